This is an optimization exercise on Yosys and OpenROAD, whose aim is small area and a short achievable clock period, not a production implementation.
At most, simulation tests tie the RTL to the original design; equivalence was not proved.
Order is by start time. A run may have started before the one above it ended, and the first run may already hold edits.
The series may have gaps, and a smaller design here may also do less where the tests do not look.
Only the layout flow was run in runs 5 to 9, 15, 16 and 19 to 22; the RTL was not checked for function there.
Power and IR drop assume default switching activity.

[design/flow/run.sh]
#!/bin/bash
# synth_recipe.tcl (not shown) runs the flow's synth.tcl, then flattens the netlist and writes it again
# the make line also repeats each setting of config.mk as NAME=value (left out here)
make -C /OpenROAD-flow-scripts/flow DESIGN_CONFIG=/design/flow/config.mk WORK_HOME=/design/flow/orfs CLKGATE_MAP_FILE= SYNTH_SCRIPT=/design/flow/synth_recipe.tcl finish
[design/flow/config.mk]
export PLATFORM = sky130hd
export DESIGN_NAME = top_fft
export DESIGN_NICKNAME = top_fft
export VERILOG_FILES = /design/flow/design.v
export SDC_FILE = /design/flow/constraint.sdc
export NUM_CORES = 4
export LEC_CHECK = 0
export CAP_MARGIN = 20
export CORE_MARGIN = 2
export CORE_UTILIZATION = 40
export SLEW_MARGIN = 20
[design/flow/constraint.sdc]
create_clock -name core_clock -period 7.0 [get_ports {clk}]
set_input_delay 1.4000 -clock core_clock [delete_from_list [all_inputs] [get_ports {clk}]]
set_output_delay 1.4000 -clock core_clock [all_outputs]
set_load 0.01 [all_outputs]
[design/flow/design.v]
module top_fft(
    input clk,
    input reset_p,
    input [23:0] fft_input,
    output [23:0] fft_output
);
    reg [3:0] cnt;
    wire in_m_s0, in_m_s1, in_m_s2;
    wire [2:0] index_0;
    reg [2:0] index_1, index_2; 
    assign index_0 = cnt[2:0];
    assign in_m_s0 = cnt[3];
    always @( posedge clk) begin
        if (reset_p) begin
            cnt <= 4'b1111;
        end
        else begin
            cnt <= cnt + 1;
        end
    end
    wire [23:0] w_first_reg_1, w_first_butterfly_0, w_first_butterfly_1, 
    w_first_reg_8, w_first_twiddle_value, w_first_2_second_output;
    reg1    first_stage_reg1(       .clk(clk),
                                    .reset_p(reset_p),
                                    .fft_input(fft_input),
                                    .fft_output_1clk(w_first_reg_1));       
    reg8    first_stage_reg8(       .clk(clk),
                                    .reset_p(reset_p),
                                    .fft_input(in_m_s0 ? w_first_butterfly_1 : w_first_reg_1 ),  
                                    .fft_output_8clk(w_first_reg_8));  
    Butterfly first_stage_butterfly(        .fft_input_A(w_first_reg_8 ),       
                                            .fft_input_B(w_first_reg_1),       
                                            .fft_output_0(w_first_butterfly_0),     
                                            .fft_output_1(w_first_butterfly_1));
    twiddle_factor first_stage_twiddle(     .fft_input(w_first_reg_8),
                                            .twiddle_factor_value(w_first_twiddle_value),                  
                                            .fft_output(w_first_2_second_output)  );         
    twiddle_w_value first_stage_w_value(    .index(index_0),     
                                            .W_value(w_first_twiddle_value));      
    wire [23:0] w_second_reg_1, w_second_butterfly_0, w_second_butterfly_1, w_second_reg_4, w_second_twiddle_value, w_second_2_third_output;
    assign in_m_s1 = (cnt == 4'd1) | (cnt == 4'd2) | (cnt == 4'd3) | (cnt == 4'd4) | (cnt == 4'd9) | (cnt == 4'd10) | (cnt == 4'd11) | (cnt == 4'd12); 
    reg1    second_stage_reg1(       .clk(clk),
                                    .reset_p(reset_p),
                                    .fft_input(in_m_s0 ? w_first_butterfly_0 : w_first_2_second_output ),
                                    .fft_output_1clk(w_second_reg_1));       
    reg4    second_stage_reg4(       .clk(clk),
                                    .reset_p(reset_p),
                                    .fft_input(in_m_s1 ? w_second_reg_1 : w_second_butterfly_1 ),  
                                    .fft_output_4clk(w_second_reg_4));  
    Butterfly second_stage_butterfly(        .fft_input_A(w_second_reg_4 ),       
                                            .fft_input_B(w_second_reg_1),       
                                            .fft_output_0(w_second_butterfly_0),     
                                            .fft_output_1(w_second_butterfly_1));
    twiddle_factor second_stage_twiddle(    .fft_input(w_second_reg_4),
                                            .twiddle_factor_value(w_second_twiddle_value),                  
                                            .fft_output(w_second_2_third_output)  );         
    twiddle_w_value second_stage_w_value(    .index(index_1),     
                                             .W_value(w_second_twiddle_value));      
    wire [23:0] w_third_reg_1, w_third_butterfly_0, w_third_butterfly_1, w_third_reg_2, w_third_twiddle_value, w_third_2_fourth_output;
    assign in_m_s2 = (cnt == 4'd2) | (cnt == 4'd3) | (cnt == 4'd6) | (cnt == 4'd7) | (cnt == 4'd10) | (cnt == 4'd11) | (cnt == 4'd14) | (cnt == 4'd15);
    reg1    third_stage_reg1(       .clk(clk),
                                    .reset_p(reset_p),
                                    .fft_input(in_m_s1 ? w_second_2_third_output : w_second_butterfly_0 ),
                                    .fft_output_1clk(w_third_reg_1));       
    reg2    third_stage_reg2(       .clk(clk),
                                    .reset_p(reset_p),
                                    .fft_input(in_m_s2 ? w_third_reg_1 : w_third_butterfly_1),  
                                    .fft_output_2clk(w_third_reg_2));  
    Butterfly third_stage_butterfly(        .fft_input_A(w_third_reg_2 ),       
                                            .fft_input_B(w_third_reg_1),       
                                            .fft_output_0(w_third_butterfly_0),     
                                            .fft_output_1(w_third_butterfly_1));
    twiddle_factor third_stage_twiddle(     .fft_input(w_third_reg_2),
                                            .twiddle_factor_value(w_third_twiddle_value),                  
                                            .fft_output(w_third_2_fourth_output)  );         
    twiddle_w_value third_stage_w_value(    .index(index_2),     
                                            .W_value(w_third_twiddle_value));      
    wire [23:0] w_fourth_reg_1_0, w_fourth_butterfly_0, w_fourth_butterfly_1, w_fourth_reg_1_1;
    assign in_m_s3 = (cnt == 4'd1) | (cnt == 4'd3) | (cnt == 4'd5) | (cnt == 4'd7) | (cnt == 4'd9) | (cnt == 4'd11) | (cnt == 4'd13) | (cnt == 4'd15);
    reg1    fourth_stage_reg1(      .clk(clk),
                                    .reset_p(reset_p),
                                    .fft_input(in_m_s2 ? w_third_2_fourth_output : w_third_butterfly_0  ),
                                    .fft_output_1clk(w_fourth_reg_1_0));       
    reg1    fourth_stage_reg1_1(    .clk(clk),
                                    .reset_p(reset_p),
                                    .fft_input(in_m_s3 ? w_fourth_reg_1_0: w_fourth_butterfly_1),  
                                    .fft_output_1clk(w_fourth_reg_1_1));  
    Butterfly fourth_stage_butterfly(        .fft_input_A(w_fourth_reg_1_1 ),       
                                            .fft_input_B(w_fourth_reg_1_0),       
                                            .fft_output_0(w_fourth_butterfly_0),     
                                            .fft_output_1(w_fourth_butterfly_1));
    wire [23:0] w_fft_output;
    assign w_fft_output = in_m_s3 ? w_fourth_reg_1_1 : w_fourth_butterfly_0;
    reg1   output_reg1(         .clk(clk),
                                .reset_p(reset_p),
                                .fft_input(w_fft_output),
                                .fft_output_1clk(fft_output));       
    always @ (posedge clk) begin
        if(reset_p) begin
            index_1 <= 3'b000;
        end
        else begin
            case (cnt)
                0: begin
                    index_1 <= 3'b000;
                end
                1: begin
                    index_1 <= 3'b010;
                end 
                2: begin
                    index_1 <= 3'b100;
                end
                3: begin
                    index_1 <= 3'b110;
                end
                8: begin
                    index_1 <= 3'b000;
                end
                9: begin
                    index_1 <= 3'b010;
                end
                10: begin
                    index_1 <= 3'b100;
                end
                11: begin
                    index_1 <= 3'b110;
                end
                default: ;
            endcase
        end
    end
    always @(posedge clk) begin
        if (reset_p) begin
            index_2 = 0;
        end
        else begin
            case (cnt)
                1: begin
                    index_2 <= 000;
                end
                2: begin
                    index_2 <= 100;
                end
                5: begin
                    index_2 <= 000;
                end 
                6: begin
                    index_2 <= 100;
                end
                9: begin
                    index_2 <= 000;
                end
                10: begin
                    index_2 <= 100;
                end
                13: begin
                    index_2 <= 000;
                end
                14: begin
                    index_2 <= 100;
                end
                default: ;
            endcase
        end
    end
endmodule
module reg8(
    input clk,
    input reset_p,
    input [23:0] fft_input,
    output reg [23:0] fft_output_8clk);
    reg [23:0] fft_reg [6:0];
    always @ (posedge clk) begin
        if (reset_p) begin
            fft_reg[0] <= 0;
            fft_reg[1] <= 0;
            fft_reg[2] <= 0;
            fft_reg[3] <= 0;
            fft_reg[4] <= 0;
            fft_reg[5] <= 0;
            fft_reg[6] <= 0;
            fft_output_8clk <= 0;
        end
        else begin
            fft_reg[0] <= fft_input;
            fft_reg[1] <= fft_reg[0];
            fft_reg[2] <= fft_reg[1];
            fft_reg[3] <= fft_reg[2];
            fft_reg[4] <= fft_reg[3];
            fft_reg[5] <= fft_reg[4];
            fft_reg[6] <= fft_reg[5];
            fft_output_8clk <= fft_reg[6];
        end
    end
endmodule
module reg4(
    input clk,
    input reset_p,
    input [23:0] fft_input,
    output reg [23:0] fft_output_4clk);
    reg [23:0] fft_reg [2:0];
    always @ (posedge clk) begin
        if (reset_p) begin
            fft_reg[0] <= 0;
            fft_reg[1] <= 0;
            fft_reg[2] <= 0;
            fft_output_4clk <= 0;
        end
        else begin
            fft_reg[0] <= fft_input;
            fft_reg[1] <= fft_reg[0];
            fft_reg[2] <= fft_reg[1];
            fft_output_4clk <= fft_reg[2];
        end
    end
endmodule
module reg2(
    input clk,
    input reset_p,
    input [23:0] fft_input,
    output reg [23:0] fft_output_2clk);
    reg [23:0] fft_reg;
    always @ (posedge clk) begin
        if (reset_p) begin
            fft_reg <= 0;
            fft_output_2clk <= 0;
        end
        else begin
            fft_reg <= fft_input;
            fft_output_2clk <= fft_reg;
        end
    end
endmodule
module reg1(
    input clk,
    input reset_p,
    input [23:0] fft_input,
    output reg [23:0] fft_output_1clk);
    always @ (posedge clk) begin
        if (reset_p) begin
            fft_output_1clk <= 0;
        end
        else begin
            fft_output_1clk <= fft_input;
        end
    end
endmodule
module Butterfly(
    input [23:0] fft_input_A,        
    input [23:0] fft_input_B,        
    output [23:0] fft_output_0,      
    output [23:0] fft_output_1
);
    wire signed [11:0] fft_input_A_r, fft_input_A_i, fft_input_B_r, fft_input_B_i;               
    wire signed [12:0] fft_input_x_0_r, fft_input_x_0_i, fft_input_x_1_r, fft_input_x_1_i;       
    assign fft_input_A_r = fft_input_A[23:12];       
    assign fft_input_A_i = fft_input_A[11:0];        
    assign fft_input_B_r = fft_input_B[23:12];       
    assign fft_input_B_i = fft_input_B[11:0];        
    assign fft_input_x_0_r = fft_input_A_r + fft_input_B_r;
    assign fft_input_x_0_i = fft_input_A_i + fft_input_B_i;
    assign fft_input_x_1_r = fft_input_A_r - fft_input_B_r;
    assign fft_input_x_1_i = fft_input_A_i - fft_input_B_i;
    assign fft_output_0 = {fft_input_x_0_r[12:1], fft_input_x_0_i[12:1]};    
    assign fft_output_1 = {fft_input_x_1_r[12:1], fft_input_x_1_i[12:1]};
endmodule
module twiddle_factor(
    input [23:0] fft_input,
    input [23:0] twiddle_factor_value,   
    output [23:0] fft_output   
);       
    wire signed [11:0] fft_input_r, fft_input_i, twiddle_factor_value_r, twiddle_factor_value_i;
    wire signed [21:0] fft_output_r, fft_output_i;           
    assign fft_input_r = fft_input[23:12];
    assign fft_input_i = fft_input[11:0];
    assign twiddle_factor_value_r = twiddle_factor_value[23:12];
    assign twiddle_factor_value_i = twiddle_factor_value[11:0];
    assign fft_output_r = fft_input_r * twiddle_factor_value_r - fft_input_i * twiddle_factor_value_i;
    assign fft_output_i = fft_input_r * twiddle_factor_value_i + fft_input_i * twiddle_factor_value_r;
    assign fft_output = {fft_output_r[21:10], fft_output_i[21:10]};
endmodule
module twiddle_w_value(
    input [2:0] index,
    output reg [23:0]  W_value
);  
always @ (*) begin
    case (index)
    3'b000 : begin
        W_value <= 24'h400000;           
    end
    3'b001 : begin
        W_value <= 24'h3B2E78;           
    end
    3'b010 : begin
        W_value <= 24'h2D4D2C;           
    end
    3'b011 : begin
        W_value <= 24'h188C4E;           
    end
    3'b100 : begin
        W_value <= 24'h000C00;           
    end
    3'b101 : begin
        W_value <= 24'hE78C4E;           
    end
    3'b110 : begin
        W_value <= 24'hD2CD2C;           
    end
    3'b111 : begin
        W_value <= 24'hC4EE78;           
    end
    endcase
end
endmodule
==> results of run 1 <==
-- repair_timing --
item / CTS / global route
resized for setup: 0 / 18
hold buffers: 0 / 0
endpoints found under the setup margin: 0 / 10
-- worst max-delay path, stage by stage, from the launching register on --
cell and delay, ps:
dfxtp_1 540, buf_4 220, nand2_1 90, fa_1 550, fa_1 550, inv_1 50, fa_1 510, fa_1 610
fa_1 450, fa_1 490, inv_1 50, fa_1 470, inv_1 40, ha_1 290, o21ai_0 120, a211oi_1 250
o21ai_0 160, o21ai_1 150, buf_4 170, a21oi_1 70, buf_4 190, o21ai_1 210, nor3_1 80, a221o_1 270
-- how the worst min path moves through the flow --
stage and endpoint:
3_3_place_gp second_stage_reg4.fft_reg[1][9]$_SDFF_PP0_, 3_5_place_dp first_stage_reg8.fft_reg[3][2]$_SDFF_PP0_, 6_report second_stage_reg4.fft_reg[2][18]$_SDFF_PP0_, 5_1_grt second_stage_reg4.fft_output_4clk[15]$_SDFF_PP0_, 2_1_floorplan first_stage_reg8.fft_output_8clk[0]$_SDFF_PP0_, 4_1_cts second_stage_reg4.fft_output_4clk[15]$_SDFF_PP0_
-- routing by layer --
| metal | track usage | routed length, um |
|---|---|---|
| met5 | 0 | 0 |
| met4 | 0.0930 | 7750 |
| met3 | 0.0324 | 8870 |
| met2 | 0.332 | 69100 |
| met1 | 0.296 | 71000 |
-- layout by cell type, fill, tap and decap left out, types with 23 or more instances in the layout --
cell type and count:
ha_1 758, a31oi_1 29, xor2_1 54, nand3_1 56, and3_1 25, xnor2_1 204
o21ai_0 130, nor2_1 241, nor2b_1 373, dfxtp_1 496, nor3_1 79, buf_4 206
a21oi_1 200, clkbuf_16 56, inv_1 1403, o21a_1 23, and2_1 361, nand2b_1 54
o21bai_1 36, clkdlybuf4s50_1 48, fa_1 850, nand2_1 351, a211oi_1 59
-- cells by family (layout without fill, tap and decap cells) --
kind of cell | count (synthesis) | after routing | share of synthesized area
buffers and inverters | 1638 | 1765 | 0.105
adder cells (fa/ha/maj) | 1609 | 1609 | 0.452
multiplexers | 17 | 17 | 0.00294
XOR/XNOR | 258 | 258 | 0.0385
other | 0 | 4 | 0
AND/OR/NAND/NOR | 1644 | 1644 | 0.149
flip-flops | 511 | 511 | 0.174
AO/OA/AOI/OAI | 686 | 686 | 0.0776
-- power by group --
group	switching (mW)	leakage (nW)	internal, mW	total (mW)
Combinational	5.51	27.0	3.94	9.46
Clock	1.34	0.952	1.81	3.15
Sequential	0.432	4.19	3.40	3.84
Total	7.29	32.1	9.16	16.4
-- layout make-up --
cell class                      instances  area (um^2)  share of cell area
Antenna cell                            4         10.0            0.000156
Clock inverter                         34          467             0.00725
Clock buffer                           67         1500              0.0234
Timing Repair Buffer                  259         2120              0.0330
Inverter                             1405         5270              0.0820
Sequential cell                       511        10200               0.159
Multi-Input combinational cell       4214        42300               0.658
Tap cell                             1917         2400              0.0373
==> key figures, run 1 <==
Routing
  • DRT Pass-1 Iters: 6
  • Initial drt markers: 2,682
  • Vias per cell: 4.93
  • Routed Antenna Nets: 0
  • WL final: 157 mm
  • Routed vias: 41,500
  • WL/cell: 18.6 um
  • DR DRC count: 0

Worst setup path
  • CP Max Fanout: 8
  • Data arrival, critical path: 7260 ps
  • Worst Path Required: 7570 ps
  • Critical path class: flop to flop
  • CP startpoint kind: flop
  • CP endpoint: second_stage_reg1.fft_output_1clk[8]$_SDFF_PP0_
  • Worst setup EP type: flop
  • Start point of the critical path: first_stage_twiddle.twiddle_factor_value[11]$_SDFF_PP1_
  • Reg-to-Reg Start: first_stage_twiddle.twiddle_factor_value[11]$_SDFF_PP1_
  • Flop-to-flop setup slack: 310 ps
  • Reg2reg end: second_stage_reg1.fft_output_1clk[8]$_SDFF_PP0_
  • Worst reg2reg path depth: 23

Die
  • Cell row count: 140
  • Initial core utilization: 0.403
  • I/O pin count: 50
  • Chip width: 387 um
  • Die height: 387 um
  • Core footprint: 0.146 mm^2
  • Die area: 0.150 mm^2

Timing
  • Max transition margin: 0.211
  • Max Slew Vio Count: 0
  • Fin crit share: 0.956
  • Final min period: 6690 ps
  • Final worst slack: 307 ps
  • Setup TNS: 0 ps
  • Final setup vio count: 0
  • RSZ-0062 raised after global routing: false
  • Max Freq: 149 MHz
  • Actual slew at the worst max-slew pin: 1180 ps
  • Min Hold Slack: 414 ps
  • Clock skew: 78.7 ps
  • Final hold violations: 0

Min path
  • HP Start: second_stage_reg4.fft_reg[1][18]$_SDFF_PP0_
  • Worst hold stages: 1
  • Worst min-delay path class: flop to flop

CTS
  • Clock latency on the worst-skew pair: 700 ps
  • Clk buf depth: 3
  • Clock transition at path regs: 70 ps
  • # Post-CTS Setup Buffers: 0
  • Clk root buf: clkbuf_16
  • CTS sink count: 511
  • H-tree depth: 2
  • Num CTS Buffers: 56
  • CTS tree: done

Global routing
  • Largest net degree at the start of global routing: 182
  • All-Layer GR Usage: 0.214
  • First-pass GRT wire length: 249 mm
  • GRT overflow: 0
  • Number of global-route vias before repair: 43,100
  • Initial antenna violation count: 1

Place
  • Placed cells: 8,306
  • Count of input and output buffers: 49
  • Worst slack, placed: 185 ps
  • Area of placed instances: 0.0623 mm^2
  • Placer congestion estimate: 0.945
  • Dpl hpwl: 131 mm

Finish
  • Design area: 0.0643 mm^2
  • Non-filler cells, final: 8,411
  • # fillers: 14,200
  • Post-layout nets: 8,082
  • Max reg flops: 168
  • Ratio of cells with drive above 1 in the final layout: 0.0567
  • Layout area overhead: 9.69%
  • Fin util: 0.442

Synth
  • Most instantiated cells after synthesis: 1,404 x inv_1, 851 x fa_1, 758 x ha_1
  • Top cells by area, synth: fa_1 29%, dfxtp_1 17%, ha_1 16%
  • Synth Flop Type: dfxtp_1
  • Number of synthesized register bits: 511
  • Post-synth EDFFs: 0
  • Mapped Cells: 6,363
  • Sequential share of the synthesized area: 0.174
  • Synthesized cell area: 0.0586 mm^2
  • Most numerous cell in the Yosys netlist: inv_1
  • Synth top area share: 0.290
  • Synthesized area per cell: 9.22 um^2
  • FFs w/ async S/R, synth: 0
  • Leading area contributor after synthesis: fa_1
  • Yosys warns: 9
  • Yosys cell types: 81

Flow run
  • # Max-Cap Violations: 0

Power and ir drop
  • Leakage: 32.1 nW
  • Worst VDD drop: 0.257 mV
  • Total power after layout: 16.4 mW
  • Pwr/cell area: 256 mW/mm^2

Outcome
  • Status: timing/DRC/antenna clean
==> run 2: changes to the inputs <==
==> design/flow/design.v (replaced) <==
module top_fft(
    input clk,
    input reset_p,
    input [23:0] fft_input,
    output reg [23:0] fft_output
);
    reg [3:0] cnt;
    reg       f1, f2;    
    always @(posedge clk) begin
        if (reset_p) begin
            cnt <= 4'b1111;
            f1  <= 1'b1;
            f2  <= 1'b1;
        end else begin
            cnt <= cnt + 4'd1;
            if (cnt == 4'd14) f1 <= 1'b0;
            if (cnt == 4'd1 && !f1) f2 <= 1'b0;
        end
    end
    wire [3:0] cm1 = cnt - 4'd1;
    wire sel1 = cnt[3];
    wire sel2 = ~cm1[2];
    wire sel3 = cnt[1];
    wire sel4 = cnt[0];
    reg  [23:0] s1_in;
    reg  [23:0] s1_dl [0:7];
    wire [23:0] s1_a = s1_dl[7];
    wire [23:0] s1_b0, s1_b1, s1_tw;
    Butterfly bf1(.fft_input_A(s1_a), .fft_input_B(s1_in), .fft_output_0(s1_b0), .fft_output_1(s1_b1));
    twiddle_factor #(.FULL(1)) tw1(.fft_input(s1_a), .k(cnt[2:0]), .fft_output(s1_tw));
    integer i;
    always @(posedge clk) begin
        s1_in <= fft_input;
        s1_dl[0] <= sel1 ? s1_b1 : s1_in;
        for (i = 1; i < 8; i = i + 1) s1_dl[i] <= s1_dl[i-1];
    end
    reg  [23:0] s2_in;
    reg  [23:0] s2_dl [0:3];
    wire [23:0] s2_a = s2_dl[3];
    wire [23:0] s2_b0, s2_b1, s2_tw;
    Butterfly bf2(.fft_input_A(s2_a), .fft_input_B(s2_in), .fft_output_0(s2_b0), .fft_output_1(s2_b1));
    twiddle_factor #(.FULL(0)) tw2(.fft_input(s2_a), .k({cm1[1:0], 1'b0}), .fft_output(s2_tw));
    always @(posedge clk) begin
        s2_in <= sel1 ? s1_b0 : s1_tw;
        s2_dl[0] <= sel2 ? s2_in : s2_b1;
        for (i = 1; i < 4; i = i + 1) s2_dl[i] <= s2_dl[i-1];
    end
    reg  [23:0] s3_in;
    reg  [23:0] s3_dl [0:1];
    wire [23:0] s3_a = s3_dl[1];
    wire [23:0] s3_b0, s3_b1, s3_tw;
    Butterfly bf3(.fft_input_A(s3_a), .fft_input_B(s3_in), .fft_output_0(s3_b0), .fft_output_1(s3_b1));
    wire [11:0] s3_neg_r = -s3_a[23:12];
    assign s3_tw = cnt[0] ? {s3_a[11:0], s3_neg_r} : s3_a;
    always @(posedge clk) begin
        s3_in <= sel2 ? s2_tw : s2_b0;
        s3_dl[0] <= sel3 ? s3_in : s3_b1;
        s3_dl[1] <= s3_dl[0];
    end
    reg  [23:0] s4_in;
    reg  [23:0] s4_dl;
    wire [23:0] s4_b0, s4_b1;
    Butterfly bf4(.fft_input_A(s4_dl), .fft_input_B(s4_in), .fft_output_0(s4_b0), .fft_output_1(s4_b1));
    always @(posedge clk) begin
        s4_in <= sel3 ? s3_tw : s3_b0;
        s4_dl <= sel4 ? s4_in : s4_b1;
        fft_output <= (reset_p | f2) ? 24'd0 : (sel4 ? s4_dl : s4_b0);
    end
endmodule
module Butterfly(
    input [23:0] fft_input_A,
    input [23:0] fft_input_B,
    output [23:0] fft_output_0,
    output [23:0] fft_output_1
);
    wire signed [11:0] ar = fft_input_A[23:12], ai = fft_input_A[11:0];
    wire signed [11:0] br = fft_input_B[23:12], bi = fft_input_B[11:0];
    wire signed [12:0] x0r = ar + br, x0i = ai + bi, x1r = ar - br, x1i = ai - bi;
    assign fft_output_0 = {x0r[12:1], x0i[12:1]};
    assign fft_output_1 = {x1r[12:1], x1i[12:1]};
endmodule
module twiddle_factor #(parameter FULL = 1) (
    input  [23:0] fft_input,
    input  [2:0]  k,
    output [23:0] fft_output
);
    wire signed [11:0] xr = fft_input[23:12];
    wire signed [11:0] xi = fft_input[11:0];
    wire signed [12:0] nxr = -{xr[11], xr};
    wire signed [12:0] nxi = -{xi[11], xi};
    wire signed [12:0] u  = k[2] ? {xi[11], xi} : {xr[11], xr};
    wire signed [12:0] v  = k[2] ? nxr : {xi[11], xi};
    wire signed [12:0] nu = k[2] ? nxi : nxr;
    wire [1:0] m = FULL ? k[1:0] : {k[1], 1'b0};
    twiddle_w_value re(.p(u), .q(v),  .m(m), .y(fft_output[23:12]));
    twiddle_w_value im(.p(v), .q(nu), .m(m), .y(fft_output[11:0]));
endmodule
module twiddle_w_value(
    input  signed [12:0] p,
    input  signed [12:0] q,
    input  [1:0] m,
    output [11:0] y
);
    wire m0 = (m == 2'd0);
    wire m2 = (m == 2'd2);
    wire sw = (m == 2'd3);
    wire signed [12:0] pp = sw ? q : p;
    wire signed [12:0] qq = sw ? p : q;
    wire signed [13:0] s  = pp + qq;
    wire signed [21:0] t  = m2 ? s : pp;
    wire signed [21:0] q2 = qq;
    wire signed [21:0] z  = 22'sd0;
    wire signed [21:0] rA = t <<< 10;
    wire signed [21:0] rB = m0 ? z : (t <<< 6);
    wire signed [21:0] rC = m0 ? z : (m2 ? (t <<< 8) : (t <<< 4));
    wire signed [21:0] rD = m0 ? z : (m2 ? (t <<< 4) : (t <<< 1));
    wire signed [21:0] rE = m0 ? z : (m2 ? (t <<< 2) : (q2 <<< 9));
    wire signed [21:0] rF = (m0 | m2) ? z : (q2 <<< 7);
    wire signed [21:0] rG = (m0 | m2) ? z : (q2 <<< 3);
    wire signed [21:0] sum = rA - rB - rC + rD + rE - rF + rG;
    assign y = sum[21:10];
endmodule
==> run 2 against run 1 <==
Effect of this change: sequential cell count fell by 25; hold slack got worse by 98 ps; the layout now fails its checks (negative setup slack); design area fell by 34%; register-to-register slack got worse by 400 ps; area after synthesis fell by 41%; die area fell by 41%; setup slack got worse by 400 ps; wire length fell by 43%; largest cell class unchanged; global-route usage fell by 1.5 points.
==> key figures, run 2 <==
Worst setup path
  • Worst setup EP type: flop
  • Worst Path Required: 7470 ps
  • CP Max Fanout: 4
  • Data arrival, critical path: 7570 ps
  • Largest stage delay, worst path: 520 ps
  • Crit path buffers/inverters: 6
  • Critical path class: flop to flop
  • CP most frequent cell: fa_1
  • Slowest cell on the critical path: fa_1
  • Flop-to-flop setup slack: -100 ps
  • Kind of cell adding the most delay to the critical path: adder cells
  • CP startpoint kind: flop

CTS
  • Clock transition at path regs: 70 ps
  • Clock latency on the worst-skew pair: 620 ps
  • Clk root buf: clkbuf_16
  • CTS tree: done
  • CTS sink count: 486
  • H-tree depth: 2
  • Num CTS Buffers: 51
  • Clk buf depth: 3

Routing
  • Routed vias: 27,600
  • DR DRC count: 0
  • Initial drt markers: 1,299
  • WL/cell: 16.2 um
  • DRT Pass-1 Iters: 5
  • Vias per cell: 4.99
  • Routed Antenna Nets: 0
  • WL final: 89.6 mm

Timing
  • Actual slew at the worst max-slew pin: 1030 ps
  • Min Hold Slack: 316 ps
  • Fin crit share: 1.01
  • Max Slew Vio Count: 0
  • RSZ-0062 raised after global routing: true
  • Final min period: 7100 ps
  • Max transition margin: 0.315
  • Clock skew: 31.2 ps
  • Max Freq: 141 MHz
  • Final setup vio count: 1
  • Final hold violations: 0
  • Final worst slack: -95.4 ps

Finish
  • Layout area overhead: 23.5%
  • Most frequent cells in the layout: 522 x inv_1, 476 x dfxtp_1, 441 x buf_4
  • Post-layout nets: 4,986
  • Commonest non-fill, non-tap cell in the layout: inv_1
  • Ratio of cells with drive above 1 in the final layout: 0.193
  • Max reg flops: 192

Die
  • Die area: 0.0888 mm^2
  • Cell row count: 107
  • Chip width: 298 um
  • Die height: 298 um
  • Core footprint: 0.0854 mm^2
  • Initial core utilization: 0.405
  • I/O pin count: 50

Synth
  • Post-synth EDFFs: 0
  • Post-synthesis mux area share: 0.0219
  • Synth Flop Type: dfxtp_1
  • Largest family of logic cells by synthesized area: adder cells
  • Mapped Cells: 3,922
  • Synthesized area per cell: 8.81 um^2
  • Top cells by area, synth: dfxtp_1 28%, ha_1 14%, fa_1 13%
  • Synthesized cell area: 0.0346 mm^2
  • FFs w/ async S/R, synth: 0
  • Yosys cell types: 80
  • Sequential share of the synthesized area: 0.282
  • Most instantiated cells after synthesis: 534 x inv_1, 486 x dfxtp_1, 379 x ha_1
  • Post-synthesis xor/xnor area fraction: 0.0661
  • Yosys warns: 4
  • Post-synthesis simple-gate area fraction: 0.121
  • Most numerous cell in the Yosys netlist: inv_1
  • Synth top area share: 0.282
  • Leading area contributor after synthesis: dfxtp_1
  • Adder-Cell Fraction of Synth Area: 0.270
  • Number of synthesized register bits: 486
  • Post-synthesis compound-gate area fraction: 0.167

Global routing
  • GRT overflow: 0
  • First-pass GRT wire length: 142 mm
  • All-Layer GR Usage: 0.198
  • Number of global-route vias before repair: 27,400
  • Largest net degree at the start of global routing: 91
  • Initial antenna violation count: 0

Flow run
  • # Max-Cap Violations: 0

Outcome
  • Status: complete, but fails checks
  • SO Viols: negative setup slack

Place
  • Placer congestion estimate: 0.915
  • Dpl hpwl: 70.6 mm
  • Count of input and output buffers: 49

Min path
  • Worst min-delay path class: flop to flop
[run 2: cell types whose count changed after synthesis, sizes merged, moves of 123 or more]
cell,previous run,this run
o21ai,144,267
nor2b,373,43
inv,1405,535
fa,851,230
ha,758,379
and2,362,29
[run 2: cell type report]
cell class | count | area (um^2)
Fill cell | 8065 | 42800
Clock inverter | 27 | 298
Clock buffer | 68 | 1450
Multi-Input combinational cell | 2778 | 23800
Inverter | 536 | 2010
Antenna cell | 1 | 2.50
Timing Repair Buffer | 498 | 3910
Sequential cell | 486 | 9740
Tap cell | 1144 | 1430
[run 2: kinds of logic (layout without fill, tap and decap cells)]
group                    Yosys count  count (layout)
multiplexers                      73              73
other                              0               1
adder cells (fa/ha/maj)          609             609
XOR/XNOR                         260             260
AO/OA/AOI/OAI                    929             929
flip-flops                       486             486
buffers and inverters            658            1129
AND/OR/NAND/NOR                  907             907
[run 2: stage by stage]
stage | cell area [um^2] | TNS, ps | util | instances | setup WS [ps]
after floorplan | 34900 | 0 | - | 3922 | 1.06
after global placement | 39300 | -1110 | 0.461 | 5398 | -219
after detailed placement | 39300 | -2740 | 0.461 | 5398 | -404
after CTS | 41700 | -33.3 | 0.488 | 5517 | -33.3
after global routing | 42700 | -2360 | 0.499 | 5537 | -356
final | 42700 | -95.4 | 0.499 | 5538 | -95.4
[run 2: worst register-to-register path, delay by kind of cell (launching register included)]
family                     cells  cell delay (ps)
AOI/OAI and AO/OA              7             1300
xor gates and xnor gates       4              710
adders and majority gates      7             2580
buffers and inverters          6              430
DFF                            1              320
muxes                          1              270
and+or+nand+nor                8             1370
[run 2: routing by layer]
layer	GRT usage	up-vias	wire [um]
met5	0	-	0
met4	0.0647	0	3030
met3	0.0228	136	3010
met2	0.343	474	42900
met1	0.258	13100	40700
li1	-	13900	-
[run 2: timing repair]
action	4_1_cts	5_1_grt
resized for setup	101	198
pin swaps	74	133
setup endpoints to repair	13	28
hold buffers	0	0
setup buffers	25	21
[run 2: worst paths after layout]
kind | startpoint | to | depth (start not counted)
min | s1_dl[3][6]$_DFF_P_ | s1_dl[4][6]$_DFF_P_ | 0
max reg2reg | s1_dl[7][1]$_DFF_P_ | s2_in[11]$_DFF_P_ | 33
max | s1_dl[7][1]$_DFF_P_ | s2_in[11]$_DFF_P_ | 33
min reg2reg | s1_dl[3][6]$_DFF_P_ | s1_dl[4][6]$_DFF_P_ | 0
Power of run 2 is left out: the tool's default activity adds up to more than one toggle a clock period on the data nets, which glitch-free logic cannot reach.
==> run 3: changes to the inputs <==
==> design/flow/design.v (replaced) <==
module top_fft(
    input clk,
    input reset_p,
    input [23:0] fft_input,
    output reg [23:0] fft_output
);
    reg [3:0] cnt;
    reg       f1, f2;    
    wire [3:0] nc = reset_p ? 4'b1111 : cnt + 4'd1;    
    always @(posedge clk) begin
        cnt <= nc;
        if (reset_p) begin
            f1  <= 1'b1;
            f2  <= 1'b1;
        end else begin
            if (cnt == 4'd14) f1 <= 1'b0;
            if (cnt == 4'd1 && !f1) f2 <= 1'b0;
        end
    end
    wire [3:0] nc1 = nc + 4'd1;
    wire [3:0] nc2 = nc + 4'd2;
    wire [3:0] ncm1 = nc - 4'd1;
    reg sel1, sel2, sel3, sel4, rot3;
    reg [2:0] k1p, k1m, k2p, k2m;
    always @(posedge clk) begin
        sel1 <= nc[3];
        sel2 <= ~ncm1[2];
        sel3 <= nc[1];
        sel4 <= nc[0];
        rot3 <= nc1[1] & nc1[0];
        k1p  <= nc2[3] ? 3'd0 : nc2[2:0];
        k1m  <= nc1[3] ? 3'd0 : nc1[2:0];
        k2p  <= nc1[2] ? 3'd0 : {nc1[1:0], 1'b0};
        k2m  <= nc[2]  ? 3'd0 : {nc[1:0], 1'b0};
    end
    reg  [23:0] s1_in;
    reg  [23:0] s1_dl [0:5];
    reg  [27:0] s1_d6;
    reg  [23:0] s1_d7;
    wire [23:0] s1_b0, s1_b1;
    wire [27:0] s1_p;
    wire [23:0] s1_m;
    Butterfly bf1(.fft_input_A(s1_d7), .fft_input_B(s1_in), .fft_output_0(s1_b0), .fft_output_1(s1_b1));
    twiddle_prep #(.FULL(1)) tp1(.x(s1_dl[5]), .k(k1p), .t(s1_p));
    twiddle_factor #(.FULL(1)) tw1(.t(s1_d6), .k(k1m), .y(s1_m));
    integer i;
    always @(posedge clk) begin
        s1_in <= fft_input;
        s1_dl[0] <= sel1 ? s1_b1 : s1_in;
        for (i = 1; i < 6; i = i + 1) s1_dl[i] <= s1_dl[i-1];
        s1_d6 <= s1_p;
        s1_d7 <= s1_m;
    end
    reg  [23:0] s2_in;
    reg  [23:0] s2_d0, s2_d1;
    reg  [27:0] s2_d2;
    reg  [23:0] s2_d3;
    wire [23:0] s2_b0, s2_b1;
    wire [27:0] s2_p;
    wire [23:0] s2_m;
    Butterfly bf2(.fft_input_A(s2_d3), .fft_input_B(s2_in), .fft_output_0(s2_b0), .fft_output_1(s2_b1));
    twiddle_prep #(.FULL(0)) tp2(.x(s2_d1), .k(k2p), .t(s2_p));
    twiddle_factor #(.FULL(0)) tw2(.t(s2_d2), .k(k2m), .y(s2_m));
    always @(posedge clk) begin
        s2_in <= sel1 ? s1_b0 : s1_d7;
        s2_d0 <= sel2 ? s2_in : s2_b1;
        s2_d1 <= s2_d0;
        s2_d2 <= s2_p;
        s2_d3 <= s2_m;
    end
    reg  [23:0] s3_in;
    reg  [23:0] s3_d0, s3_d1;
    wire [23:0] s3_b0, s3_b1;
    Butterfly bf3(.fft_input_A(s3_d1), .fft_input_B(s3_in), .fft_output_0(s3_b0), .fft_output_1(s3_b1));
    wire [11:0] s3_neg_r = -s3_d0[23:12];
    always @(posedge clk) begin
        s3_in <= sel2 ? s2_d3 : s2_b0;
        s3_d0 <= sel3 ? s3_in : s3_b1;
        s3_d1 <= rot3 ? {s3_d0[11:0], s3_neg_r} : s3_d0;
    end
    reg  [23:0] s4_in;
    reg  [23:0] s4_dl;
    wire [23:0] s4_b0, s4_b1;
    Butterfly bf4(.fft_input_A(s4_dl), .fft_input_B(s4_in), .fft_output_0(s4_b0), .fft_output_1(s4_b1));
    always @(posedge clk) begin
        s4_in <= sel3 ? s3_d1 : s3_b0;
        s4_dl <= sel4 ? s4_in : s4_b1;
        fft_output <= (reset_p | f2) ? 24'd0 : (sel4 ? s4_dl : s4_b0);
    end
endmodule
module Butterfly(
    input [23:0] fft_input_A,
    input [23:0] fft_input_B,
    output [23:0] fft_output_0,
    output [23:0] fft_output_1
);
    wire signed [11:0] ar = fft_input_A[23:12], ai = fft_input_A[11:0];
    wire signed [11:0] br = fft_input_B[23:12], bi = fft_input_B[11:0];
    wire signed [12:0] x0r = ar + br, x0i = ai + bi, x1r = ar - br, x1i = ai - bi;
    assign fft_output_0 = {x0r[12:1], x0i[12:1]};
    assign fft_output_1 = {x1r[12:1], x1i[12:1]};
endmodule
module twiddle_factor #(parameter FULL = 1) (
    input  [27:0] t,
    input  [2:0]  k,
    output [23:0] y
);
    wire signed [13:0] tr = {t[27:26], t[23:12]};
    wire signed [13:0] ti = {t[25:24], t[11:0]};
    wire [1:0] m = FULL ? k[1:0] : {k[1], 1'b0};
    twiddle_cmul re(.t(tr), .q(ti), .neg(m == 2'd3), .m(m), .y(y[23:12]));
    twiddle_cmul im(.t(ti), .q(tr), .neg(m == 2'd1), .m(m), .y(y[11:0]));
endmodule
module twiddle_cmul(
    input  signed [13:0] t,
    input  signed [13:0] q,
    input  neg,
    input  [1:0] m,
    output [11:0] y
);
    wire m0  = (m == 2'd0);
    wire m2  = (m == 2'd2);
    wire m13 = m[0];
    wire signed [21:0] tt = t;
    wire signed [13:0] qn = q ^ {14{neg}};
    wire signed [21:0] qx = qn;
    wire signed [21:0] z  = 22'sd0;
    wire signed [21:0] rA = {tt[11:0], 10'd0} | (neg ? 22'sd392 : z);
    wire signed [21:0] rB = m0 ? z : (tt <<< 6);
    wire signed [21:0] rC = m0 ? z : (m2 ? (tt <<< 8) : (tt <<< 4));
    wire signed [21:0] rD = m0 ? z : (m2 ? (tt <<< 4) : (tt <<< 1));
    wire signed [21:0] rE = m0 ? z : (m2 ? (tt <<< 2) : (qx <<< 9));
    wire signed [21:0] rF = m13 ? (qx <<< 7) : z;
    wire signed [21:0] rG = m13 ? (qx <<< 3) : z;
    wire signed [21:0] sum = rA - rB - rC + rD + rE - rF + rG;
    assign y = sum[21:10];
endmodule
module twiddle_prep #(parameter FULL = 1) (
    input  [23:0] x,
    input  [2:0]  k,
    output [27:0] t
);
    wire signed [11:0] xr12 = x[23:12];
    wire signed [11:0] xi12 = x[11:0];
    wire signed [13:0] xr = xr12;
    wire signed [13:0] xi = xi12;
    reg  signed [13:0] tr, ti;
    always @(*) begin
        case (k)
            3'd0: begin tr = xr;      ti = xi;       end
            3'd1: begin tr = xr;      ti = xi;       end
            3'd2: begin tr = xr + xi; ti = xi - xr;  end
            3'd3: begin tr = xi;      ti = -xr;      end
            3'd4: begin tr = xi;      ti = -xr;      end
            3'd5: begin tr = xi;      ti = -xr;      end
            3'd6: begin tr = xi - xr; ti = -xr - xi; end
            default: begin tr = -xr;  ti = -xi;      end
        endcase
        if (!FULL && k[0]) begin tr = xr; ti = xi; end
    end
    assign t = {tr[13:12], ti[13:12], tr[11:0], ti[11:0]};
endmodule
==> run 3 against run 2 <==
Effect of this change: now clean on timing, DRC and antenna; wire length down 4.2%; hold slack worse by 7.3 ps; clock skew up 9.8 ps; sequential cell count up 18; critical path type unchanged.
==> key figures, run 3 <==
Synth
  • Most numerous cell in the Yosys netlist: inv_1
  • Leading area contributor after synthesis: dfxtp_1
  • Synth Flop Type: dfxtp_1
  • Synthesized cell area: 0.0360 mm^2
  • Mapped Cells: 4,047
  • Post-synthesis compound-gate area fraction: 0.162
  • FFs w/ async S/R, synth: 0
  • Synth top area share: 0.280
  • Post-synthesis xor/xnor area fraction: 0.0645
  • Top cells by area, synth: dfxtp_1 28%, ha_1 13%, fa_1 13%
  • Yosys warns: 5
  • Sequential share of the synthesized area: 0.280
  • Post-synthesis mux area share: 0.0233
  • Most instantiated cells after synthesis: 514 x inv_1, 504 x dfxtp_1, 387 x ha_1
  • Post-synth EDFFs: 0
  • Adder-Cell Fraction of Synth Area: 0.268
  • Yosys cell types: 89
  • Post-synthesis simple-gate area fraction: 0.134
  • Number of synthesized register bits: 504
  • Synthesized area per cell: 8.89 um^2
  • Largest family of logic cells by synthesized area: adder cells

Worst setup path
  • Crit path buffers/inverters: 4
  • Worst path cell trace: buf_4 -> or2_1 -> and2_1 -> fa_1 -> inv_1 -> fa_1 -> fa_1 -> inv_1 -> fa_1 -> inv_1 -> ha_1 -> a21o_1 -> a21oi_1 -> nand2_1 -> a21oi_1 -> nor3_1 -> o32a_1 -> a21oi_1 -> xnor2_1
  • Kind of cell adding the most delay to the critical path: adder cells
  • Largest stage delay, worst path: 750 ps
  • Data arrival, critical path: 6160 ps
  • Reg-to-Reg Start: k1m[1]$_SDFF_PP0_
  • Worst setup EP type: flop
  • CP Max Fanout: 32
  • Worst Path Required: 7540 ps
  • Start point of the critical path: k1m[1]$_SDFF_PP0_
  • Critical path class: flop to flop
  • Slowest cell on the critical path: or2_1
  • CP startpoint kind: flop
  • CP most frequent cell: fa_1

CTS
  • CTS sink count: 504
  • Clk buf depth: 3
  • Post-CTS resize count: 0
  • Clk root buf: clkbuf_16
  • H-tree depth: 2
  • CTS tree: done
  • Num CTS Buffers: 57
  • CTS Hold Bufs: 0
  • # Post-CTS Setup Buffers: 0
  • Clock transition at path regs: 70 ps
  • Clock latency on the worst-skew pair: 640 ps

Min path
  • HP Start: s1_dl[1][0]$_DFF_P_
  • Worst min-delay path class: flop to flop

Timing
  • RSZ-0062 raised after global routing: false
  • Max Freq: 178 MHz
  • Final min period: 5620 ps
  • Clock skew: 41.0 ps
  • Final hold violations: 0
  • Final setup vio count: 0
  • Actual slew at the worst max-slew pin: 1060 ps
  • Max transition margin: 0.292
  • Fin crit share: 0.803
  • Min Hold Slack: 308 ps
  • Max Slew Vio Count: 0
  • Setup TNS: 0 ps

Die
  • Chip width: 304 um
  • I/O pin count: 50
  • Initial core utilization: 0.402
  • Die area: 0.0924 mm^2
  • Core footprint: 0.0896 mm^2
  • Die height: 304 um
  • Cell row count: 110

Routing
  • Routed vias: 27,100
  • Initial drt markers: 1,923
  • Vias per cell: 5.14
  • DR DRC count: 0
  • Routed Antenna Nets: 0
  • WL/cell: 16.3 um
  • DRT Pass-1 Iters: 5
  • WL final: 85.8 mm

Finish
  • Layout area overhead: 9.87%
  • # fillers: 8,676
  • Ratio of cells with drive above 1 in the final layout: 0.0511
  • Most frequent cells in the layout: 514 x inv_1, 494 x dfxtp_1, 387 x ha_1
  • Commonest non-fill, non-tap cell in the layout: inv_1
  • Fin util: 0.441
  • Post-layout nets: 4,695
  • Max reg flops: 144

Place
  • Placer congestion estimate: 0.885
  • Dpl hpwl: 67.5 mm
  • Count of input and output buffers: 49

Global routing
  • Number of global-route vias before repair: 26,200
  • Initial antenna violation count: 0
  • Largest net degree at the start of global routing: 83
  • GRT overflow: 0
  • All-Layer GR Usage: 0.186
  • First-pass GRT wire length: 141 mm

Flow run
  • # Max-Cap Violations: 0

Outcome
  • Status: timing/DRC/antenna clean
[run 3: changes by cell type after synthesis, moves of 21 or more]
| cell | delta |
|---|---|
| o21ai_1 | +32 |
| nor2_1 | +23 |
| nor3_1 | +21 |
| o21ai_0 | -78 |
| a31oi_1 | +25 |
| mux2i_1 | -40 |
| nand2_1 | +45 |
| a21oi_1 | -27 |
| a21o_1 | -38 |
| xnor2_1 | +21 |
[run 3: cell families (layout without fill, tap and decap cells)]
group,count (synthesis),count (layout)
AO/OA/AOI/OAI,904,904
XOR/XNOR,265,265
adder cells (fa/ha/maj),627,627
buffers and inverters,645,688
flip-flops,504,504
multiplexers,60,60
other,0,1
AND/OR/NAND/NOR,1042,1042
[run 3: area by class of cell]
class | count | area [um^2] | area share
timing repair buffer | 65 | 611 | 0.0154
clock buffer | 72 | 1560 | 0.0396
multi-input combinational | 2898 | 23400 | 0.593
antenna | 1 | 2.50 | 0.0000633
clock inverter | 35 | 410 | 0.0104
sequential | 504 | 10100 | 0.255
inverter | 516 | 1940 | 0.0490
tap | 1176 | 1470 | 0.0372
[run 3: routing by layer]
metal  global-route usage  routed length (um)  vias up
li1                     -                   -    13600
met1                0.272               43000    12700
met2                0.293               37300      591
met3               0.0258                3920       98
met4               0.0401                1630        0
met5                    0                   0        -
[run 3: path summary, 6_finish.rpt]
| path | end | slack, ps | cells past startpoint |
|---|---|---|---|
| worst max-delay path | s1_d7[23]$_DFF_P_ | 1380 | 19 |
| worst min-delay path | s1_dl[2][0]$_DFF_P_ | 310 | 0 |
| worst max register to register | s1_d7[23]$_DFF_P_ | 1380 | 19 |
| worst min register to register | s1_dl[2][0]$_DFF_P_ | 310 | 0 |
[run 3: through the flow]
stage | setup WS (ps) | cell area, um^2 | std cells
finish | 1380 | 39500 | 5267
global route | 916 | 39500 | 5266
CTS | 1370 | 39500 | 5266
detailed placement | 1400 | 37600 | 5159
global placement | 1400 | 37600 | 5159
floorplan | 1670 | 36000 | 4047
Power of run 3 is left out for the same reason.
==> run 4: changes to the inputs <==
--- a/design/flow/config.mk
+++ b/design/flow/config.mk
@@ -10,2 +10,3 @@
 export CORE_UTILIZATION = 40
+export SETUP_SLACK_MARGIN = 3.5
 export SLEW_MARGIN = 20
==> run 4 against run 3 <==
Effect of this change: sequential cell count unchanged; count of clock-buffer cells in the layout down 8; clock skew down 8.1 ps; area after synthesis unchanged; critical path type unchanged; core utilization up 2.6 points; design area up 5.9%; wire length up 5.3%; die area unchanged; sequential share of layout area down 1.4 points; hold slack better by 11 ps; largest cell class unchanged.
==> key figures, run 4 <==
Finish
  • Fin util: 0.467
  • Commonest non-fill, non-tap cell in the layout: inv_1
  • # fillers: 8,496
  • Post-layout nets: 4,783
  • Max reg flops: 144
  • Non-filler cells, final: 5,355
  • Ratio of cells with drive above 1 in the final layout: 0.126
  • Multi-input gate area: 0.0247 mm^2
  • Sequential cell area: 0.0101 mm^2
  • Most frequent cells in the layout: 499 x inv_1, 484 x dfxtp_1, 360 x ha_1
  • Layout area overhead: 16.3%

Worst setup path
  • Worst Path Required: 7540 ps
  • Worst setup EP type: flop
  • Largest stage delay, worst path: 490 ps
  • Critical path class: flop to flop
  • CP Max Fanout: 7
  • CP startpoint kind: flop
  • Slowest cell on the critical path: fa_1
  • Data arrival, critical path: 5360 ps
  • Worst path cell trace: buf_12 -> or2_4 -> buf_6 -> and2_1 -> fa_1 -> inv_1 -> fa_1 -> fa_1 -> inv_1 -> fa_1 -> inv_2 -> ha_4 -> a21o_1 -> a21oi_2 -> nand2_2 -> a21oi_4 -> nor3_4 -> o32a_1 -> a21oi_2 -> xnor2_1
  • CP most frequent cell: fa_1
  • Flop-to-flop setup slack: 2180 ps

Routing
  • Routed Antenna Nets: 0
  • Vias per cell: 5.16
  • Initial drt markers: 1,758
  • WL/cell: 16.9 um
  • Routed vias: 27,700
  • WL final: 90.4 mm
  • DRT Pass-1 Iters: 5
  • DR DRC count: 0

Synth
  • Most numerous cell in the Yosys netlist: inv_1
  • Top cells by area, synth: dfxtp_1 28%, ha_1 13%, fa_1 13%
  • Most instantiated cells after synthesis: 514 x inv_1, 504 x dfxtp_1, 387 x ha_1
  • Number of synthesized register bits: 504
  • Yosys cell types: 89
  • Synth top area share: 0.280
  • Post-synth EDFFs: 0
  • Synth Flop Type: dfxtp_1
  • Synthesized area per cell: 8.89 um^2
  • Mapped Cells: 4,047
  • FFs w/ async S/R, synth: 0
  • Sequential share of the synthesized area: 0.280
  • Leading area contributor after synthesis: dfxtp_1
  • Synthesized cell area: 0.0360 mm^2
  • Yosys warns: 5

Global routing
  • Initial antenna violation count: 5
  • First-pass GRT wire length: 146 mm
  • GRT overflow: 0
  • Number of global-route vias before repair: 27,300
  • All-Layer GR Usage: 0.194
  • Largest net degree at the start of global routing: 83

CTS
  • Clock transition at path regs: 70 ps
  • CTS Hold Bufs: 0
  • H-tree depth: 2
  • CTS sink count: 504
  • CTS tree: done
  • Num CTS Buffers: 57
  • Clk buf depth: 3
  • Clock latency on the worst-skew pair: 630 ps
  • Clk root buf: clkbuf_16

Die
  • Initial core utilization: 0.402
  • Core footprint: 0.0896 mm^2
  • Cell row count: 110
  • Die height: 304 um
  • I/O pin count: 50
  • Die area: 0.0924 mm^2
  • Chip width: 304 um

Flow run
  • # Max-Cap Violations: 0

Timing
  • RSZ-0062 raised after global routing: true
  • Final setup vio count: 0
  • Max transition margin: 0.352
  • Fin crit share: 0.689
  • Max Freq: 207 MHz
  • Clock skew: 32.8 ps
  • Setup TNS: 0 ps
  • Max Slew Vio Count: 0
  • Actual slew at the worst max-slew pin: 965 ps
  • Min Hold Slack: 320 ps
  • Final min period: 4820 ps
  • Final hold violations: 0

Min path
  • Worst min-delay path class: flop to flop

Place
  • Dpl hpwl: 69.0 mm
  • Placed cells: 5,158
  • Count of input and output buffers: 49
  • Placer congestion estimate: 0.885

Outcome
  • Status: timing/DRC/antenna clean
## run 4: changes by cell type in the layout (fill, tap and decap cells not counted), moves of 15 or more
cell / before / now
fa_2: 0 / 16
buf_4: 16 / 74
inv_1: 514 / 499
ha_4: 0 / 24
nand2_1: 358 / 313
a21oi_1: 239 / 217
ha_1: 387 / 360
nand2_2: 0 / 29
inv_2: 0 / 15
fa_1: 240 / 224
a21oi_2: 0 / 18
## run 4: critical path, delay by kind of cell (launching register included)
family                     cells  cell delay (ps)
adders and majority gates      5             2150
AOI/OAI and AO/OA              5             1060
DFF                            1              370
xor gates and xnor gates       1              120
and+or+nand+nor                4              620
buffers and inverters          5              430
## run 4: logic make-up (layout without fill, tap and decap cells)
family | after synthesis | after routing | share of synthesized area
adder cells (fa/ha/maj) | 627 | 627 | 0.268
AO/OA/AOI/OAI | 904 | 904 | 0.162
multiplexers | 60 | 60 | 0.0233
AND/OR/NAND/NOR | 1042 | 1043 | 0.134
flip-flops | 504 | 504 | 0.280
XOR/XNOR | 265 | 265 | 0.0645
buffers and inverters | 645 | 775 | 0.0683
other | 0 | 1 | 0
## run 4: metrics by stage
step / setup WS, ps / instance area (um^2)
3_3_place_gp: 1570 / 37900
2_1_floorplan: 2430 / 36500
3_5_place_dp: 1530 / 37900
5_1_grt: 2010 / 41900
4_1_cts: 2180 / 41000
6_report: 2180 / 41900
## run 4: cell type report
| cell class | instances | share of cell area |
|---|---|---|
| timing repair buffer | 152 | 0.0367 |
| clock inverter | 43 | 0.0132 |
| clock buffer | 64 | 0.0357 |
| antenna | 1 | 0.0000598 |
| tap | 1176 | 0.0352 |
| multi-input combinational | 2899 | 0.591 |
| sequential | 504 | 0.242 |
| inverter | 516 | 0.0463 |
## run 4: worst paths after layout
| kind | start | end | cells after the start |
|---|---|---|---|
| worst max-delay path | k1m[0]$_SDFF_PP0_ | s1_d7[23]$_DFF_P_ | 20 |
| worst min-delay path | s1_dl[2][19]$_DFF_P_ | s1_dl[3][19]$_DFF_P_ | 0 |
| worst max register to register | k1m[0]$_SDFF_PP0_ | s1_d7[23]$_DFF_P_ | 20 |
| worst min register to register | s1_dl[2][19]$_DFF_P_ | s1_dl[3][19]$_DFF_P_ | 0 |
## run 4: per-layer routing
layer | global-route usage | vias to the layer above | wire length (um)
met4 | 0.0492 | 4 | 2040
met3 | 0.0302 | 151 | 5000
met1 | 0.277 | 13100 | 43600
li1 | - | 13800 | -
met5 | 0 | - | 27
met2 | 0.304 | 641 | 39800
## run 4: timing repair
item	CTS	global route
pin swaps	78	80
setup endpoints to repair	55	53
gates resized for setup	110	121
gates cloned	4	1
setup buffers	52	32
Power of run 4 is left out for the same reason.
==> run 5: changes to the inputs <==
==> design/flow/design.v (replaced) <==
module top_fft(
    input clk,
    input reset_p,
    input [23:0] fft_input,
    output reg [23:0] fft_output
);
    reg [3:0] cnt;
    reg       f1, f2;    
    wire [3:0] nc = reset_p ? 4'b1111 : cnt + 4'd1;    
    always @(posedge clk) begin
        cnt <= nc;
        if (reset_p) begin
            f1  <= 1'b1;
            f2  <= 1'b1;
        end else begin
            if (cnt == 4'd14) f1 <= 1'b0;
            if (cnt == 4'd1 && !f1) f2 <= 1'b0;
        end
    end
    wire [3:0] nc1 = nc + 4'd1;
    wire [3:0] nc2 = nc + 4'd2;
    wire [3:0] ncm1 = nc - 4'd1;
    wire [3:0] nc0m1 = nc;
    wire [3:0] nc1m1 = nc1 - 4'd1;
    wire [2:0] k1_p = nc2[3] ? 3'd0 : nc2[2:0];
    wire [2:0] k1_m = nc1[3] ? 3'd0 : nc1[2:0];
    wire [2:0] k1_a = nc[3]  ? 3'd0 : nc[2:0];
    wire [2:0] k2_p = nc1[2] ? 3'd0 : {nc1[1:0], 1'b0};
    wire [2:0] k2_m = nc[2]  ? 3'd0 : {nc[1:0], 1'b0};
    wire [2:0] k2_a = ncm1[2] ? 3'd0 : {ncm1[1:0], 1'b0};
    wire [1:0]  ps1_n, ps2_n, ps1_x, ps2_x, ps1_y, ps2_y;
    wire [28:0] ct1_n, ct2_n, ct1_x, ct2_x, ct1_y, ct2_y;
    twiddle_w_value w1p(.k(k1_p), .psel(ps1_n), .ctl(ct1_x));
    twiddle_w_value w1m(.k(k1_m), .psel(ps1_x), .ctl(ct1_n));
    twiddle_w_value w1a(.k(k1_a), .psel(ps1_y), .ctl(ct1_y));
    twiddle_w_value w2p(.k(k2_p), .psel(ps2_n), .ctl(ct2_x));
    twiddle_w_value w2m(.k(k2_m), .psel(ps2_x), .ctl(ct2_n));
    twiddle_w_value w2a(.k(k2_a), .psel(ps2_y), .ctl(ct2_y));
    reg sel1, sel2, sel3, sel4, rot3;
    reg [1:0]  ps1, ps2;
    reg [28:0] ct1, ct2;
    reg h1r, h1i, h2r, h2i;
    always @(posedge clk) begin
        sel1 <= nc[3];
        sel2 <= ~ncm1[2];
        sel3 <= nc[1];
        sel4 <= nc[0];
        rot3 <= nc1[1] & nc1[0];
        ps1 <= ps1_n;
        ps2 <= ps2_n;
        ct1 <= ct1_n;
        ct2 <= ct2_n;
        h1r <= ct1_y[13]; h1i <= ct1_y[0];
        h2r <= ct2_y[13]; h2i <= ct2_y[0];
    end
    reg  [23:0] s1_in;
    reg  [23:0] s1_dl [0:5];
    reg  [25:0] s1_d6;
    reg  [49:0] s1_d7;
    wire [23:0] s1_a = s1_d7[49:26];
    wire [23:0] s1_b0, s1_b1, s1_y;
    wire [25:0] s1_p;
    wire [49:0] s1_m;
    Butterfly bf1(.fft_input_A(s1_a), .fft_input_B(s1_in), .fft_output_0(s1_b0), .fft_output_1(s1_b1));
    twiddle_prep tp1(.x(s1_dl[5]), .psel(ps1), .t(s1_p));
    twiddle_factor #(.FULL(1)) tw1(.t(s1_d6), .ctl(ct1), .y(s1_m));
    twiddle_add ta1(.y(s1_d7), .hr(h1r), .hi(h1i), .o(s1_y));
    integer i;
    always @(posedge clk) begin
        s1_in <= fft_input;
        s1_dl[0] <= sel1 ? s1_b1 : s1_in;
        for (i = 1; i < 6; i = i + 1) s1_dl[i] <= s1_dl[i-1];
        s1_d6 <= s1_p;
        s1_d7 <= s1_m;
    end
    reg  [23:0] s2_in;
    reg  [23:0] s2_d0, s2_d1;
    reg  [25:0] s2_d2;
    reg  [49:0] s2_d3;
    wire [23:0] s2_a = s2_d3[49:26];
    wire [23:0] s2_b0, s2_b1, s2_y;
    wire [25:0] s2_p;
    wire [49:0] s2_m;
    Butterfly bf2(.fft_input_A(s2_a), .fft_input_B(s2_in), .fft_output_0(s2_b0), .fft_output_1(s2_b1));
    twiddle_prep tp2(.x(s2_d1), .psel(ps2), .t(s2_p));
    twiddle_factor #(.FULL(0)) tw2(.t(s2_d2), .ctl(ct2), .y(s2_m));
    twiddle_add ta2(.y(s2_d3), .hr(h2r), .hi(h2i), .o(s2_y));
    always @(posedge clk) begin
        s2_in <= sel1 ? s1_b0 : s1_y;
        s2_d0 <= sel2 ? s2_in : s2_b1;
        s2_d1 <= s2_d0;
        s2_d2 <= s2_p;
        s2_d3 <= s2_m;
    end
    reg  [23:0] s3_in;
    reg  [23:0] s3_d0, s3_d1;
    wire [23:0] s3_b0, s3_b1;
    Butterfly bf3(.fft_input_A(s3_d1), .fft_input_B(s3_in), .fft_output_0(s3_b0), .fft_output_1(s3_b1));
    wire [11:0] s3_neg_r = -s3_d0[23:12];
    always @(posedge clk) begin
        s3_in <= sel2 ? s2_y : s2_b0;
        s3_d0 <= sel3 ? s3_in : s3_b1;
        s3_d1 <= rot3 ? {s3_d0[11:0], s3_neg_r} : s3_d0;
    end
    reg  [23:0] s4_in;
    reg  [23:0] s4_dl;
    wire [23:0] s4_b0, s4_b1;
    Butterfly bf4(.fft_input_A(s4_dl), .fft_input_B(s4_in), .fft_output_0(s4_b0), .fft_output_1(s4_b1));
    always @(posedge clk) begin
        s4_in <= sel3 ? s3_d1 : s3_b0;
        s4_dl <= sel4 ? s4_in : s4_b1;
        fft_output <= (reset_p | f2) ? 24'd0 : (sel4 ? s4_dl : s4_b0);
    end
endmodule
module Butterfly(
    input [23:0] fft_input_A,
    input [23:0] fft_input_B,
    output [23:0] fft_output_0,
    output [23:0] fft_output_1
);
    wire signed [11:0] ar = fft_input_A[23:12], ai = fft_input_A[11:0];
    wire signed [11:0] br = fft_input_B[23:12], bi = fft_input_B[11:0];
    wire signed [12:0] x0r = ar + br, x0i = ai + bi, x1r = ar - br, x1i = ai - bi;
    assign fft_output_0 = {x0r[12:1], x0i[12:1]};
    assign fft_output_1 = {x1r[12:1], x1i[12:1]};
endmodule
module twiddle_factor #(parameter FULL = 1) (
    input  [25:0] t,
    input  [28:0] ctl,
    output [49:0] y
);
    wire [12:0] tr = {t[25], t[23:12]};
    wire [12:0] ti = {t[24], t[11:0]};
    wire en = ctl[28], en2 = ctl[27], en13 = FULL ? ctl[26] : 1'b0;
    wire [11:0] sr, si, cr, ci;
    wire        kr, ki;
    twiddle_csa re(.t(tr), .q(ti), .en(en), .en2(en2), .en13(en13), .invT(ctl[25]), .invQ(ctl[24]), .kl(ctl[23:14]),
                   .sh(sr), .ch(cr), .cin(kr));
    twiddle_csa im(.t(ti), .q(tr), .en(en), .en2(en2), .en13(en13), .invT(ctl[12]), .invQ(ctl[11]), .kl(ctl[10:1]),
                   .sh(si), .ch(ci), .cin(ki));
    assign y = {sr, si, cr, ci, kr, ki};
endmodule
module twiddle_csa(
    input  [12:0] t,
    input  [12:0] q,
    input  en, en2, en13, invT, invQ,
    input  [9:0] kl,
    output [11:0] sh,
    output [11:0] ch,
    output cin
);
    wire [21:0] te = {{9{t[12]}}, t};
    wire [21:0] qe = {{9{q[12]}}, q};
    wire [21:0] tp = te ^ {22{invT}};
    wire [21:0] tn = ~tp;
    wire [21:0] qp = qe ^ {22{invQ}};
    wire [21:0] qn = ~qp;
    wire [21:0] z = 22'd0;
    wire [21:0] rA = {tp[11:0], kl};
    wire [21:0] rB = en ? (tn << 6) : z;
    wire [21:0] rC = en ? (en2 ? (tn << 8) : (tn << 4)) : z;
    wire [21:0] rD = en ? (en2 ? (tp << 4) : (tp << 1)) : z;
    wire [21:0] rE = en2 ? (tp << 2) : (en13 ? (qp << 9) : z);
    wire [21:0] rF = en13 ? (qn << 7) : z;
    wire [21:0] rG = en13 ? (qp << 3) : z;
    wire [21:0] s1 = rA ^ rB ^ rC, c1 = ((rA & rB) | (rA & rC) | (rB & rC)) << 1;
    wire [21:0] s2 = rD ^ rE ^ rF, c2 = ((rD & rE) | (rD & rF) | (rE & rF)) << 1;
    wire [21:0] s3 = s1 ^ c1 ^ s2, c3 = ((s1 & c1) | (s1 & s2) | (c1 & s2)) << 1;
    wire [21:0] s4 = c2 ^ rG ^ s3, c4 = ((c2 & rG) | (c2 & s3) | (rG & s3)) << 1;
    wire [21:0] s5 = s4 ^ c4 ^ c3, c5 = ((s4 & c4) | (s4 & c3) | (c4 & c3)) << 1;
    wire [10:0] lo = {1'b0, s5[9:0]} + {1'b0, c5[9:0]};
    assign sh = s5[21:10];
    assign ch = c5[21:10];
    assign cin = lo[10];
endmodule
module twiddle_add(
    input  [49:0] y,
    input  hr, hi,
    output [23:0] o
);
    wire [11:0] re = y[49:38] + y[25:14] + y[1] + hr;
    wire [11:0] im = y[37:26] + y[13:2]  + y[0] + hi;
    assign o = {re, im};
endmodule
module twiddle_w_value(
    input  [2:0] k,
    output reg [1:0] psel,
    output reg [28:0] ctl
);
    always @(*) begin
        case (k)
            3'd0: begin psel = 2'd0; ctl = {3'b000, 2'b00, 10'd0,   1'b0, 2'b00, 10'd0,   1'b0}; end
            3'd1: begin psel = 2'd0; ctl = {3'b101, 2'b00, 10'd208, 1'b0, 2'b01, 10'd600, 1'b0}; end
            3'd2: begin psel = 2'd1; ctl = {3'b110, 2'b00, 10'd320, 1'b0, 2'b00, 10'd320, 1'b0}; end
            3'd3: begin psel = 2'd2; ctl = {3'b101, 2'b00, 10'd208, 1'b0, 2'b10, 10'd130, 1'b1}; end
            3'd4: begin psel = 2'd2; ctl = {3'b000, 2'b00, 10'd0,   1'b0, 2'b10, 10'd0,   1'b1}; end
            3'd5: begin psel = 2'd2; ctl = {3'b101, 2'b01, 10'd600, 1'b0, 2'b11, 10'd522, 1'b1}; end
            3'd6: begin psel = 2'd3; ctl = {3'b110, 2'b00, 10'd320, 1'b0, 2'b10, 10'd20,  1'b1}; end
            default: begin psel = 2'd0; ctl = {3'b101, 2'b10, 10'd130, 1'b1, 2'b11, 10'd522, 1'b1}; end
        endcase
    end
endmodule
module twiddle_prep(
    input  [23:0] x,
    input  [1:0]  psel,
    output [25:0] t
);
    wire signed [11:0] xr12 = x[23:12];
    wire signed [11:0] xi12 = x[11:0];
    wire signed [12:0] xr = xr12;
    wire signed [12:0] xi = xi12;
    wire signed [12:0] sum  = xr + xi;
    wire signed [12:0] diff = xi - xr;
    reg  signed [12:0] tr, ti;
    always @(*) begin
        case (psel)
            2'd0: begin tr = xr;   ti = xi;   end
            2'd1: begin tr = sum;  ti = diff; end
            2'd2: begin tr = xi;   ti = xr;   end
            default: begin tr = diff; ti = sum; end
        endcase
    end
    assign t = {tr[12], ti[12], tr[11:0], ti[11:0]};
endmodule
==> run 5 against run 4 <==
Effect of this change: fmax grew 19%; sequential share of layout area grew 2.0 points; still clean; wire length grew 1.3%; non-clock buffer count shrank 25; global-route usage shrank 0.67 points; clock skew grew 2.5 ps; hold slack lost 6.7 ps; sequential cell count grew 69; synthesized cell count grew 3.2%.
==> key figures, run 5 <==
Worst setup path
  • Worst setup EP type: flop
  • Largest stage delay, worst path: 500 ps
  • CP startpoint kind: flop
  • Kind of cell adding the most delay to the critical path: adder cells
  • CP most frequent cell: a21o_1
  • Slowest cell on the critical path: fa_1
  • Worst reg2reg path depth: 18
  • Worst path cell trace: buf_12 -> xnor2_4 -> inv_2 -> o21ai_1 -> nor2_1 -> ha_1 -> inv_1 -> fa_1 -> fa_1 -> inv_1 -> fa_1 -> ha_1 -> and4b_1 -> a41o_1 -> a21o_1 -> a21o_1 -> a21o_1 -> a21o_1
  • Crit path buffers/inverters: 4
  • Critical path class: flop to flop
  • Levels on crit path: 18
  • CP Max Fanout: 7
  • Data arrival, critical path: 4580 ps
  • Worst Path Required: 7520 ps

CTS
  • Clk buf depth: 3
  • CTS tree: done
  • CTS sink count: 573
  • Clk root buf: clkbuf_16
  • H-tree depth: 3
  • CTS Hold Bufs: 0
  • Clock transition at path regs: 60 ps
  • Num CTS Buffers: 66
  • Clock latency on the worst-skew pair: 640 ps

Synth
  • FFs w/ async S/R, synth: 0
  • Yosys warns: 5
  • Most instantiated cells after synthesis: 573 x dfxtp_1, 521 x inv_1, 446 x ha_1
  • Synthesized cell area: 0.0385 mm^2
  • Post-synthesis xor/xnor area fraction: 0.0692
  • Post-synth EDFFs: 0
  • Mapped Cells: 4,175
  • Adder-Cell Fraction of Synth Area: 0.281
  • Synthesized area per cell: 9.21 um^2
  • Synth Flop Type: dfxtp_1
  • Top cells by area, synth: dfxtp_1 30%, ha_1 15%, fa_1 14%
  • Most numerous cell in the Yosys netlist: dfxtp_1
  • Sequential share of the synthesized area: 0.298
  • Leading area contributor after synthesis: dfxtp_1
  • Yosys cell types: 82
  • Post-synthesis mux area share: 0.0306
  • Synth top area share: 0.298
  • Post-synthesis simple-gate area fraction: 0.120
  • Largest family of logic cells by synthesized area: adder cells
  • Number of synthesized register bits: 573
  • Post-synthesis compound-gate area fraction: 0.132

Routing
  • DR DRC count: 0
  • Routed vias: 27,800
  • WL final: 91.6 mm
  • WL/cell: 16.6 um
  • DRT Pass-1 Iters: 5
  • Vias per cell: 5.03
  • Initial drt markers: 1,776
  • Routed Antenna Nets: 0

Flow run
  • # Max-Cap Violations: 0

Place
  • Placer congestion estimate: 0.860
  • Dpl hpwl: 69.9 mm
  • Count of input and output buffers: 49

Timing
  • Final setup vio count: 0
  • RSZ-0062 raised after global routing: true
  • Actual slew at the worst max-slew pin: 1050 ps
  • Fin crit share: 0.580
  • Max Slew Vio Count: 0
  • Clock skew: 35.3 ps
  • Final hold violations: 0
  • Max transition margin: 0.293
  • Max Freq: 246 MHz
  • Setup TNS: 0 ps
  • Final min period: 4060 ps

Die
  • Chip width: 314 um
  • I/O pin count: 50
  • Initial core utilization: 0.404
  • Core footprint: 0.0952 mm^2
  • Cell row count: 113
  • Die area: 0.0986 mm^2
  • Die height: 314 um

Outcome
  • Status: timing/DRC/antenna clean

Global routing
  • All-Layer GR Usage: 0.187
  • First-pass GRT wire length: 147 mm
  • Number of global-route vias before repair: 27,200
  • Initial antenna violation count: 5
  • Largest net degree at the start of global routing: 87
  • GRT overflow: 0

Finish
  • Max reg flops: 144
  • Ratio of cells with drive above 1 in the final layout: 0.0925
  • Post-layout nets: 4,944
  • Layout area overhead: 14.2%
  • Commonest non-fill, non-tap cell in the layout: dfxtp_1
  • Most frequent cells in the layout: 556 x dfxtp_1, 504 x inv_1, 444 x ha_1

Min path
  • Worst min-delay path class: flop to flop
  • Worst hold stages: 0
## run 5: path summary, 6_finish.rpt
| kind | from | end | slack, ps |
|---|---|---|---|
| max reg2reg | ct1[25]$_DFF_P_ | s1_d7[1]$_DFF_P_ | 2940 |
| max | ct1[25]$_DFF_P_ | s1_d7[1]$_DFF_P_ | 2940 |
| min | s2_d0[0]$_DFF_P_ | s2_d1[0]$_DFF_P_ | 310 |
| min reg2reg | s2_d0[0]$_DFF_P_ | s2_d1[0]$_DFF_P_ | 310 |
## run 5: what timing repair did
| item | in CTS | in global routing |
|---|---|---|
| cloned | 3 | 1 |
| pin swaps | 16 | 50 |
| setup endpoints to repair | 70 | 54 |
| gates resized for setup | 83 | 98 |
| setup buffers | 30 | 24 |
## run 5: metrics by stage
stage / cell area [um^2] / instances / hold WS (ps) / worst slack (ps) / util
after floorplan: 38900 / 4186 / 310 / 3120 / -
after global placement: 40300 / 5349 / 310 / 2370 / 0.423
after detailed placement: 40300 / 5350 / 312 / 2290 / 0.424
after CTS: 43300 / 5501 / 308 / 2920 / 0.455
after global routing: 43900 / 5526 / 320 / 2840 / 0.462
final: 43900 / 5527 / 313 / 2940 / 0.462
## run 5: cells by family (layout without fill, tap and decap cells)
| group | after synthesis | after routing |
|---|---|---|
| xor gates and xnor gates | 304 | 304 |
| DFF | 573 | 573 |
| adders and majority gates | 707 | 707 |
| muxes | 100 | 100 |
| and+or+nand+nor | 981 | 981 |
| AOI/OAI and AO/OA | 812 | 812 |
| other | 2 | 14 |
| buffers and inverters | 696 | 771 |
## run 5: final cells by class
type / instances / area, um^2
flip-flops and latches: 573 / 11500
multi-input cells: 2917 / 25200
diodes: 1 / 2.50
repair buffers: 127 / 1340
inverters: 526 / 1990
well taps: 1265 / 1580
clock buffers: 86 / 1840
fillers: 8960 / 51200
clock inverters: 32 / 428
## run 5: per-layer routing
| layer | wire length (um) | share of wire | track usage |
|---|---|---|---|
| met3 | 4350 | 0.047 | 0.0296 |
| met1 | 43000 | 0.47 | 0.261 |
| met4 | 2910 | 0.032 | 0.0630 |
| met5 | 12 | 0.00013 | 0 |
| met2 | 41400 | 0.45 | 0.294 |
Power of run 5 is not shown: the default activity estimate is doubtful for this run.
==> run 6: changes to the inputs <==
--- a/design/flow/config.mk
+++ b/design/flow/config.mk
@@ -10,3 +10,3 @@
 export CORE_UTILIZATION = 40
-export SETUP_SLACK_MARGIN = 3.5
+export SETUP_SLACK_MARGIN = 4.5
 export SLEW_MARGIN = 20
==> run 6 against run 5 <==
Effect of this change: still clean on timing, DRC and antenna; non-clock buffer count is 120 higher; count of clock-buffer cells in the layout is 4 higher; synthesized cell count stayed put; clock skew is 6.6 ps lower.
==> key figures, run 6 <==
Synth
  • Synthesized area per cell: 9.21 um^2
  • Most instantiated cells after synthesis: 573 x dfxtp_1, 521 x inv_1, 446 x ha_1
  • Post-synthesis xor/xnor area fraction: 0.0692
  • Post-synthesis simple-gate area fraction: 0.120
  • Number of synthesized register bits: 573
  • Most numerous cell in the Yosys netlist: dfxtp_1
  • Synthesized cell area: 0.0385 mm^2
  • Sequential share of the synthesized area: 0.298
  • Mapped Cells: 4,175
  • Leading area contributor after synthesis: dfxtp_1
  • Synth top area share: 0.298
  • FFs w/ async S/R, synth: 0
  • Largest family of logic cells by synthesized area: adder cells
  • Yosys warns: 5
  • Post-synth EDFFs: 0
  • Yosys cell types: 82
  • Post-synthesis mux area share: 0.0306
  • Top cells by area, synth: dfxtp_1 30%, ha_1 15%, fa_1 14%
  • Adder-Cell Fraction of Synth Area: 0.281
  • Synth Flop Type: dfxtp_1
  • Post-synthesis compound-gate area fraction: 0.132

CTS
  • Clk root buf: clkbuf_16
  • Clk buf depth: 3
  • CTS tree: done
  • H-tree depth: 3
  • Num CTS Buffers: 67
  • CTS Hold Bufs: 0
  • CTS sink count: 573
  • Clock transition at path regs: 70 ps
  • Clock latency on the worst-skew pair: 630 ps

Place
  • Dpl hpwl: 72.4 mm
  • Count of input and output buffers: 49
  • Placed cells: 5,346
  • Placer congestion estimate: 0.865

Worst setup path
  • Critical path class: flop to flop
  • Flop-to-flop setup slack: 2990 ps
  • Worst Path Required: 7510 ps
  • Reg2reg end: s1_d7[1]$_DFF_P_
  • CP Max Fanout: 7
  • Data arrival, critical path: 4520 ps
  • Reg-to-Reg Start: ct1[25]$_DFF_P_
  • Worst setup EP type: flop
  • CP startpoint kind: flop
  • Worst reg2reg path depth: 17

Routing
  • Routed Antenna Nets: 0
  • WL final: 101 mm
  • Initial drt markers: 1,733
  • Vias per cell: 5.11
  • Routed vias: 28,900
  • DR DRC count: 0
  • DRT Pass-1 Iters: 5
  • WL/cell: 17.9 um

Finish
  • Max reg flops: 144
  • Most frequent cells in the layout: 512 x dfxtp_1, 468 x inv_1, 365 x ha_1
  • Ratio of cells with drive above 1 in the final layout: 0.228
  • Commonest non-fill, non-tap cell in the layout: dfxtp_1
  • Post-layout nets: 5,066
  • Layout area overhead: 24.9%
  • Non-filler cells, final: 5,652

Global routing
  • GRT overflow: 0
  • All-Layer GR Usage: 0.201
  • First-pass GRT wire length: 156 mm
  • Largest net degree at the start of global routing: 74
  • Initial antenna violation count: 11
  • Number of global-route vias before repair: 28,700

Die
  • Core footprint: 0.0952 mm^2
  • Chip width: 314 um
  • I/O pin count: 50
  • Die area: 0.0986 mm^2
  • Initial core utilization: 0.404
  • Die height: 314 um
  • Cell row count: 113

Flow run
  • # Max-Cap Violations: 0

Min path
  • Worst hold stages: 0
  • HP Start: s1_dl[2][0]$_DFF_P_
  • Worst min-delay path class: flop to flop
  • Worst Hold Path EP: s1_dl[3][0]$_DFF_P_

Timing
  • Clock skew: 28.8 ps
  • Actual slew at the worst max-slew pin: 1060 ps
  • Setup TNS: 0 ps
  • Max Freq: 249 MHz
  • Final min period: 4010 ps
  • Final hold violations: 0
  • Max Slew Vio Count: 0
  • Fin crit share: 0.573
  • Final setup vio count: 0
  • RSZ-0062 raised after global routing: true
  • Max transition margin: 0.295

Outcome
  • Status: timing/DRC/antenna clean
run 6: cell types whose count changed in the layout (fill, tap and decap cells not counted), moves of 40 or more:
cell,delta
nor2_1,-40
buf_6,+40
fa_2,+50
buf_4,+69
o21ai_0,-47
fa_1,-50
ha_1,-79
dfxtp_1,-44
ha_4,+62
run 6: how the worst max path moves through the flow:
stage                         start                to  slack, ps  depth (start not counted)
detailed placement  ct1[27]$_DFF_P_  s1_d7[1]$_DFF_P_       2180                         15
CTS                 ct1[25]$_DFF_P_  s1_d7[1]$_DFF_P_       3000                         17
finish              ct1[25]$_DFF_P_  s1_d7[1]$_DFF_P_       2990                         17
floorplan           ct1[25]$_DFF_P_  s1_d7[1]$_DFF_P_       3120                         18
global placement    ct1[27]$_DFF_P_  s1_d7[1]$_DFF_P_       2210                         15
global route        ct1[25]$_DFF_P_  s1_d7[1]$_DFF_P_       2850                         17
run 6: final cells by class:
type                            count  area (um^2)
Timing Repair Buffer              247         2570
Multi-Input combinational cell   2917        27900
Clock inverter                     31          409
Antenna cell                        2         5.00
Sequential cell                   573        11600
Timing Repair inverter              1         8.76
Clock buffer                       90         1930
Inverter                          526         2020
Fill cell                        8608        47100
Tap cell                         1265         1580
run 6: per-layer routing:
layer | vias up | track usage | routed length [um]
li1 | 14100 | - | -
met1 | 14100 | 0.258 | 44100
met2 | 561 | 0.347 | 49900
met3 | 168 | 0.0262 | 3780
met4 | 2 | 0.0668 | 3220
met5 | - | 0 | 20
run 6: cells by family (layout without fill, tap and decap cells):
kind of cell,count (synthesis),count (layout)
and+or+nand+nor,981,981
AOI/OAI and AO/OA,812,812
adders and majority gates,707,707
buffers and inverters,696,895
DFF,573,573
xor gates and xnor gates,304,304
muxes,100,100
other,2,15
run 6: repair_timing:
item                                   in CTS  in global routing
setup endpoints to repair                 230                190
pin swaps                                 148                149
gates resized for setup                   500                262
setup buffers                             125                 46
cloned                                      9                  3
endpoints found under the hold margin       0                  0
run 6: per-stage QoR:
stage / area, um^2 / utilization / setup slack (ps) / hold WS, ps
floorplan: 40000 / - / 3120 / 310
global placement: 41200 / 0.433 / 2210 / 310
detailed placement: 41200 / 0.433 / 2180 / 312
CTS: 46500 / 0.489 / 3000 / 320
global route: 48000 / 0.505 / 2850 / 327
finish: 48000 / 0.505 / 2990 / 319
run 6: critical path, cell delays in order (launching register included):
cell	delay (ps)
dfxtp_4	510
xnor2_4	170
nand2_2	90
o21ai_2	60
nor2_1	50
ha_1	270
inv_1	50
fa_1	440
fa_1	490
inv_1	50
fa_1	440
ha_1	280
and4b_1	170
a41o_1	210
a21o_1	160
a21o_1	150
a21o_1	150
a21o_1	140
Power of run 6 is not shown: the default activity estimate is doubtful for this run.
==> run 7: changes to the inputs <==
==> design/flow/design.v (replaced) <==
module top_fft(
    input clk,
    input reset_p,
    input [23:0] fft_input,
    output reg [23:0] fft_output
);
    reg [3:0] cnt;
    reg       f1, f2;    
    wire [3:0] nc = reset_p ? 4'b1111 : cnt + 4'd1;    
    always @(posedge clk) begin
        cnt <= nc;
        if (reset_p) begin
            f1  <= 1'b1;
            f2  <= 1'b1;
        end else begin
            if (cnt == 4'd14) f1 <= 1'b0;
            if (cnt == 4'd1 && !f1) f2 <= 1'b0;
        end
    end
    wire [3:0] nc1 = nc + 4'd1;
    wire [3:0] nc2 = nc + 4'd2;
    wire [3:0] ncm1 = nc - 4'd1;
    wire [2:0] k1_p = nc2[3] ? 3'd0 : nc2[2:0];
    wire [2:0] k1_m = nc1[3] ? 3'd0 : nc1[2:0];
    wire [2:0] k2_p = nc1[2] ? 3'd0 : {nc1[1:0], 1'b0};
    wire [2:0] k2_m = nc[2]  ? 3'd0 : {nc[1:0], 1'b0};
    wire [3:0]  c1p_n, c2p_n, c1x, c2x;
    wire [44:0] c1m_n, c1y;
    wire [32:0] c2m_n, c2y;
    twiddle_w_value  w1p(.k(k1_p), .p1(c1p_n), .p2(c1y));
    twiddle_w_value  w1m(.k(k1_m), .p1(c1x),   .p2(c1m_n));
    twiddle_w_value2 w2p(.k(k2_p), .p1(c2p_n), .p2(c2y));
    twiddle_w_value2 w2m(.k(k2_m), .p1(c2x),   .p2(c2m_n));
    reg sel1, sel2, sel3, sel4, rot3;
    reg [3:0]  c1p, c2p;
    reg [44:0] c1m;
    reg [32:0] c2m;
    always @(posedge clk) begin
        sel1 <= nc[3];
        sel2 <= ~ncm1[2];
        sel3 <= nc[1];
        sel4 <= nc[0];
        rot3 <= nc1[1] & nc1[0];
        c1p <= c1p_n;
        c2p <= c2p_n;
        c1m <= c1m_n;
        c2m <= c2m_n;
    end
    reg  [23:0] s1_in;
    reg  [23:0] s1_dl [0:5];
    reg  [25:0] s1_d6;
    reg  [77:0] s1_d7;
    wire [23:0] s1_a = s1_d7[77:54];
    wire [23:0] s1_b0, s1_b1;
    wire [25:0] s1_p;
    wire [77:0] s1_m;
    wire [11:0] s1_yr, s1_yi;
    Butterfly bf1(.fft_input_A(s1_a), .fft_input_B(s1_in), .fft_output_0(s1_b0), .fft_output_1(s1_b1));
    twiddle_prep tp1(.x(s1_dl[5]), .p1(c1p), .t(s1_p));
    twiddle_factor tw1(.t(s1_d6), .p2(c1m), .y(s1_m));
    twiddle_add ta1r(.a(s1_d7[77:66]), .s(s1_d7[53:42]), .c(s1_d7[29:18]), .gpc(s1_d7[5:3]), .y(s1_yr));
    twiddle_add ta1i(.a(s1_d7[65:54]), .s(s1_d7[41:30]), .c(s1_d7[17:6]),  .gpc(s1_d7[2:0]), .y(s1_yi));
    integer i;
    always @(posedge clk) begin
        s1_in <= fft_input;
        s1_dl[0] <= sel1 ? s1_b1 : s1_in;
        for (i = 1; i < 6; i = i + 1) s1_dl[i] <= s1_dl[i-1];
        s1_d6 <= s1_p;
        s1_d7 <= s1_m;
    end
    reg  [23:0] s2_in;
    reg  [23:0] s2_d0, s2_d1;
    reg  [25:0] s2_d2;
    reg  [53:0] s2_d3;
    wire [23:0] s2_a = s2_d3[53:30];
    wire [23:0] s2_b0, s2_b1;
    wire [25:0] s2_p;
    wire [53:0] s2_m;
    wire [11:0] s2_yr, s2_yi;
    Butterfly bf2(.fft_input_A(s2_a), .fft_input_B(s2_in), .fft_output_0(s2_b0), .fft_output_1(s2_b1));
    twiddle_prep tp2(.x(s2_d1), .p1(c2p), .t(s2_p));
    twiddle_factor2 tw2(.t(s2_d2), .p2(c2m), .y(s2_m));
    twiddle_add ta2r(.a(12'd0), .s(s2_d3[53:42]), .c(s2_d3[29:18]), .gpc(s2_d3[5:3]), .y(s2_yr));
    twiddle_add ta2i(.a(12'd0), .s(s2_d3[41:30]), .c(s2_d3[17:6]),  .gpc(s2_d3[2:0]), .y(s2_yi));
    always @(posedge clk) begin
        s2_in <= sel1 ? s1_b0 : {s1_yr, s1_yi};
        s2_d0 <= sel2 ? s2_in : s2_b1;
        s2_d1 <= s2_d0;
        s2_d2 <= s2_p;
        s2_d3 <= s2_m;
    end
    reg  [23:0] s3_in;
    reg  [23:0] s3_d0, s3_d1;
    wire [23:0] s3_b0, s3_b1;
    Butterfly bf3(.fft_input_A(s3_d1), .fft_input_B(s3_in), .fft_output_0(s3_b0), .fft_output_1(s3_b1));
    wire [11:0] s3_neg_r = -s3_d0[23:12];
    always @(posedge clk) begin
        s3_in <= sel2 ? {s2_yr, s2_yi} : s2_b0;
        s3_d0 <= sel3 ? s3_in : s3_b1;
        s3_d1 <= rot3 ? {s3_d0[11:0], s3_neg_r} : s3_d0;
    end
    reg  [23:0] s4_in;
    reg  [23:0] s4_dl;
    wire [23:0] s4_b0, s4_b1;
    Butterfly bf4(.fft_input_A(s4_dl), .fft_input_B(s4_in), .fft_output_0(s4_b0), .fft_output_1(s4_b1));
    always @(posedge clk) begin
        s4_in <= sel3 ? s3_d1 : s3_b0;
        s4_dl <= sel4 ? s4_in : s4_b1;
        fft_output <= (reset_p | f2) ? 24'd0 : (sel4 ? s4_dl : s4_b0);
    end
endmodule
module Butterfly(
    input [23:0] fft_input_A,
    input [23:0] fft_input_B,
    output [23:0] fft_output_0,
    output [23:0] fft_output_1
);
    wire signed [11:0] ar = fft_input_A[23:12], ai = fft_input_A[11:0];
    wire signed [11:0] br = fft_input_B[23:12], bi = fft_input_B[11:0];
    wire signed [12:0] x0r = ar + br, x0i = ai + bi, x1r = ar - br, x1i = ai - bi;
    assign fft_output_0 = {x0r[12:1], x0i[12:1]};
    assign fft_output_1 = {x1r[12:1], x1i[12:1]};
endmodule
module twiddle_factor(
    input  [25:0] t,
    input  [44:0] p2,
    output [77:0] y
);
    wire [12:0] tr = {t[25], t[23:12]};
    wire [12:0] ti = {t[24], t[11:0]};
    wire en = p2[44], en2 = p2[43], en13 = p2[42], m1 = p2[41], m3 = p2[40];
    wire [11:0] ar, ai, sr, si, cr, ci;
    wire [2:0]  kr, ki;
    twiddle_csa re(.t(tr), .q(ti), .en(en), .en2(en2), .en13(en13), .qneg(m3), .inv(p2[39]),
                   .ke(p2[38:30]), .kf(p2[29:20]), .a(ar), .sh(sr), .ch(cr), .gpc(kr));
    twiddle_csa im(.t(ti), .q(tr), .en(en), .en2(en2), .en13(en13), .qneg(m1), .inv(p2[19]),
                   .ke(p2[18:10]), .kf(p2[9:0]), .a(ai), .sh(si), .ch(ci), .gpc(ki));
    assign y = {ar, ai, sr, si, cr, ci, kr, ki};
endmodule
module twiddle_csa(
    input  [12:0] t,
    input  [12:0] q,
    input  en, en2, en13, qneg, inv,
    input  [8:0] ke,
    input  [9:0] kf,
    output [11:0] a,
    output [11:0] sh,
    output [11:0] ch,
    output [2:0] gpc
);
    wire [21:0] tp = {{9{t[12]}}, t};
    wire [21:0] tn = ~tp;
    wire [21:0] qp = {{9{q[12]}}, q} ^ {22{qneg}};
    wire [21:0] qn = ~qp;
    wire [21:0] z = 22'd0;
    assign a = t[11:0] + {11'd0, inv};
    wire [21:0] rB = en ? (tn << 6) : z;
    wire [21:0] rC = en ? (en2 ? (tn << 8) : (tn << 4)) : z;
    wire [21:0] rD = en ? (en2 ? (tp << 4) : (tp << 1)) : z;
    wire [21:0] rE = (en2 ? (tp << 2) : z) | (en13 ? (qp << 9) : z) | {13'd0, ke};
    wire [21:0] rF = (en13 ? (qn << 7) : z) | {12'd0, kf};
    wire [21:0] rG = en13 ? (qp << 3) : z;
    wire [21:0] s1 = rB ^ rC ^ rD, c1 = ((rB & rC) | (rB & rD) | (rC & rD)) << 1;
    wire [21:0] s2 = rE ^ rF ^ rG, c2 = ((rE & rF) | (rE & rG) | (rF & rG)) << 1;
    wire [21:0] s3 = s1 ^ c1 ^ s2, c3 = ((s1 & c1) | (s1 & s2) | (c1 & s2)) << 1;
    wire [21:0] s4 = s3 ^ c3 ^ c2, c4 = ((s3 & c3) | (s3 & c2) | (c3 & c2)) << 1;
    twiddle_lowcarry lc(.s(s4[9:0]), .c(c4[9:0]), .gpc(gpc));
    assign sh = s4[21:10];
    assign ch = c4[21:10];
endmodule
module twiddle_lowcarry(
    input  [9:0] s,
    input  [9:0] c,
    output [2:0] gpc
);
    wire [6:0] lo = {1'b0, s[5:0]} + {1'b0, c[5:0]};
    wire [3:0] g = s[9:6] & c[9:6];
    wire [3:0] p = s[9:6] | c[9:6];
    wire gg = g[3] | (p[3] & g[2]) | (p[3] & p[2] & g[1]) | (p[3] & p[2] & p[1] & g[0]);
    wire pp = &p;
    assign gpc = {gg, pp, lo[6]};
endmodule
module twiddle_factor2(
    input  [25:0] t,
    input  [32:0] p2,
    output [53:0] y
);
    wire [12:0] tr = {t[25], t[23:12]};
    wire [12:0] ti = {t[24], t[11:0]};
    wire [11:0] sr, si, cr, ci;
    wire [2:0]  kr, ki;
    twiddle_csa2 re(.t(tr), .en(p2[32]), .ka(p2[31:22]), .kb(p2[21:16]), .sh(sr), .ch(cr), .gpc(kr));
    twiddle_csa2 im(.t(ti), .en(p2[32]), .ka(p2[15:6]),  .kb(p2[5:0]),   .sh(si), .ch(ci), .gpc(ki));
    assign y = {sr, si, cr, ci, kr, ki};
endmodule
module twiddle_csa2(
    input  [12:0] t,
    input  en,
    input  [9:0] ka,
    input  [5:0] kb,
    output [11:0] sh,
    output [11:0] ch,
    output [2:0] gpc
);
    wire [21:0] tp = {{9{t[12]}}, t};
    wire [21:0] tn = ~tp;
    wire [21:0] z = 22'd0;
    wire [21:0] rA = {t[11:0], ka};
    wire [21:0] rB = (en ? (tn << 6) : z) | {16'd0, kb};
    wire [21:0] rC = en ? (tn << 8) : z;
    wire [21:0] rD = en ? (tp << 4) : z;
    wire [21:0] rE = en ? (tp << 2) : z;
    wire [21:0] s1 = rA ^ rB ^ rC, c1 = ((rA & rB) | (rA & rC) | (rB & rC)) << 1;
    wire [21:0] s2 = s1 ^ c1 ^ rD, c2 = ((s1 & c1) | (s1 & rD) | (c1 & rD)) << 1;
    wire [21:0] s3 = s2 ^ c2 ^ rE, c3 = ((s2 & c2) | (s2 & rE) | (c2 & rE)) << 1;
    twiddle_lowcarry lc(.s(s3[9:0]), .c(c3[9:0]), .gpc(gpc));
    assign sh = s3[21:10];
    assign ch = c3[21:10];
endmodule
module twiddle_add(
    input  [11:0] a,
    input  [11:0] s,
    input  [11:0] c,
    input  [2:0]  gpc,
    output [11:0] y
);
    wire cin = gpc[2] | (gpc[1] & gpc[0]);
    wire [11:0] s2 = a ^ s ^ c;
    wire [11:0] c2 = (a & s) | (a & c) | (s & c);
    assign y = s2 + {c2[10:0], cin};
endmodule
module twiddle_w_value(
    input  [2:0] k,
    output reg [3:0]  p1,     
    output reg [44:0] p2      
);
    always @(*) begin
        case (k)
            3'd0: begin p1 = {2'd0, 2'b00}; p2 = {5'b00000, 1'b0, 9'd0,   10'd0,   1'b0, 9'd0,   10'd0};   end
            3'd1: begin p1 = {2'd0, 2'b00}; p2 = {5'b10110, 1'b0, 9'd208, 10'd0,   1'b0, 9'd511, 10'd89};  end
            3'd2: begin p1 = {2'd1, 2'b00}; p2 = {5'b11000, 1'b0, 9'd0,   10'd320, 1'b0, 9'd0,   10'd320}; end
            3'd3: begin p1 = {2'd2, 2'b01}; p2 = {5'b10101, 1'b0, 9'd208, 10'd0,   1'b1, 9'd130, 10'd0};   end
            3'd4: begin p1 = {2'd2, 2'b01}; p2 = {5'b00000, 1'b0, 9'd0,   10'd0,   1'b1, 9'd0,   10'd0};   end
            3'd5: begin p1 = {2'd2, 2'b01}; p2 = {5'b10110, 1'b0, 9'd511, 10'd89,  1'b1, 9'd511, 10'd11};  end
            3'd6: begin p1 = {2'd3, 2'b01}; p2 = {5'b11000, 1'b0, 9'd0,   10'd320, 1'b1, 9'd0,   10'd20};  end
            default: begin p1 = {2'd0, 2'b11}; p2 = {5'b10101, 1'b1, 9'd130, 10'd0, 1'b1, 9'd511, 10'd11};  end
        endcase
    end
endmodule
module twiddle_w_value2(
    input  [2:0] k,
    output reg [3:0]  p1,     
    output reg [32:0] p2      
);
    always @(*) begin
        case (k[2:1])
            2'd0: begin p1 = {2'd0, 2'b00}; p2 = {1'b0, 10'd0,   6'd0, 10'd0,    6'd0};  end
            2'd1: begin p1 = {2'd1, 2'b00}; p2 = {1'b1, 10'd320, 6'd0, 10'd320,  6'd0};  end
            2'd2: begin p1 = {2'd2, 2'b01}; p2 = {1'b0, 10'd0,   6'd0, 10'd1023, 6'd1};  end
            default: begin p1 = {2'd3, 2'b01}; p2 = {1'b1, 10'd320, 6'd0, 10'd1023, 6'd21}; end
        endcase
    end
endmodule
module twiddle_prep(
    input  [23:0] x,
    input  [3:0]  p1,
    output [25:0] t
);
    wire signed [11:0] xr12 = x[23:12];
    wire signed [11:0] xi12 = x[11:0];
    wire signed [12:0] xr = xr12;
    wire signed [12:0] xi = xi12;
    wire signed [12:0] sum  = xr + xi;
    wire signed [12:0] diff = xi - xr;
    reg  [12:0] tr, ti;
    always @(*) begin
        case (p1[3:2])
            2'd0: begin tr = xr;   ti = xi;   end
            2'd1: begin tr = sum;  ti = diff; end
            2'd2: begin tr = xi;   ti = xr;   end
            default: begin tr = diff; ti = sum; end
        endcase
    end
    wire [12:0] ur = tr ^ {13{p1[1]}};
    wire [12:0] ui = ti ^ {13{p1[0]}};
    assign t = {ur[12], ui[12], ur[11:0], ui[11:0]};
endmodule
--- a/design/flow/config.mk
+++ b/design/flow/config.mk
@@ -10,3 +10,3 @@
 export CORE_UTILIZATION = 40
-export SETUP_SLACK_MARGIN = 4.5
+export SETUP_SLACK_MARGIN = 4.3
 export SLEW_MARGIN = 20
==> run 7 against run 6 <==
Effect of this change: design area shrank 8.0%; critical endpoint is now s1_d7[2]$_DFF_P_; area after synthesis decreased by 1.5%; sequential share of layout area increased by 3.4 points; die area shrank 1.5%; count of clock-buffer cells in the layout grew 2; critical path type unchanged; fmax increased by 26%; global-route usage shrank 1.1 points; non-clock buffer count fell by 100; highest routed layer is now met4; wire length is 6.5% lower.
==> key figures, run 7 <==
Outcome
  • Status: timing/DRC/antenna clean

Timing
  • Final hold violations: 0
  • Fin crit share: 0.455
  • Setup TNS: 0 ps
  • Max Freq: 314 MHz
  • Max Slew Vio Count: 0
  • Clock skew: 36.5 ps
  • RSZ-0062 raised after global routing: true
  • Final min period: 3180 ps
  • Final setup vio count: 0
  • Actual slew at the worst max-slew pin: 1100 ps
  • Max transition margin: 0.265

CTS
  • Clock transition at path regs: 60 ps
  • Clock latency on the worst-skew pair: 620 ps
  • Clk root buf: clkbuf_16
  • CTS Hold Bufs: 0
  • Num CTS Buffers: 71
  • CTS tree: done
  • H-tree depth: 3
  • Clk buf depth: 3
  • CTS sink count: 602

Synth
  • FFs w/ async S/R, synth: 0
  • Post-synth EDFFs: 0
  • Top cells by area, synth: dfxtp_1 32%, fa_1 13%, ha_1 12%
  • Yosys cell types: 88
  • Most instantiated cells after synthesis: 602 x dfxtp_1, 434 x inv_1, 359 x ha_1
  • Synth top area share: 0.318
  • Synthesized cell area: 0.0379 mm^2
  • Sequential share of the synthesized area: 0.318
  • Synth Flop Type: dfxtp_1
  • Leading area contributor after synthesis: dfxtp_1
  • Most numerous cell in the Yosys netlist: dfxtp_1
  • Mapped Cells: 4,091
  • Yosys warns: 6
  • Synthesized area per cell: 9.25 um^2
  • Number of synthesized register bits: 602

Routing
  • WL final: 94.4 mm
  • DR DRC count: 0
  • Initial drt markers: 1,809
  • WL/cell: 17.3 um
  • Routed Antenna Nets: 0
  • Vias per cell: 5.09
  • DRT Pass-1 Iters: 5
  • Routed vias: 27,800

Min path
  • Worst min-delay path class: flop to flop

Global routing
  • Busiest grt layer: met2
  • Number of global-route vias before repair: 26,700
  • All-Layer GR Usage: 0.190
  • GRT met1 Usage: 0.254
  • First-pass GRT wire length: 147 mm
  • Met2 Usage GRT: 0.309
  • Met3 Use GR: 0.0321
  • Largest net degree at the start of global routing: 90
  • GRT overflow: 0
  • Initial antenna violation count: 2

Finish
  • Multi-input gate area: 0.0248 mm^2
  • Fin util: 0.472
  • Layout area overhead: 16.6%
  • Sequential cell area: 0.0122 mm^2
  • Most frequent cells in the layout: 539 x dfxtp_1, 422 x inv_1, 334 x ha_1
  • Post-layout nets: 4,766
  • Antenna cells: 0
  • Commonest non-fill, non-tap cell in the layout: dfxtp_1
  • Max reg flops: 144
  • # fillers: 8,905
  • Ratio of cells with drive above 1 in the final layout: 0.145

Place
  • Placer congestion estimate: 0.869
  • Count of input and output buffers: 49
  • Dpl hpwl: 69.3 mm

Worst setup path
  • Data arrival, critical path: 3730 ps
  • Worst Path Required: 7550 ps
  • Critical path class: flop to flop
  • CP startpoint kind: flop
  • CP Max Fanout: 11
  • Worst setup EP type: flop
  • Flop-to-flop setup slack: 3820 ps

Flow run
  • # Max-Cap Violations: 0

Die
  • Cell row count: 112
  • Initial core utilization: 0.404
  • Die height: 312 um
  • I/O pin count: 50
  • Chip width: 312 um
  • Die area: 0.0971 mm^2
  • Core footprint: 0.0936 mm^2
## run 7: cell types whose count changed after synthesis, moves of 16 or more
cell / before / now
ha_1: 446 / 359
inv_1: 521 / 434
nor2_1: 321 / 274
nand2b_1: 50 / 86
and2_1: 70 / 37
dfxtp_1: 573 / 602
a21oi_1: 234 / 262
xor2_1: 93 / 117
fa_1: 261 / 239
nor2b_1: 59 / 79
xnor2_1: 211 / 195
## run 7: area by class of cell
type | count | area share
Clock buffer | 92 | 0.0464
Inverter | 438 | 0.0375
Clock inverter | 34 | 0.00881
Sequential cell | 602 | 0.276
Multi-Input combinational cell | 2880 | 0.561
Timing Repair Buffer | 147 | 0.0350
Timing Repair inverter | 2 | 0.000340
Tap cell | 1254 | 0.0355
## run 7: kinds of logic (layout without fill, tap and decap cells)
| kind of cell | count (synthesis) | in the layout | synth area share |
|---|---|---|---|
| and+or+nand+nor | 998 | 998 | 0.127 |
| AOI/OAI and AO/OA | 871 | 871 | 0.142 |
| buffers and inverters | 609 | 713 | 0.0624 |
| adders and majority gates | 604 | 604 | 0.247 |
| DFF | 602 | 602 | 0.318 |
| xor gates and xnor gates | 312 | 312 | 0.0722 |
| muxes | 95 | 95 | 0.0310 |
## run 7: path summary, 6_finish.rpt
| path | startpoint | to | cells past startpoint |
|---|---|---|---|
| setup reg to reg | s1_d6[14]$_DFF_P_ | s1_d7[2]$_DFF_P_ | 9 |
| hold / removal | s1_dl[2][21]$_DFF_P_ | s1_dl[3][21]$_DFF_P_ | 0 |
| hold reg to reg | s1_dl[2][21]$_DFF_P_ | s1_dl[3][21]$_DFF_P_ | 0 |
| setup / recovery | s1_d6[14]$_DFF_P_ | s1_d7[2]$_DFF_P_ | 9 |
## run 7: critical path, stage by stage, from the launching register on
cell and delay (ps):
dfxtp_2 520, xor2_1 310, and2_1 260, ha_1 290
fa_1 450, fa_1 540, nand2_1 60, maj3_2 290
maj3_2 290, a21oi_1 110
## run 7: what timing repair did
| action | CTS | global route |
|---|---|---|
| pin swaps | 74 | 84 |
| endpoints found under the hold margin | 0 | 0 |
| endpoints found under the setup margin | 155 | 143 |
| gates resized for setup | 247 | 193 |
| gates cloned | 7 | 1 |
| buffers inserted | 42 | 36 |
## run 7: per-stage QoR
stage          hold WS, ps  setup WS, ps  cell area [um^2]  std cells
6_report               316          3820             44200       5449
5_1_grt                325          3690             44200       5449
4_1_cts                317          3850             43100       5412
3_5_place_dp           312          3280             39500       5237
3_3_place_gp           310          3280             39500       5237
2_1_floorplan          310          3810             38200       4091
## run 7: metal layers
layer / wire length (um) / vias to the layer above
li1: - / 13700
met1: 43100 / 13300
met2: 43600 / 578
met3: 4260 / 163
met4: 3400 / 0
met5: 0 / -
Power of run 7 is not shown: the default activity estimate is doubtful for this run.
==> run 8: changes to the inputs <==
--- a/design/flow/config.mk
+++ b/design/flow/config.mk
@@ -10,3 +10,3 @@
 export CORE_UTILIZATION = 40
-export SETUP_SLACK_MARGIN = 4.3
+export SETUP_SLACK_MARGIN = 3.8
 export SLEW_MARGIN = 20
==> run 8 against run 7 <==
Effect of this change: core utilization fell by 1.9 points; setup slack got worse by 1.9 ps; design area down 4.1%; cell count down 1.0%; count of clock-buffer cells in the layout is 4 lower; first-iteration DRC count is 9.5% lower; sequential cell count unchanged; area after synthesis stayed put; via count fell by 1.6%; still clean on timing, DRC and antenna.
==> key figures, run 8 <==
Outcome
  • Status: timing/DRC/antenna clean

Die
  • Core footprint: 0.0936 mm^2
  • Cell row count: 112
  • Die height: 312 um
  • Initial core utilization: 0.404
  • Chip width: 312 um
  • Die area: 0.0971 mm^2
  • I/O pin count: 50

Global routing
  • Initial antenna violation count: 3
  • All-Layer GR Usage: 0.186
  • Number of global-route vias before repair: 26,500
  • GRT overflow: 0
  • Largest net degree at the start of global routing: 89
  • First-pass GRT wire length: 145 mm

Timing
  • Max Slew Vio Count: 0
  • Max Freq: 314 MHz
  • RSZ-0062 raised after global routing: true
  • Final worst slack: 3810 ps
  • Final setup vio count: 0
  • Min Hold Slack: 315 ps
  • Max transition margin: 0.288
  • Actual slew at the worst max-slew pin: 1060 ps
  • Setup TNS: 0 ps
  • Clock skew: 22.0 ps
  • Fin crit share: 0.455
  • Final min period: 3190 ps
  • Final hold violations: 0

Worst setup path
  • Kind of cell adding the most delay to the critical path: adder cells
  • Worst Path Required: 7540 ps
  • Worst path cell trace: buf_12 -> nor2b_1 -> fa_1 -> inv_1 -> fa_1 -> inv_1 -> fa_1 -> nand2_1 -> maj3_2 -> maj3_2 -> a21oi_2
  • Critical path class: flop to flop
  • Crit path buffers/inverters: 3
  • Levels on crit path: 11
  • Reg-to-Reg Start: c1m[44]$_DFF_P_
  • Data arrival, critical path: 3730 ps
  • CP endpoint: s1_d7[2]$_DFF_P_
  • Reg2reg end: s1_d7[2]$_DFF_P_
  • Largest stage delay, worst path: 540 ps
  • Worst reg2reg path depth: 11
  • CP startpoint kind: flop
  • Start point of the critical path: c1m[44]$_DFF_P_
  • Worst setup EP type: flop
  • CP most frequent cell: fa_1
  • CP Max Fanout: 19
  • Flop-to-flop setup slack: 3810 ps
  • Slowest cell on the critical path: fa_1

Place
  • Placer congestion estimate: 0.868
  • Area of placed instances: 0.0394 mm^2
  • Count of input and output buffers: 49
  • Worst slack, placed: 3010 ps
  • Dpl hpwl: 68.8 mm

CTS
  • Clk buf depth: 3
  • CTS sink count: 602
  • Clk root buf: clkbuf_16
  • Clock transition at path regs: 60 ps
  • H-tree depth: 3
  • CTS tree: done
  • Clock latency on the worst-skew pair: 620 ps
  • Num CTS Buffers: 72
  • CTS Hold Bufs: 0

Synth
  • Leading area contributor after synthesis: dfxtp_1
  • Synthesized cell area: 0.0379 mm^2
  • Most numerous cell in the Yosys netlist: dfxtp_1
  • Largest family of logic cells by synthesized area: adder cells
  • Sequential share of the synthesized area: 0.318
  • FFs w/ async S/R, synth: 0
  • Post-synthesis simple-gate area fraction: 0.127
  • Post-synth EDFFs: 0
  • Synthesized area per cell: 9.25 um^2
  • Mapped Cells: 4,091
  • Synth top area share: 0.318
  • Most instantiated cells after synthesis: 602 x dfxtp_1, 434 x inv_1, 359 x ha_1
  • Post-synthesis mux area share: 0.0310
  • Synth Flop Type: dfxtp_1
  • Yosys cell types: 88
  • Top cells by area, synth: dfxtp_1 32%, fa_1 13%, ha_1 12%
  • Adder-Cell Fraction of Synth Area: 0.247
  • Yosys warns: 6
  • Number of synthesized register bits: 602
  • Post-synthesis compound-gate area fraction: 0.142
  • Post-synthesis xor/xnor area fraction: 0.0722

Min path
  • Worst min-delay path class: flop to flop

Finish
  • Ratio of cells with drive above 1 in the final layout: 0.0710
  • Most frequent cells in the layout: 578 x dfxtp_1, 433 x inv_1, 359 x ha_1
  • # fillers: 9,072
  • Post-layout nets: 4,707
  • Commonest non-fill, non-tap cell in the layout: dfxtp_1
  • Design area: 0.0424 mm^2
  • Layout area overhead: 11.9%
  • Max reg flops: 144
  • Multi-input gate area: 0.0236 mm^2
  • Antenna cells: 0
  • Sequential cell area: 0.0121 mm^2

Flow run
  • # Max-Cap Violations: 0

Routing
  • WL/cell: 16.8 um
  • DRT Pass-1 Iters: 5
  • Vias per cell: 5.06
  • Initial drt markers: 1,638
  • Met3 routed WL: 3.40 mm
  • WL final: 90.9 mm
  • Met2 WL: 42.0 mm
  • Post-route met1 wirelength: 42.8 mm
  • DR DRC count: 0
  • Routed vias: 27,300
  • Max layer used: met4
  • Routed Antenna Nets: 0
run 8: layout make-up:
| type | count | share of cell area |
|---|---|---|
| Multi-Input combinational cell | 2880 | 0.557 |
| Clock buffer | 88 | 0.0466 |
| Timing Repair inverter | 1 | 0.000118 |
| Inverter | 438 | 0.0390 |
| Sequential cell | 602 | 0.286 |
| Tap cell | 1254 | 0.0370 |
| Clock inverter | 41 | 0.0129 |
| Timing Repair Buffer | 88 | 0.0219 |
run 8: cells by family after synthesis:
family / after synthesis
adders and majority gates: 604
DFF: 602
AOI/OAI and AO/OA: 871
and+or+nand+nor: 998
muxes: 95
buffers and inverters: 609
xor gates and xnor gates: 312
run 8: worst min-delay path by stage:
stage | startpoint | endpoint | slack [ps] | cells after the start
after floorplan | s1_dl[0][0]$_DFF_P_ | s1_dl[1][0]$_DFF_P_ | 310 | 0
after global placement | s1_dl[0][22]$_DFF_P_ | s1_dl[1][22]$_DFF_P_ | 310 | 0
after detailed placement | s1_dl[1][12]$_DFF_P_ | s1_dl[2][12]$_DFF_P_ | 310 | 0
after CTS | s1_dl[2][2]$_DFF_P_ | s1_dl[3][2]$_DFF_P_ | 320 | 0
after global routing | s1_dl[2][17]$_DFF_P_ | s1_dl[3][17]$_DFF_P_ | 320 | 0
final | s1_dl[2][2]$_DFF_P_ | s1_dl[3][2]$_DFF_P_ | 310 | 0
run 8: stage by stage:
step           instances  utilization
6_report            5392        0.453
5_1_grt             5392        0.453
4_1_cts             5383        0.450
3_5_place_dp        5239        0.420
3_3_place_gp        5239        0.420
2_1_floorplan       4091            -
run 8: worst reg2reg max path, cell delays in order, from the launching register on:
cell and delay [ps]:
dfxtp_4 350, buf_12 150, nor2b_1 160, fa_1 540, inv_1 50, fa_1 530, inv_1 50, fa_1 500
nand2_1 60, maj3_2 300, maj3_2 320, a21oi_2 120
run 8: what timing repair did:
action	4_1_cts	5_1_grt
setup buffers	12	7
resized for setup	32	33
pin swaps	1	0
setup endpoints to repair	53	37
cloned	3	2
run 8: layer usage:
layer	global-route usage	vias up
li1	-	13600
met1	0.254	13000
met2	0.304	503
met3	0.0286	138
met4	0.0577	0
met5	0	-
Power of run 8 is not shown: the default activity estimate is doubtful for this run.
==> run 9: changes to the inputs <==
--- a/design/flow/config.mk
+++ b/design/flow/config.mk
@@ -9,3 +9,3 @@
 export CORE_MARGIN = 2
-export CORE_UTILIZATION = 40
+export CORE_UTILIZATION = 65
 export SETUP_SLACK_MARGIN = 3.8
==> run 9 against run 8 <==
Effect of this change: design area shrank 1.8%; synthesized cell count is the same; global-route usage grew 12 points; hold slack lost 11 ps; sequential share of layout area grew 0.52 points; fmax shrank 1.6%; register-to-register slack lost 50 ps; non-clock buffer count grew 1; wire length grew 0.63%.
==> key figures, run 9 <==
Timing
  • RSZ-0062 raised after global routing: true
  • Clock skew: 21.2 ps
  • Final min period: 3240 ps
  • Final setup vio count: 0
  • Max Slew Vio Count: 0
  • Max transition margin: 0.412
  • Final hold violations: 0
  • Fin crit share: 0.462
  • Setup TNS: 0 ps
  • Max Freq: 309 MHz
  • Actual slew at the worst max-slew pin: 860 ps

CTS
  • Num CTS Buffers: 66
  • CTS tree: done
  • CTS sink count: 602
  • Clk root buf: clkbuf_16
  • H-tree depth: 3
  • Clock transition at path regs: 70 ps
  • Clk buf depth: 3
  • Clock latency on the worst-skew pair: 610 ps

Min path
  • HP Start: s2_d0[18]$_DFF_P_
  • Worst min-delay path class: flop to flop

Die
  • Die area: 0.0602 mm^2
  • Die height: 245 um
  • I/O pin count: 50
  • Chip width: 245 um
  • Cell row count: 88
  • Core footprint: 0.0576 mm^2
  • Initial core utilization: 0.657

Worst setup path
  • Reg-to-Reg Start: c1m[43]$_DFF_P_
  • Start point of the critical path: c1m[43]$_DFF_P_
  • Crit path buffers/inverters: 3
  • Largest stage delay, worst path: 520 ps
  • CP Max Fanout: 6
  • Slowest cell on the critical path: fa_1
  • Critical path class: flop to flop
  • CP most frequent cell: fa_1
  • CP startpoint kind: flop
  • Worst setup EP type: flop
  • Kind of cell adding the most delay to the critical path: adder cells
  • Worst Path Required: 7530 ps
  • Data arrival, critical path: 3760 ps
  • Worst path cell trace: buf_12 -> nand2b_4 -> nor2_2 -> fa_1 -> inv_2 -> fa_1 -> inv_1 -> fa_1 -> nand2_1 -> maj3_2 -> maj3_2 -> a21oi_1

Place
  • Count of input and output buffers: 49
  • Dpl hpwl: 68.6 mm
  • Placer congestion estimate: 0.942

Routing
  • Vias per cell: 5.75
  • WL final: 91.4 mm
  • Post-route met1 wirelength: 40.3 mm
  • Initial drt markers: 2,110
  • WL/cell: 18.7 um
  • Routed Antenna Nets: 0
  • DRT Pass-1 Iters: 6
  • Max layer used: met4
  • DR DRC count: 0
  • Met2 WL: 43.4 mm
  • Met3 routed WL: 4.42 mm
  • Routed vias: 28,200

Finish
  • Post-layout nets: 4,702
  • Most frequent cells in the layout: 579 x dfxtp_1, 432 x inv_1, 359 x ha_1
  • Commonest non-fill, non-tap cell in the layout: dfxtp_1
  • Max reg flops: 144
  • # fillers: 4,294
  • Layout area overhead: 9.85%
  • Ratio of cells with drive above 1 in the final layout: 0.0700

Synth
  • Mapped Cells: 4,091
  • Yosys warns: 6
  • Most instantiated cells after synthesis: 602 x dfxtp_1, 434 x inv_1, 359 x ha_1
  • Top cells by area, synth: dfxtp_1 32%, fa_1 13%, ha_1 12%
  • Synthesized area per cell: 9.25 um^2
  • Sequential share of the synthesized area: 0.318
  • FFs w/ async S/R, synth: 0
  • Number of synthesized register bits: 602
  • Yosys cell types: 88
  • Most numerous cell in the Yosys netlist: dfxtp_1
  • Synthesized cell area: 0.0379 mm^2
  • Synth top area share: 0.318
  • Leading area contributor after synthesis: dfxtp_1
  • Synth Flop Type: dfxtp_1
  • Post-synth EDFFs: 0

Global routing
  • First-pass GRT wire length: 146 mm
  • Largest net degree at the start of global routing: 85
  • Initial antenna violation count: 3
  • Number of global-route vias before repair: 27,800
  • GRT overflow: 0
  • All-Layer GR Usage: 0.306

Flow run
  • # Max-Cap Violations: 0

Outcome
  • Status: timing/DRC/antenna clean
-- run 9: layout make-up --
| type | count | area (um^2) | share of cell area |
|---|---|---|---|
| diodes | 2 | 5.00 | 0.000120 |
| flip-flops and latches | 602 | 12100 | 0.291 |
| well taps | 765 | 957 | 0.0230 |
| multi-input cells | 2880 | 23600 | 0.568 |
| repair inverters | 1 | 7.51 | 0.000181 |
| clock inverters | 31 | 378 | 0.00909 |
| repair buffers | 89 | 1000 | 0.0241 |
| inverters | 438 | 1650 | 0.0397 |
| clock buffers | 89 | 1880 | 0.0452 |
-- run 9: logic make-up after synthesis --
family,share of synthesized area
simple gates,0.127
compound gates,0.142
buf+inv,0.0624
fa+ha+maj,0.247
flops,0.318
xor+xnor,0.0722
mux,0.0310
-- run 9: metrics by stage --
step	util	setup slack, ps	hold WS [ps]	area, um^2	std cells
detailed placement	0.673	2920	312	38700	4748
global placement	0.673	2970	310	38700	4748
global route	0.722	3660	325	41600	4895
CTS	0.719	3740	313	41400	4888
floorplan	-	3790	310	38000	4091
finish	0.722	3760	303	41600	4897
-- run 9: what timing repair did --
action	in CTS	in global routing
resized for setup	45	32
pin swaps	2	7
gates cloned	5	2
setup buffers	15	5
hold buffers	0	0
endpoints found under the setup margin	65	31
-- run 9: worst register-to-register path, delay by kind of cell, from the launching register on --
| family | cells | cell delay, ps |
|---|---|---|
| fa+ha+maj | 5 | 2110 |
| flops | 1 | 420 |
| compound gates | 1 | 130 |
| simple gates | 3 | 280 |
| buf+inv | 3 | 220 |
-- run 9: worst paths after layout --
kind                       endpoint  slack, ps  cells past startpoint
hold reg to reg   s2_d1[18]$_DFF_P_        300                      0
setup / recovery   s1_d7[2]$_DFF_P_       3760                     12
setup reg to reg   s1_d7[2]$_DFF_P_       3760                     12
hold / removal    s2_d1[18]$_DFF_P_        300                      0
-- run 9: layer usage --
layer / vias to the layer above / track usage
met5: - / 0
met4: 0 / 0.109
met3: 167 / 0.0401
met2: 761 / 0.511
met1: 13600 / 0.408
li1: 13700 / -
Power of run 9 is not shown: the default activity estimate is doubtful for this run.
==> run 10: changes to the inputs <==
==> design/flow/design.v (replaced) <==
module top_fft(
    input clk,
    input reset_p,
    input [23:0] fft_input,
    output reg [23:0] fft_output
);
    reg [3:0] cnt;
    reg       f1, f2;    
    wire [3:0] nc = reset_p ? 4'b1111 : cnt + 4'd1;    
    always @(posedge clk) begin
        cnt <= nc;
        if (reset_p) begin
            f1  <= 1'b1;
            f2  <= 1'b1;
        end else begin
            if (cnt == 4'd14) f1 <= 1'b0;
            if (cnt == 4'd1 && !f1) f2 <= 1'b0;
        end
    end
    wire [3:0] nc1 = nc + 4'd1;
    wire [3:0] nc2 = nc + 4'd2;
    wire [3:0] ncm1 = nc - 4'd1;
    wire [2:0] k1_p = nc2[3] ? 3'd0 : nc2[2:0];
    wire [2:0] k1_m = nc1[3] ? 3'd0 : nc1[2:0];
    wire [2:0] k2_p = nc1[2] ? 3'd0 : {nc1[1:0], 1'b0};
    wire [2:0] k2_m = nc[2]  ? 3'd0 : {nc[1:0], 1'b0};
    wire [5:0]  c1p_n, c2p_n, c1x, c2x;
    wire [42:0] c1m_n, c1y;
    wire [32:0] c2m_n, c2y;
    twiddle_w_value  w1p(.k(k1_p), .p1(c1p_n), .p2(c1y));
    twiddle_w_value  w1m(.k(k1_m), .p1(c1x),   .p2(c1m_n));
    twiddle_w_value2 w2p(.k(k2_p), .p1(c2p_n), .p2(c2y));
    twiddle_w_value2 w2m(.k(k2_m), .p1(c2x),   .p2(c2m_n));
    reg sel1, sel2, sel3, sel4, rot3;
    reg [5:0]  c1p, c2p;
    reg [42:0] c1m;
    reg [32:0] c2m;
    always @(posedge clk) begin
        sel1 <= nc[3];
        sel2 <= ~ncm1[2];
        sel3 <= nc[1];
        sel4 <= nc[0];
        rot3 <= nc1[1] & nc1[0];
        c1p <= c1p_n;
        c2p <= c2p_n;
        c1m <= c1m_n;
        c2m <= c2m_n;
    end
    reg  [23:0] s1_in;
    reg  [23:0] s1_dl [0:5];
    reg  [51:0] s1_d6;
    reg  [97:0] s1_d7;
    wire [23:0] s1_a = {s1_d7[97:86], s1_d7[48:37]};
    wire [23:0] s1_b0, s1_b1;
    wire [51:0] s1_p;
    wire [97:0] s1_m;
    wire [11:0] s1_yr, s1_yi;
    Butterfly bf1(.fft_input_A(s1_a), .fft_input_B(s1_in), .fft_output_0(s1_b0), .fft_output_1(s1_b1));
    twiddle_prep #(.QOUT(1)) tp1(.x(s1_dl[5]), .p1(c1p), .t(s1_p));
    twiddle_factor tw1(.t(s1_d6), .p2(c1m), .y(s1_m));
    twiddle_add ta1r(.a(s1_d7[97:86]), .s(s1_d7[85:68]), .c(s1_d7[67:50]), .cin(s1_d7[49]), .y(s1_yr));
    twiddle_add ta1i(.a(s1_d7[48:37]), .s(s1_d7[36:19]), .c(s1_d7[18:1]),  .cin(s1_d7[0]),  .y(s1_yi));
    integer i;
    always @(posedge clk) begin
        s1_in <= fft_input;
        s1_dl[0] <= sel1 ? s1_b1 : s1_in;
        for (i = 1; i < 6; i = i + 1) s1_dl[i] <= s1_dl[i-1];
        s1_d6 <= s1_p;
        s1_d7 <= s1_m;
    end
    reg  [23:0] s2_in;
    reg  [23:0] s2_d0, s2_d1;
    reg  [25:0] s2_d2;
    reg  [73:0] s2_d3;
    wire [23:0] s2_a = {s2_d3[73:62], s2_d3[36:25]};
    wire [23:0] s2_b0, s2_b1;
    wire [25:0] s2_p;
    wire [73:0] s2_m;
    wire [11:0] s2_yr, s2_yi;
    Butterfly bf2(.fft_input_A(s2_a), .fft_input_B(s2_in), .fft_output_0(s2_b0), .fft_output_1(s2_b1));
    twiddle_prep #(.QOUT(0)) tp2(.x(s2_d1), .p1(c2p), .t(s2_p));
    twiddle_factor2 tw2(.t(s2_d2), .p2(c2m), .y(s2_m));
    twiddle_add2 ta2r(.s(s2_d3[73:56]), .c(s2_d3[55:38]), .cin(s2_d3[37]), .y(s2_yr));
    twiddle_add2 ta2i(.s(s2_d3[36:19]), .c(s2_d3[18:1]),  .cin(s2_d3[0]),  .y(s2_yi));
    always @(posedge clk) begin
        s2_in <= sel1 ? s1_b0 : {s1_yr, s1_yi};
        s2_d0 <= sel2 ? s2_in : s2_b1;
        s2_d1 <= s2_d0;
        s2_d2 <= s2_p;
        s2_d3 <= s2_m;
    end
    reg  [23:0] s3_in;
    reg  [23:0] s3_d0, s3_d1;
    wire [23:0] s3_b0, s3_b1;
    Butterfly bf3(.fft_input_A(s3_d1), .fft_input_B(s3_in), .fft_output_0(s3_b0), .fft_output_1(s3_b1));
    wire [11:0] s3_neg_r = -s3_d0[23:12];
    always @(posedge clk) begin
        s3_in <= sel2 ? {s2_yr, s2_yi} : s2_b0;
        s3_d0 <= sel3 ? s3_in : s3_b1;
        s3_d1 <= rot3 ? {s3_d0[11:0], s3_neg_r} : s3_d0;
    end
    reg  [23:0] s4_in;
    reg  [23:0] s4_dl;
    wire [23:0] s4_b0, s4_b1;
    Butterfly bf4(.fft_input_A(s4_dl), .fft_input_B(s4_in), .fft_output_0(s4_b0), .fft_output_1(s4_b1));
    always @(posedge clk) begin
        s4_in <= sel3 ? s3_d1 : s3_b0;
        s4_dl <= sel4 ? s4_in : s4_b1;
        fft_output <= (reset_p | f2) ? 24'd0 : (sel4 ? s4_dl : s4_b0);
    end
endmodule
module Butterfly(
    input [23:0] fft_input_A,
    input [23:0] fft_input_B,
    output [23:0] fft_output_0,
    output [23:0] fft_output_1
);
    wire signed [11:0] ar = fft_input_A[23:12], ai = fft_input_A[11:0];
    wire signed [11:0] br = fft_input_B[23:12], bi = fft_input_B[11:0];
    wire signed [12:0] x0r = ar + br, x0i = ai + bi, x1r = ar - br, x1i = ai - bi;
    assign fft_output_0 = {x0r[12:1], x0i[12:1]};
    assign fft_output_1 = {x1r[12:1], x1i[12:1]};
endmodule
module twiddle_factor(
    input  [51:0] t,
    input  [42:0] p2,
    output [97:0] y
);
    wire [12:0] qr = t[51:39], qi = t[38:26], tr = t[25:13], ti = t[12:0];
    wire en = p2[42], en2 = p2[41], en13 = p2[40];
    twiddle_csa re(.t(tr), .q(qr), .en(en), .en2(en2), .en13(en13), .inv(p2[39]),
                   .ke(p2[38:30]), .kf(p2[29:20]), .y(y[97:49]));
    twiddle_csa im(.t(ti), .q(qi), .en(en), .en2(en2), .en13(en13), .inv(p2[19]),
                   .ke(p2[18:10]), .kf(p2[9:0]), .y(y[48:0]));
endmodule
module twiddle_csa(
    input  [12:0] t,
    input  [12:0] q,
    input  en, en2, en13, inv,
    input  [8:0] ke,
    input  [9:0] kf,
    output [48:0] y
);
    wire [21:0] tp = {{9{t[12]}}, t};
    wire [21:0] tn = ~tp;
    wire [21:0] qp = {{9{q[12]}}, q};
    wire [21:0] qn = ~qp;
    wire [21:0] z = 22'd0;
    wire [11:0] a = t[11:0] + {11'd0, inv};
    wire [21:0] rB = en ? (tn << 6) : z;
    wire [21:0] rC = en ? (en2 ? (tn << 8) : (tn << 4)) : z;
    wire [21:0] rD = en ? (en2 ? (tp << 4) : (tp << 1)) : z;
    wire [21:0] rE = (en2 ? (tp << 2) : z) | (en13 ? (qp << 9) : z) | {13'd0, ke};
    wire [21:0] rF = (en13 ? (qn << 7) : z) | {12'd0, kf};
    wire [21:0] rG = en13 ? (qp << 3) : z;
    wire [21:0] s1 = rB ^ rC ^ rD, c1 = ((rB & rC) | (rB & rD) | (rC & rD)) << 1;
    wire [21:0] s2 = rE ^ rF ^ rG, c2 = ((rE & rF) | (rE & rG) | (rF & rG)) << 1;
    wire [21:0] s3 = s1 ^ c1 ^ s2, c3 = ((s1 & c1) | (s1 & s2) | (c1 & s2)) << 1;
    wire [21:0] s4 = s3 ^ c3 ^ c2, c4 = ((s3 & c3) | (s3 & c2) | (c3 & c2)) << 1;
    wire [4:0] lo = {1'b0, s4[3:0]} + {1'b0, c4[3:0]};
    assign y = {a, s4[21:4], c4[21:4], lo[4]};
endmodule
module twiddle_factor2(
    input  [25:0] t,
    input  [32:0] p2,
    output [73:0] y
);
    wire [12:0] tr = t[25:13], ti = t[12:0];
    twiddle_csa2 re(.t(tr), .en(p2[32]), .ka(p2[31:22]), .kb(p2[21:16]), .y(y[73:37]));
    twiddle_csa2 im(.t(ti), .en(p2[32]), .ka(p2[15:6]),  .kb(p2[5:0]),   .y(y[36:0]));
endmodule
module twiddle_csa2(
    input  [12:0] t,
    input  en,
    input  [9:0] ka,
    input  [5:0] kb,
    output [36:0] y
);
    wire [21:0] tp = {{9{t[12]}}, t};
    wire [21:0] tn = ~tp;
    wire [21:0] z = 22'd0;
    wire [21:0] rA = {t[11:0], ka};
    wire [21:0] rB = (en ? (tn << 6) : z) | {16'd0, kb};
    wire [21:0] rC = en ? (tn << 8) : z;
    wire [21:0] rD = en ? (tp << 4) : z;
    wire [21:0] rE = en ? (tp << 2) : z;
    wire [21:0] s1 = rA ^ rB ^ rC, c1 = ((rA & rB) | (rA & rC) | (rB & rC)) << 1;
    wire [21:0] s2 = s1 ^ c1 ^ rD, c2 = ((s1 & c1) | (s1 & rD) | (c1 & rD)) << 1;
    wire [21:0] s3 = s2 ^ c2 ^ rE, c3 = ((s2 & c2) | (s2 & rE) | (c2 & rE)) << 1;
    wire [4:0] lo = {1'b0, s3[3:0]} + {1'b0, c3[3:0]};
    assign y = {s3[21:4], c3[21:4], lo[4]};
endmodule
module twiddle_add(
    input  [11:0] a,
    input  [17:0] s,
    input  [17:0] c,
    input  cin,
    output [11:0] y
);
    wire [17:0] a6 = {a, 6'd0};
    wire [17:0] s2 = a6 ^ s ^ c;
    wire [17:0] c2 = (a6 & s) | (a6 & c) | (s & c);
    wire [17:0] r  = s2 + {c2[16:0], cin};
    assign y = r[17:6];
endmodule
module twiddle_add2(
    input  [17:0] s,
    input  [17:0] c,
    input  cin,
    output [11:0] y
);
    wire [17:0] r = s + c + {17'd0, cin};
    assign y = r[17:6];
endmodule
module twiddle_w_value(
    input  [2:0] k,
    output reg [5:0]  p1,     
    output reg [42:0] p2      
);
    always @(*) begin
        case (k)
            3'd0: begin p1 = {2'd0, 4'b0000}; p2 = {3'b000, 1'b0, 9'd0,   10'd0,   1'b0, 9'd0,   10'd0};   end
            3'd1: begin p1 = {2'd0, 4'b0010}; p2 = {3'b101, 1'b0, 9'd208, 10'd0,   1'b0, 9'd511, 10'd89};  end
            3'd2: begin p1 = {2'd1, 4'b0000}; p2 = {3'b110, 1'b0, 9'd0,   10'd320, 1'b0, 9'd0,   10'd320}; end
            3'd3: begin p1 = {2'd2, 4'b0101}; p2 = {3'b101, 1'b0, 9'd208, 10'd0,   1'b1, 9'd130, 10'd0};   end
            3'd4: begin p1 = {2'd2, 4'b0100}; p2 = {3'b000, 1'b0, 9'd0,   10'd0,   1'b1, 9'd0,   10'd0};   end
            3'd5: begin p1 = {2'd2, 4'b0110}; p2 = {3'b101, 1'b0, 9'd511, 10'd89,  1'b1, 9'd511, 10'd11};  end
            3'd6: begin p1 = {2'd3, 4'b0100}; p2 = {3'b110, 1'b0, 9'd0,   10'd320, 1'b1, 9'd0,   10'd20};  end
            default: begin p1 = {2'd0, 4'b1101}; p2 = {3'b101, 1'b1, 9'd130, 10'd0, 1'b1, 9'd511, 10'd11}; end
        endcase
    end
endmodule
module twiddle_w_value2(
    input  [2:0] k,
    output reg [5:0]  p1,     
    output reg [32:0] p2      
);
    always @(*) begin
        case (k[2:1])
            2'd0: begin p1 = {2'd0, 4'b0000}; p2 = {1'b0, 10'd0,   6'd0, 10'd0,    6'd0};  end
            2'd1: begin p1 = {2'd1, 4'b0000}; p2 = {1'b1, 10'd320, 6'd0, 10'd320,  6'd0};  end
            2'd2: begin p1 = {2'd2, 4'b0100}; p2 = {1'b0, 10'd0,   6'd0, 10'd1023, 6'd1};  end
            default: begin p1 = {2'd3, 4'b0100}; p2 = {1'b1, 10'd320, 6'd0, 10'd1023, 6'd21}; end
        endcase
    end
endmodule
module twiddle_prep #(parameter QOUT = 1) (
    input  [23:0] x,
    input  [5:0]  p1,
    output [QOUT*26+25:0] t
);
    wire [12:0] xr = {x[23], x[23:12]};
    wire [12:0] xi = {x[11], x[11:0]};
    wire [1:0] ps = p1[5:4];
    wire ir = p1[3], ii = p1[2], m1 = p1[1], m3 = p1[0];
    wire n3 = (ps == 2'd3), n1 = (ps == 2'd1);
    wire [12:0] ar = ((ps == 2'd2) ? 13'd0 : (xr ^ {13{n3}})) ^ {13{ir}};
    wire [12:0] br = ((ps == 2'd0) ? 13'd0 : xi) ^ {13{ir}};
    wire [12:0] ai = ((ps == 2'd2) ? 13'd0 : xi) ^ {13{ii}};
    wire [12:0] bi = ((ps == 2'd0) ? 13'd0 : (xr ^ {13{n1}})) ^ {13{ii}};
    wire cr = n3 ^ ir, ci = n1 ^ ii;
    wire [13:0] sr = {ar, cr} + {br, cr};
    wire [13:0] si = {ai, ci} + {bi, ci};
    wire [12:0] tr = sr[13:1];
    wire [12:0] ti = si[13:1];
    generate if (QOUT) begin : g_q
        wire [12:0] qr = ti ^ {13{m3}};
        wire [12:0] qi = tr ^ {13{m1}};
        assign t = {qr, qi, tr, ti};
    end else begin : g_noq
        assign t = {tr, ti};
    end endgenerate
endmodule
--- a/design/flow/config.mk
+++ b/design/flow/config.mk
@@ -9,4 +9,4 @@
 export CORE_MARGIN = 2
-export CORE_UTILIZATION = 65
-export SETUP_SLACK_MARGIN = 3.8
+export CORE_UTILIZATION = 40
+export SETUP_SLACK_MARGIN = 4.6
 export SLEW_MARGIN = 20
==> run 10 against run 9 <==
Effect of this change: sequential share of layout area is 1.5 points lower; critical path type unchanged; synthesized cell count is 1.7% lower; setup slack better by 400 ps; cell count is 14% higher; via count is 0.72% higher; area after synthesis is 1.9% higher; global-route usage is 11 points lower; hold slack better by 3.2 ps.
==> key figures, run 10 <==
Flow run
  • # Max-Cap Violations: 0

Synth
  • Most instantiated cells after synthesis: 665 x dfxtp_1, 405 x inv_1, 362 x ha_1
  • Leading area contributor after synthesis: dfxtp_1
  • FFs w/ async S/R, synth: 0
  • Synthesized cell area: 0.0386 mm^2
  • Post-synth EDFFs: 0
  • Mapped Cells: 4,020
  • Top cells by area, synth: dfxtp_1 35%, fa_1 12%, ha_1 12%
  • Synth Flop Type: dfxtp_1
  • Synth top area share: 0.345
  • Number of synthesized register bits: 665
  • Yosys cell types: 96
  • Sequential share of the synthesized area: 0.345
  • Synthesized area per cell: 9.60 um^2
  • Most numerous cell in the Yosys netlist: dfxtp_1
  • Yosys warns: 5

CTS
  • Clk root buf: clkbuf_16
  • Clock transition at path regs: 60 ps
  • H-tree depth: 3
  • Num CTS Buffers: 77
  • CTS Hold Bufs: 0
  • CTS sink count: 665
  • CTS tree: done
  • Clock latency on the worst-skew pair: 670 ps
  • Clk buf depth: 3

Worst setup path
  • CP Max Fanout: 3
  • Worst setup EP type: flop
  • Critical path class: flop to flop
  • CP startpoint kind: flop
  • Data arrival, critical path: 3380 ps
  • Worst Path Required: 7550 ps
  • Worst reg2reg path depth: 9
  • Reg2reg end: s2_in[10]$_DFF_P_
  • Flop-to-flop setup slack: 4170 ps
  • Reg-to-Reg Start: s1_d7[7]$_DFF_P_

Routing
  • DRT Pass-1 Iters: 5
  • DR DRC count: 0
  • Routed vias: 28,400
  • Initial drt markers: 1,565
  • WL final: 97.9 mm
  • Vias per cell: 5.07
  • Routed Antenna Nets: 0
  • WL/cell: 17.5 um

Timing
  • Final hold violations: 0
  • Final setup vio count: 0
  • Max Slew Vio Count: 0
  • Clock skew: 47.1 ps
  • RSZ-0062 raised after global routing: true
  • Actual slew at the worst max-slew pin: 928 ps
  • Setup TNS: 0 ps
  • Final min period: 2830 ps
  • Fin crit share: 0.405
  • Max transition margin: 0.382
  • Max Freq: 353 MHz

Finish
  • Max reg flops: 144
  • Most frequent cells in the layout: 582 x dfxtp_1, 361 x inv_1, 307 x ha_1
  • Sequential cell area: 0.0135 mm^2
  • Post-layout nets: 4,893
  • Layout area overhead: 26.8%
  • Ratio of cells with drive above 1 in the final layout: 0.265
  • Commonest non-fill, non-tap cell in the layout: dfxtp_1
  • Multi-input gate area: 0.0265 mm^2
  • # fillers: 8,375

Die
  • I/O pin count: 50
  • Cell row count: 113
  • Initial core utilization: 0.405
  • Core footprint: 0.0953 mm^2
  • Chip width: 315 um
  • Die area: 0.0990 mm^2
  • Die height: 315 um

Global routing
  • First-pass GRT wire length: 154 mm
  • GRT overflow: 0
  • Initial antenna violation count: 2
  • Number of global-route vias before repair: 28,500
  • All-Layer GR Usage: 0.195
  • Largest net degree at the start of global routing: 71

Place
  • Placer congestion estimate: 0.853
  • Dpl hpwl: 67.9 mm
  • Count of input and output buffers: 49

Min path
  • Worst min-delay path class: flop to flop
  • HP Start: s2_d0[2]$_DFF_P_
  • Worst hold stages: 0
  • Worst Hold Path EP: s2_d1[2]$_DFF_P_

Outcome
  • Status: timing/DRC/antenna clean
-- run 10: metal layers --
layer / wire length [um] / global-route usage / vias to the layer above
li1: - / - / 13900
met4: 2410 / 0.0580 / 0
met5: 0 / 0 / -
met2: 45200 / 0.316 / 531
met3: 4190 / 0.0283 / 153
met1: 46200 / 0.269 / 13800
-- run 10: what timing repair did --
action / CTS / global route
resized for setup: 568 / 380
gates cloned: 11 / 2
pin swaps: 214 / 266
setup buffers: 160 / 76
hold endpoints to repair: 0 / 0
endpoints found under the setup margin: 299 / 266
-- run 10: layout make-up --
class	count	share of cell area
Multi-Input combinational cell	2805	0.542
Sequential cell	665	0.276
Timing Repair Buffer	310	0.0637
Clock buffer	97	0.0419
Tap cell	1265	0.0323
Inverter	410	0.0318
Clock inverter	43	0.0122
Antenna cell	1	0.0000511
-- run 10: logic make-up after synthesis --
kind of cell	share of synthesized area
AO/OA/AOI/OAI	0.131
XOR/XNOR	0.0771
adder cells (fa/ha/maj)	0.240
buffers and inverters	0.0543
flip-flops	0.345
multiplexers	0.0248
AND/OR/NAND/NOR	0.128
-- run 10: worst max-delay path by stage --
stage                      startpoint                end  cells past startpoint
floorplan                     reset_p     c1m[4]$_DFF_P_                     10
global route           c1p[5]$_DFF_P_  s1_d6[35]$_DFF_P_                     13
CTS                 s1_d7[37]$_DFF_P_   s2_in[9]$_DFF_P_                      9
global placement       cnt[1]$_DFF_P_     c1m[6]$_DFF_P_                      8
detailed placement     c2p[2]$_DFF_P_  s2_d2[10]$_DFF_P_                     13
finish               s1_d7[7]$_DFF_P_  s2_in[10]$_DFF_P_                      9
-- run 10: worst max-delay path, cell delays in order, from the launching register on --
cell	delay, ps
dfxtp_2	320
fa_1	570
ha_4	210
and3_4	160
a2111oi_4	400
o211ai_1	240
a31o_1	290
a21oi_2	130
xor2_1	80
mux2i_2	300
-- run 10: stage by stage --
stage / util / instances / hold slack [ps] / cell area [um^2] / setup slack (ps)
3_3_place_gp: 0.427 / 5206 / 310 / 40700 / 3480
2_1_floorplan: - / 4020 / 310 / 39500 / 4260
6_report: 0.513 / 5596 / 306 / 48900 / 4170
4_1_cts: 0.490 / 5517 / 306 / 46700 / 4170
3_5_place_dp: 0.427 / 5206 / 312 / 40700 / 3390
5_1_grt: 0.513 / 5595 / 308 / 48900 / 4060
Power of run 10 is not shown: the default activity estimate is doubtful for this run.
==> run 11: changes to the inputs <==
--- a/design/flow/config.mk
+++ b/design/flow/config.mk
@@ -10,3 +10,3 @@
 export CORE_UTILIZATION = 40
-export SETUP_SLACK_MARGIN = 4.6
+export SETUP_SLACK_MARGIN = 4.2
 export SLEW_MARGIN = 20
==> run 11 against run 10 <==
Effect of this change: register-to-register slack better by 40 ps; critical endpoint is now s1_d6[49]$_DFF_P_; still clean on timing, DRC and antenna; count of clock-buffer cells in the layout unchanged; cell count is 3.4% lower; design area down 9.7%; clock skew down 12 ps; core utilization shrank 5.0 points; sequential cell count unchanged.
==> key figures, run 11 <==
Routing
  • Routed vias: 26,900
  • Routed Antenna Nets: 0
  • Post-route met1 wirelength: 43.8 mm
  • WL/cell: 16.7 um
  • Vias per cell: 4.98
  • Max layer used: met4
  • Initial drt markers: 1,388
  • DR DRC count: 0
  • Met2 WL: 40.5 mm
  • DRT Pass-1 Iters: 6
  • WL final: 90.3 mm
  • Met3 routed WL: 3.72 mm

Die
  • Cell row count: 113
  • Die area: 0.0990 mm^2
  • Initial core utilization: 0.405
  • Chip width: 315 um
  • I/O pin count: 50
  • Core footprint: 0.0953 mm^2
  • Die height: 315 um

Timing
  • Setup TNS: 0 ps
  • Max Freq: 358 MHz
  • Max Slew Vio Count: 0
  • Final setup vio count: 0
  • Final worst slack: 4210 ps
  • Max transition margin: 0.269
  • Actual slew at the worst max-slew pin: 1100 ps
  • Clock skew: 35.0 ps
  • Fin crit share: 0.399
  • RSZ-0062 raised after global routing: true
  • Final min period: 2790 ps
  • Final hold violations: 0

Synth
  • FFs w/ async S/R, synth: 0
  • Most numerous cell in the Yosys netlist: dfxtp_1
  • Leading area contributor after synthesis: dfxtp_1
  • Synth top area share: 0.345
  • Yosys cell types: 96
  • Most instantiated cells after synthesis: 665 x dfxtp_1, 405 x inv_1, 362 x ha_1
  • Sequential share of the synthesized area: 0.345
  • Number of synthesized register bits: 665
  • Yosys warns: 5
  • Mapped Cells: 4,020
  • Synthesized cell area: 0.0386 mm^2
  • Post-synth EDFFs: 0
  • Synthesized area per cell: 9.60 um^2
  • Synth Flop Type: dfxtp_1
  • Top cells by area, synth: dfxtp_1 35%, fa_1 12%, ha_1 12%

Worst setup path
  • Worst reg2reg path depth: 13
  • Flop-to-flop setup slack: 4210 ps
  • Kind of cell adding the most delay to the critical path: compound AO/OA/AOI/OAI gates
  • Largest stage delay, worst path: 370 ps
  • Crit path buffers/inverters: 1
  • Reg2reg end: s1_d6[49]$_DFF_P_
  • Reg-to-Reg Start: c1p[4]$_DFF_P_
  • Critical path class: flop to flop
  • Worst path cell trace: buf_8 -> nor2b_4 -> mux2i_2 -> xnor2_2 -> ha_4 -> or3_1 -> a211o_1 -> nand3_2 -> a31o_4 -> o21ai_2 -> a211oi_2 -> nor2_1 -> xor2_1
  • CP Max Fanout: 6
  • Worst Path Required: 7480 ps
  • Worst setup EP type: flop
  • CP startpoint kind: flop
  • Slowest cell on the critical path: dfxtp_4
  • Data arrival, critical path: 3270 ps

Global routing
  • All-Layer GR Usage: 0.180
  • Initial antenna violation count: 4
  • First-pass GRT wire length: 143 mm
  • Largest net degree at the start of global routing: 85
  • Number of global-route vias before repair: 26,700
  • GRT overflow: 0

CTS
  • Num CTS Buffers: 76
  • Clock latency on the worst-skew pair: 640 ps
  • H-tree depth: 3
  • Clk root buf: clkbuf_16
  • CTS Hold Bufs: 0
  • CTS sink count: 665
  • CTS tree: done
  • Clock transition at path regs: 70 ps
  • Clk buf depth: 3

Place
  • Dpl hpwl: 67.7 mm
  • Placer congestion estimate: 0.842
  • Count of input and output buffers: 49
  • Worst slack, placed: 3260 ps

Min path
  • HP Start: s2_d0[8]$_DFF_P_
  • Worst hold stages: 0
  • Worst Hold Path EP: s2_d1[8]$_DFF_P_
  • Worst min-delay path class: flop to flop

Flow run
  • # Max-Cap Violations: 0

Finish
  • Most frequent cells in the layout: 641 x dfxtp_1, 402 x inv_1, 350 x ha_1
  • Ratio of cells with drive above 1 in the final layout: 0.101
  • Commonest non-fill, non-tap cell in the layout: dfxtp_1
  • Antenna cells: 0
  • # fillers: 9,060
  • Max reg flops: 144
  • Layout area overhead: 14.5%
  • Post-layout nets: 4,704

Outcome
  • Status: timing/DRC/antenna clean
[run 11: cell counts after synthesis]
No cell type changed its count.
[run 11: area by class of cell]
| cell class | instances | area (um^2) | share of cell area |
|---|---|---|---|
| inverters | 410 | 1550 | 0.0351 |
| multi-input cells | 2804 | 23900 | 0.540 |
| flip-flops and latches | 665 | 13400 | 0.303 |
| well taps | 1265 | 1580 | 0.0358 |
| clock buffers | 97 | 2100 | 0.0476 |
| clock inverters | 41 | 455 | 0.0103 |
| repair buffers | 123 | 1260 | 0.0285 |
[run 11: cell families after synthesis]
group / after synthesis / share of synthesized area
fa+ha+maj: 598 / 0.240
mux: 92 / 0.0248
xor+xnor: 338 / 0.0771
compound gates: 765 / 0.131
flops: 665 / 0.345
buf+inv: 551 / 0.0543
simple gates: 1011 / 0.128
[run 11: how the worst max path moves through the flow]
stage / from / to / slack [ps] / depth (start not counted)
after floorplan: c1m[41]$_DFF_P_ / s1_d7[78]$_DFF_P_ / 4200 / 8
after global placement: c2p[2]$_DFF_P_ / s2_d2[10]$_DFF_P_ / 3350 / 13
after detailed placement: c2p[2]$_DFF_P_ / s2_d2[10]$_DFF_P_ / 3260 / 13
after CTS: s1_d7[7]$_DFF_P_ / s2_in[9]$_DFF_P_ / 4170 / 10
after global routing: c1p[4]$_DFF_P_ / s1_d6[36]$_DFF_P_ / 4080 / 13
final: c1p[4]$_DFF_P_ / s1_d6[49]$_DFF_P_ / 4210 / 13
[run 11: metal layers]
layer  GRT usage  vias to the layer above
met5           0                        -
met4      0.0554                        0
met3      0.0275                      125
met2       0.287                      435
met1       0.252                    12800
li1            -                    13500
[run 11: what timing repair did]
action,in CTS,in global routing
pin swaps,13,61
gates resized for setup,95,109
gates cloned,1,7
setup endpoints to repair,180,101
setup buffers,12,37
[run 11: through the flow]
stage,hold slack [ps],std cells,instance area [um^2],utilization
after floorplan,310,4020,38700,-
after global placement,310,5210,40300,0.423
after detailed placement,312,5210,40300,0.423
after CTS,304,5361,43200,0.454
after global routing,319,5405,44200,0.464
final,315,5405,44200,0.464
Power of run 11 is not shown: the default activity estimate is doubtful for this run.
==> run 12: changes to the inputs <==
--- a/design/flow/config.mk
+++ b/design/flow/config.mk
@@ -9,3 +9,5 @@
 export CORE_MARGIN = 2
-export CORE_UTILIZATION = 40
+export CORE_UTILIZATION = 60
+export CTS_CLUSTER_DIAMETER = 100
+export CTS_CLUSTER_SIZE = 30
 export SETUP_SLACK_MARGIN = 4.2
==> run 12 against run 11 <==
Effect of this change: clock skew fell by 7.4 ps; sequential cell count is the same; die area is 33% lower; still clean; global-route usage up 9.6 points; design area down 4.7%; hold slack better by 8.4 ps; critical path depth shrank 4.
==> key figures, run 12 <==
Place
  • Placer congestion estimate: 0.889
  • Count of input and output buffers: 49
  • Dpl hpwl: 71.9 mm

Die
  • Chip width: 258 um
  • Die height: 258 um
  • Cell row count: 92
  • Initial core utilization: 0.609
  • Core footprint: 0.0633 mm^2
  • Die area: 0.0664 mm^2
  • I/O pin count: 50

Timing
  • Actual slew at the worst max-slew pin: 1030 ps
  • RSZ-0062 raised after global routing: true
  • Max Freq: 355 MHz
  • Setup TNS: 0 ps
  • Max Slew Vio Count: 0
  • Final setup vio count: 0
  • Fin crit share: 0.403
  • Final hold violations: 0
  • Final min period: 2820 ps
  • Max transition margin: 0.311
  • Clock skew: 27.6 ps

Min path
  • Worst hold stages: 0
  • Worst min-delay path class: flop to flop

Outcome
  • Status: timing/DRC/antenna clean

Worst setup path
  • Worst path cell trace: fa_1 -> ha_4 -> and3_4 -> a2111oi_4 -> o211ai_1 -> a31o_1 -> or2_0 -> a21oi_2 -> a21oi_2
  • CP Max Fanout: 3
  • Data arrival, critical path: 3290 ps
  • Critical path class: flop to flop
  • Crit path buffers/inverters: 0
  • CP startpoint kind: flop
  • Worst reg2reg path depth: 9
  • Largest stage delay, worst path: 570 ps
  • Kind of cell adding the most delay to the critical path: compound AO/OA/AOI/OAI gates
  • CP most frequent cell: a21oi_2
  • Slowest cell on the critical path: fa_1
  • Worst Path Required: 7470 ps
  • Levels on crit path: 9
  • Worst setup EP type: flop

Synth
  • Post-synthesis simple-gate area fraction: 0.128
  • FFs w/ async S/R, synth: 0
  • Synthesized area per cell: 9.60 um^2
  • Number of synthesized register bits: 665
  • Post-synthesis xor/xnor area fraction: 0.0771
  • Post-synthesis mux area share: 0.0248
  • Top cells by area, synth: dfxtp_1 35%, fa_1 12%, ha_1 12%
  • Post-synth EDFFs: 0
  • Largest family of logic cells by synthesized area: adder cells
  • Most instantiated cells after synthesis: 665 x dfxtp_1, 405 x inv_1, 362 x ha_1
  • Mapped Cells: 4,020
  • Leading area contributor after synthesis: dfxtp_1
  • Synth top area share: 0.345
  • Synthesized cell area: 0.0386 mm^2
  • Most numerous cell in the Yosys netlist: dfxtp_1
  • Sequential share of the synthesized area: 0.345
  • Adder-Cell Fraction of Synth Area: 0.240
  • Yosys cell types: 96
  • Post-synthesis compound-gate area fraction: 0.131
  • Synth Flop Type: dfxtp_1
  • Yosys warns: 5

Finish
  • Post-layout nets: 4,653
  • Ratio of cells with drive above 1 in the final layout: 0.0846
  • Most frequent cells in the layout: 642 x dfxtp_1, 403 x inv_1, 351 x ha_1
  • Commonest non-fill, non-tap cell in the layout: dfxtp_1
  • Sequential cell area: 0.0134 mm^2
  • Max reg flops: 144
  • Fin util: 0.665
  • Multi-input gate area: 0.0240 mm^2
  • Layout area overhead: 9.07%
  • # fillers: 5,081

Routing
  • Initial drt markers: 1,843
  • WL/cell: 19.0 um
  • DR DRC count: 0
  • Vias per cell: 5.60
  • WL final: 92.8 mm
  • Routed vias: 27,400
  • DRT Pass-1 Iters: 5
  • Routed Antenna Nets: 0

CTS
  • Clock latency on the worst-skew pair: 650 ps
  • Clock transition at path regs: 120 ps
  • H-tree depth: 1
  • Clk buf depth: 3
  • CTS Hold Bufs: 0
  • Num CTS Buffers: 30
  • CTS tree: done
  • CTS sink count: 665
  • Clk root buf: clkbuf_16

Global routing
  • Largest net degree at the start of global routing: 85
  • GRT overflow: 0
  • All-Layer GR Usage: 0.277
  • First-pass GRT wire length: 147 mm
  • Initial antenna violation count: 10
  • Number of global-route vias before repair: 27,800

Flow run
  • # Max-Cap Violations: 0
[run 12: cell counts after synthesis]
No cell type changed its count.
[run 12: what timing repair did]
action / in CTS / in global routing
endpoints found under the setup margin: 199 / 96
cloned: 3 / 1
resized for setup: 113 / 108
pin swaps: 16 / 57
setup buffers: 12 / 37
[run 12: cell families after synthesis]
logic type,after synthesis
and+or+nand+nor,1011
AOI/OAI and AO/OA,765
DFF,665
adders and majority gates,598
buffers and inverters,551
xor gates and xnor gates,338
muxes,92
[run 12: per-layer routing]
| metal | global-route usage | vias to the layer above | routed length (um) |
|---|---|---|---|
| met3 | 0.0350 | 140 | 4210 |
| li1 | - | 13400 | - |
| met2 | 0.456 | 600 | 42900 |
| met5 | 0 | - | 0 |
| met1 | 0.383 | 13300 | 43000 |
| met4 | 0.0787 | 0 | 2710 |
[run 12: worst paths after layout]
path | startpoint | endpoint | slack (ps)
setup / recovery | s1_d7[7]$_DFF_P_ | s2_in[9]$_DFF_P_ | 4180
hold / removal | s1_dl[2][12]$_DFF_P_ | s1_dl[3][12]$_DFF_P_ | 320
setup reg to reg | s1_d7[7]$_DFF_P_ | s2_in[9]$_DFF_P_ | 4180
hold reg to reg | s1_dl[2][12]$_DFF_P_ | s1_dl[3][12]$_DFF_P_ | 320
[run 12: area by class of cell]
| class | count | area share |
|---|---|---|
| Antenna cell | 2 | 0.000119 |
| Tap cell | 846 | 0.0252 |
| Clock buffer | 33 | 0.0188 |
| Multi-Input combinational cell | 2804 | 0.569 |
| Clock inverter | 14 | 0.00529 |
| Sequential cell | 665 | 0.317 |
| Timing Repair Buffer | 118 | 0.0273 |
| Inverter | 410 | 0.0368 |
[run 12: through the flow]
| step | cell area (um^2) | hold WS, ps | cells | setup slack, ps |
|---|---|---|---|---|
| 2_1_floorplan | 38700 | 310 | 4020 | 4200 |
| 3_3_place_gp | 39800 | 310 | 4790 | 3300 |
| 3_5_place_dp | 39800 | 312 | 4790 | 3280 |
| 4_1_cts | 41300 | 325 | 4852 | 4180 |
| 5_1_grt | 42100 | 338 | 4890 | 4060 |
| 6_report | 42100 | 323 | 4892 | 4180 |
Power of run 12 is not shown: the default activity estimate is doubtful for this run.
==> run 13: changes to the inputs <==
--- a/design/flow/config.mk
+++ b/design/flow/config.mk
@@ -9,3 +9,3 @@
 export CORE_MARGIN = 2
-export CORE_UTILIZATION = 60
+export CORE_UTILIZATION = 40
 export CTS_CLUSTER_DIAMETER = 100
==> run 13 against run 12 <==
Effect of this change: non-clock buffer count increased by 3; critical path depth rose by 4; design area increased by 1.1%; core utilization decreased by 22 points; area after synthesis did not move; first-iteration DRC count is 21% lower; highest routed layer unchanged.
==> key figures, run 13 <==
Outcome
  • Status: timing/DRC/antenna clean

Routing
  • DR DRC count: 0
  • Routed vias: 26,500
  • Initial drt markers: 1,462
  • WL final: 88.6 mm
  • WL/cell: 16.7 um
  • DRT Pass-1 Iters: 6
  • Routed Antenna Nets: 0
  • Vias per cell: 4.98

Timing
  • Final hold violations: 0
  • Fin crit share: 0.397
  • Clock skew: 24.6 ps
  • Max Freq: 360 MHz
  • Final setup vio count: 0
  • Actual slew at the worst max-slew pin: 1130 ps
  • Max Slew Vio Count: 0
  • Final min period: 2780 ps
  • Setup TNS: 0 ps
  • RSZ-0062 raised after global routing: true
  • Max transition margin: 0.249

Worst setup path
  • Worst setup EP type: flop
  • Worst reg2reg path depth: 13
  • Reg-to-Reg Start: c1p[5]$_DFF_P_
  • CP startpoint kind: flop
  • Worst path cell trace: buf_12 -> or2_4 -> nand2_2 -> xnor2_1 -> ha_2 -> or3_1 -> a211oi_2 -> nor3_2 -> nor2_1 -> a21oi_2 -> a21o_1 -> a21o_1 -> xor3_1
  • Data arrival, critical path: 3340 ps
  • CP most frequent cell: a21o_1
  • Kind of cell adding the most delay to the critical path: simple AND/OR/NAND/NOR gates
  • CP Max Fanout: 12
  • Flop-to-flop setup slack: 4220 ps
  • Slowest cell on the critical path: dfxtp_4
  • Reg2reg end: s1_d6[36]$_DFF_P_
  • Crit path buffers/inverters: 1
  • Critical path class: flop to flop
  • Largest stage delay, worst path: 380 ps
  • Worst Path Required: 7560 ps

Finish
  • Post-layout nets: 4,657
  • Most frequent cells in the layout: 640 x dfxtp_1, 402 x inv_1, 349 x ha_1
  • Multi-input gate area: 0.0238 mm^2
  • # fillers: 9,196
  • Commonest non-fill, non-tap cell in the layout: dfxtp_1
  • Max reg flops: 144
  • Sequential cell area: 0.0134 mm^2
  • Layout area overhead: 10.3%
  • Ratio of cells with drive above 1 in the final layout: 0.0835

Synth
  • Leading area contributor after synthesis: dfxtp_1
  • Sequential share of the synthesized area: 0.345
  • Most instantiated cells after synthesis: 665 x dfxtp_1, 405 x inv_1, 362 x ha_1
  • Yosys cell types: 96
  • Mapped Cells: 4,020
  • Synth top area share: 0.345
  • Top cells by area, synth: dfxtp_1 35%, fa_1 12%, ha_1 12%
  • Synthesized cell area: 0.0386 mm^2
  • Yosys warns: 5
  • FFs w/ async S/R, synth: 0
  • Most numerous cell in the Yosys netlist: dfxtp_1
  • Synthesized area per cell: 9.60 um^2
  • Number of synthesized register bits: 665
  • Post-synthesis compound-gate area fraction: 0.131
  • Largest family of logic cells by synthesized area: adder cells
  • Post-synth EDFFs: 0
  • Post-synthesis simple-gate area fraction: 0.128
  • Adder-Cell Fraction of Synth Area: 0.240
  • Synth Flop Type: dfxtp_1
  • Post-synthesis mux area share: 0.0248
  • Post-synthesis xor/xnor area fraction: 0.0771

Global routing
  • Number of global-route vias before repair: 26,100
  • First-pass GRT wire length: 140 mm
  • GRT overflow: 0
  • Initial antenna violation count: 5
  • All-Layer GR Usage: 0.176
  • Largest net degree at the start of global routing: 85

CTS
  • Clk root buf: clkbuf_16
  • CTS tree: done
  • Clock latency on the worst-skew pair: 670 ps
  • Clk buf depth: 3
  • CTS sink count: 665
  • H-tree depth: 1
  • Clock transition at path regs: 110 ps
  • Num CTS Buffers: 31

Min path
  • HP Start: s2_d0[13]$_DFF_P_
  • Worst hold stages: 0
  • Worst Hold Path EP: s2_d1[13]$_DFF_P_
  • Worst min-delay path class: flop to flop

Die
  • I/O pin count: 50
  • Die area: 0.0990 mm^2
  • Chip width: 315 um
  • Initial core utilization: 0.405
  • Core footprint: 0.0953 mm^2
  • Cell row count: 113
  • Die height: 315 um

Place
  • Count of input and output buffers: 49
  • Placer congestion estimate: 0.842
  • Dpl hpwl: 67.7 mm

Flow run
  • # Max-Cap Violations: 0
==> run 13: cell counts after synthesis <==
No cell type changed its count.
==> run 13: final cells by class <==
class	count	share of cell area
antenna	1	0.0000588
clock buffer	32	0.0183
clock inverter	17	0.00565
inverter	410	0.0364
multi-input combinational	2804	0.560
sequential	665	0.314
tap	1265	0.0372
timing repair buffer	121	0.0282
==> run 13: layer usage <==
metal	GRT usage	part of all wire
met1	0.252	0.49
met2	0.282	0.45
met3	0.0190	0.035
met4	0.0459	0.024
met5	0	0
==> run 13: metrics by stage <==
step | setup slack [ps] | hold WS, ps | cells | utilization | cell area, um^2
after global routing | 4100 | 327 | 5314 | 0.447 | 42600
after global placement | 3350 | 310 | 5210 | 0.423 | 40300
final | 4220 | 326 | 5315 | 0.447 | 42600
after floorplan | 4200 | 310 | 4020 | - | 38700
after detailed placement | 3260 | 312 | 5210 | 0.423 | 40300
after CTS | 4160 | 326 | 5273 | 0.438 | 41700
==> run 13: how the worst max path moves through the flow <==
| stage | startpoint | to | slack [ps] | depth (start not counted) |
|---|---|---|---|---|
| detailed placement | c2p[2]$_DFF_P_ | s2_d2[10]$_DFF_P_ | 3260 | 13 |
| CTS | s1_d7[7]$_DFF_P_ | s2_in[9]$_DFF_P_ | 4160 | 10 |
| finish | c1p[5]$_DFF_P_ | s1_d6[36]$_DFF_P_ | 4220 | 13 |
| floorplan | c1m[41]$_DFF_P_ | s1_d7[78]$_DFF_P_ | 4200 | 8 |
| global placement | c2p[2]$_DFF_P_ | s2_d2[10]$_DFF_P_ | 3350 | 13 |
| global route | c1p[5]$_DFF_P_ | s1_d6[51]$_DFF_P_ | 4100 | 11 |
==> run 13: cells by family after synthesis <==
kind of cell    Yosys count
simple gates           1011
xor+xnor                338
compound gates          765
fa+ha+maj               598
flops                   665
mux                      92
buf+inv                 551
==> run 13: repair_timing <==
action,4_1_cts,5_1_grt
pin swaps,18,46
setup endpoints to repair,182,104
cloned,1,4
buffers inserted,13,37
gates resized for setup,97,106
hold buffers,0,0
hold endpoints to repair,0,0
Power of run 13 is not shown: the default activity estimate is doubtful for this run.
==> run 14: changes to the inputs <==
--- a/design/flow/design.v
+++ b/design/flow/design.v
@@ -19,18 +19,26 @@
     end
-    wire [3:0] nc1 = nc + 4'd1;
-    wire [3:0] nc2 = nc + 4'd2;
+    reg [3:0] v4, v3, v2;
+    always @(posedge clk) begin
+        v4 <= nc + 4'd4;
+        v3 <= v4;
+        v2 <= v3;
+    end
     wire [3:0] ncm1 = nc - 4'd1;
-    wire [2:0] k1_p = nc2[3] ? 3'd0 : nc2[2:0];
-    wire [2:0] k1_m = nc1[3] ? 3'd0 : nc1[2:0];
-    wire [2:0] k2_p = nc1[2] ? 3'd0 : {nc1[1:0], 1'b0};
-    wire [2:0] k2_m = nc[2]  ? 3'd0 : {nc[1:0], 1'b0};
-    wire [5:0]  c1p_n, c2p_n, c1x, c2x;
-    wire [42:0] c1m_n, c1y;
-    wire [32:0] c2m_n, c2y;
-    twiddle_w_value  w1p(.k(k1_p), .p1(c1p_n), .p2(c1y));
-    twiddle_w_value  w1m(.k(k1_m), .p1(c1x),   .p2(c1m_n));
-    twiddle_w_value2 w2p(.k(k2_p), .p1(c2p_n), .p2(c2y));
-    twiddle_w_value2 w2m(.k(k2_m), .p1(c2x),   .p2(c2m_n));
+    wire [3:0] nc1  = nc + 4'd1;
+    wire [2:0] k1_p = v4[3] ? 3'd0 : v4[2:0];           
+    wire [2:0] k1_x = v3[3] ? 3'd0 : v3[2:0];           
+    wire [2:0] k1_m = v2[3] ? 3'd0 : v2[2:0];           
+    wire [2:0] k2_p = v2[2] ? 3'd0 : {v2[1:0], 1'b0};    
+    wire [2:0] k2_m = nc[2]  ? 3'd0 : {nc[1:0], 1'b0};       
+    wire [5:0]  c1p_n, c1x_n, c2p_n, u1, u2, u3;
+    wire [42:0] c1m_n, u4, u5;
+    wire [32:0] c2m_n, u6;
+    twiddle_w_value  w1p(.k(k1_p), .p1(c1p_n), .p2(u4));
+    twiddle_w_value  w1x(.k(k1_x), .p1(c1x_n), .p2(u5));
+    twiddle_w_value  w1m(.k(k1_m), .p1(u1),    .p2(c1m_n));
+    twiddle_w_value2 w2p(.k(k2_p), .p1(c2p_n), .p2(u6));
+    twiddle_w_value2 w2m(.k(k2_m), .p1(u2),    .p2(c2m_n));
     reg sel1, sel2, sel3, sel4, rot3;
     reg [5:0]  c1p, c2p;
+    reg [1:0]  c1x;
     reg [42:0] c1m;
@@ -44,2 +52,3 @@
         c1p <= c1p_n;
+        c1x <= c1x_n[1:0];
         c2p <= c2p_n;
@@ -49,3 +58,4 @@
     reg  [23:0] s1_in;
-    reg  [23:0] s1_dl [0:5];
+    reg  [23:0] s1_dl [0:4];
+    reg  [25:0] s1_d5;
     reg  [51:0] s1_d6;
@@ -54,3 +64,3 @@
     wire [23:0] s1_b0, s1_b1;
-    wire [51:0] s1_p;
+    wire [25:0] s1_p;
     wire [97:0] s1_m;
@@ -58,3 +68,3 @@
     Butterfly bf1(.fft_input_A(s1_a), .fft_input_B(s1_in), .fft_output_0(s1_b0), .fft_output_1(s1_b1));
-    twiddle_prep #(.QOUT(1)) tp1(.x(s1_dl[5]), .p1(c1p), .t(s1_p));
+    twiddle_prep #(.QOUT(0)) tp1(.x(s1_dl[4]), .p1(c1p), .t(s1_p));
     twiddle_factor tw1(.t(s1_d6), .p2(c1m), .y(s1_m));
@@ -62,2 +72,3 @@
     twiddle_add ta1i(.a(s1_d7[48:37]), .s(s1_d7[36:19]), .c(s1_d7[18:1]),  .cin(s1_d7[0]),  .y(s1_yi));
+    wire [12:0] s1_tr = s1_d5[25:13], s1_ti = s1_d5[12:0];
     integer i;
@@ -66,4 +77,5 @@
         s1_dl[0] <= sel1 ? s1_b1 : s1_in;
-        for (i = 1; i < 6; i = i + 1) s1_dl[i] <= s1_dl[i-1];
-        s1_d6 <= s1_p;
+        for (i = 1; i < 5; i = i + 1) s1_dl[i] <= s1_dl[i-1];
+        s1_d5 <= s1_p;
+        s1_d6 <= {s1_ti ^ {13{c1x[0]}}, s1_tr ^ {13{c1x[1]}}, s1_tr, s1_ti};
         s1_d7 <= s1_m;
@@ -117,7 +129,59 @@
 );
-    wire signed [11:0] ar = fft_input_A[23:12], ai = fft_input_A[11:0];
-    wire signed [11:0] br = fft_input_B[23:12], bi = fft_input_B[11:0];
-    wire signed [12:0] x0r = ar + br, x0i = ai + bi, x1r = ar - br, x1i = ai - bi;
-    assign fft_output_0 = {x0r[12:1], x0i[12:1]};
-    assign fft_output_1 = {x1r[12:1], x1i[12:1]};
+    bf_addsub re(.a(fft_input_A[23:12]), .b(fft_input_B[23:12]), .s(fft_output_0[23:12]), .d(fft_output_1[23:12]));
+    bf_addsub im(.a(fft_input_A[11:0]),  .b(fft_input_B[11:0]),  .s(fft_output_0[11:0]),  .d(fft_output_1[11:0]));
+endmodule
+module bf_addsub(
+    input  [11:0] a,
+    input  [11:0] b,
+    output [11:0] s,
+    output [11:0] d
+);
+    wire [12:0] ae = {a[11], a};
+    wire [12:0] be = {b[11], b};
+    wire [12:0] p  = ae ^ be;
+    wire [12:0] gs = ae & be;
+    wire [12:0] gd = ae & ~be;
+    wire [12:0] cs, cd;    
+    bf_prefix ps(.g(gs), .p(p),  .cin(1'b0), .c(cs));
+    bf_prefix pd(.g(gd), .p(~p), .cin(1'b1), .c(cd));
+    wire [12:0] sum  = p ^ cs;
+    wire [12:0] diff = ~p ^ cd;
+    assign s = sum[12:1];
+    assign d = diff[12:1];
+endmodule
+module bf_prefix(
+    input  [12:0] g,
+    input  [12:0] p,
+    input  cin,
+    output [12:0] c
+);
+    wire [12:0] g0 = {g[12:1], g[0] | (p[0] & cin)};
+    wire [12:0] g1, p1, g2, p2, g3, p3, g4;
+    genvar i;
+    generate for (i = 0; i < 13; i = i + 1) begin : l
+        if (i >= 1) begin
+            assign g1[i] = g0[i] | (p[i] & g0[i-1]);
+            assign p1[i] = p[i] & p[i-1];
+        end else begin
+            assign g1[i] = g0[i];
+            assign p1[i] = p[i];
+        end
+        if (i >= 2) begin
+            assign g2[i] = g1[i] | (p1[i] & g1[i-2]);
+            assign p2[i] = p1[i] & p1[i-2];
+        end else begin
+            assign g2[i] = g1[i];
+            assign p2[i] = p1[i];
+        end
+        if (i >= 4) begin
+            assign g3[i] = g2[i] | (p2[i] & g2[i-4]);
+            assign p3[i] = p2[i] & p2[i-4];
+        end else begin
+            assign g3[i] = g2[i];
+            assign p3[i] = p2[i];
+        end
+        if (i >= 8) assign g4[i] = g3[i] | (p3[i] & g3[i-8]);
+        else        assign g4[i] = g3[i];
+    end endgenerate
+    assign c = {g4[11:0], cin};
 endmodule
--- a/design/flow/config.mk
+++ b/design/flow/config.mk
@@ -12,3 +12,3 @@
 export CTS_CLUSTER_SIZE = 30
-export SETUP_SLACK_MARGIN = 4.2
+export SETUP_SLACK_MARGIN = 4.4
 export SLEW_MARGIN = 20
==> run 14 against run 13 <==
Effect of this change: hold slack worse by 15 ps; critical path type unchanged; setup slack better by 100 ps; design area is 3.1% higher; sequential cell count is 12 higher; non-clock buffer count is 43 higher.
==> key figures, run 14 <==
Global routing
  • Initial antenna violation count: 3
  • Largest net degree at the start of global routing: 89
  • Number of global-route vias before repair: 26,300
  • First-pass GRT wire length: 144 mm
  • GRT overflow: 0
  • All-Layer GR Usage: 0.182

Finish
  • Layout area overhead: 13.7%
  • Commonest non-fill, non-tap cell in the layout: dfxtp_1
  • Most frequent cells in the layout: 620 x dfxtp_1, 403 x inv_1, 339 x ha_1
  • Max reg flops: 120
  • Ratio of cells with drive above 1 in the final layout: 0.143
  • Post-layout nets: 4,709

Die
  • Initial core utilization: 0.405
  • I/O pin count: 50
  • Core footprint: 0.0953 mm^2
  • Die area: 0.0989 mm^2
  • Cell row count: 113
  • Die height: 315 um
  • Chip width: 315 um

Worst setup path
  • Data arrival, critical path: 3230 ps
  • Crit path buffers/inverters: 2
  • Worst path cell trace: buf_4 -> buf_4 -> nor2b_1 -> mux2i_1 -> xnor2_1 -> ha_1 -> a21o_1 -> a21oi_2 -> o21a_1 -> o31ai_4 -> a21o_1 -> a21oi_2 -> xnor2_1
  • CP startpoint kind: flop
  • Largest stage delay, worst path: 410 ps
  • Worst setup EP type: flop
  • Critical path class: flop to flop
  • CP Max Fanout: 6
  • Kind of cell adding the most delay to the critical path: compound AO/OA/AOI/OAI gates
  • Slowest cell on the critical path: dfxtp_4
  • Worst Path Required: 7550 ps

Timing
  • Setup TNS: 0 ps
  • Actual slew at the worst max-slew pin: 1030 ps
  • Final hold violations: 0
  • Clock skew: 45.8 ps
  • Final min period: 2680 ps
  • Final worst slack: 4320 ps
  • Max transition margin: 0.310
  • Max Slew Vio Count: 0
  • Fin crit share: 0.383
  • Final setup vio count: 0
  • RSZ-0062 raised after global routing: true
  • Max Freq: 373 MHz

Place
  • Worst slack, placed: 3250 ps
  • Placer congestion estimate: 0.869
  • Count of input and output buffers: 49
  • Dpl hpwl: 68.7 mm

Synth
  • Synth top area share: 0.351
  • Top cells by area, synth: dfxtp_1 35%, fa_1 12%, ha_1 12%
  • Yosys warns: 5
  • Synthesized cell area: 0.0386 mm^2
  • Number of synthesized register bits: 677
  • Most numerous cell in the Yosys netlist: dfxtp_1
  • Most instantiated cells after synthesis: 677 x dfxtp_1, 413 x inv_1, 357 x ha_1
  • Sequential share of the synthesized area: 0.351
  • Leading area contributor after synthesis: dfxtp_1
  • Synth Flop Type: dfxtp_1
  • Mapped Cells: 4,035
  • Synthesized area per cell: 9.56 um^2
  • FFs w/ async S/R, synth: 0
  • Post-synth EDFFs: 0
  • Yosys cell types: 85

Routing
  • Initial drt markers: 1,509
  • WL final: 90.9 mm
  • Routed Antenna Nets: 0
  • WL/cell: 16.9 um
  • DRT Pass-1 Iters: 5
  • Vias per cell: 5.00
  • DR DRC count: 0
  • Routed vias: 26,900

Flow run
  • # Max-Cap Violations: 0

Outcome
  • Status: timing/DRC/antenna clean

CTS
  • H-tree depth: 2
  • CTS tree: done
  • Clk buf depth: 3
  • Clk root buf: clkbuf_16
  • Clock latency on the worst-skew pair: 620 ps
  • Num CTS Buffers: 35
  • CTS sink count: 677
  • Clock transition at path regs: 110 ps

Min path
  • Worst min-delay path class: flop to flop
## run 14: changes by cell type after synthesis, sizes merged, moves of 9 or more
cell,change
nand3,-23
a21oi,+14
nor2,+13
dfxtp,+12
o21a,+12
a21o,-10
or3,-10
and3,-9
## run 14: what timing repair did
item	4_1_cts	5_1_grt
endpoints found under the hold margin	0	0
hold buffers	0	0
pin swaps	44	135
cloned	5	11
setup endpoints to repair	184	151
resized for setup	246	279
buffers inserted	42	44
## run 14: layer usage
layer | up-vias | wire length (um) | share of wire | GRT usage
li1 | 13500 | - | - | -
met1 | 12900 | 44400 | 0.49 | 0.264
met4 | 0 | 1570 | 0.017 | 0.0347
met2 | 457 | 41000 | 0.45 | 0.291
met5 | - | 0 | 0 | 0
met3 | 78 | 3870 | 0.043 | 0.0227
## run 14: stage by stage
stage / hold WS, ps / cells / util / instance area, um^2
floorplan: 310 / 4035 / - / 38700
global placement: 310 / 5216 / 0.422 / 40200
detailed placement: 312 / 5216 / 0.422 / 40200
CTS: 309 / 5322 / 0.446 / 42500
global route: 320 / 5377 / 0.460 / 43900
finish: 311 / 5378 / 0.460 / 43900
## run 14: final timing paths
| check | from | to | slack (ps) | cells past startpoint |
|---|---|---|---|---|
| hold / removal | v3[2]$_DFF_P_ | v2[2]$_DFF_P_ | 310 | 0 |
| setup reg to reg | c1p[4]$_DFF_P_ | s1_d5[24]$_DFF_P_ | 4320 | 13 |
| hold reg to reg | v3[2]$_DFF_P_ | v2[2]$_DFF_P_ | 310 | 0 |
| setup / recovery | c1p[4]$_DFF_P_ | s1_d5[24]$_DFF_P_ | 4320 | 13 |
## run 14: layout make-up
type                            count  area (um^2)
Timing Repair Buffer              164         1630
Fill cell                        9006        51400
Sequential cell                   677        13700
Clock inverter                     20          329
Multi-Input combinational cell   2798        24200
Clock buffer                       39          932
Antenna cell                        1         2.50
Inverter                          414         1560
Tap cell                         1265         1580
## run 14: cells by family after synthesis
| family | synth area share |
|---|---|
| AO/OA/AOI/OAI | 0.130 |
| XOR/XNOR | 0.0765 |
| adder cells (fa/ha/maj) | 0.238 |
| buffers and inverters | 0.0550 |
| flip-flops | 0.351 |
| multiplexers | 0.0237 |
| AND/OR/NAND/NOR | 0.126 |
Power of run 14 is left out: the tool's default activity adds up to more than one toggle a clock period on the data nets, which glitch-free logic cannot reach.
==> run 15: changes to the inputs <==
--- a/design/flow/design.v
+++ b/design/flow/design.v
@@ -158,30 +158,20 @@
     wire [12:0] g0 = {g[12:1], g[0] | (p[0] & cin)};
-    wire [12:0] g1, p1, g2, p2, g3, p3, g4;
-    genvar i;
-    generate for (i = 0; i < 13; i = i + 1) begin : l
-        if (i >= 1) begin
-            assign g1[i] = g0[i] | (p[i] & g0[i-1]);
-            assign p1[i] = p[i] & p[i-1];
-        end else begin
-            assign g1[i] = g0[i];
-            assign p1[i] = p[i];
+    wire [12:0] gl [0:4];
+    wire [12:0] pl [0:4];
+    assign gl[0] = g0;
+    assign pl[0] = p;
+    genvar l, i;
+    generate for (l = 0; l < 4; l = l + 1) begin : lv
+        for (i = 0; i < 13; i = i + 1) begin : b
+            if ((i >> l) & 1) begin
+                localparam integer j = ((i >> l) << l) - 1;
+                assign gl[l+1][i] = gl[l][i] | (pl[l][i] & gl[l][j]);
+                assign pl[l+1][i] = pl[l][i] & pl[l][j];
+            end else begin
+                assign gl[l+1][i] = gl[l][i];
+                assign pl[l+1][i] = pl[l][i];
+            end
         end
-        if (i >= 2) begin
-            assign g2[i] = g1[i] | (p1[i] & g1[i-2]);
-            assign p2[i] = p1[i] & p1[i-2];
-        end else begin
-            assign g2[i] = g1[i];
-            assign p2[i] = p1[i];
-        end
-        if (i >= 4) begin
-            assign g3[i] = g2[i] | (p2[i] & g2[i-4]);
-            assign p3[i] = p2[i] & p2[i-4];
-        end else begin
-            assign g3[i] = g2[i];
-            assign p3[i] = p2[i];
-        end
-        if (i >= 8) assign g4[i] = g3[i] | (p3[i] & g3[i-8]);
-        else        assign g4[i] = g3[i];
     end endgenerate
-    assign c = {g4[11:0], cin};
+    assign c = {gl[4][11:0], cin};
 endmodule
--- a/design/flow/config.mk
+++ b/design/flow/config.mk
@@ -12,3 +12,3 @@
 export CTS_CLUSTER_SIZE = 30
-export SETUP_SLACK_MARGIN = 4.4
+export SETUP_SLACK_MARGIN = 4.2
 export SLEW_MARGIN = 20
==> run 15 against run 14 <==
Effect of this change: cell count shrank 8.3%; critical path depth shrank 2; sequential share of layout area grew 1.8 points; via count shrank 13%; sequential cell count is the same; first-iteration DRC count shrank 22%; design area shrank 5.9%.
==> key figures, run 15 <==
Timing
  • Final worst slack: 3980 ps
  • Max transition margin: 0.280
  • Final hold violations: 0
  • Clock skew: 29.9 ps
  • Setup TNS: 0 ps
  • RSZ-0062 raised after global routing: true
  • Final min period: 3020 ps
  • Max Slew Vio Count: 0
  • Fin crit share: 0.431
  • Max Freq: 331 MHz
  • Actual slew at the worst max-slew pin: 1080 ps
  • Final setup vio count: 0

Synth
  • Synthesized area per cell: 10.2 um^2
  • Top cells by area, synth: dfxtp_1 37%, fa_1 15%, ha_1 11%
  • Synth Flop Type: dfxtp_1
  • Sequential share of the synthesized area: 0.365
  • Most numerous cell in the Yosys netlist: dfxtp_1
  • Yosys cell types: 69
  • FFs w/ async S/R, synth: 0
  • Yosys warns: 6
  • Leading area contributor after synthesis: dfxtp_1
  • Synthesized cell area: 0.0371 mm^2
  • Post-synth EDFFs: 0
  • Synth top area share: 0.365
  • Mapped Cells: 3,636
  • Most instantiated cells after synthesis: 677 x dfxtp_1, 375 x inv_1, 341 x ha_1
  • Number of synthesized register bits: 677

Worst setup path
  • Critical path class: flop to flop
  • CP startpoint kind: flop
  • Worst setup EP type: flop
  • Worst Path Required: 7530 ps
  • CP Max Fanout: 3
  • Worst reg2reg path depth: 11
  • Reg2reg end: s2_in[11]$_DFF_P_
  • CP endpoint: s2_in[11]$_DFF_P_
  • Reg-to-Reg Start: s1_d7[25]$_DFF_P_
  • Start point of the critical path: s1_d7[25]$_DFF_P_
  • Data arrival, critical path: 3550 ps
  • Flop-to-flop setup slack: 3980 ps

CTS
  • CTS tree: done
  • Clock transition at path regs: 110 ps
  • Clk root buf: clkbuf_16
  • H-tree depth: 1
  • Clk buf depth: 3
  • CTS sink count: 677
  • CTS Hold Bufs: 0
  • Num CTS Buffers: 31
  • Clock latency on the worst-skew pair: 650 ps

Die
  • Initial core utilization: 0.404
  • Chip width: 309 um
  • I/O pin count: 50
  • Die height: 309 um
  • Cell row count: 111
  • Core footprint: 0.0918 mm^2
  • Die area: 0.0952 mm^2

Place
  • Count of input and output buffers: 49
  • Area of placed instances: 0.0388 mm^2
  • Dpl hpwl: 63.5 mm
  • Placer congestion estimate: 0.845
  • Worst slack, placed: 3190 ps

Finish
  • Layout area overhead: 11.3%
  • Most frequent cells in the layout: 639 x dfxtp_1, 374 x inv_1, 333 x ha_1
  • Max reg flops: 120
  • Design area: 0.0413 mm^2
  • Post-layout nets: 4,323
  • Ratio of cells with drive above 1 in the final layout: 0.103
  • Commonest non-fill, non-tap cell in the layout: dfxtp_1

Routing
  • DR DRC count: 0
  • WL final: 82.1 mm
  • Routed Antenna Nets: 0
  • WL/cell: 16.6 um
  • Initial drt markers: 1,184
  • Vias per cell: 4.76
  • DRT Pass-1 Iters: 5
  • Routed vias: 23,500

Min path
  • Worst min-delay path class: flop to flop

Global routing
  • All-Layer GR Usage: 0.173
  • First-pass GRT wire length: 130 mm
  • GRT overflow: 0
  • Initial antenna violation count: 4
  • Number of global-route vias before repair: 23,500
  • Largest net degree at the start of global routing: 81

Outcome
  • Status: timing/DRC/antenna clean

Flow run
  • # Max-Cap Violations: 0
==> run 15: cell types whose count changed after synthesis, sizes merged, moves of 31 or more <==
| cell | delta |
|---|---|
| nor2 | -72 |
| nor3 | -57 |
| a21oi | -55 |
| fa | +48 |
| o21ai | -40 |
| inv | -38 |
| mux2 | +31 |
==> run 15: metal layers <==
layer	wire length, um	track usage	up-vias	part of all wire
li1	-	-	11900	-
met1	40300	0.248	11200	0.49
met2	36700	0.278	336	0.45
met3	3500	0.0236	71	0.043
met4	1530	0.0348	2	0.019
met5	13	0	-	0.00016
==> run 15: cell families after synthesis <==
| group | count (synthesis) | synth area share |
|---|---|---|
| fa+ha+maj | 625 | 0.268 |
| simple gates | 791 | 0.102 |
| compound gates | 595 | 0.103 |
| mux | 113 | 0.0324 |
| buf+inv | 501 | 0.0507 |
| xor+xnor | 334 | 0.0788 |
| flops | 677 | 0.365 |
==> run 15: what timing repair did <==
action | CTS | global route
resized for setup | 110 | 146
endpoints found under the setup margin | 161 | 125
setup buffers | 30 | 35
pin swaps | 23 | 73
gates cloned | 1 | 3
==> run 15: stage by stage <==
step | util | hold slack (ps) | cells
after detailed placement | 0.423 | 312 | 4813
final | 0.450 | 326 | 4931
after CTS | 0.439 | 331 | 4891
after global placement | 0.423 | 310 | 4813
after global routing | 0.450 | 336 | 4929
after floorplan | - | 310 | 3636
==> run 15: critical path, stage by stage, from the launching register on <==
cell and delay [ps]:
dfxtp_2 340, fa_1 510, ha_4 320, o21a_1 120, nor2_1 60, a311oi_4 360
a31oi_4 170, o21ai_4 190, a31oi_4 120, o21bai_4 140, nor4_1 70, or4_1 510
==> run 15: area by class of cell <==
cell class | instances | area (um^2)
clock buffers | 31 | 776
multi-input cells | 2459 | 22500
well taps | 1243 | 1560
inverters | 376 | 1420
fillers | 8647 | 50500
diodes | 2 | 5.00
flip-flops and latches | 677 | 13600
repair buffers | 127 | 1160
clock inverters | 16 | 240
==> run 15: worst min-delay path by stage <==
stage	start	to	slack [ps]	cells past startpoint
final	s2_d0[23]$_DFF_P_	s2_d1[23]$_DFF_P_	330	0
after global routing	s2_d0[23]$_DFF_P_	s2_d1[23]$_DFF_P_	340	0
after CTS	s2_d0[23]$_DFF_P_	s2_d1[23]$_DFF_P_	330	0
after detailed placement	s1_dl[0][5]$_DFF_P_	s1_dl[1][5]$_DFF_P_	310	0
after global placement	s1_dl[0][10]$_DFF_P_	s1_dl[1][10]$_DFF_P_	310	0
after floorplan	s1_dl[0][0]$_DFF_P_	s1_dl[1][0]$_DFF_P_	310	0
Power of run 15 is left out for the same reason.
==> run 16: changes to the inputs <==
--- a/design/flow/config.mk
+++ b/design/flow/config.mk
@@ -12,3 +12,3 @@
 export CTS_CLUSTER_SIZE = 30
-export SETUP_SLACK_MARGIN = 4.2
+export SETUP_SLACK_MARGIN = 4.3
 export SLEW_MARGIN = 20
==> run 16 against run 15 <==
Effect of this change: still clean on timing, DRC and antenna; cell count rose by 1.3%; sequential cell count did not move; critical path depth did not move; clock skew rose by 4.3 ps; non-clock buffer count rose by 61; fmax rose by 0.32%; via count rose by 1.2%; critical path type unchanged; highest routed layer is now met4.
==> key figures, run 16 <==
Worst setup path
  • Levels on crit path: 11
  • Flop-to-flop setup slack: 3990 ps
  • Kind of cell adding the most delay to the critical path: compound AO/OA/AOI/OAI gates
  • Worst setup EP type: flop
  • Worst Path Required: 7520 ps
  • Worst reg2reg path depth: 11
  • Worst path cell trace: fa_1 -> ha_4 -> o21a_1 -> nor2_2 -> a311oi_4 -> a31oi_4 -> o21ai_4 -> a31oi_4 -> o21bai_4 -> nor4_2 -> or4_1
  • CP startpoint kind: flop
  • Largest stage delay, worst path: 530 ps
  • Critical path class: flop to flop
  • Start point of the critical path: s1_d7[7]$_DFF_P_
  • Crit path buffers/inverters: 0
  • CP endpoint: s2_in[11]$_DFF_P_
  • CP Max Fanout: 3
  • Data arrival, critical path: 3530 ps
  • CP most frequent cell: a31oi_4
  • Slowest cell on the critical path: or4_1
  • Reg-to-Reg Start: s1_d7[7]$_DFF_P_
  • Reg2reg end: s2_in[11]$_DFF_P_

Global routing
  • GRT overflow: 0
  • First-pass GRT wire length: 131 mm
  • Number of global-route vias before repair: 23,800
  • Initial antenna violation count: 1
  • All-Layer GR Usage: 0.173
  • Largest net degree at the start of global routing: 81

Finish
  • Max reg flops: 120
  • Commonest non-fill, non-tap cell in the layout: dfxtp_1
  • Layout area overhead: 14.0%
  • Most frequent cells in the layout: 624 x dfxtp_1, 372 x inv_1, 333 x ha_1
  • Antenna cells: 0
  • Post-layout nets: 4,386
  • Ratio of cells with drive above 1 in the final layout: 0.137

Synth
  • Mapped Cells: 3,636
  • Synth top area share: 0.365
  • FFs w/ async S/R, synth: 0
  • Yosys cell types: 69
  • Synthesized cell area: 0.0371 mm^2
  • Post-synthesis xor/xnor area fraction: 0.0788
  • Top cells by area, synth: dfxtp_1 37%, fa_1 15%, ha_1 11%
  • Post-synthesis compound-gate area fraction: 0.103
  • Most instantiated cells after synthesis: 677 x dfxtp_1, 375 x inv_1, 341 x ha_1
  • Post-synth EDFFs: 0
  • Synthesized area per cell: 10.2 um^2
  • Sequential share of the synthesized area: 0.365
  • Leading area contributor after synthesis: dfxtp_1
  • Synth Flop Type: dfxtp_1
  • Number of synthesized register bits: 677
  • Most numerous cell in the Yosys netlist: dfxtp_1
  • Post-synthesis mux area share: 0.0324
  • Yosys warns: 6
  • Largest family of logic cells by synthesized area: adder cells
  • Post-synthesis simple-gate area fraction: 0.102
  • Adder-Cell Fraction of Synth Area: 0.268

Timing
  • Final worst slack: 3990 ps
  • Setup TNS: 0 ps
  • Final hold violations: 0
  • Actual slew at the worst max-slew pin: 978 ps
  • RSZ-0062 raised after global routing: true
  • Clock skew: 34.2 ps
  • Max transition margin: 0.347
  • Max Freq: 332 MHz
  • Max Slew Vio Count: 0
  • Fin crit share: 0.430
  • Final min period: 3010 ps
  • Final setup vio count: 0

Die
  • Die height: 309 um
  • Cell row count: 111
  • Die area: 0.0952 mm^2
  • Initial core utilization: 0.404
  • I/O pin count: 50
  • Core footprint: 0.0918 mm^2
  • Chip width: 309 um

CTS
  • H-tree depth: 1
  • Num CTS Buffers: 31
  • CTS Hold Bufs: 0
  • CTS tree: done
  • CTS sink count: 677
  • Clk buf depth: 3
  • Clock transition at path regs: 100 ps
  • Clk root buf: clkbuf_16
  • Clock latency on the worst-skew pair: 640 ps

Routing
  • DRT Pass-1 Iters: 5
  • Initial drt markers: 1,293
  • WL/cell: 16.5 um
  • Routed Antenna Nets: 0
  • Vias per cell: 4.75
  • Routed vias: 23,700
  • DR DRC count: 0
  • WL final: 82.6 mm

Place
  • Dpl hpwl: 63.2 mm
  • Placer congestion estimate: 0.872
  • Worst slack, placed: 3390 ps
  • Count of input and output buffers: 49

Outcome
  • Status: timing/DRC/antenna clean

Min path
  • Worst min-delay path class: flop to flop
  • HP Start: s2_d0[6]$_DFF_P_

Flow run
  • # Max-Cap Violations: 0
==> run 16: cell counts after synthesis <==
Identical to the previous run, type by type.
==> run 16: cell families after synthesis <==
group                    Yosys count
AO/OA/AOI/OAI                    595
buffers and inverters            501
AND/OR/NAND/NOR                  791
multiplexers                     113
adder cells (fa/ha/maj)          625
flip-flops                       677
XOR/XNOR                         334
==> run 16: final cells by class <==
cell class              instances  area [um^2]
fillers                      8572        49500
multi-input cells            2461        22900
flip-flops and latches        677        13700
repair buffers                188         1750
well taps                    1243         1560
inverters                     376         1420
clock buffers                  33          803
clock inverters                17          249
==> run 16: metal layers <==
| layer | vias up | share of wire | track usage |
|---|---|---|---|
| met5 | - | 0 | 0 |
| met4 | 0 | 0.026 | 0.0419 |
| met3 | 88 | 0.035 | 0.0175 |
| met2 | 330 | 0.45 | 0.279 |
| met1 | 11300 | 0.49 | 0.250 |
| li1 | 12000 | - | - |
==> run 16: per-stage QoR <==
| stage | hold slack (ps) | cells | area [um^2] | utilization |
|---|---|---|---|---|
| 4_1_cts | 325 | 4928 | 41000 | 0.447 |
| 6_report | 324 | 4995 | 42300 | 0.461 |
| 2_1_floorplan | 310 | 3636 | 37200 | - |
| 3_5_place_dp | 312 | 4815 | 38800 | 0.423 |
| 5_1_grt | 337 | 4995 | 42300 | 0.461 |
| 3_3_place_gp | 310 | 4815 | 38800 | 0.423 |
==> run 16: timing repair <==
item,4_1_cts,5_1_grt
setup buffers,60,64
gates cloned,3,3
setup endpoints to repair,216,145
pin swaps,46,111
resized for setup,196,169
==> run 16: worst min-delay path by stage <==
stage,to,slack [ps],depth (start not counted)
3_3_place_gp,s1_dl[2][14]$_DFF_P_,310,0
3_5_place_dp,s1_dl[1][8]$_DFF_P_,310,0
6_report,s2_d1[6]$_DFF_P_,320,0
4_1_cts,s1_dl[1][3]$_DFF_P_,320,0
5_1_grt,s1_dl[3][17]$_DFF_P_,340,0
2_1_floorplan,s1_dl[1][0]$_DFF_P_,310,0
Power of run 16 is left out for the same reason.
==> run 17: changes to the inputs <==
--- a/design/flow/design.v
+++ b/design/flow/design.v
@@ -158,20 +158,30 @@
     wire [12:0] g0 = {g[12:1], g[0] | (p[0] & cin)};
-    wire [12:0] gl [0:4];
-    wire [12:0] pl [0:4];
-    assign gl[0] = g0;
-    assign pl[0] = p;
-    genvar l, i;
-    generate for (l = 0; l < 4; l = l + 1) begin : lv
-        for (i = 0; i < 13; i = i + 1) begin : b
-            if ((i >> l) & 1) begin
-                localparam integer j = ((i >> l) << l) - 1;
-                assign gl[l+1][i] = gl[l][i] | (pl[l][i] & gl[l][j]);
-                assign pl[l+1][i] = pl[l][i] & pl[l][j];
-            end else begin
-                assign gl[l+1][i] = gl[l][i];
-                assign pl[l+1][i] = pl[l][i];
-            end
+    wire [12:0] g1, p1, g2, p2, g3, p3, g4;
+    genvar i;
+    generate for (i = 0; i < 13; i = i + 1) begin : l
+        if (i >= 1) begin
+            assign g1[i] = g0[i] | (p[i] & g0[i-1]);
+            assign p1[i] = p[i] & p[i-1];
+        end else begin
+            assign g1[i] = g0[i];
+            assign p1[i] = p[i];
         end
+        if (i >= 2) begin
+            assign g2[i] = g1[i] | (p1[i] & g1[i-2]);
+            assign p2[i] = p1[i] & p1[i-2];
+        end else begin
+            assign g2[i] = g1[i];
+            assign p2[i] = p1[i];
+        end
+        if (i >= 4) begin
+            assign g3[i] = g2[i] | (p2[i] & g2[i-4]);
+            assign p3[i] = p2[i] & p2[i-4];
+        end else begin
+            assign g3[i] = g2[i];
+            assign p3[i] = p2[i];
+        end
+        if (i >= 8) assign g4[i] = g3[i] | (p3[i] & g3[i-8]);
+        else        assign g4[i] = g3[i];
     end endgenerate
-    assign c = {gl[4][11:0], cin};
+    assign c = {g4[11:0], cin};
 endmodule
--- a/design/flow/config.mk
+++ b/design/flow/config.mk
@@ -12,3 +12,3 @@
 export CTS_CLUSTER_SIZE = 30
-export SETUP_SLACK_MARGIN = 4.3
+export SETUP_SLACK_MARGIN = 4.2
 export SLEW_MARGIN = 20
==> run 17 against run 16 <==
Effect of this change: still clean; first-iteration DRC count rose by 22%; via count is 10% higher; die area grew 3.9%; core utilization fell by 1.8 points; critical path depth is 2 higher; largest cell class unchanged; highest routed layer is now met5.
==> key figures, run 17 <==
Outcome
  • Status: timing/DRC/antenna clean

Routing
  • WL/cell: 16.6 um
  • Initial drt markers: 1,578
  • DR DRC count: 0
  • DRT Pass-1 Iters: 5
  • Vias per cell: 4.92
  • Routed vias: 26,100
  • WL final: 88.0 mm
  • Routed Antenna Nets: 0

Worst setup path
  • Critical path class: flop to flop
  • Worst path cell trace: buf_12 -> mux2i_4 -> xnor2_2 -> inv_1 -> fa_2 -> nor2b_1 -> o21ai_1 -> a21boi_1 -> o21ai_1 -> nand2_1 -> a21oi_1 -> or4b_1 -> nand4_1
  • Crit path buffers/inverters: 2
  • CP most frequent cell: o21ai_1
  • Slowest cell on the critical path: or4b_1
  • Data arrival, critical path: 3290 ps
  • Kind of cell adding the most delay to the critical path: simple AND/OR/NAND/NOR gates
  • Worst setup EP type: flop
  • Largest stage delay, worst path: 500 ps
  • Worst Path Required: 7550 ps
  • CP Max Fanout: 10
  • CP startpoint kind: flop

Synth
  • Number of synthesized register bits: 677
  • Yosys warns: 5
  • Mapped Cells: 4,035
  • Synth Flop Type: dfxtp_1
  • Most instantiated cells after synthesis: 677 x dfxtp_1, 413 x inv_1, 357 x ha_1
  • Sequential share of the synthesized area: 0.351
  • Yosys cell types: 85
  • Leading area contributor after synthesis: dfxtp_1
  • Top cells by area, synth: dfxtp_1 35%, fa_1 12%, ha_1 12%
  • FFs w/ async S/R, synth: 0
  • Synth top area share: 0.351
  • Synthesized cell area: 0.0386 mm^2
  • Synthesized area per cell: 9.56 um^2
  • Post-synth EDFFs: 0
  • Most numerous cell in the Yosys netlist: dfxtp_1

Place
  • Placed cells: 5,217
  • Placer congestion estimate: 0.847
  • Dpl hpwl: 69.4 mm
  • Count of input and output buffers: 49

Timing
  • Final setup vio count: 0
  • Min Hold Slack: 327 ps
  • Max Slew Vio Count: 0
  • RSZ-0062 raised after global routing: true
  • Fin crit share: 0.391
  • Final hold violations: 0
  • Actual slew at the worst max-slew pin: 1030 ps
  • Setup TNS: 0 ps
  • Final min period: 2740 ps
  • Max Freq: 365 MHz
  • Max transition margin: 0.312
  • Clock skew: 42.8 ps

Die
  • Die area: 0.0989 mm^2
  • Cell row count: 113
  • Core footprint: 0.0953 mm^2
  • I/O pin count: 50
  • Die height: 315 um
  • Initial core utilization: 0.405
  • Chip width: 315 um

CTS
  • Clk buf depth: 3
  • Clock transition at path regs: 110 ps
  • CTS tree: done
  • Num CTS Buffers: 34
  • Clock latency on the worst-skew pair: 610 ps
  • CTS sink count: 677
  • H-tree depth: 2
  • Clk root buf: clkbuf_16

Global routing
  • First-pass GRT wire length: 141 mm
  • All-Layer GR Usage: 0.179
  • Largest net degree at the start of global routing: 93
  • Initial antenna violation count: 5
  • Number of global-route vias before repair: 26,000
  • GRT overflow: 0

Finish
  • Ratio of cells with drive above 1 in the final layout: 0.0703
  • Layout area overhead: 9.32%
  • Max reg flops: 120
  • Commonest non-fill, non-tap cell in the layout: dfxtp_1
  • Fin util: 0.443
  • Post-layout nets: 4,638
  • Non-filler cells, final: 5,305
  • Most frequent cells in the layout: 649 x dfxtp_1, 412 x inv_1, 353 x ha_1
  • # fillers: 9,172

Flow run
  • # Max-Cap Violations: 0

Min path
  • Worst min-delay path class: flop to flop
run 17: cell count changes after synthesis, moves of 20 or more:
cell / previous run / this run
fa_1: 284 / 236
nand2_1: 263 / 283
nor2_1: 175 / 247
a21o_1: 63 / 33
inv_1: 375 / 413
nor3_1: 26 / 82
o21ai_0: 150 / 177
mux2_2: 58 / 27
a21oi_1: 184 / 239
xnor2_1: 206 / 227
run 17: final timing paths:
| check | slack (ps) | cells past startpoint | end | start |
|---|---|---|---|---|
| hold reg to reg | 330 | 0 | s1_dl[1][3]$_DFF_P_ | s1_dl[0][3]$_DFF_P_ |
| hold / removal | 330 | 0 | s1_dl[1][3]$_DFF_P_ | s1_dl[0][3]$_DFF_P_ |
| setup / recovery | 4260 | 13 | s1_d5[11]$_DFF_P_ | c1p[5]$_DFF_P_ |
| setup reg to reg | 4260 | 13 | s1_d5[11]$_DFF_P_ | c1p[5]$_DFF_P_ |
run 17: timing repair:
action                     4_1_cts  5_1_grt
hold buffers                     0        0
buffers inserted                14       13
setup endpoints to repair      157       85
hold endpoints to repair         0        0
gates cloned                     2        2
pin swaps                        8       32
resized for setup              101       85
run 17: cells by family after synthesis:
kind of cell	count (synthesis)	share of synthesized area
AO/OA/AOI/OAI	781	0.130
XOR/XNOR	337	0.0765
adder cells (fa/ha/maj)	593	0.238
buffers and inverters	561	0.0550
flip-flops	677	0.351
multiplexers	88	0.0237
AND/OR/NAND/NOR	998	0.126
run 17: area by class of cell:
class | count | area [um^2] | area share
Antenna cell | 1 | 2.50 | 0.0000593
Clock buffer | 37 | 883 | 0.0209
Clock inverter | 19 | 262 | 0.00620
Inverter | 414 | 1560 | 0.0369
Multi-Input combinational cell | 2797 | 23300 | 0.553
Sequential cell | 677 | 13600 | 0.323
Tap cell | 1265 | 1580 | 0.0375
Timing Repair Buffer | 95 | 951 | 0.0225
run 17: metrics by stage:
| stage | setup slack, ps | area (um^2) |
|---|---|---|
| after floorplan | 4210 | 38600 |
| after global routing | 4100 | 42200 |
| after CTS | 4120 | 41800 |
| after detailed placement | 3290 | 40200 |
| after global placement | 3400 | 40200 |
| final | 4260 | 42200 |
run 17: layer usage:
layer	up-vias	track usage	routed length, um
met5	-	0	13
met4	2	0.0438	2030
met3	84	0.0273	3520
met2	390	0.283	38700
met1	12300	0.256	43800
li1	13300	-	-
Power of run 17 is left out for the same reason.
==> run 18: changes to the inputs <==
--- a/design/flow/config.mk
+++ b/design/flow/config.mk
@@ -9,5 +9,6 @@
 export CORE_MARGIN = 2
-export CORE_UTILIZATION = 40
+export CORE_UTILIZATION = 50
 export CTS_CLUSTER_DIAMETER = 100
 export CTS_CLUSTER_SIZE = 30
+export PLACE_DENSITY = 0.7
 export SETUP_SLACK_MARGIN = 4.2
==> run 18 against run 17 <==
Effect of this change: still clean; wire length decreased by 3.8%; design area decreased by 1.0%; sequential share of layout area increased by 0.35 points; first-iteration DRC count increased by 10%; sequential cell count unchanged; critical endpoint unchanged.
==> key figures, run 18 <==
Worst setup path
  • Critical path class: flop to flop
  • Worst Path Required: 7590 ps
  • Start point of the critical path: c1p[5]$_DFF_P_
  • Reg-to-Reg Start: c1p[5]$_DFF_P_
  • CP endpoint: s1_d5[11]$_DFF_P_
  • Worst setup EP type: flop
  • Worst reg2reg path depth: 13
  • Data arrival, critical path: 3320 ps
  • Flop-to-flop setup slack: 4270 ps
  • CP Max Fanout: 13
  • Reg2reg end: s1_d5[11]$_DFF_P_
  • CP startpoint kind: flop

Global routing
  • Largest net degree at the start of global routing: 89
  • GRT overflow: 0
  • Initial antenna violation count: 2
  • Number of global-route vias before repair: 26,200
  • All-Layer GR Usage: 0.216
  • First-pass GRT wire length: 138 mm

CTS
  • H-tree depth: 1
  • Num CTS Buffers: 31
  • CTS tree: done
  • Clk root buf: clkbuf_16
  • Clock transition at path regs: 110 ps
  • CTS sink count: 677
  • CTS Hold Bufs: 0
  • Clk buf depth: 3
  • Clock latency on the worst-skew pair: 650 ps

Finish
  • Commonest non-fill, non-tap cell in the layout: dfxtp_1
  • # fillers: 6,718
  • Max reg flops: 120
  • Post-layout nets: 4,635
  • Ratio of cells with drive above 1 in the final layout: 0.0652
  • Most frequent cells in the layout: 652 x dfxtp_1, 412 x inv_1, 352 x ha_1
  • Non-filler cells, final: 5,063
  • Layout area overhead: 8.21%

Synth
  • Synthesized area per cell: 9.56 um^2
  • Leading area contributor after synthesis: dfxtp_1
  • Post-synth EDFFs: 0
  • Synthesized cell area: 0.0386 mm^2
  • Synth Flop Type: dfxtp_1
  • Most instantiated cells after synthesis: 677 x dfxtp_1, 413 x inv_1, 357 x ha_1
  • Number of synthesized register bits: 677
  • Yosys cell types: 85
  • FFs w/ async S/R, synth: 0
  • Sequential share of the synthesized area: 0.351
  • Yosys warns: 5
  • Synth top area share: 0.351
  • Mapped Cells: 4,035
  • Top cells by area, synth: dfxtp_1 35%, fa_1 12%, ha_1 12%
  • Most numerous cell in the Yosys netlist: dfxtp_1

Place
  • Placed cells: 4,981
  • Dpl hpwl: 65.5 mm
  • Count of input and output buffers: 49
  • Placer congestion estimate: 0.879

Die
  • Core footprint: 0.0762 mm^2
  • Cell row count: 101
  • I/O pin count: 50
  • Initial core utilization: 0.506
  • Die height: 282 um
  • Chip width: 282 um
  • Die area: 0.0794 mm^2

Timing
  • Final min period: 2730 ps
  • Max transition margin: 0.290
  • Max Freq: 366 MHz
  • RSZ-0062 raised after global routing: true
  • Final hold violations: 0
  • Setup TNS: 0 ps
  • Clock skew: 26.7 ps
  • Final setup vio count: 0
  • Fin crit share: 0.391
  • Actual slew at the worst max-slew pin: 1060 ps
  • Max Slew Vio Count: 0

Min path
  • HP Start: s1_dl[3][2]$_DFF_P_
  • Worst min-delay path class: flop to flop
  • Worst hold stages: 0

Routing
  • Met2 WL: 38.4 mm
  • Met3 routed WL: 3.22 mm
  • DRT Pass-1 Iters: 7
  • Post-route met1 wirelength: 41.3 mm
  • WL/cell: 16.7 um
  • DR DRC count: 0
  • Initial drt markers: 1,739
  • Max layer used: met4
  • WL final: 84.7 mm
  • Routed vias: 26,500
  • Vias per cell: 5.24
  • Routed Antenna Nets: 0

Outcome
  • Status: timing/DRC/antenna clean

Flow run
  • # Max-Cap Violations: 0
## run 18: cell count changes in the layout (fill, tap and decap cells not counted), moves of 3 or more
cell       previous run  this run
dfxtp_2              21        14
clkinv_8              6         3
clkbuf_16            36        31
a41oi_2               3         0
clkinv_4              5         1
o31ai_1              26        29
dfxtp_4               7        11
a41oi_1               0         3
o31ai_2               6         3
dfxtp_1             649       652
## run 18: layout make-up
type                    count  area (um^2)  share of cell area
diodes                      1         2.50           0.0000599
clock buffers              34          797              0.0191
clock inverters            15          262             0.00626
inverters                 414         1560              0.0374
multi-input cells        2797        23300               0.558
flip-flops and latches    677        13600               0.326
well taps                1030         1290              0.0309
repair buffers             95          937              0.0225
## run 18: metrics by stage
stage	area (um^2)	util	setup WS (ps)	hold WS, ps
finish	41700	0.548	4270	326
global route	41700	0.548	4160	333
CTS	41400	0.543	4200	328
detailed placement	39900	0.524	3260	312
global placement	39900	0.524	3400	310
floorplan	38600	-	4210	310
## run 18: kinds of logic after synthesis
kind of cell	Yosys count	share of synthesized area
XOR/XNOR	337	0.0765
multiplexers	88	0.0237
AND/OR/NAND/NOR	998	0.126
flip-flops	677	0.351
buffers and inverters	561	0.0550
adder cells (fa/ha/maj)	593	0.238
AO/OA/AOI/OAI	781	0.130
## run 18: worst min path at each step
stage,end,slack [ps]
detailed placement,s1_dl[4][22]$_DFF_P_,310
global placement,s1_dl[2][3]$_DFF_P_,310
floorplan,s1_dl[1][0]$_DFF_P_,310
finish,s1_dl[4][2]$_DFF_P_,330
CTS,s1_dl[4][2]$_DFF_P_,330
global route,s1_dl[1][12]$_DFF_P_,330
## run 18: critical path, stage by stage (launching register included)
cell and delay, ps:
dfxtp_2 350, buf_12 150, nand2b_1 190, xnor2_2 160, inv_1 80, fa_2 400, nor2b_1 120, o21ai_1 100
a21boi_1 220, o21ai_1 130, nand2_1 100, a21oi_1 90, or4b_1 480, nand4_1 100
## run 18: repair_timing
item,in CTS,in global routing
endpoints found under the setup margin,164,70
setup buffers,15,14
gates cloned,2,1
gates resized for setup,96,82
pin swaps,6,30
## run 18: routing by layer
metal,GRT usage,up-vias
li1,-,13300
met1,0.313,12700
met2,0.351,476
met3,0.0205,88
met4,0.0435,0
met5,0,-
Power of run 18 is left out for the same reason.
==> run 19: changes to the inputs <==
--- a/design/flow/design.v
+++ b/design/flow/design.v
@@ -158,30 +158,20 @@
     wire [12:0] g0 = {g[12:1], g[0] | (p[0] & cin)};
-    wire [12:0] g1, p1, g2, p2, g3, p3, g4;
-    genvar i;
-    generate for (i = 0; i < 13; i = i + 1) begin : l
-        if (i >= 1) begin
-            assign g1[i] = g0[i] | (p[i] & g0[i-1]);
-            assign p1[i] = p[i] & p[i-1];
-        end else begin
-            assign g1[i] = g0[i];
-            assign p1[i] = p[i];
+    wire [12:0] gl [0:4];
+    wire [12:0] pl [0:4];
+    assign gl[0] = g0;
+    assign pl[0] = p;
+    genvar l, i;
+    generate for (l = 0; l < 4; l = l + 1) begin : lv
+        for (i = 0; i < 13; i = i + 1) begin : b
+            if ((i >> l) & 1) begin
+                localparam integer j = ((i >> l) << l) - 1;
+                assign gl[l+1][i] = gl[l][i] | (pl[l][i] & gl[l][j]);
+                assign pl[l+1][i] = pl[l][i] & pl[l][j];
+            end else begin
+                assign gl[l+1][i] = gl[l][i];
+                assign pl[l+1][i] = pl[l][i];
+            end
         end
-        if (i >= 2) begin
-            assign g2[i] = g1[i] | (p1[i] & g1[i-2]);
-            assign p2[i] = p1[i] & p1[i-2];
-        end else begin
-            assign g2[i] = g1[i];
-            assign p2[i] = p1[i];
-        end
-        if (i >= 4) begin
-            assign g3[i] = g2[i] | (p2[i] & g2[i-4]);
-            assign p3[i] = p2[i] & p2[i-4];
-        end else begin
-            assign g3[i] = g2[i];
-            assign p3[i] = p2[i];
-        end
-        if (i >= 8) assign g4[i] = g3[i] | (p3[i] & g3[i-8]);
-        else        assign g4[i] = g3[i];
     end endgenerate
-    assign c = {g4[11:0], cin};
+    assign c = {gl[4][11:0], cin};
 endmodule
--- a/design/flow/config.mk
+++ b/design/flow/config.mk
@@ -13,3 +13,3 @@
 export PLACE_DENSITY = 0.7
-export SETUP_SLACK_MARGIN = 4.2
+export SETUP_SLACK_MARGIN = 4.35
 export SLEW_MARGIN = 20
==> run 19 against run 18 <==
Effect of this change: still clean on timing, DRC and antenna; highest routed layer unchanged; wire length decreased by 1.1%; largest cell class unchanged; cell count is 6.7% lower; setup slack got worse by 320 ps; critical endpoint is now s2_in[11]$_DFF_P_; area after synthesis decreased by 3.8%; critical path depth decreased by 1; die area decreased by 3.7%; sequential cell count did not move.
==> key figures, run 19 <==
Outcome
  • Status: timing/DRC/antenna clean

Worst setup path
  • Reg-to-Reg Start: s1_d7[7]$_DFF_P_
  • Slowest cell on the critical path: fa_1
  • Worst Path Required: 7500 ps
  • Flop-to-flop setup slack: 3950 ps
  • Kind of cell adding the most delay to the critical path: compound AO/OA/AOI/OAI gates
  • Data arrival, critical path: 3550 ps
  • Reg2reg end: s2_in[11]$_DFF_P_
  • Worst path cell trace: fa_1 -> ha_4 -> a21oi_4 -> o21a_1 -> a311oi_4 -> buf_6 -> a31oi_4 -> o21ai_4 -> a31oi_4 -> o21bai_4 -> and4_1 -> or4_4
  • Crit path buffers/inverters: 1
  • CP startpoint kind: flop
  • Worst setup EP type: flop
  • Start point of the critical path: s1_d7[7]$_DFF_P_
  • Worst reg2reg path depth: 12
  • Critical path class: flop to flop
  • CP most frequent cell: a31oi_4
  • CP Max Fanout: 3
  • Largest stage delay, worst path: 580 ps

Place
  • Placer congestion estimate: 0.892
  • Dpl hpwl: 61.1 mm
  • Count of input and output buffers: 49

Timing
  • Max Freq: 327 MHz
  • Min Hold Slack: 327 ps
  • Final setup vio count: 0
  • Actual slew at the worst max-slew pin: 830 ps
  • Final hold violations: 0
  • Final min period: 3050 ps
  • Max Slew Vio Count: 0
  • Clock skew: 23.9 ps
  • RSZ-0062 raised after global routing: true
  • Fin crit share: 0.436
  • Max transition margin: 0.447
  • Setup TNS: 0 ps

Finish
  • Layout area overhead: 13.7%
  • Post-layout nets: 4,402
  • Commonest non-fill, non-tap cell in the layout: dfxtp_1
  • Max reg flops: 120
  • Most frequent cells in the layout: 620 x dfxtp_1, 366 x inv_1, 331 x ha_1
  • Ratio of cells with drive above 1 in the final layout: 0.153
  • Antenna cells: 0
  • Fin util: 0.576

Die
  • Initial core utilization: 0.507
  • Die area: 0.0764 mm^2
  • Chip width: 276 um
  • Die height: 276 um
  • I/O pin count: 50
  • Core footprint: 0.0732 mm^2
  • Cell row count: 99

Routing
  • Initial drt markers: 1,699
  • DRT Pass-1 Iters: 5
  • WL/cell: 17.7 um
  • WL final: 83.8 mm
  • Vias per cell: 5.17
  • DR DRC count: 0
  • Routed Antenna Nets: 0
  • Routed vias: 24,400

Min path
  • Worst hold stages: 0
  • Worst min-delay path class: flop to flop
  • Worst Hold Path EP: s2_d1[8]$_DFF_P_
  • HP Start: s2_d0[8]$_DFF_P_

Synth
  • Mapped Cells: 3,636
  • Top cells by area, synth: dfxtp_1 37%, fa_1 15%, ha_1 11%
  • Most instantiated cells after synthesis: 677 x dfxtp_1, 375 x inv_1, 341 x ha_1
  • Post-synth EDFFs: 0
  • Synthesized cell area: 0.0371 mm^2
  • Yosys cell types: 69
  • Synth Flop Type: dfxtp_1
  • Number of synthesized register bits: 677
  • FFs w/ async S/R, synth: 0
  • Synth top area share: 0.365
  • Synthesized area per cell: 10.2 um^2
  • Leading area contributor after synthesis: dfxtp_1
  • Sequential share of the synthesized area: 0.365
  • Most numerous cell in the Yosys netlist: dfxtp_1
  • Yosys warns: 6

Global routing
  • Number of global-route vias before repair: 24,300
  • GRT overflow: 0
  • Largest net degree at the start of global routing: 82
  • All-Layer GR Usage: 0.211
  • Initial antenna violation count: 2
  • First-pass GRT wire length: 130 mm

CTS
  • CTS sink count: 677
  • H-tree depth: 1
  • CTS tree: done
  • Clk buf depth: 3
  • Num CTS Buffers: 30
  • Clock transition at path regs: 110 ps
  • CTS Hold Bufs: 0
  • Clock latency on the worst-skew pair: 640 ps
  • Clk root buf: clkbuf_16

Flow run
  • # Max-Cap Violations: 0
[run 19: how the worst max path moves through the flow]
stage / endpoint / slack (ps) / cells after the start
after floorplan: s2_in[11]$_DFF_P_ / 4110 / 11
after global placement: s2_d2[10]$_DFF_P_ / 3320 / 14
after detailed placement: s2_d2[10]$_DFF_P_ / 3240 / 14
after CTS: s2_in[11]$_DFF_P_ / 3920 / 12
after global routing: s2_in[11]$_DFF_P_ / 3850 / 12
final: s2_in[11]$_DFF_P_ / 3950 / 12
[run 19: per-layer routing]
layer	vias up	wire length, um	track usage
li1	12000	-	-
met1	11800	39400	0.301
met2	493	38200	0.341
met3	108	4090	0.0262
met4	0	2110	0.0503
met5	-	0	0
[run 19: repair_timing]
item / 4_1_cts / 5_1_grt
cloned: 2 / 6
buffers inserted: 81 / 59
gates resized for setup: 225 / 241
pin swaps: 82 / 140
endpoints found under the setup margin: 212 / 152
[run 19: area by class of cell]
type / count / area, um^2
clock buffers: 32 / 779
flip-flops and latches: 677 / 13700
inverters: 376 / 1420
repair inverters: 1 / 5.00
well taps: 959 / 1200
repair buffers: 205 / 1920
fillers: 6086 / 31000
clock inverters: 12 / 163
multi-input cells: 2460 / 23000
[run 19: cell families after synthesis]
group / after synthesis / share of synthesized area
buffers and inverters: 501 / 0.0507
adders and majority gates: 625 / 0.268
xor gates and xnor gates: 334 / 0.0788
DFF: 677 / 0.365
muxes: 113 / 0.0324
and+or+nand+nor: 791 / 0.102
AOI/OAI and AO/OA: 595 / 0.103
[run 19: metrics by stage]
step / std cells / cell area, um^2 / worst slack [ps]
after floorplan: 3636 / 37200 / 4110
after global placement: 4530 / 38500 / 3320
after detailed placement: 4530 / 38500 / 3240
after CTS: 4657 / 40700 / 3920
after global routing: 4722 / 42200 / 3850
final: 4722 / 42200 / 3950
[run 19: worst reg2reg max path, cell delays in order, from the launching register on]
cell	delay, ps
dfxtp_2	330
fa_1	580
ha_4	230
a21oi_4	120
o21a_1	170
a311oi_4	50
buf_6	140
a31oi_4	210
o21ai_4	90
a31oi_4	200
o21bai_4	80
and4_1	200
or4_4	530
Power of run 19 is left out for the same reason.
==> run 20: changes to the inputs <==
--- a/design/flow/config.mk
+++ b/design/flow/config.mk
@@ -13,3 +13,3 @@
 export PLACE_DENSITY = 0.7
-export SETUP_SLACK_MARGIN = 4.35
+export SETUP_SLACK_MARGIN = 4.2
 export SLEW_MARGIN = 20
==> run 20 against run 19 <==
Effect of this change: still clean on timing, DRC and antenna; synthesized cell count unchanged; fmax about the same; setup slack about the same; area after synthesis unchanged; critical endpoint unchanged; highest routed layer unchanged.
==> key figures, run 20 <==
Routing
  • DR DRC count: 0
  • WL final: 79.7 mm
  • Routed Antenna Nets: 0
  • Vias per cell: 5.12
  • Routed vias: 23,900
  • Initial drt markers: 1,420
  • WL/cell: 17.1 um
  • DRT Pass-1 Iters: 7

Synth
  • Number of synthesized register bits: 677
  • Yosys warns: 6
  • Synthesized area per cell: 10.2 um^2
  • Post-synth EDFFs: 0
  • Yosys cell types: 69
  • Synth top area share: 0.365
  • FFs w/ async S/R, synth: 0
  • Most numerous cell in the Yosys netlist: dfxtp_1
  • Sequential share of the synthesized area: 0.365
  • Top cells by area, synth: dfxtp_1 37%, fa_1 15%, ha_1 11%
  • Most instantiated cells after synthesis: 677 x dfxtp_1, 375 x inv_1, 341 x ha_1
  • Synthesized cell area: 0.0371 mm^2
  • Synth Flop Type: dfxtp_1
  • Leading area contributor after synthesis: dfxtp_1
  • Mapped Cells: 3,636

Place
  • Placer congestion estimate: 0.909
  • Dpl hpwl: 60.6 mm
  • Count of input and output buffers: 49

Worst setup path
  • Slowest cell on the critical path: or4_1
  • Data arrival, critical path: 3560 ps
  • Critical path class: flop to flop
  • Largest stage delay, worst path: 540 ps
  • CP startpoint kind: flop
  • Worst Path Required: 7510 ps
  • CP most frequent cell: a31oi_4
  • Flop-to-flop setup slack: 3950 ps
  • Worst path cell trace: fa_1 -> ha_4 -> o21a_1 -> nor2_1 -> a311oi_4 -> a31oi_4 -> o21ai_4 -> a31oi_4 -> o21bai_4 -> nor4_1 -> or4_1
  • CP Max Fanout: 3
  • Worst setup EP type: flop

Global routing
  • First-pass GRT wire length: 127 mm
  • Number of global-route vias before repair: 23,900
  • Initial antenna violation count: 0
  • Largest net degree at the start of global routing: 81
  • GRT overflow: 0
  • All-Layer GR Usage: 0.207

Die
  • Die height: 276 um
  • Initial core utilization: 0.507
  • Cell row count: 99
  • Core footprint: 0.0732 mm^2
  • Chip width: 276 um
  • I/O pin count: 50
  • Die area: 0.0764 mm^2

CTS
  • H-tree depth: 1
  • Num CTS Buffers: 30
  • Clk root buf: clkbuf_16
  • CTS sink count: 677
  • CTS tree: done
  • CTS Hold Bufs: 0
  • Clock transition at path regs: 110 ps
  • Clk buf depth: 3
  • Clock latency on the worst-skew pair: 630 ps

Finish
  • Commonest non-fill, non-tap cell in the layout: dfxtp_1
  • Antenna cells: 0
  • # fillers: 6,214
  • Sequential cell area: 0.0136 mm^2
  • Layout area overhead: 10.6%
  • Post-layout nets: 4,349
  • Most frequent cells in the layout: 644 x dfxtp_1, 374 x inv_1, 338 x ha_1
  • Max reg flops: 120
  • Multi-input gate area: 0.0225 mm^2
  • Ratio of cells with drive above 1 in the final layout: 0.106

Timing
  • Final min period: 3050 ps
  • Final hold violations: 0
  • Max Slew Vio Count: 0
  • Actual slew at the worst max-slew pin: 1020 ps
  • Max Freq: 327 MHz
  • Min Hold Slack: 329 ps
  • Fin crit share: 0.436
  • Setup TNS: 0 ps
  • Final setup vio count: 0
  • Max transition margin: 0.319
  • Clock skew: 30.9 ps
  • RSZ-0062 raised after global routing: true

Min path
  • Worst min-delay path class: flop to flop

Flow run
  • # Max-Cap Violations: 0

Outcome
  • Status: timing/DRC/antenna clean
## run 20: cell count changes in the layout (fill, tap and decap cells not counted), moves of 10 or more
cell	previous run	this run
a21oi_2	40	20
dlygate4sd2_1	6	24
fa_1	261	271
fa_2	23	13
dfxtp_1	620	644
a21oi_1	140	161
buf_4	119	85
o21ai_0	113	132
dfxtp_2	36	18
o21ai_1	24	12
clkdlybuf4s15_1	13	0
## run 20: logic make-up after synthesis
family | after synthesis | share of synthesized area
and+or+nand+nor | 791 | 0.102
adders and majority gates | 625 | 0.268
AOI/OAI and AO/OA | 595 | 0.103
DFF | 677 | 0.365
buffers and inverters | 501 | 0.0507
muxes | 113 | 0.0324
xor gates and xnor gates | 334 | 0.0788
## run 20: path summary, 6_finish.rpt
path / from / endpoint / cells after the start
max: s1_d7[7]$_DFF_P_ / s2_in[11]$_DFF_P_ / 11
min: s1_dl[1][7]$_DFF_P_ / s1_dl[2][7]$_DFF_P_ / 0
max reg2reg: s1_d7[7]$_DFF_P_ / s2_in[11]$_DFF_P_ / 11
min reg2reg: s1_dl[1][7]$_DFF_P_ / s1_dl[2][7]$_DFF_P_ / 0
## run 20: what timing repair did
| item | CTS | global route |
|---|---|---|
| pin swaps | 30 | 91 |
| endpoints found under the setup margin | 162 | 103 |
| setup buffers | 44 | 48 |
| gates cloned | 2 | 1 |
| gates resized for setup | 127 | 134 |
| hold endpoints to repair | 0 | 0 |
## run 20: through the flow
step                       util  setup WS (ps)  cell area (um^2)  instances
after floorplan               -           4110             37200       3636
after global placement    0.525           3320             38500       4530
after detailed placement  0.525           3250             38500       4530
after CTS                 0.548           3920             40100       4621
after global routing      0.561           3870             41100       4670
final                     0.561           3950             41100       4670
## run 20: area by class of cell
class	instances	share of cell area
multi-input combinational	2460	0.547
inverter	376	0.0345
tap	959	0.0292
sequential	677	0.332
clock buffer	32	0.0192
timing repair buffer	153	0.0334
clock inverter	13	0.00433
## run 20: routing by layer
metal,routed length (um),global-route usage,vias up
li1,-,-,11900
met1,38300,0.294,11400
met2,35200,0.327,456
met3,3150,0.0225,133
met4,3080,0.0722,0
met5,0,0,-
## run 20: worst max-delay path: cells and delay by family (launching register included)
family | cells | cell delay [ps]
adder cells (fa/ha/maj) | 2 | 850
flip-flops | 1 | 340
AO/OA/AOI/OAI | 6 | 1080
AND/OR/NAND/NOR | 3 | 660
Power of run 20 is left out for the same reason.
==> run 21: changes to the inputs <==
--- a/design/flow/design.v
+++ b/design/flow/design.v
@@ -165,6 +165,6 @@
         for (i = 0; i < 13; i = i + 1) begin : b
-            if ((i >> l) & 1) begin
-                localparam integer j = ((i >> l) << l) - 1;
-                assign gl[l+1][i] = gl[l][i] | (pl[l][i] & gl[l][j]);
-                assign pl[l+1][i] = pl[l][i] & pl[l][j];
+            localparam integer d = (l == 0) ? 1 : (1 << l);
+            if ((i % 2 == 1) && (i >= d + (l == 0 ? 0 : 1))) begin
+                assign gl[l+1][i] = gl[l][i] | (pl[l][i] & gl[l][i-d]);
+                assign pl[l+1][i] = pl[l][i] & pl[l][i-d];
             end else begin
@@ -175,3 +175,8 @@
     end endgenerate
-    assign c = {gl[4][11:0], cin};
+    wire [12:0] gf;
+    generate for (i = 0; i < 13; i = i + 1) begin : f
+        if (i % 2 == 0 && i >= 2) assign gf[i] = g0[i] | (p[i] & gl[4][i-1]);
+        else                      assign gf[i] = gl[4][i];
+    end endgenerate
+    assign c = {gf[11:0], cin};
 endmodule
--- a/design/flow/config.mk
+++ b/design/flow/config.mk
@@ -9,6 +9,5 @@
 export CORE_MARGIN = 2
-export CORE_UTILIZATION = 50
+export CORE_UTILIZATION = 40
 export CTS_CLUSTER_DIAMETER = 100
 export CTS_CLUSTER_SIZE = 30
-export PLACE_DENSITY = 0.7
 export SETUP_SLACK_MARGIN = 4.2
==> run 21 against run 20 <==
Effect of this change: synthesized cell count increased by 1.8%; clock skew increased by 20 ps; fmax increased by 10%; critical path depth unchanged; highest routed layer unchanged; die area increased by 27%; largest cell class unchanged; still clean; setup slack improved by 290 ps; core utilization decreased by 11 points; hold slack got worse by 8.2 ps.
==> key figures, run 21 <==
Global routing
  • Number of global-route vias before repair: 24,000
  • Largest net degree at the start of global routing: 74
  • All-Layer GR Usage: 0.169
  • Initial antenna violation count: 1
  • First-pass GRT wire length: 131 mm
  • GRT overflow: 0

Finish
  • Commonest non-fill, non-tap cell in the layout: dfxtp_1
  • Max reg flops: 120
  • Layout area overhead: 10.6%
  • Fin util: 0.448
  • Design area: 0.0420 mm^2
  • Ratio of cells with drive above 1 in the final layout: 0.102
  • # fillers: 8,991
  • Most frequent cells in the layout: 625 x dfxtp_1, 382 x inv_1, 332 x ha_1
  • Post-layout nets: 4,409

CTS
  • Clk buf depth: 3
  • Clock latency on the worst-skew pair: 610 ps
  • Clock transition at path regs: 110 ps
  • H-tree depth: 2
  • CTS sink count: 677
  • Num CTS Buffers: 35
  • CTS Hold Bufs: 0
  • CTS tree: done
  • Clk root buf: clkbuf_16

Worst setup path
  • Slowest cell on the critical path: o41ai_2
  • Reg2reg end: s1_d5[24]$_DFF_P_
  • Worst reg2reg path depth: 11
  • CP Max Fanout: 7
  • Critical path class: flop to flop
  • Worst path cell trace: or2_4 -> nand2_2 -> xnor2_2 -> fa_2 -> a21o_1 -> a21oi_2 -> nor2b_2 -> o41ai_2 -> o21ai_1 -> o41a_1 -> xor2_1
  • CP startpoint kind: flop
  • Data arrival, critical path: 3280 ps
  • Largest stage delay, worst path: 400 ps
  • Worst Path Required: 7510 ps
  • Worst setup EP type: flop
  • Crit path buffers/inverters: 0
  • Flop-to-flop setup slack: 4230 ps
  • Reg-to-Reg Start: c1p[5]$_DFF_P_
  • Kind of cell adding the most delay to the critical path: compound AO/OA/AOI/OAI gates

Synth
  • Most instantiated cells after synthesis: 677 x dfxtp_1, 384 x inv_1, 341 x ha_1
  • Synth top area share: 0.357
  • Top cells by area, synth: dfxtp_1 36%, fa_1 17%, ha_1 11%
  • Yosys warns: 6
  • FFs w/ async S/R, synth: 0
  • Mapped Cells: 3,701
  • Synthesized area per cell: 10.2 um^2
  • Post-synth EDFFs: 0
  • Yosys cell types: 82
  • Sequential share of the synthesized area: 0.357
  • Synth Flop Type: dfxtp_1
  • Number of synthesized register bits: 677
  • Synthesized cell area: 0.0379 mm^2
  • Leading area contributor after synthesis: dfxtp_1
  • Most numerous cell in the Yosys netlist: dfxtp_1

Timing
  • Final setup vio count: 0
  • Actual slew at the worst max-slew pin: 1090 ps
  • Final min period: 2770 ps
  • Fin crit share: 0.395
  • Clock skew: 50.6 ps
  • Final hold violations: 0
  • Max transition margin: 0.271
  • Max Slew Vio Count: 0
  • Max Freq: 361 MHz
  • Final worst slack: 4230 ps
  • RSZ-0062 raised after global routing: true
  • Setup TNS: 0 ps

Die
  • Chip width: 312 um
  • Cell row count: 112
  • Core footprint: 0.0936 mm^2
  • Die area: 0.0973 mm^2
  • Initial core utilization: 0.405
  • I/O pin count: 50
  • Die height: 312 um

Place
  • Area of placed instances: 0.0396 mm^2
  • Placer congestion estimate: 0.851
  • Count of input and output buffers: 49
  • Dpl hpwl: 63.7 mm
  • Worst slack, placed: 3100 ps

Routing
  • WL final: 82.5 mm
  • WL/cell: 16.5 um
  • DR DRC count: 0
  • Vias per cell: 4.83
  • Routed vias: 24,100
  • Initial drt markers: 1,383
  • Routed Antenna Nets: 0
  • DRT Pass-1 Iters: 5

Min path
  • Worst min-delay path class: flop to flop
  • Worst Hold Path EP: s2_d1[21]$_DFF_P_
  • HP Start: s2_d0[21]$_DFF_P_
  • Worst hold stages: 0

Flow run
  • # Max-Cap Violations: 0

Outcome
  • Status: timing/DRC/antenna clean
==> run 21: changes by cell type in the layout (fill, tap and decap cells not counted), sizes merged, moves of 10 or more <==
cell   before  now
xnor2     206  182
xor2      128  117
a21o       63   31
buf       103   55
mux2i      55   65
o21a       25   39
nor4b       0   11
fa        284  316
nand3      48   34
inv       382  395
nor2      176  193
a31oi      21   10
nor3       26   45
==> run 21: stage by stage <==
step                      hold slack, ps  cells
after floorplan                      310   3701
after global placement               310   4899
after detailed placement             312   4899
after CTS                            317   4971
after global routing                 322   5001
final                                320   5002
==> run 21: cell type report <==
cell class                      instances  area [um^2]  area share
Antenna cell                            1         2.50   0.0000597
Multi-Input combinational cell       2523        23100       0.550
Sequential cell                       677        13700       0.326
Timing Repair Buffer                  105          985      0.0235
Inverter                              384         1450      0.0344
Tap cell                             1254         1570      0.0374
Clock inverter                         21          295     0.00704
Clock buffer                           37          905      0.0216
==> run 21: metal layers <==
| metal | wire length [um] | up-vias | share of wire | global-route usage |
|---|---|---|---|---|
| met5 | 0 | - | 0 | 0 |
| met4 | 1590 | 0 | 0.019 | 0.0328 |
| met3 | 2640 | 79 | 0.032 | 0.0168 |
| met2 | 37300 | 340 | 0.45 | 0.274 |
| met1 | 41000 | 11600 | 0.50 | 0.246 |
| li1 | - | 12100 | - | - |
==> run 21: worst max path at each step <==
stage                         startpoint                 to  slack, ps  depth (start not counted)
after detailed placement  c1p[5]$_DFF_P_  s1_d5[24]$_DFF_P_       3100                         11
after floorplan           c1p[5]$_DFF_P_  s1_d5[24]$_DFF_P_       4160                         12
after CTS                 c1p[4]$_DFF_P_  s1_d5[11]$_DFF_P_       4010                         12
after global routing      c1p[5]$_DFF_P_  s1_d5[24]$_DFF_P_       4100                         11
final                     c1p[5]$_DFF_P_  s1_d5[24]$_DFF_P_       4230                         11
after global placement    c1p[5]$_DFF_P_  s1_d5[24]$_DFF_P_       3140                         11
==> run 21: cells by family (layout without fill, tap and decap cells) <==
family	after synthesis	after routing	synth area share
compound gates	590	590	0.0994
xor+xnor	299	299	0.0691
fa+ha+maj	657	657	0.279
buf+inv	501	547	0.0499
flops	677	677	0.357
mux	126	126	0.0353
other cells	0	1	0
simple gates	851	851	0.110
==> run 21: repair_timing <==
action | 4_1_cts | 5_1_grt
setup endpoints to repair | 186 | 127
gates cloned | 0 | 1
buffers inserted | 14 | 28
resized for setup | 111 | 157
pin swaps | 11 | 60
Power of run 21 is left out for the same reason.
==> run 22: changes to the inputs <==
--- a/design/flow/config.mk
+++ b/design/flow/config.mk
@@ -9,5 +9,6 @@
 export CORE_MARGIN = 2
-export CORE_UTILIZATION = 40
+export CORE_UTILIZATION = 50
 export CTS_CLUSTER_DIAMETER = 100
 export CTS_CLUSTER_SIZE = 30
+export PLACE_DENSITY = 0.7
 export SETUP_SLACK_MARGIN = 4.2
==> run 22 against run 21 <==
Effect of this change: wire length is 3.1% lower; design area down 1.5%; synthesized cell count unchanged; global-route usage increased by 3.5 points; area after synthesis unchanged; sequential cell count unchanged; largest cell class unchanged; critical path type unchanged; clock skew down 18 ps; non-clock buffer count fell by 3.
==> key figures, run 22 <==
Outcome
  • Status: timing/DRC/antenna clean

Worst setup path
  • Critical path class: flop to flop
  • Worst Path Required: 7540 ps
  • Largest stage delay, worst path: 400 ps
  • Crit path buffers/inverters: 0
  • Worst setup EP type: flop
  • CP startpoint kind: flop
  • Slowest cell on the critical path: o41ai_2
  • Worst path cell trace: or2_4 -> nand2_1 -> xnor2_1 -> fa_2 -> a21o_1 -> a21oi_2 -> nor2b_1 -> o41ai_2 -> o21ai_1 -> o41a_1 -> xor2_1
  • CP Max Fanout: 12
  • Kind of cell adding the most delay to the critical path: compound AO/OA/AOI/OAI gates
  • Data arrival, critical path: 3310 ps

Synth
  • Most instantiated cells after synthesis: 677 x dfxtp_1, 384 x inv_1, 341 x ha_1
  • Sequential share of the synthesized area: 0.357
  • Number of synthesized register bits: 677
  • Mapped Cells: 3,701
  • Yosys warns: 6
  • Top cells by area, synth: dfxtp_1 36%, fa_1 17%, ha_1 11%
  • Most numerous cell in the Yosys netlist: dfxtp_1
  • Leading area contributor after synthesis: dfxtp_1
  • Synth Flop Type: dfxtp_1
  • Yosys cell types: 82
  • Synthesized area per cell: 10.2 um^2
  • FFs w/ async S/R, synth: 0
  • Synthesized cell area: 0.0379 mm^2
  • Post-synth EDFFs: 0
  • Synth top area share: 0.357

Finish
  • Post-layout nets: 4,401
  • Commonest non-fill, non-tap cell in the layout: dfxtp_1
  • Layout area overhead: 8.98%
  • Max reg flops: 120
  • Most frequent cells in the layout: 626 x dfxtp_1, 382 x inv_1, 336 x ha_1
  • Ratio of cells with drive above 1 in the final layout: 0.0973

Timing
  • Clock skew: 32.6 ps
  • Max Slew Vio Count: 0
  • Max transition margin: 0.347
  • Setup TNS: 0 ps
  • Final hold violations: 0
  • Min Hold Slack: 320 ps
  • Actual slew at the worst max-slew pin: 978 ps
  • Max Freq: 361 MHz
  • RSZ-0062 raised after global routing: true
  • Final setup vio count: 0
  • Fin crit share: 0.396
  • Final min period: 2770 ps

Global routing
  • Number of global-route vias before repair: 24,300
  • GRT overflow: 0
  • Largest net degree at the start of global routing: 76
  • Initial antenna violation count: 1
  • First-pass GRT wire length: 128 mm
  • All-Layer GR Usage: 0.204

CTS
  • H-tree depth: 1
  • Clk root buf: clkbuf_16
  • Clock latency on the worst-skew pair: 650 ps
  • CTS Hold Bufs: 0
  • CTS sink count: 677
  • CTS tree: done
  • Clk buf depth: 3
  • Clock transition at path regs: 110 ps
  • Num CTS Buffers: 30

Die
  • Core footprint: 0.0748 mm^2
  • I/O pin count: 50
  • Die height: 279 um
  • Cell row count: 100
  • Initial core utilization: 0.507
  • Chip width: 279 um
  • Die area: 0.0781 mm^2

Place
  • Count of input and output buffers: 49
  • Placer congestion estimate: 0.871
  • Dpl hpwl: 61.6 mm

Routing
  • DR DRC count: 0
  • WL final: 80.0 mm
  • Vias per cell: 5.20
  • Initial drt markers: 1,389
  • Routed Antenna Nets: 0
  • Routed vias: 24,400
  • DRT Pass-1 Iters: 8
  • WL/cell: 17.0 um

Flow run
  • # Max-Cap Violations: 0

Min path
  • Worst min-delay path class: flop to flop
run 22: layer usage:
| layer | share of wire | vias up | GRT usage | wire, um |
|---|---|---|---|---|
| li1 | - | 12100 | - | - |
| met1 | 0.48 | 11800 | 0.293 | 38100 |
| met2 | 0.45 | 420 | 0.331 | 36400 |
| met3 | 0.041 | 103 | 0.0220 | 3280 |
| met4 | 0.027 | 0 | 0.0528 | 2200 |
| met5 | 0 | - | 0 | 0 |
run 22: cell type report:
cell class	instances	area (um^2)
fillers	6516	33500
multi-input cells	2523	23100
diodes	1	2.50
well taps	969	1210
repair buffers	102	955
flip-flops and latches	677	13700
inverters	384	1450
clock inverters	11	185
clock buffers	33	793
run 22: cells by family after synthesis:
| family | after synthesis | share of synthesized area |
|---|---|---|
| muxes | 126 | 0.0353 |
| xor gates and xnor gates | 299 | 0.0691 |
| adders and majority gates | 657 | 0.279 |
| buffers and inverters | 501 | 0.0499 |
| AOI/OAI and AO/OA | 590 | 0.0994 |
| DFF | 677 | 0.357 |
| and+or+nand+nor | 851 | 0.110 |
run 22: per-stage QoR:
stage	utilization	cells	setup slack (ps)	cell area (um^2)
detailed placement	0.525	4615	3070	39300
floorplan	-	3701	4160	37900
global placement	0.525	4615	3100	39300
finish	0.552	4700	4230	41300
global route	0.552	4699	4110	41300
CTS	0.542	4672	4050	40600
run 22: final timing paths:
check / startpoint / endpoint / slack [ps] / cells after the start
min: s1_dl[3][3]$_DFF_P_ / s1_dl[4][3]$_DFF_P_ / 320 / 0
max reg2reg: c1p[4]$_DFF_P_ / s1_d5[24]$_DFF_P_ / 4230 / 11
max: c1p[4]$_DFF_P_ / s1_d5[24]$_DFF_P_ / 4230 / 11
min reg2reg: s1_dl[3][3]$_DFF_P_ / s1_dl[4][3]$_DFF_P_ / 320 / 0
run 22: repair_timing:
item / CTS / global route
pin swaps: 19 / 54
gates cloned: 0 / 2
resized for setup: 115 / 148
buffers inserted: 13 / 24
setup endpoints to repair: 185 / 114
Power of run 22 is left out for the same reason.

[port drivers added, routing unchanged]
Ports are ideal in the flow. The routed layouts listed here were re-timed in OpenROAD. Step 1 assumes that a clkbuf_16 drives the clock port and a buf_2 every other input. Step 2, shift: input delay + t, output delay - t, t = (earliest + latest rising clock arrival at the registers) / 2. This alone moves slack from input paths to output paths. Three values: ideal ports, drivers, drivers and shift; two values: the first two.
| run | t, ns | slack for setup (ns) | worst register clock-pin slew, ns | pins driven straight from the clock port |
|---|---|---|---|---|
| run 1 | 0.734 | 0.307 / 0.307 / 0.307 | 0.07 / 0.07 | 1 |
| run 2 | 0.672 | -0.095 / -0.095 / -0.095 | 0.08 / 0.08 | 1 |
| run 3 | 0.689 | 1.379 / 1.379 / 1.379 | 0.07 / 0.07 | 1 |
| run 4 | 0.674 | 2.180 / 2.180 / 2.180 | 0.07 / 0.07 | 1 |
| run 5 | 0.684 | 2.942 / 2.942 / 2.942 | 0.06 / 0.06 | 1 |
| run 6 | 0.677 | 2.986 / 2.986 / 2.986 | 0.07 / 0.07 | 1 |
| run 7 | 0.670 | 3.816 / 3.816 / 3.816 | 0.06 / 0.06 | 1 |
| run 8 | 0.671 | 3.814 / 3.814 / 3.508 | 0.07 / 0.07 | 1 |
| run 9 | 0.661 | 3.763 / 3.763 / 3.361 | 0.07 / 0.07 | 1 |
| run 10 | 0.718 | 4.165 / 4.165 / 4.008 | 0.07 / 0.07 | 1 |
| run 11 | 0.688 | 4.205 / 4.205 / 3.651 | 0.07 / 0.07 | 1 |
| run 12 | 0.704 | 4.180 / 4.180 / 3.589 | 0.12 / 0.12 | 1 |
| run 13 | 0.718 | 4.220 / 4.220 / 3.614 | 0.12 / 0.12 | 1 |
| run 14 | 0.654 | 4.321 / 4.321 / 3.995 | 0.12 / 0.12 | 1 |
| run 15 | 0.697 | 3.983 / 3.983 / 3.798 | 0.11 / 0.11 | 1 |
| run 16 | 0.692 | 3.992 / 3.992 / 3.895 | 0.11 / 0.11 | 1 |
| run 17 | 0.643 | 4.260 / 4.260 / 3.922 | 0.11 / 0.11 | 1 |
| run 18 | 0.698 | 4.266 / 4.212 / 3.816 | 0.11 / 0.11 | 1 |
| run 19 | 0.688 | 3.946 / 3.946 / 3.766 | 0.11 / 0.11 | 1 |
| run 20 | 0.680 | 3.946 / 3.946 / 3.751 | 0.11 / 0.11 | 1 |
| run 21 | 0.650 | 4.232 / 4.232 / 3.880 | 0.12 / 0.12 | 1 |
| run 22 | 0.691 | 4.226 / 4.226 / 3.884 | 0.12 / 0.12 | 1 |
For run 13, which loses most, drivers alone change the setup slack by 0.000 ns; drivers and shift together by -0.606 ns.
